What follows belongs to an exercise in optimizing a design on an open flow for small area, a short achievable clock period and few clock cycles per item; a production flow would make more cautious choices. RTL that was checked went through simulation tests only; none was proved equivalent to the original. Order is by start time. A run may have started before the one above it ended, and the first run may already hold edits. Some runs may be left out. An edit can pass the tests and still lose a function that they never use. For runs 2, 3, 5 to 9, 12 to 14 and 19, only the layout was checked, not whether the RTL still works.

===== flow/design.v =====
module fft8 #(
    parameter integer WIDTH = 16   
)(
    input  logic                   clk,
    input  logic                   rst,
    input  logic                   in_valid,
    output logic                   in_ready,      
    input  logic [8*WIDTH-1:0]     in_re_flat,    
    input  logic [8*WIDTH-1:0]     in_im_flat,    
    output logic                   out_valid,
    output logic [8*WIDTH-1:0]     out_re_flat,   
    output logic [8*WIDTH-1:0]     out_im_flat    
);
    logic signed [WIDTH-1:0] in_re [0:7], in_im [0:7];
    logic signed [WIDTH-1:0] out_re [0:7], out_im [0:7];
    always_comb begin
        for (int i = 0; i < 8; i++) begin
            in_re[i] = in_re_flat[WIDTH*i +: WIDTH];
            in_im[i] = in_im_flat[WIDTH*i +: WIDTH];
            out_re_flat[WIDTH*i +: WIDTH] = out_re[i];
            out_im_flat[WIDTH*i +: WIDTH] = out_im[i];
        end
    end
    localparam signed [WIDTH-1:0] W1_re = 16'sd23170;  
    localparam signed [WIDTH-1:0] W1_im = -16'sd23170;
    localparam signed [WIDTH-1:0] W2_re = 16'sd0;
    localparam signed [WIDTH-1:0] W2_im = -16'sd32768;  
    localparam signed [WIDTH-1:0] W3_re = -16'sd23170;
    localparam signed [WIDTH-1:0] W3_im = -16'sd23170;
    logic signed [WIDTH-1:0] stage0_re [0:7], stage0_im [0:7];  
    logic signed [WIDTH-1:0] stage1_re [0:7], stage1_im [0:7];  
    logic signed [WIDTH-1:0] stage2_re [0:7], stage2_im [0:7];  
    logic signed [31:0] mul_re, mul_im;
    logic signed [WIDTH-1:0] t2_re, t2_im;
    typedef enum logic [1:0] {IDLE, STAGE1, STAGE2, STAGE3} state_t;
    (* fsm_encoding = "none" *) state_t state;
    assign in_ready = (state == IDLE);
    always_ff @(posedge clk or posedge rst) begin
        if (rst) begin
            state <= IDLE;
            out_valid <= 1'b0;
        end else begin
            case (state)
                IDLE: begin
                    out_valid <= 1'b0;
                    if (in_valid) state <= STAGE1;
                end
                STAGE1: state <= STAGE2;
                STAGE2: state <= STAGE3;
                STAGE3: begin
                    out_valid <= 1'b1;
                    state <= IDLE;
                end
            endcase
        end
    end
    always_ff @(posedge clk) begin
        begin
            case (state)
                IDLE: begin
                    if (in_valid) begin
                        for (int i = 0; i < 8; i++) begin
                            stage0_re[i] <= in_re[i];
                            stage0_im[i] <= in_im[i];
                        end
                    end
                end
                STAGE1: begin
                    stage1_re[0] <= stage0_re[0] + stage0_re[4];
                    stage1_im[0] <= stage0_im[0] + stage0_im[4];
                    stage1_re[4] <= stage0_re[0] - stage0_re[4];
                    stage1_im[4] <= stage0_im[0] - stage0_im[4];
                    stage1_re[1] <= stage0_re[1] + stage0_re[5];
                    stage1_im[1] <= stage0_im[1] + stage0_im[5];
                    stage1_re[5] <= stage0_re[1] - stage0_re[5];
                    stage1_im[5] <= stage0_im[1] - stage0_im[5];
                    stage1_re[2] <= stage0_re[2] + stage0_re[6];
                    stage1_im[2] <= stage0_im[2] + stage0_im[6];
                    stage1_re[6] <= stage0_re[2] - stage0_re[6];
                    stage1_im[6] <= stage0_im[2] - stage0_im[6];
                    stage1_re[3] <= stage0_re[3] + stage0_re[7];
                    stage1_im[3] <= stage0_im[3] + stage0_im[7];
                    stage1_re[7] <= stage0_re[3] - stage0_re[7];
                    stage1_im[7] <= stage0_im[3] - stage0_im[7];
                end
                STAGE2: begin
                    stage2_re[0] <= stage1_re[0] + stage1_re[2];
                    stage2_im[0] <= stage1_im[0] + stage1_im[2];
                    stage2_re[2] <= stage1_re[0] - stage1_re[2];
                    stage2_im[2] <= stage1_im[0] - stage1_im[2];
                    stage2_re[1] <= stage1_re[4] + stage1_im[6];
                    stage2_im[1] <= stage1_im[4] - stage1_re[6];
                    stage2_re[3] <= stage1_re[4] - stage1_im[6];
                    stage2_im[3] <= stage1_im[4] + stage1_re[6];
                    stage2_re[4] <= stage1_re[1] + stage1_re[3];
                    stage2_im[4] <= stage1_im[1] + stage1_im[3];
                    stage2_re[6] <= stage1_re[1] - stage1_re[3];
                    stage2_im[6] <= stage1_im[1] - stage1_im[3];
                    stage2_re[5] <= stage1_re[5] + stage1_im[7];
                    stage2_im[5] <= stage1_im[5] - stage1_re[7];
                    stage2_re[7] <= stage1_re[5] - stage1_im[7];
                    stage2_im[7] <= stage1_im[5] + stage1_re[7];
                end
                STAGE3: begin
                    out_re[0] <= stage2_re[0] + stage2_re[4];
                    out_im[0] <= stage2_im[0] + stage2_im[4];
                    out_re[4] <= stage2_re[0] - stage2_re[4];
                    out_im[4] <= stage2_im[0] - stage2_im[4];
                    mul_re = stage2_re[5]*W1_re - stage2_im[5]*W1_im;
                    mul_im = stage2_re[5]*W1_im + stage2_im[5]*W1_re;
                    mul_re = mul_re >>> (WIDTH-1);
                    mul_im = mul_im >>> (WIDTH-1);
                    out_re[1] <= stage2_re[1] + mul_re[WIDTH-1:0];
                    out_im[1] <= stage2_im[1] + mul_im[WIDTH-1:0];
                    out_re[5] <= stage2_re[1] - mul_re[WIDTH-1:0];
                    out_im[5] <= stage2_im[1] - mul_im[WIDTH-1:0];
                    mul_re = stage2_re[6]*W2_re - stage2_im[6]*W2_im;
                    mul_im = stage2_re[6]*W2_im + stage2_im[6]*W2_re;
                    mul_re = mul_re >>> (WIDTH-1);
                    mul_im = mul_im >>> (WIDTH-1);
                    out_re[2] <= stage2_re[2] + mul_re[WIDTH-1:0];
                    out_im[2] <= stage2_im[2] + mul_im[WIDTH-1:0];
                    out_re[6] <= stage2_re[2] - mul_re[WIDTH-1:0];
                    out_im[6] <= stage2_im[2] - mul_im[WIDTH-1:0];
                    mul_re = stage2_re[7]*W3_re - stage2_im[7]*W3_im;
                    mul_im = stage2_re[7]*W3_im + stage2_im[7]*W3_re;
                    mul_re = mul_re >>> (WIDTH-1);
                    mul_im = mul_im >>> (WIDTH-1);
                    out_re[3] <= stage2_re[3] + mul_re[WIDTH-1:0];
                    out_im[3] <= stage2_im[3] + mul_im[WIDTH-1:0];
                    out_re[7] <= stage2_re[3] - mul_re[WIDTH-1:0];
                    out_im[7] <= stage2_im[3] - mul_im[WIDTH-1:0];
                end
            endcase
        end
    end
endmodule

===== flow/run.sh =====
#!/bin/bash
# synth_recipe.tcl (not shown) runs the flow's synth.tcl, then flattens the netlist and writes it again
# the make line also repeats each setting of config.mk as NAME=value (left out here)
make -C /OpenROAD-flow-scripts/flow DESIGN_CONFIG=/design/flow/config.mk WORK_HOME=/design/flow/orfs CLKGATE_MAP_FILE= SYNTH_SCRIPT=/design/flow/synth_recipe.tcl finish

===== flow/config.mk =====
export PLATFORM = sky130hd
export DESIGN_NAME = fft8
export DESIGN_NICKNAME = fft8
export VERILOG_FILES = /design/flow/design.v
export SDC_FILE = /design/flow/constraint.sdc
export NUM_CORES = 4
export LEC_CHECK = 0
export CAP_MARGIN = 20
export CORE_MARGIN = 2
export CORE_UTILIZATION = 40
export PLACE_DENSITY = 0.6
export SLEW_MARGIN = 20

===== flow/constraint.sdc =====
create_clock -name core_clock -period 11.0 [get_ports {clk}]
set_input_delay 2.2000 -clock core_clock [delete_from_list [all_inputs] [get_ports {clk}]]
set_output_delay 2.2000 -clock core_clock [all_outputs]
set_load 0.01 [all_outputs]

==> summary.txt, run 1 <==
status: timing/DRC/antenna clean
Critical Path RT: 11.53 ns
fmax: 0.0981 GHz
Post-Syn Area: 94,400 µm²
Worst Tran Pin Value: 1.09 ns
vias after detailed routing: 66.0k
Critical Path Max Stage Delay: 0.71 ns
Die Footprint: 240,000 µm²
RSZ-0062 raised after global routing: no
drt initial violations: 4,144
die height: 490 µm
Syn Area/Cell: 10.3 µm²
CTS root buffer: clkbuf_16
PostCTS Resize Cnt: 0
critical path peak fanout: 7
Core Area: 235,000 µm²
Max-slew headroom: 27.6%
Area growth syn-to-layout: 13.8%
worst skew pair latency: 0.82 ns
Crit. End Element: register
pin count of the biggest net entering global routing: 143
Final Net Count: 12.1k
sequential cell area: 30,100 µm²
YS warnings: 11
fraction of layout cells with a size suffix above 1: 2.98%
Worst setup SP type: register
vias in the first global route: 66.4k
total wire length: 276,000 µm
Worst Path Arrival: 10.72 ns
via/cell ratio: 5.09
Yosys cell types: 75
async set or reset register ratio after synthesis: 0.299%
detailed placement HPWL: 233,000 µm
clock tree sinks: 1,003
Setup Skew: 0.0787 ns
antenna violations before repair: 25
Num CTS Buffers: 116
EDFF count, synth: 1,000
drt drc: 0
port bufs: 516
WL/cell: 21.3 µm
setup violation total in the final timing report: 0
ys flop type: edfxtp_1
most common cell after layout, fill and taps aside: inv_1
row count: 178
Die W: 490 µm
final hold violations: 0
Seq cells post-synth: 1,003
DRT Pass-1 Iters: 8
first-pass GRT wire length: 406,000 µm
syn_nets: 11.5k
crit path time final: 10.19 ns
I/O Pins: 517
post-synthesis sequential area ratio: 31.9%
post-CTS setup buffers: 0
hold crit path type: reg -> reg
maxcap violations: 0
Final Max Tran Viols: 0
multi-input logic area: 57,000 µm²
H-Tree Depth: 3
total gr overflow: 0
commonest non-fill, non-tap cells in the layout: inv_1 (1,851), ha_1 (1,551), edfxtp_1 (1,000)
WS Path Type: reg -> reg
CP dominant cell by count: inv_1
post-cts hold buffer count: 0
cells after synthesis: 9,139
post-route setup TNS: 0 ns
fillers: 21.9k
effective utilization at floorplan: 40.2%
Worst-path clk slew: 0.07 ns
period utilisation layout: 92.7%
gr usage total: 22.7%
ANT nets after route: 0
Slowest-stage cell, CP: a2111oi_0
CTS tree: built
CTS Buffer Depth: 3
GP Congestion: 0.938
worst max-delay path, delay by kind of cell, from the launching register on:
kind                     cells  cell delay (ns)
AND/OR/NAND/NOR              4             0.75
XOR/XNOR                     3             0.74
buffers and inverters        8             0.69
adder cells (fa/ha/maj)      9             3.84
flip-flops                   1             0.43
AO/OA/AOI/OAI               13             3.50
sequential cells by signal, indices dropped and copies added (netlist names):
register	flops
out_im	124
out_re	124
out_valid	1
stage0_im	128
stage0_re	128
stage1_im	124
stage1_re	124
stage2_im	124
stage2_re	124
state	2
cells in the mapped netlist (all sizes together) (25+ instances only):
master | number | area, µm²
nand2 | 196 | 736
xor2 | 188 | 1650
nor2 | 471 | 1770
nand2b | 87 | 544
o41ai | 43 | 392
fa | 584 | 11700
nand3 | 86 | 430
and3 | 124 | 776
a31oi | 50 | 313
mux2i | 28 | 280
ha | 1554 | 19400
a21o | 102 | 766
a21boi | 31 | 233
clkbuf | 82 | 308
nor3 | 155 | 776
o2111ai | 25 | 219
and2 | 49 | 307
o21ai | 399 | 2000
inv | 1851 | 6950
a2111oi | 31 | 280
o21a | 32 | 240
o31ai | 28 | 210
nor2b | 143 | 895
nor4 | 62 | 388
or3 | 49 | 322
or2 | 27 | 169
xnor2 | 660 | 5780
edfxtp | 1000 | 30000
o21bai | 163 | 1220
a21oi | 559 | 2800
cells by family after synthesis:
| kind of cell | after synthesis | synth area share [%] |
|---|---|---|
| buf+inv | 1946 | 7.77 |
| simple gates | 1526 | 8.17 |
| compound gates | 1641 | 10.8 |
| flops | 1003 | 31.9 |
| xor+xnor | 853 | 7.99 |
| mux | 32 | 0.345 |
| fa+ha+maj | 2138 | 33.0 |
per-layer routing:
metal	GRT usage, %	wire length [µm]
met5	0	13
met4	7.73	9850
met3	2.45	12600
met2	38.5	132000
met1	30.0	122000
cell type report:
class,count,area share (%)
Clock buffer,129,2.75
Multi-Input combinational cell,6190,53.0
Antenna cell,9,0.0210
Inverter,1851,6.47
Timing Repair Buffer,551,5.08
Clock inverter,90,0.965
Sequential cell,1003,28.0
Tap cell,3150,3.67
path summary, 6_finish.rpt:
check                                 from       endpoint  slack, ns  depth (start not counted)
setup reg to reg           stage2_re[7][5]  out_re[7][15]       0.81                         37
max in group asynchronous              rst       state[0]       9.31                          2
hold reg to reg                  out_valid      out_valid       0.52                          1
setup / recovery           stage2_re[7][5]  out_re[7][15]       0.81                         37
hold / removal                   out_valid      out_valid       0.52                          1
min in group asynchronous              rst      out_valid       1.55                          2
stage by stage:
step           hold slack, ns  setup WS (ns)  instances  cell area, µm²  util, %
3_5_place_dp            0.502          0.804      12700          103000     44.0
5_1_grt                 0.553          0.263      13000          107000     45.7
6_report                0.522          0.807      13000          107000     45.7
4_1_cts                 0.529          0.814      13000          107000     45.7
2_1_floorplan           0.550           1.18       9139           94400        -
3_3_place_gp            0.501          0.787      12700          103000     44.0
Testbench counts, summed over its fixed seeds: cycles 8,200, items 2,048.
Power of run 1 is not shown: default switching activity piles up to over one toggle a cycle in this logic, so the estimate is an artifact.
==> run 2: changes to the inputs <==
==> flow/design.v (replaced) <==
module fft8 #(
    parameter integer WIDTH = 16,
    parameter bit R0 = 1'b1,    
    parameter bit R1 = 1'b1,    
    parameter bit R2 = 1'b1,    
    parameter bit R3 = 1'b1     
)(
    input  logic                   clk,
    input  logic                   rst,
    input  logic                   in_valid,
    output logic                   in_ready,
    input  logic [8*WIDTH-1:0]     in_re_flat,
    input  logic [8*WIDTH-1:0]     in_im_flat,
    output logic                   out_valid,
    output logic [8*WIDTH-1:0]     out_re_flat,
    output logic [8*WIDTH-1:0]     out_im_flat
);
    localparam integer NREG = R0 + R1 + R2 + R3;
    logic [NREG-1:0] vld;
    always_ff @(posedge clk or posedge rst) begin
        if (rst) begin
            vld      <= '0;
            in_ready <= 1'b0;
        end else begin
            vld      <= {vld, in_valid & in_ready};
            in_ready <= 1'b1;
        end
    end
    assign out_valid = vld[NREG-1];
    logic signed [WIDTH-1:0] x_re [0:7], x_im [0:7];
    logic signed [WIDTH-1:0] a_re [0:7], a_im [0:7];
    logic signed [WIDTH-1:0] b_re [0:7], b_im [0:7];
    logic signed [WIDTH-1:0] y_re [0:7], y_im [0:7];
    logic signed [WIDTH-1:0] s0_re [0:7], s0_im [0:7];
    logic signed [WIDTH-1:0] s1_re [0:7], s1_im [0:7];
    logic signed [WIDTH-1:0] s2_re [0:7], s2_im [0:7];
    logic signed [WIDTH-1:0] s3_re [0:7], s3_im [0:7];
    always_comb
        for (int i = 0; i < 8; i++) begin
            x_re[i] = in_re_flat[WIDTH*i +: WIDTH];
            x_im[i] = in_im_flat[WIDTH*i +: WIDTH];
        end
    generate
        if (R0) begin : g_r0
            always_ff @(posedge clk)
                for (int i = 0; i < 8; i++) begin
                    s0_re[i] <= x_re[i];
                    s0_im[i] <= x_im[i];
                end
        end else begin : g_n0
            always_comb
                for (int i = 0; i < 8; i++) begin
                    s0_re[i] = x_re[i];
                    s0_im[i] = x_im[i];
                end
        end
    endgenerate
    always_comb
        for (int k = 0; k < 4; k++) begin
            a_re[k]   = s0_re[k] + s0_re[k+4];
            a_im[k]   = s0_im[k] + s0_im[k+4];
            a_re[k+4] = s0_re[k] - s0_re[k+4];
            a_im[k+4] = s0_im[k] - s0_im[k+4];
        end
    generate
        if (R1) begin : g_r1
            always_ff @(posedge clk)
                for (int i = 0; i < 8; i++) begin
                    s1_re[i] <= a_re[i];
                    s1_im[i] <= a_im[i];
                end
        end else begin : g_n1
            always_comb
                for (int i = 0; i < 8; i++) begin
                    s1_re[i] = a_re[i];
                    s1_im[i] = a_im[i];
                end
        end
    endgenerate
    always_comb begin
        b_re[0] = s1_re[0] + s1_re[2];  b_im[0] = s1_im[0] + s1_im[2];
        b_re[2] = s1_re[0] - s1_re[2];  b_im[2] = s1_im[0] - s1_im[2];
        b_re[4] = s1_re[1] + s1_re[3];  b_im[4] = s1_im[1] + s1_im[3];
        b_re[6] = s1_re[1] - s1_re[3];  b_im[6] = s1_im[1] - s1_im[3];
        b_re[1] = s1_re[4] + s1_im[6];  b_im[1] = s1_im[4] - s1_re[6];
        b_re[3] = s1_re[4] - s1_im[6];  b_im[3] = s1_im[4] + s1_re[6];
        b_re[5] = s1_re[5] + s1_im[7];  b_im[5] = s1_im[5] - s1_re[7];
        b_re[7] = s1_re[5] - s1_im[7];  b_im[7] = s1_im[5] + s1_re[7];
    end
    generate
        if (R2) begin : g_r2
            always_ff @(posedge clk)
                for (int i = 0; i < 8; i++) begin
                    s2_re[i] <= b_re[i];
                    s2_im[i] <= b_im[i];
                end
        end else begin : g_n2
            always_comb
                for (int i = 0; i < 8; i++) begin
                    s2_re[i] = b_re[i];
                    s2_im[i] = b_im[i];
                end
        end
    endgenerate
    logic signed [16:0] p1s, p1d, p3s, p3d;
    logic signed [31:0] m1r, m1i, m3r, m3i;
    always_comb begin
        p1s = s2_re[5] + s2_im[5];           
        p1d = s2_im[5] - s2_re[5];           
        p3d = s2_im[7] - s2_re[7];           
        p3s = s2_re[7] + s2_im[7];           
        m1r = (32'sd23170 * p1s) >>> 15;
        m1i = (32'sd23170 * p1d) >>> 15;
        m3r = (32'sd23170 * p3d) >>> 15;
        m3i = (-32'sd23170 * p3s) >>> 15;
        y_re[0] = s2_re[0] + s2_re[4];  y_im[0] = s2_im[0] + s2_im[4];
        y_re[4] = s2_re[0] - s2_re[4];  y_im[4] = s2_im[0] - s2_im[4];
        y_re[2] = s2_re[2] + s2_im[6];  y_im[2] = s2_im[2] - s2_re[6];
        y_re[6] = s2_re[2] - s2_im[6];  y_im[6] = s2_im[2] + s2_re[6];
        y_re[1] = s2_re[1] + m1r[15:0]; y_im[1] = s2_im[1] + m1i[15:0];
        y_re[5] = s2_re[1] - m1r[15:0]; y_im[5] = s2_im[1] - m1i[15:0];
        y_re[3] = s2_re[3] + m3r[15:0]; y_im[3] = s2_im[3] + m3i[15:0];
        y_re[7] = s2_re[3] - m3r[15:0]; y_im[7] = s2_im[3] - m3i[15:0];
    end
    generate
        if (R3) begin : g_r3
            always_ff @(posedge clk)
                for (int i = 0; i < 8; i++) begin
                    s3_re[i] <= y_re[i];
                    s3_im[i] <= y_im[i];
                end
        end else begin : g_n3
            always_comb
                for (int i = 0; i < 8; i++) begin
                    s3_re[i] = y_re[i];
                    s3_im[i] = y_im[i];
                end
        end
    endgenerate
    always_comb
        for (int i = 0; i < 8; i++) begin
            out_re_flat[WIDTH*i +: WIDTH] = s3_re[i];
            out_im_flat[WIDTH*i +: WIDTH] = s3_im[i];
        end
endmodule
==> run 2 against run 1 <==
  * Sequential share of layout area fell by 3.4 points
  * Via count is 22% lower
  * Routed wire length down 28%
  * Die area is 26% lower
  * Critical path depth down 1
  * Register-to-register slack improved by 0.35 ns
  * Highest routed layer is now met4
  * Still clean on timing, DRC and antenna
  * Critical path type unchanged
  * Area after synthesis shrank 26%
  * Worst setup slack better by 0.35 ns
==> summary.txt, run 2 <==
status: timing/DRC/antenna clean
H-Tree Depth: 3 (unchanged)
Seq cells post-synth: 1,005 (+0.20%)
Non-Filler Instances: 10.5k (-19%)
synth top area cells: dfxtp_1 (29%), ha_1 (23%), fa_1 (9.4%)
CTS tree: built
Die W: 423 µm (-14%)
via/cell ratio: 4.88 (-4.2%)
GP Congestion: 0.958 (+2.2%)
Worst Tran Pin Value: 1.16 ns (+0.0762 ns)
final hold violations: 0 (unchanged)
ys flop type: dfxtp_1
Setup Skew: 0.0346 ns (-0.0441 ns)
YS warnings: 17 (+6)
area leader, netlist: dfxtp_1
Worst-path clk slew: 0.06 ns (about the same)
Post-Syn Area: 70,100 µm² (-26%)
antenna violations before repair: 22 (-12%)
Setup WS pre-CTS: 1.21 ns (+0.405 ns)
M3 GR Usage: 2.24% (-0.21 points)
cell count after placement: 10.3k (-19%)
Die Footprint: 179,000 µm² (-26%)
Final Net Count: 9,944 (-18%)
Critical Path Max Stage Delay: 0.61 ns (-0.10 ns)
Worst Path Buf+Inv: 2 (-6)
syn_nets: 9,394 (-19%)
DRT Pass-1 Iters: 6 (-2)
Area growth syn-to-layout: 16.7%
drt initial violations: 2,444 (-41%)
clock tree sinks: 1,005 (+0.20%)
Worst Path Arrival: 10.46 ns (-0.26 ns)
row count: 153 (-14%)
vias after detailed routing: 51.3k (-22%)
cells after synthesis: 7,537 (-18%)
detailed placement HPWL: 169,000 µm (-27%)
die height: 423 µm (-14%)
design area: 81,800 µm² (-24%)
fin worst setup slack: 1.16 ns (+0.352 ns)
setup violation total in the final timing report: 0 (unchanged)
EDFF count, synth: 0 (-100%)
total gr overflow: 0 (unchanged)
Critical Path Start: s2_re[7][1]
hold wc startpoint: vld[0]
first-pass GRT wire length: 301,000 µm (-26%)
GRT met1 Usage: 27.0% (-3.0 points)
RSZ-0062 raised after global routing: no
CTS Buffer Depth: 3 (unchanged)
GR peak layer: met2
post-synthesis sequential area ratio: 28.7% (-3.2 points)
GRT met2 Usage: 38.7% (+0.25 points)
top-count cell post-synth: inv_1
fmax: 0.102 GHz (+3.6%)
fraction of layout cells with a size suffix above 1: 3.19% (+0.21 points)
port bufs: 516 (unchanged)
Core Area: 174,000 µm² (-26%)
worst skew pair latency: 0.77 ns (-0.05 ns)
drt drc: 0 (unchanged)
CP top delay family: compound AO/OA/AOI/OAI gates
r2r startpoint: s2_re[7][1]
Max-slew headroom: 21.5% (-6.1 points)
I/O Pins: 517 (unchanged)
ANT nets after route: 0 (unchanged)
Post-synth top cells: inv_1 (1,422), ha_1 (1,270), dfxtp_1 (1,000), xnor2_1 (590), nor2_1 (452)
maxcap violations: 0 (unchanged)
Area after DPL: 77,900 µm² (-25%)
Critical Path RT: 11.61 ns (+0.08 ns)
critical path peak fanout: 6 (-1)
Num CTS Buffers: 111 (-4.3%)
Slowest-stage cell, CP: xnor2_1
top cell type's share of synthesized area: 28.6% (-3.3 points)
vias in the first global route: 52.6k (-21%)
post-route setup TNS: 0 ns (unchanged)
WL/cell: 18.8 µm (-12%)
async set or reset register ratio after synthesis: 0.498% (+0.20 points)
crit path time final: 9.84 ns (-0.352 ns)
PostCTS Resize Cnt: 0 (unchanged)
Yosys cell types: 89 (+19%)
gr usage total: 21.9% (-0.77 points)
post-cts hold buffer count: 0 (unchanged)
total wire length: 198,000 µm (-28%)
biggest regs: s0_im x128, s0_re x128
effective utilization at floorplan: 40.3% (+0.11 points)
post-CTS setup buffers: 0 (unchanged)
Crit. End Element: register
period utilisation layout: 89.5% (-3.2 points)
pin count of the biggest net entering global routing: 29 (-80%)
hold crit path type: reg -> reg
CTS root buffer: clkbuf_16
most common cell after layout, fill and taps aside: inv_1
Worst setup SP type: register
Final Max Tran Viols: 0 (unchanged)
commonest non-fill, non-tap cells in the layout: inv_1 (1,422), ha_1 (1,270), dfxtp_1 (1,000)
WS Path Type: reg -> reg
Syn Area/Cell: 9.30 µm² (-9.9%)
-- run 2: cell types whose count changed in the layout (fill, tap and decap cells not counted), moves of 20 or more --
| cell | change |
|---|---|
| nor3_1 | -28 |
| o21bai_1 | -20 |
| edfxtp_1 | -1000 |
| a21o_1 | -34 |
| ha_1 | -281 |
| o21ai_0 | -66 |
| inv_1 | -429 |
| clkbuf_8 | +21 |
| dfxtp_1 | +1000 |
| nand2_1 | -87 |
| xor2_1 | -68 |
| a21oi_1 | -111 |
| xnor2_1 | -70 |
| fa_1 | -256 |
-- run 2: final cells by class --
class | instances | area (µm²)
repair buffers | 533 | 5290
flip-flops and latches | 1005 | 20100
inverters | 1425 | 5350
well taps | 2325 | 2910
fillers | 16400 | 92200
multi-input cells | 5011 | 44200
clock buffers | 152 | 3160
clock inverters | 56 | 722
diodes | 12 | 30.0
-- run 2: worst paths after layout --
check | to | slack [ns] | depth (start not counted)
setup / recovery | s3_re[7][15] | 1.16 | 36
hold / removal | vld[1] | 0.35 | 0
min in group asynchronous | vld[2] | 1.64 | 2
max in group asynchronous | in_ready | 9.20 | 2
setup reg to reg | s3_re[7][15] | 1.16 | 36
hold reg to reg | vld[1] | 0.35 | 0
-- run 2: through the flow --
stage,hold slack [ns],util (%)
finish,0.349,47.0
global route,0.366,47.0
CTS,0.355,47.0
detailed placement,0.340,44.8
global placement,0.336,44.8
floorplan,0.331,-
-- run 2: cell families after synthesis --
kind of cell / synth area share (%)
AO/OA/AOI/OAI: 12.0
other: 0.0107
multiplexers: 0.332
XOR/XNOR: 8.95
adder cells (fa/ha/maj): 32.0
buffers and inverters: 8.20
flip-flops: 28.7
AND/OR/NAND/NOR: 9.75
-- run 2: per-layer routing --
metal  up-vias  share of wire [%]  wire (µm)
met5         -                  0          0
met4         0                4.4       8620
met3       259                3.3       6520
met2       962                 49      96100
met1     24300                 44      86700
li1      25700                  -          -
Power of run 2 is left out for the same reason.
==> run 3: changes to the inputs <==
==> flow/design.v (replaced) <==
module fft8_twiddle #(
    parameter bit CEIL = 1'b0     
)(
    input  logic signed [16:0] s,
    output logic [15:0]        hi_a,
    output logic [15:0]        hi_b,
    output logic               c15
);
    localparam logic [30:0] K = 31'(-(64'sd23170 <<< 16) + (CEIL ? 64'sd32767 : 64'sd0));
    logic [30:0] u;
    logic [30:0] t0, t1, t2, t3, t4, t5;
    logic [30:0] a1, b1, a2, b2, a3, b3, a4, b4, a5, b5;
    logic [15:0] lo;
    always_comb begin
        u  = {14'd0, ~s[16], s[15:0]};
        t0 = u << 1;  t1 = u << 7;  t2 = u << 9;
        t3 = u << 11; t4 = u << 12; t5 = u << 14;
        a1 = t0 ^ t1 ^ t2;  b1 = ((t0 & t1) | (t0 & t2) | (t1 & t2)) << 1;
        a2 = t3 ^ t4 ^ t5;  b2 = ((t3 & t4) | (t3 & t5) | (t4 & t5)) << 1;
        a3 = a1 ^ b1 ^ a2;  b3 = ((a1 & b1) | (a1 & a2) | (b1 & a2)) << 1;
        a4 = b2 ^ K ^ a3;   b4 = ((b2 & K) | (b2 & a3) | (K & a3)) << 1;
        a5 = a4 ^ b4 ^ b3;  b5 = ((a4 & b4) | (a4 & b3) | (b4 & b3)) << 1;
        lo   = {1'b0, a5[14:0]} + {1'b0, b5[14:0]};
        c15  = lo[15];
        hi_a = a5[30:15];
        hi_b = b5[30:15];
    end
endmodule
module fft8_bfly_t (
    input  logic [15:0] b,
    input  logic [15:0] ha,
    input  logic [15:0] hb,
    input  logic        c,
    output logic [15:0] y,
    output logic [15:0] z
);
    logic [15:0] p1, q1, p2, q2;
    always_comb begin
        p1 = b ^ ha ^ hb;
        q1 = {((b & ha) | (b & hb) | (ha & hb)), 1'b0};
        y  = p1 + q1 + {15'd0, c};
        p2 = b ^ ~ha ^ ~hb;
        q2 = {((b & ~ha) | (b & ~hb) | (~ha & ~hb)), 1'b1};
        z  = p2 + q2 + {15'd0, ~c};
    end
endmodule
module fft8 #(
    parameter integer WIDTH = 16,
    parameter bit RT = 1'b0       
)(
    input  logic                   clk,
    input  logic                   rst,
    input  logic                   in_valid,
    output logic                   in_ready,
    input  logic [8*WIDTH-1:0]     in_re_flat,
    input  logic [8*WIDTH-1:0]     in_im_flat,
    output logic                   out_valid,
    output logic [8*WIDTH-1:0]     out_re_flat,
    output logic [8*WIDTH-1:0]     out_im_flat
);
    localparam integer NREG = 3 + RT;
    logic [NREG-1:0] vld;
    always_ff @(posedge clk or posedge rst) begin
        if (rst) begin
            vld      <= '0;
            in_ready <= 1'b0;
        end else begin
            vld      <= {vld[NREG-2:0], in_valid & in_ready};
            in_ready <= 1'b1;
        end
    end
    assign out_valid = vld[NREG-1];
    logic signed [15:0] x_re [0:7], x_im [0:7];
    always_comb
        for (int i = 0; i < 8; i++) begin
            x_re[i] = in_re_flat[16*i +: 16];
            x_im[i] = in_im_flat[16*i +: 16];
        end
    logic signed [15:0] a_re [0:7], a_im [0:7];
    always_ff @(posedge clk)
        for (int k = 0; k < 4; k++) begin
            a_re[k]   <= x_re[k] + x_re[k+4];
            a_im[k]   <= x_im[k] + x_im[k+4];
            a_re[k+4] <= x_re[k] - x_re[k+4];
            a_im[k+4] <= x_im[k] - x_im[k+4];
        end
    logic signed [15:0] b_re [0:7], b_im [0:7];
    logic signed [15:0] b5_re, b5_im, b7_re, b7_im;
    logic signed [16:0] s1, d1, s3, d3;
    always_comb begin
        b5_re = a_re[5] + a_im[7];  b5_im = a_im[5] - a_re[7];
        b7_re = a_re[5] - a_im[7];  b7_im = a_im[5] + a_re[7];
    end
    always_ff @(posedge clk) begin
        b_re[0] <= a_re[0] + a_re[2];  b_im[0] <= a_im[0] + a_im[2];
        b_re[2] <= a_re[0] - a_re[2];  b_im[2] <= a_im[0] - a_im[2];
        b_re[4] <= a_re[1] + a_re[3];  b_im[4] <= a_im[1] + a_im[3];
        b_re[6] <= a_re[1] - a_re[3];  b_im[6] <= a_im[1] - a_im[3];
        b_re[1] <= a_re[4] + a_im[6];  b_im[1] <= a_im[4] - a_re[6];
        b_re[3] <= a_re[4] - a_im[6];  b_im[3] <= a_im[4] + a_re[6];
        s1 <= b5_re + b5_im;
        d1 <= b5_im - b5_re;
        s3 <= b7_re + b7_im;
        d3 <= b7_im - b7_re;
    end
    logic [15:0] t_a [0:3], t_b [0:3];
    logic        t_c [0:3];
    fft8_twiddle u_t0 (.s(s1), .hi_a(t_a[0]), .hi_b(t_b[0]), .c15(t_c[0]));
    fft8_twiddle u_t1 (.s(d1), .hi_a(t_a[1]), .hi_b(t_b[1]), .c15(t_c[1]));
    fft8_twiddle u_t2 (.s(d3), .hi_a(t_a[2]), .hi_b(t_b[2]), .c15(t_c[2]));
    fft8_twiddle #(.CEIL(1'b1)) u_t3 (.s(s3), .hi_a(t_a[3]), .hi_b(t_b[3]), .c15(t_c[3]));
    logic [15:0] r_a [0:3], r_b [0:3];
    logic        r_c [0:3];
    logic signed [15:0] c_re [0:7], c_im [0:7];    
    generate
        if (RT) begin : g_rt
            always_ff @(posedge clk) begin
                for (int k = 0; k < 4; k++) begin
                    r_a[k] <= t_a[k];
                    r_b[k] <= t_b[k];
                    r_c[k] <= t_c[k];
                end
                for (int k = 0; k < 5; k++) begin
                    c_re[k] <= b_re[k];
                    c_im[k] <= b_im[k];
                end
                c_re[6] <= b_re[6];  c_im[6] <= b_im[6];
            end
        end else begin : g_nt
            always_comb begin
                for (int k = 0; k < 4; k++) begin
                    r_a[k] = t_a[k];
                    r_b[k] = t_b[k];
                    r_c[k] = t_c[k];
                end
                for (int k = 0; k < 5; k++) begin
                    c_re[k] = b_re[k];
                    c_im[k] = b_im[k];
                end
                c_re[6] = b_re[6];  c_im[6] = b_im[6];
            end
        end
    endgenerate
    assign c_re[5] = '0;  assign c_im[5] = '0;
    assign c_re[7] = '0;  assign c_im[7] = '0;
    logic [15:0] o_re [0:7], o_im [0:7];
    fft8_bfly_t u_x1r (.b(c_re[1]), .ha(r_a[0]), .hb(r_b[0]), .c(r_c[0]), .y(o_re[1]), .z(o_re[5]));
    fft8_bfly_t u_x1i (.b(c_im[1]), .ha(r_a[1]), .hb(r_b[1]), .c(r_c[1]), .y(o_im[1]), .z(o_im[5]));
    fft8_bfly_t u_x3r (.b(c_re[3]), .ha(r_a[2]), .hb(r_b[2]), .c(r_c[2]), .y(o_re[3]), .z(o_re[7]));
    fft8_bfly_t u_x3i (.b(c_im[3]), .ha(r_a[3]), .hb(r_b[3]), .c(r_c[3]), .y(o_im[7]), .z(o_im[3]));
    always_comb begin
        o_re[0] = c_re[0] + c_re[4];  o_im[0] = c_im[0] + c_im[4];
        o_re[4] = c_re[0] - c_re[4];  o_im[4] = c_im[0] - c_im[4];
        o_re[2] = c_re[2] + c_im[6];  o_im[2] = c_im[2] - c_re[6];
        o_re[6] = c_re[2] - c_im[6];  o_im[6] = c_im[2] + c_re[6];
    end
    logic [15:0] y_re [0:7], y_im [0:7];
    always_ff @(posedge clk)
        for (int i = 0; i < 8; i++) begin
            y_re[i] <= o_re[i];
            y_im[i] <= o_im[i];
        end
    always_comb
        for (int i = 0; i < 8; i++) begin
            out_re_flat[16*i +: 16] = y_re[i];
            out_im_flat[16*i +: 16] = y_im[i];
        end
endmodule
==> run 3 against run 2 <==
  * Area after synthesis is 15% lower
  * Routed wire length is 8.3% lower
  * Clock skew is 0.036 ns higher
  * Non-clock buffer count is 16 lower
  * Fmax is 64% higher
  * Sequential cell count is 249 lower
  * Register-to-register slack better by 3.8 ns
  * Sequential share of layout area is 3.0 points lower
  * Final cell count is 13% lower
  * Via count is 12% lower
==> summary.txt, run 3 <==
post-synthesis sequential area ratio: 25.4% (-3.4 points)
RSZ-0062 raised after global routing: no
Syn Area/Cell: 9.04 µm² (-2.8%)
Crit. End Element: register
drt initial violations: 2,753 (+13%)
post-CTS setup buffers: 0 (unchanged)
fmax: 0.167 GHz (+64%)
Final Max Tran Viols: 0 (unchanged)
async set or reset register ratio after synthesis: 0.529% (+0.032 points)
EDFF count, synth: 0 (unchanged)
Critical Path RT: 11.64 ns (+0.03 ns)
crit path time final: 5.99 ns (-3.85 ns)
Yosys cell types: 80 (-10%)
H-Tree Depth: 3 (unchanged)
Worst-path clk slew: 0.06 ns (about the same)
clock tree sinks: 756 (-25%)
fin worst setup slack: 5.01 ns (+3.85 ns)
most common cell after layout, fill and taps aside: inv_1
CTS root buffer: clkbuf_16
biggest regs: y_im x126, y_re x126
total wire length: 182,000 µm (-8.3%)
port bufs: 516 (unchanged)
detailed placement HPWL: 155,000 µm (-8.7%)
largest family of logic cells by synthesized area: adder cells
antenna violations before repair: 25 (+14%)
Setup Skew: 0.0704 ns (+0.0358 ns)
DRT Pass-1 Iters: 8 (+2)
hold crit path type: reg -> reg
Core Area: 148,000 µm² (-15%)
mux contribution to synthesized area: 0.0712% (-0.26 points)
ys flop type: dfxtp_1
Area after DPL: 66,800 µm² (-14%)
cells after synthesis: 6,609 (-12%)
Die W: 390 µm (-7.6%)
Die Footprint: 152,000 µm² (-15%)
worst skew pair latency: 0.74 ns (-0.03 ns)
effective utilization at floorplan: 40.4% (+0.076 points)
Post-synth top cells: inv_1 (1,220), ha_1 (959), dfxtp_1 (752), xnor2_1 (548), a21oi_1 (535)
design area: 70,100 µm² (-14%)
critical path peak fanout: 6 (unchanged)
synth top area cells: dfxtp_1 (25%), ha_1 (20%), fa_1 (13%)
setup violation total in the final timing report: 0 (unchanged)
status: timing/DRC/antenna clean
commonest non-fill, non-tap cells in the layout: inv_1 (1,220), ha_1 (959), dfxtp_1 (752)
via/cell ratio: 4.98 (+2.1%)
period utilisation layout: 54.5% (-35 points)
top cell type's share of synthesized area: 25.2% (-3.4 points)
WL/cell: 19.9 µm (+5.8%)
post-cts hold buffer count: 0 (unchanged)
Post-Syn Area: 59,700 µm² (-15%)
fillers: 14.0k (-14%)
PostCTS Resize Cnt: 0 (unchanged)
Setup WS pre-CTS: 5.02 ns (+3.82 ns)
CTS tree: built
Final Net Count: 8,697 (-13%)
CTS Buffer Depth: 3 (unchanged)
pin count of the biggest net entering global routing: 16 (-45%)
post-synthesis xor/xnor area fraction: 10.4% (+1.4 points)
GP Congestion: 0.967 (+1.0%)
Adder-Cell Fraction of Synth Area: 32.7% (+0.65 points)
post-synthesis simple-gate area fraction: 8.54% (-1.2 points)
row count: 141 (-7.8%)
Worst Path Arrival: 6.64 ns (-3.82 ns)
final hold violations: 0 (unchanged)
die height: 390 µm (-7.6%)
area leader, netlist: dfxtp_1
Area growth syn-to-layout: 17.4%
fraction of layout cells with a size suffix above 1: 3.07% (-0.12 points)
maxcap violations: 0 (unchanged)
ANT nets after route: 0 (unchanged)
vias after detailed routing: 45.4k (-12%)
first-pass GRT wire length: 270,000 µm (-10%)
total gr overflow: 0 (unchanged)
syn_nets: 8,203 (-13%)
Num CTS Buffers: 93 (-16%)
Worst Tran Pin Value: 1.18 ns (+0.0176 ns)
YS warnings: 53 (+36)
vias in the first global route: 45.3k (-14%)
drt drc: 0 (unchanged)
top-count cell post-synth: inv_1
Compound-Gate Fraction of Synth Area: 14.5% (+2.5 points)
WS Path Type: reg -> reg
I/O Pins: 517 (unchanged)
gr usage total: 23.4% (+1.5 points)
Seq cells post-synth: 756 (-25%)
Worst setup SP type: register
post-route setup TNS: 0 ns (unchanged)
Max-slew headroom: 20.5% (-1.0 points)
Core Util, Final: 47.4% (+0.37 points)
==> run 3: cell count changes after synthesis, moves of 63 or more <==
cell,before,now
a21oi_1,448,535
and3_1,119,33
dfxtp_1,1000,752
ha_1,1270,959
inv_1,1422,1220
nand3_1,80,17
o21ai_0,334,255
==> run 3: worst max-delay path: stages, from the launching register on <==
cell and delay, ns:
dfxtp_1 0.56, inv_1 0.15, fa_1 0.55, inv_1 0.06, fa_1 0.49, inv_1 0.04, ha_1 0.28, fa_1 0.50
inv_1 0.05, ha_1 0.29, o2111ai_1 0.12, o21ai_0 0.19, a21o_1 0.17, ha_1 0.17, inv_1 0.06, fa_1 0.42
a21o_1 0.21, a21oi_2 0.17, nor2b_1 0.09, o41a_1 0.35, o41a_1 0.39, a211oi_2 0.22, o21bai_1 0.08, a21oi_1 0.17
xnor2_1 0.14
==> run 3: per-layer routing <==
metal | global-route usage (%) | share of wire, % | vias up | wire length, µm
li1 | - | - | 22400 | -
met1 | 32.7 | 47 | 21500 | 85500
met2 | 37.6 | 45 | 1247 | 81000
met3 | 3.39 | 5.6 | 208 | 10300
met4 | 6.40 | 2.6 | 8 | 4720
met5 | 0 | 0.026 | - | 48
==> run 3: cell families (layout without fill, tap and decap cells) <==
logic type	after synthesis	after routing
buffers and inverters	1338	1905
other	1	11
adder cells (fa/ha/maj)	1335	1335
XOR/XNOR	706	706
multiplexers	4	4
AO/OA/AOI/OAI	1380	1380
AND/OR/NAND/NOR	1089	1089
flip-flops	756	756
==> run 3: metrics by stage <==
| stage | hold WS, ns | std cells |
|---|---|---|
| global route | 0.364 | 9107 |
| floorplan | 0.331 | 6609 |
| global placement | 0.333 | 8938 |
| CTS | 0.358 | 9106 |
| finish | 0.354 | 9116 |
| detailed placement | 0.336 | 8938 |
==> run 3: final cells by class <==
| class | instances | area (µm²) | area share, % |
|---|---|---|---|
| antenna | 10 | 25.0 | 0.0357 |
| clock buffer | 118 | 2570 | 3.67 |
| clock inverter | 50 | 722 | 1.03 |
| inverter | 1220 | 4580 | 6.53 |
| multi-input combinational | 4515 | 39500 | 56.3 |
| sequential | 756 | 15200 | 21.6 |
| tap | 1930 | 2410 | 3.44 |
| timing repair buffer | 517 | 5170 | 7.37 |
==> run 3: final timing paths <==
kind	from	end	slack [ns]	cells after the start
max	s3[4]	y_im[3][14]	5.01	24
min	vld[1]	vld[2]	0.35	0
max reg2reg	s3[4]	y_im[3][14]	5.01	24
min reg2reg	vld[1]	vld[2]	0.35	0
max in group asynchronous	rst	vld[2]	9.17	2
min in group asynchronous	rst	in_ready	1.68	2
Power of run 3 is left out for the same reason.
==> run 4: changes to the inputs <==
--- a/flow/design.v
+++ b/flow/design.v
@@ -47,5 +47,5 @@
 module fft8 #(
     parameter integer WIDTH = 16,
-    parameter bit RT = 1'b0       
+    parameter bit RT = 1'b1       
 )(
     input  logic                   clk,
==> run 4 against run 3 <==
  * Final area rose by 14%
  * Via count rose by 8.9%
  * Fmax rose by 25%
  * Final cell count rose by 9.8%
  * Worst setup slack improved by 1.2 ns
  * First-iteration DRC count fell by 6.8%
  * Count of clock-buffer cells in the layout rose by 37
  * Largest cell class unchanged
==> summary.txt, run 4 <==
Hold Slack: 0.304 ns (-0.0498 ns)
Num CTS Buffers: 120 (+29%)
Die W: 417 µm (+6.7%)
fin worst setup slack: 6.20 ns (+1.19 ns)
top-count cell post-synth: inv_1
maxcap violations: 0 (unchanged)
cells after synthesis: 7,207 (+9.0%)
Max-slew headroom: 33.5% (+13 points)
worst hold endpoint: c_im[2][9]
vias after detailed routing: 49.4k (+8.9%)
I/O Pins: 517 (unchanged)
Post-Syn Area: 68,100 µm² (+14%)
final hold violations: 0 (unchanged)
post-route setup TNS: 0 ns (unchanged)
R2R Path End: s1[15]
H-Tree Depth: 3 (unchanged)
r2r startpoint: a_im[5][0]
Worst Tran Pin Value: 0.988 ns (-0.192 ns)
Area after DPL: 75,300 µm² (+13%)
Seq cells post-synth: 1,075 (+42%)
antenna violations before repair: 23 (-8.0%)
CTS tree: built
Core Area: 169,000 µm² (+14%)
Crit. End Element: register
first-pass GRT wire length: 299,000 µm (+11%)
die height: 417 µm (+6.7%)
commonest non-fill, non-tap cells in the layout: inv_1 (1,168), dfxtp_1 (1,070), ha_1 (956)
RSZ-0062 raised after global routing: no
top cell type's share of synthesized area: 31.5% (+6.3 points)
worst skew pair latency: 0.81 ns (+0.07 ns)
ys flop type: dfxtp_1
Worst setup SP type: register
most common cell after layout, fill and taps aside: inv_1
Critical Path RT: 11.59 ns (-0.05 ns)
drt initial violations: 2,567 (-6.8%)
total gr overflow: 0 (unchanged)
Final Net Count: 9,266 (+6.5%)
row count: 151 (+7.1%)
EDFF count, synth: 0 (unchanged)
DRT Pass-1 Iters: 6 (-2)
WS Path Type: reg -> reg
Post-synth top cells: inv_1 (1,168), dfxtp_1 (1,070), ha_1 (956), nor2_1 (567), xnor2_1 (540)
period utilisation layout: 43.7% (-11 points)
YS warnings: 53 (unchanged)
Setup WS pre-CTS: 5.85 ns (+0.829 ns)
pin count of the biggest net entering global routing: 22 (+6)
Syn Area/Cell: 9.45 µm² (+4.5%)
post-cts hold buffer count: 0 (unchanged)
design area: 79,800 µm² (+14%)
area leader, netlist: dfxtp_1
post-synthesis sequential area ratio: 31.7% (+6.3 points)
hold crit path type: reg -> reg
Worst-path clk slew: 0.06 ns (about the same)
effective utilization at floorplan: 40.2% (-0.14 points)
WHS Path Cells: 0 (unchanged)
PostCTS Resize Cnt: 0 (unchanged)
Area growth syn-to-layout: 17.2%
post-CTS setup buffers: 0 (unchanged)
Final Max Tran Viols: 0 (unchanged)
detailed placement HPWL: 170,000 µm (+9.6%)
Setup Skew: 0.0617 ns (-0.00871 ns)
total wire length: 199,000 µm (+9.8%)
CTS Buffer Depth: 3 (unchanged)
Worst Path Arrival: 5.39 ns (-1.25 ns)
crit path time final: 4.80 ns (-1.19 ns)
clock tree sinks: 1,075 (+42%)
vias in the first global route: 49.7k (+9.7%)
WL/cell: 19.9 µm (about the same)
async set or reset register ratio after synthesis: 0.465% (-0.064 points)
biggest regs: y_im x126, y_re x126
CTS root buffer: clkbuf_16
gr usage total: 22.6% (-0.81 points)
critical path peak fanout: 7 (+1)
hold wc startpoint: b_im[2][9]
r2r setup slk: 6.20 ns (+1.19 ns)
GP Congestion: 0.956 (-1.2%)
port bufs: 516 (unchanged)
via/cell ratio: 4.94 (-0.83%)
status: timing/DRC/antenna clean
ANT nets after route: 0 (unchanged)
fmax: 0.208 GHz (+25%)
syn_nets: 8,799 (+7.3%)
setup violation total in the final timing report: 0 (unchanged)
Yosys cell types: 95 (+19%)
fraction of layout cells with a size suffix above 1: 3.62% (+0.56 points)
Die Footprint: 173,000 µm² (+14%)
synth top area cells: dfxtp_1 (31%), ha_1 (18%), fa_1 (11%)
drt drc: 0 (unchanged)
Reg2Reg Depth: 19 (-21%)
## run 4: cell count changes in the layout (fill, tap and decap cells not counted), sizes merged, moves of 18 or more
| cell | change |
|---|---|
| a21oi | -35 |
| o21ai | -41 |
| xor2 | +28 |
| nor4 | +25 |
| nand2b | +18 |
| o21bai | +27 |
| nor2 | +54 |
| inv | -48 |
| nand3 | +52 |
| a21o | +34 |
| nor3 | +45 |
| clkbuf | +37 |
| dfxtp | +318 |
## run 4: layer usage
metal	GRT usage, %	part of all wire, %
met3	3.05	3.5
met4	8.65	4.1
met2	39.9	49
met5	0	0.063
met1	27.8	43
## run 4: worst max path at each step
stage | start | cells after the start | end
after floorplan | in_re_flat[16] | 11 | a_re[5][14]
after global placement | in_im_flat[0] | 12 | a_im[0][14]
after detailed placement | in_im_flat[0] | 12 | a_im[0][14]
after CTS | a_im[5][0] | 19 | s1[15]
after global routing | a_im[5][0] | 18 | s1[16]
final | a_im[5][0] | 19 | s1[15]
## run 4: layout make-up
class / count / area [µm²]
diodes: 10 / 25.0
clock buffers: 155 / 3330
well taps: 2218 / 2780
flip-flops and latches: 1075 / 21500
inverters: 1174 / 4410
fillers: 16100 / 89500
multi-input cells: 4787 / 41400
clock inverters: 74 / 1120
repair buffers: 516 / 5160
## run 4: critical path: stages (launching register included)
cell	delay, ns
dfxtp_1	0.48
inv_1	0.13
ha_1	0.23
fa_1	0.41
nor2b_1	0.17
o21a_1	0.15
o21ai_1	0.08
a21oi_1	0.21
and4_1	0.22
nor3_1	0.07
xnor2_1	0.37
ha_1	0.41
and3_1	0.20
a221o_1	0.37
a21oi_1	0.16
o31ai_1	0.12
a21oi_1	0.23
o21bai_1	0.08
a21oi_1	0.21
xnor2_1	0.33
## run 4: through the flow
stage                     utilization (%)  instances
after floorplan                         -       7207
after global placement               44.5       9770
after detailed placement             44.5       9770
after CTS                            47.1       9999
after global routing                 47.1      10000
final                                47.1      10000
## run 4: cell families after synthesis
logic type      synth area share [%]
compound gates                  13.5
buf+inv                         7.51
fa+ha+maj                       28.7
simple gates                    9.27
flops                           31.7
xor+xnor                        9.34
mux                           0.0294
other cells                  0.00551
Testbench counts for the RTL of run 4, summed over its fixed seeds: cycles 2,080, items 2,048.
Power of run 4 is left out for the same reason.
==> run 5: changes to the inputs <==
--- a/flow/design.v
+++ b/flow/design.v
@@ -46,6 +46,5 @@
 endmodule
 module fft8 #(
-    parameter integer WIDTH = 16,
-    parameter bit RT = 1'b1       
+    parameter integer WIDTH = 16
 )(
     input  logic                   clk,
@@ -59,5 +58,5 @@
     output logic [8*WIDTH-1:0]     out_im_flat
 );
-    localparam integer NREG = 3 + RT;
+    localparam integer NREG = 5;
     logic [NREG-1:0] vld;
     always_ff @(posedge clk or posedge rst) begin
@@ -86,10 +85,4 @@
         end
     logic signed [15:0] b_re [0:7], b_im [0:7];
-    logic signed [15:0] b5_re, b5_im, b7_re, b7_im;
-    logic signed [16:0] s1, d1, s3, d3;
-    always_comb begin
-        b5_re = a_re[5] + a_im[7];  b5_im = a_im[5] - a_re[7];
-        b7_re = a_re[5] - a_im[7];  b7_im = a_im[5] + a_re[7];
-    end
     always_ff @(posedge clk) begin
         b_re[0] <= a_re[0] + a_re[2];  b_im[0] <= a_im[0] + a_im[2];
@@ -99,8 +92,21 @@
         b_re[1] <= a_re[4] + a_im[6];  b_im[1] <= a_im[4] - a_re[6];
         b_re[3] <= a_re[4] - a_im[6];  b_im[3] <= a_im[4] + a_re[6];
-        s1 <= b5_re + b5_im;
-        d1 <= b5_im - b5_re;
-        s3 <= b7_re + b7_im;
-        d3 <= b7_im - b7_re;
+        b_re[5] <= a_re[5] + a_im[7];  b_im[5] <= a_im[5] - a_re[7];
+        b_re[7] <= a_re[5] - a_im[7];  b_im[7] <= a_im[5] + a_re[7];
+    end
+    logic signed [16:0] s1, d1, s3, d3;
+    logic signed [15:0] e_re [0:7], e_im [0:7];     
+    logic signed [15:0] q_re [0:1], q_im [0:1];     
+    always_ff @(posedge clk) begin
+        s1 <= b_re[5] + b_im[5];
+        d1 <= b_im[5] - b_re[5];
+        s3 <= b_re[7] + b_im[7];
+        d3 <= b_im[7] - b_re[7];
+        e_re[0] <= b_re[0] + b_re[4];  e_im[0] <= b_im[0] + b_im[4];
+        e_re[4] <= b_re[0] - b_re[4];  e_im[4] <= b_im[0] - b_im[4];
+        e_re[2] <= b_re[2] + b_im[6];  e_im[2] <= b_im[2] - b_re[6];
+        e_re[6] <= b_re[2] - b_im[6];  e_im[6] <= b_im[2] + b_re[6];
+        q_re[0] <= b_re[1];  q_im[0] <= b_im[1];
+        q_re[1] <= b_re[3];  q_im[1] <= b_im[3];
     end
     logic [15:0] t_a [0:3], t_b [0:3];
@@ -112,47 +118,31 @@
     logic [15:0] r_a [0:3], r_b [0:3];
     logic        r_c [0:3];
-    logic signed [15:0] c_re [0:7], c_im [0:7];    
-    generate
-        if (RT) begin : g_rt
-            always_ff @(posedge clk) begin
-                for (int k = 0; k < 4; k++) begin
-                    r_a[k] <= t_a[k];
-                    r_b[k] <= t_b[k];
-                    r_c[k] <= t_c[k];
-                end
-                for (int k = 0; k < 5; k++) begin
-                    c_re[k] <= b_re[k];
-                    c_im[k] <= b_im[k];
-                end
-                c_re[6] <= b_re[6];  c_im[6] <= b_im[6];
-            end
-        end else begin : g_nt
-            always_comb begin
-                for (int k = 0; k < 4; k++) begin
-                    r_a[k] = t_a[k];
-                    r_b[k] = t_b[k];
-                    r_c[k] = t_c[k];
-                end
-                for (int k = 0; k < 5; k++) begin
-                    c_re[k] = b_re[k];
-                    c_im[k] = b_im[k];
-                end
-                c_re[6] = b_re[6];  c_im[6] = b_im[6];
-            end
+    logic signed [15:0] f_re [0:7], f_im [0:7];     
+    logic signed [15:0] g_re [0:1], g_im [0:1];     
+    always_ff @(posedge clk) begin
+        for (int k = 0; k < 4; k++) begin
+            r_a[k] <= t_a[k];
+            r_b[k] <= t_b[k];
+            r_c[k] <= t_c[k];
         end
-    endgenerate
-    assign c_re[5] = '0;  assign c_im[5] = '0;
-    assign c_re[7] = '0;  assign c_im[7] = '0;
+        for (int k = 0; k < 8; k += 2) begin
+            f_re[k] <= e_re[k];
+            f_im[k] <= e_im[k];
+        end
+        for (int k = 0; k < 2; k++) begin
+            g_re[k] <= q_re[k];
+            g_im[k] <= q_im[k];
+        end
+    end
     logic [15:0] o_re [0:7], o_im [0:7];
-    fft8_bfly_t u_x1r (.b(c_re[1]), .ha(r_a[0]), .hb(r_b[0]), .c(r_c[0]), .y(o_re[1]), .z(o_re[5]));
-    fft8_bfly_t u_x1i (.b(c_im[1]), .ha(r_a[1]), .hb(r_b[1]), .c(r_c[1]), .y(o_im[1]), .z(o_im[5]));
-    fft8_bfly_t u_x3r (.b(c_re[3]), .ha(r_a[2]), .hb(r_b[2]), .c(r_c[2]), .y(o_re[3]), .z(o_re[7]));
-    fft8_bfly_t u_x3i (.b(c_im[3]), .ha(r_a[3]), .hb(r_b[3]), .c(r_c[3]), .y(o_im[7]), .z(o_im[3]));
-    always_comb begin
-        o_re[0] = c_re[0] + c_re[4];  o_im[0] = c_im[0] + c_im[4];
-        o_re[4] = c_re[0] - c_re[4];  o_im[4] = c_im[0] - c_im[4];
-        o_re[2] = c_re[2] + c_im[6];  o_im[2] = c_im[2] - c_re[6];
-        o_re[6] = c_re[2] - c_im[6];  o_im[6] = c_im[2] + c_re[6];
-    end
+    fft8_bfly_t u_x1r (.b(g_re[0]), .ha(r_a[0]), .hb(r_b[0]), .c(r_c[0]), .y(o_re[1]), .z(o_re[5]));
+    fft8_bfly_t u_x1i (.b(g_im[0]), .ha(r_a[1]), .hb(r_b[1]), .c(r_c[1]), .y(o_im[1]), .z(o_im[5]));
+    fft8_bfly_t u_x3r (.b(g_re[1]), .ha(r_a[2]), .hb(r_b[2]), .c(r_c[2]), .y(o_re[3]), .z(o_re[7]));
+    fft8_bfly_t u_x3i (.b(g_im[1]), .ha(r_a[3]), .hb(r_b[3]), .c(r_c[3]), .y(o_im[7]), .z(o_im[3]));
+    always_comb
+        for (int k = 0; k < 8; k += 2) begin
+            o_re[k] = f_re[k];
+            o_im[k] = f_im[k];
+        end
     logic [15:0] y_re [0:7], y_im [0:7];
     always_ff @(posedge clk)
==> run 5 against run 4 <==
  * Final cell count increased by 7.4%
  * Clock skew decreased by 0.036 ns
  * Worst setup slack improved by 0.22 ns
  * Die area increased by 8.1%
  * Worst hold slack improved by 0.015 ns
  * Area after synthesis increased by 8.2%
  * Non-clock buffer count increased by 3
==> summary.txt, run 5 <==
vias in the first global route: 52.8k (+6.3%)
r2r setup slk: 7.21 ns (+1.01 ns)
CTS Buffer Depth: 3 (unchanged)
RSZ-0062 raised after global routing: no
CP endpoint: a_re[2][14]
detailed placement HPWL: 175,000 µm (+3.0%)
Yosys cell types: 89 (-6.3%)
Critical Path Start: in_re_flat[32]
CTS root buffer: clkbuf_16
I/O Pins: 517 (unchanged)
Worst Tran Pin Value: 1.01 ns (+0.0262 ns)
Worst Path Arrival: 5.26 ns (-0.13 ns)
die height: 433 µm (+4.0%)
most common cell after layout, fill and taps aside: dfxtp_1
Area growth syn-to-layout: 17.9%
syn_nets: 9,220 (+4.8%)
Syn Area/Cell: 9.65 µm² (+2.2%)
fmax: 0.218 GHz (+4.8%)
ys flop type: dfxtp_1
total wire length: 209,000 µm (+4.8%)
row count: 157 (+4.0%)
WS Path Type: in -> reg
maxcap violations: 0 (unchanged)
EDFF count, synth: 0 (unchanged)
post-synthesis simple-gate area fraction: 9.07% (-0.20 points)
Setup WS pre-CTS: 5.59 ns (-0.265 ns)
first-pass GRT wire length: 313,000 µm (+4.5%)
biggest regs: y_im x126, y_re x126
Crit. End Element: register
Worst setup SP type: input pin
fraction of layout cells with a size suffix above 1: 3.79% (+0.17 points)
async set or reset register ratio after synthesis: 0.454% (-0.012 points)
antenna violations before repair: 25 (+8.7%)
drt drc: 0 (unchanged)
effective utilization at floorplan: 40.2% (about the same)
design area: 86,800 µm² (+8.8%)
Die Footprint: 188,000 µm² (+8.1%)
Seq cells post-synth: 1,323 (+23%)
post-cts hold buffer count: 0 (unchanged)
post-CTS setup buffers: 0 (unchanged)
gr usage total: 22.0% (-0.64 points)
Compound-Gate Fraction of Synth Area: 13.2% (-0.34 points)
sequential cell area: 26,500 µm² (+23%)
critical path peak fanout: 3 (-4)
largest family of logic cells by synthesized area: adder cells
mux contribution to synthesized area: 0.122% (+0.093 points)
clock tree sinks: 1,323 (+23%)
worst skew pair latency: 0.81 ns (about the same)
Final Net Count: 9,740 (+5.1%)
Num CTS Buffers: 152 (+27%)
Worst-path clk slew: 0.06 ns (about the same)
fillers: 17.3k (+7.5%)
Setup Skew: 0.0254 ns (-0.0363 ns)
Area after DPL: 81,300 µm² (+8.0%)
Adder-Cell Fraction of Synth Area: 26.4% (-2.2 points)
fin worst setup slack: 6.42 ns (+0.222 ns)
crit path time final: 4.58 ns (-0.222 ns)
Post-synth top cells: dfxtp_1 (1,317), inv_1 (1,231), ha_1 (957), nor2_1 (568), a21oi_1 (548)
Die W: 433 µm (+4.0%)
WL/cell: 19.4 µm (-2.5%)
post-synthesis xor/xnor area fraction: 8.01% (-1.3 points)
Core Area: 183,000 µm² (+8.2%)
drt initial violations: 2,675 (+4.2%)
port bufs: 516 (unchanged)
cells after synthesis: 7,630 (+5.9%)
H-Tree Depth: 4 (+1)
top-count cell post-synth: dfxtp_1
ANT nets after route: 0 (unchanged)
hold wc startpoint: e_re[4][10]
vias after detailed routing: 52.7k (+6.8%)
Critical Path RT: 11.68 ns (+0.09 ns)
period utilisation layout: 41.7% (-2.0 points)
post-synthesis sequential area ratio: 36.0% (+4.4 points)
via/cell ratio: 4.91 (-0.61%)
Post-Syn Area: 73,600 µm² (+8.2%)
GP Congestion: 0.923 (-3.4%)
area leader, netlist: dfxtp_1
post-route setup TNS: 0 ns (unchanged)
DRT Pass-1 Iters: 6 (unchanged)
YS warnings: 57 (+7.5%)
final hold violations: 0 (unchanged)
status: timing/DRC/antenna clean
Final Max Tran Viols: 0 (unchanged)
synth top area cells: dfxtp_1 (36%), ha_1 (16%), fa_1 (10%)
R2R Path End: y_re[7][14]
pin count of the biggest net entering global routing: 22 (unchanged)
setup violation total in the final timing report: 0 (unchanged)
commonest non-fill, non-tap cells in the layout: dfxtp_1 (1,317), inv_1 (1,231), ha_1 (957)
total gr overflow: 0 (unchanged)
CTS tree: built
Reg2Reg Depth: 13 (-6)
PostCTS Resize Cnt: 0 (unchanged)
hold crit path type: reg -> reg
Max-slew headroom: 31.9% (-1.5 points)
multi-input logic area: 41,800 µm² (+1.0%)
top cell type's share of synthesized area: 35.8% (+4.3 points)
r2r startpoint: g_re[1][0]
==> run 5: per-stage QoR <==
stage / util (%) / hold slack (ns) / cells
after floorplan: - / 0.310 / 7630
after global placement: 44.4 / 0.310 / 10500
after detailed placement: 44.4 / 0.312 / 10500
after CTS: 47.4 / 0.319 / 10700
after global routing: 47.4 / 0.317 / 10800
final: 47.4 / 0.319 / 10800
==> run 5: cells by family (layout without fill, tap and decap cells) <==
logic type	after synthesis	count (layout)
adder cells (fa/ha/maj)	1331	1331
buffers and inverters	1396	2043
multiplexers	9	9
AO/OA/AOI/OAI	1528	1528
other	1	13
flip-flops	1323	1323
XOR/XNOR	673	673
AND/OR/NAND/NOR	1369	1369
==> run 5: worst min path at each step <==
stage / slack (ns) / depth (start not counted) / end
floorplan: 0.31 / 0 / f_im[0][10]
global placement: 0.31 / 0 / g_re[0][12]
detailed placement: 0.31 / 0 / f_im[2][11]
CTS: 0.32 / 0 / f_re[4][1]
global route: 0.32 / 0 / f_re[4][10]
finish: 0.32 / 0 / f_re[4][10]
==> run 5: worst max-delay path: stages <==
cell and delay, ns:
clkdlybuf4s50_1 0.49, ha_1 0.45, inv_1 0.11, fa_1 0.43
o21bai_1 0.16, a21oi_1 0.14, o21ba_2 0.23, o41ai_1 0.40
a311oi_1 0.22, o21bai_1 0.18, a21oi_1 0.10, xor2_1 0.16
==> run 5: layer usage <==
| layer | GRT usage [%] | up-vias | part of all wire, % |
|---|---|---|---|
| met4 | 9.13 | 8 | 4.0 |
| met5 | 0 | - | 0.024 |
| met1 | 26.9 | 25200 | 43 |
| met3 | 2.98 | 323 | 3.9 |
| li1 | - | 26000 | - |
| met2 | 38.6 | 1175 | 49 |
==> run 5: final cells by class <==
type,instances,share of cell area (%)
Timing Repair Buffer,519,5.98
Clock buffer,194,4.90
Clock inverter,87,1.38
Inverter,1243,5.38
Sequential cell,1323,30.6
Multi-Input combinational cell,4911,48.2
Tap cell,2464,3.55
Antenna cell,12,0.0346
Power of run 5 is left out for the same reason.
==> run 6: changes to the inputs <==
--- a/flow/design.v
+++ b/flow/design.v
@@ -45,4 +45,37 @@
     end
 endmodule
+module fft8_bf #(
+    parameter integer N = 16
+)(
+    input  logic [N-1:0] a,
+    input  logic [N-1:0] b,
+    output logic [N-1:0] s,
+    output logic [N-1:0] d
+);
+    localparam integer L = $clog2(N);
+    logic [N-1:0] p, g, h;
+    logic [N-1:0] gs [0:L], ps [0:L], gd [0:L], pd [0:L];
+    always_comb begin
+        p = a ^ b;
+        g = a & b;             
+        h = a & ~b;            
+        gs[0] = g;  ps[0] = p;
+        gd[0] = h;  pd[0] = ~p;
+        gd[0][0] = h[0] | ~p[0];
+        for (int l = 0; l < L; l++) begin
+            gs[l+1] = gs[l];  ps[l+1] = ps[l];
+            gd[l+1] = gd[l];  pd[l+1] = pd[l];
+            for (int j = 0; j < N; j++)
+                if ((j >> l) & 1) begin
+                    gs[l+1][j] = gs[l][j] | (ps[l][j] & gs[l][((j >> l) << l) - 1]);
+                    ps[l+1][j] = ps[l][j] & ps[l][((j >> l) << l) - 1];
+                    gd[l+1][j] = gd[l][j] | (pd[l][j] & gd[l][((j >> l) << l) - 1]);
+                    pd[l+1][j] = pd[l][j] & pd[l][((j >> l) << l) - 1];
+                end
+        end
+        s = p ^ {gs[L][N-2:0], 1'b0};
+        d = ~p ^ {gd[L][N-2:0], 1'b1};
+    end
+endmodule
 module fft8 #(
     parameter integer WIDTH = 16
@@ -76,35 +109,50 @@
             x_im[i] = in_im_flat[16*i +: 16];
         end
+    logic [15:0] a_re_c [0:7], a_im_c [0:7];
+    for (genvar k = 0; k < 4; k++) begin : g_s1
+        fft8_bf u_re (.a(x_re[k]), .b(x_re[k+4]), .s(a_re_c[k]), .d(a_re_c[k+4]));
+        fft8_bf u_im (.a(x_im[k]), .b(x_im[k+4]), .s(a_im_c[k]), .d(a_im_c[k+4]));
+    end
     logic signed [15:0] a_re [0:7], a_im [0:7];
     always_ff @(posedge clk)
-        for (int k = 0; k < 4; k++) begin
-            a_re[k]   <= x_re[k] + x_re[k+4];
-            a_im[k]   <= x_im[k] + x_im[k+4];
-            a_re[k+4] <= x_re[k] - x_re[k+4];
-            a_im[k+4] <= x_im[k] - x_im[k+4];
-        end
+        for (int k = 0; k < 8; k++) begin
+            a_re[k] <= a_re_c[k];
+            a_im[k] <= a_im_c[k];
+        end
+    logic [15:0] b_re_c [0:7], b_im_c [0:7];
+    fft8_bf u_b0r (.a(a_re[0]), .b(a_re[2]), .s(b_re_c[0]), .d(b_re_c[2]));
+    fft8_bf u_b0i (.a(a_im[0]), .b(a_im[2]), .s(b_im_c[0]), .d(b_im_c[2]));
+    fft8_bf u_b4r (.a(a_re[1]), .b(a_re[3]), .s(b_re_c[4]), .d(b_re_c[6]));
+    fft8_bf u_b4i (.a(a_im[1]), .b(a_im[3]), .s(b_im_c[4]), .d(b_im_c[6]));
+    fft8_bf u_b1r (.a(a_re[4]), .b(a_im[6]), .s(b_re_c[1]), .d(b_re_c[3]));
+    fft8_bf u_b1i (.a(a_im[4]), .b(a_re[6]), .s(b_im_c[3]), .d(b_im_c[1]));
+    fft8_bf u_b5r (.a(a_re[5]), .b(a_im[7]), .s(b_re_c[5]), .d(b_re_c[7]));
+    fft8_bf u_b5i (.a(a_im[5]), .b(a_re[7]), .s(b_im_c[7]), .d(b_im_c[5]));
     logic signed [15:0] b_re [0:7], b_im [0:7];
-    always_ff @(posedge clk) begin
-        b_re[0] <= a_re[0] + a_re[2];  b_im[0] <= a_im[0] + a_im[2];
-        b_re[2] <= a_re[0] - a_re[2];  b_im[2] <= a_im[0] - a_im[2];
-        b_re[4] <= a_re[1] + a_re[3];  b_im[4] <= a_im[1] + a_im[3];
-        b_re[6] <= a_re[1] - a_re[3];  b_im[6] <= a_im[1] - a_im[3];
-        b_re[1] <= a_re[4] + a_im[6];  b_im[1] <= a_im[4] - a_re[6];
-        b_re[3] <= a_re[4] - a_im[6];  b_im[3] <= a_im[4] + a_re[6];
-        b_re[5] <= a_re[5] + a_im[7];  b_im[5] <= a_im[5] - a_re[7];
-        b_re[7] <= a_re[5] - a_im[7];  b_im[7] <= a_im[5] + a_re[7];
-    end
+    always_ff @(posedge clk)
+        for (int k = 0; k < 8; k++) begin
+            b_re[k] <= b_re_c[k];
+            b_im[k] <= b_im_c[k];
+        end
     logic signed [16:0] s1, d1, s3, d3;
     logic signed [15:0] e_re [0:7], e_im [0:7];     
     logic signed [15:0] q_re [0:1], q_im [0:1];     
+    logic [16:0] s1_c, d1_c, s3_c, d3_c;
+    logic [15:0] e_re_c [0:7], e_im_c [0:7];
+    fft8_bf #(.N(17)) u_s1 (.a({b_im[5][15], b_im[5]}), .b({b_re[5][15], b_re[5]}), .s(s1_c), .d(d1_c));
+    fft8_bf #(.N(17)) u_s3 (.a({b_im[7][15], b_im[7]}), .b({b_re[7][15], b_re[7]}), .s(s3_c), .d(d3_c));
+    fft8_bf u_e0r (.a(b_re[0]), .b(b_re[4]), .s(e_re_c[0]), .d(e_re_c[4]));
+    fft8_bf u_e0i (.a(b_im[0]), .b(b_im[4]), .s(e_im_c[0]), .d(e_im_c[4]));
+    fft8_bf u_e2r (.a(b_re[2]), .b(b_im[6]), .s(e_re_c[2]), .d(e_re_c[6]));
+    fft8_bf u_e2i (.a(b_im[2]), .b(b_re[6]), .s(e_im_c[6]), .d(e_im_c[2]));
     always_ff @(posedge clk) begin
-        s1 <= b_re[5] + b_im[5];
-        d1 <= b_im[5] - b_re[5];
-        s3 <= b_re[7] + b_im[7];
-        d3 <= b_im[7] - b_re[7];
-        e_re[0] <= b_re[0] + b_re[4];  e_im[0] <= b_im[0] + b_im[4];
-        e_re[4] <= b_re[0] - b_re[4];  e_im[4] <= b_im[0] - b_im[4];
-        e_re[2] <= b_re[2] + b_im[6];  e_im[2] <= b_im[2] - b_re[6];
-        e_re[6] <= b_re[2] - b_im[6];  e_im[6] <= b_im[2] + b_re[6];
+        s1 <= s1_c;
+        d1 <= d1_c;
+        s3 <= s3_c;
+        d3 <= d3_c;
+        for (int k = 0; k < 8; k += 2) begin
+            e_re[k] <= e_re_c[k];
+            e_im[k] <= e_im_c[k];
+        end
         q_re[0] <= b_re[1];  q_im[0] <= b_im[1];
         q_re[1] <= b_re[3];  q_im[1] <= b_im[3];
==> flow/flow/run.sh (new file) <==
#!/bin/bash
# The standard layout, with the port buffers made of sky130_fd_sc_hd__buf_2
# instead of the flow's default pick.  make's output goes to standard.log;
# each ORFS step keeps its own log under orfs/logs/.
set -euo pipefail
bash standard.sh "BUFFER_PORTS_ARGS=-buffer_cell sky130_fd_sc_hd__buf_2" finish > standard.log 2>&1
==> flow/standard.sh (new file) <==
#!/bin/bash
# synth_recipe.tcl (not shown) runs the flow's synth.tcl, then flattens the netlist and writes it again
# the make line also repeats each setting of config.mk as NAME=value (left out here)
make -C /OpenROAD-flow-scripts/flow DESIGN_CONFIG=/design/flow/config.mk WORK_HOME=/design/flow/orfs CLKGATE_MAP_FILE= SYNTH_SCRIPT=/design/flow/synth_recipe.tcl "${@:-finish}"
removed: flow/run.sh
==> run 6 against run 5 <==
  * Final area shrank 8.4%
  * Sequential share of layout area grew 2.8 points
  * Clock skew decreased by 0.0037 ns
  * Synthesized cell count is 16% lower
  * Critical endpoint is now a_re[1][15]
  * Largest cell class unchanged
==> summary.txt, run 6 <==
status: timing/DRC/antenna clean
fmax: 0.243 GHz (+11%)
Worst Path Buf+Inv: 2 (unchanged)
GR peak layer: met2
clock tree sinks: 1,323 (unchanged)
top cell type's share of synthesized area: 38.3% (+2.5 points)
drt initial violations: 2,015 (-25%)
total gr overflow: 0 (unchanged)
fillers: 15.9k (-7.9%)
biggest regs: y_im x126, y_re x126
effective utilization at floorplan: 40.2% (about the same)
die height: 419 µm (-3.3%)
CTS Buffer Depth: 3 (unchanged)
port bufs: 516 (unchanged)
Post-synth top cells: dfxtp_1 (1,317), inv_1 (1,128), ha_1 (913), fa_1 (506), a21oi_1 (357)
M3 GR Usage: 3.11% (+0.13 points)
vias after detailed routing: 44.1k (-16%)
post-CTS setup buffers: 0 (unchanged)
Critical Path RT: 11.68 ns (about the same)
Cell Chain, Critical Path: buf_2 > ha_1 > inv_1 > fa_1 > o21ba_2 > o21bai_1 > a21oi_2 > o31ai_2 > or3_4 > mux2i_1 > nor2_1
gr usage total: 21.1% (-0.90 points)
fin worst setup slack: 6.88 ns (+0.461 ns)
detailed placement HPWL: 156,000 µm (-11%)
setup violation total in the final timing report: 0 (unchanged)
Die Footprint: 175,000 µm² (-6.4%)
hold crit path type: reg -> reg
via/cell ratio: 4.67 (-4.8%)
Core Area: 171,000 µm² (-6.4%)
Worst-path clk slew: 0.06 ns (about the same)
Post-Syn Area: 68,900 µm² (-6.5%)
Setup WS pre-CTS: 5.97 ns (+0.381 ns)
pin count of the biggest net entering global routing: 22 (unchanged)
antenna violations before repair: 55 (+120%)
Critical Path Max Stage Delay: 0.58 ns (+0.09 ns)
async set or reset register ratio after synthesis: 0.454% (unchanged)
Die W: 419 µm (-3.3%)
Max-slew headroom: 45.1% (+13 points)
ys flop type: dfxtp_1
total wire length: 185,000 µm (-11%)
Final Net Count: 8,669 (-11%)
first-pass GRT wire length: 274,000 µm (-12%)
post-cts hold buffer count: 0 (unchanged)
GRT met1 Usage: 24.5% (-2.4 points)
Worst Path Arrival: 4.81 ns (-0.45 ns)
Seq cells post-synth: 1,323 (unchanged)
H-Tree Depth: 4 (unchanged)
PostCTS Resize Cnt: 0 (unchanged)
syn_nets: 8,076 (-12%)
RSZ-0062 raised after global routing: no
fraction of layout cells with a size suffix above 1: 12.2% (+8.4 points)
Yosys cell types: 66 (-26%)
commonest non-fill, non-tap cells in the layout: dfxtp_1 (1,317), inv_1 (1,128), ha_1 (913)
sequential cell area: 26,500 µm² (unchanged)
area leader, netlist: dfxtp_1
YS warnings: 73 (+28%)
Final Max Tran Viols: 0 (unchanged)
Setup Skew: 0.0217 ns (-0.00372 ns)
post-synthesis sequential area ratio: 38.5% (+2.5 points)
DRT Pass-1 Iters: 5 (-1)
drt drc: 0 (unchanged)
WL/cell: 19.6 µm (+0.78%)
Slowest-stage cell, CP: o21bai_1
CTS root buffer: clkbuf_16
post-route setup TNS: 0 ns (unchanged)
synth top area cells: dfxtp_1 (38%), ha_1 (17%), fa_1 (15%)
top-count cell post-synth: dfxtp_1
row count: 152 (-3.2%)
ANT nets after route: 0 (unchanged)
CP top delay family: compound AO/OA/AOI/OAI gates
most common cell after layout, fill and taps aside: dfxtp_1
critical path peak fanout: 3 (unchanged)
Worst setup SP type: input pin
Num CTS Buffers: 153 (+0.66%)
maxcap violations: 0 (unchanged)
final hold violations: 0 (unchanged)
GP Congestion: 0.916 (-0.84%)
Area growth syn-to-layout: 15.4%
multi-input logic area: 37,700 µm² (-9.8%)
Worst Tran Pin Value: 0.814 ns (-0.200 ns)
worst skew pair latency: 0.79 ns (-0.02 ns)
WS Path Type: in -> reg
I/O Pins: 517 (unchanged)
cells after synthesis: 6,398 (-16%)
CTS tree: built
period utilisation layout: 37.5% (-4.2 points)
vias in the first global route: 45.4k (-14%)
Syn Area/Cell: 10.8 µm² (+12%)
EDFF count, synth: 0 (unchanged)
GRT met2 Usage: 37.4% (-1.2 points)
crit path time final: 4.12 ns (-0.461 ns)
Crit. End Element: register
run 6: cell families (layout without fill, tap and decap cells):
logic type               after synthesis  in the layout  share of synthesized area, %
adder cells (fa/ha/maj)             1419           1419                          31.3
flip-flops                          1323           1323                          38.5
buffers and inverters               1208           1924                          6.70
AO/OA/AOI/OAI                       1093           1093                          10.5
AND/OR/NAND/NOR                      742            742                          5.13
XOR/XNOR                             595            595                          7.57
multiplexers                          17             17                         0.247
other                                  1             32                       0.00545
run 6: worst reg2reg max path: stages, from the launching register on:
cell and delay (ns):
dfxtp_1 0.45, fa_1 0.48, inv_1 0.08, ha_1 0.18
inv_1 0.07, fa_1 0.48, a211oi_1 0.27, o21bai_1 0.14
a21oi_1 0.23, o21bai_1 0.12, a211oi_1 0.60, o21ai_0 0.24
xor2_1 0.18
run 6: cell type report:
class / instances / share of cell area (%)
multi-input combinational: 3867 / 47.5
tap: 2310 / 3.64
sequential: 1323 / 33.4
clock inverter: 83 / 1.46
antenna: 31 / 0.0976
timing repair buffer: 518 / 3.27
clock buffer: 195 / 5.39
inverter: 1128 / 5.33
run 6: metrics by stage:
step	instances	util [%]	cell area, µm²	hold WS [ns]
2_1_floorplan	6398	-	68900	0.310
6_report	9455	46.4	79500	0.319
4_1_cts	9424	46.3	79400	0.321
3_5_place_dp	9146	43.2	74000	0.312
5_1_grt	9449	46.4	79500	0.323
3_3_place_gp	9146	43.2	74000	0.310
run 6: path summary, 6_finish.rpt:
check	start	endpoint	slack (ns)	cells past startpoint
worst max register to register	g_re[1][0]	y_re[5][14]	7.36	12
worst min register to register	q_im[0][3]	g_im[0][3]	0.32	0
worst max-delay path	in_re_flat[80]	a_re[1][15]	6.88	11
min in group asynchronous	rst	vld[4]	1.32	2
worst min-delay path	q_im[0][3]	g_im[0][3]	0.32	0
max in group asynchronous	rst	in_ready	9.47	2
run 6: metal layers:
metal	up-vias	wire (µm)
met3	354	6260
met4	20	9930
li1	21700	-
met1	21200	75700
met2	863	93000
met5	-	124
Power of run 6 is left out for the same reason.
==> run 7: changes to the inputs <==
==> flow/flow/run.sh (replaced) <==
#!/bin/bash
# The standard layout, with the port buffers made of sky130_fd_sc_hd__buf_2
# instead of the flow's default pick, and timing repair asked to leave 7 ns
# of setup slack.  make's output goes to standard.log; each ORFS step keeps
# its own log under orfs/logs/.
set -euo pipefail
bash standard.sh "BUFFER_PORTS_ARGS=-buffer_cell sky130_fd_sc_hd__buf_2" SETUP_SLACK_MARGIN=7 finish > standard.log 2>&1
==> run 7 against run 6 <==
  * Utilization decreased by 0.065 points
  * Area after synthesis unchanged
  * Worst hold slack got worse by 0.011 ns
  * Highest routed layer unchanged
  * Clock skew increased by 0.011 ns
  * Final area decreased by 0.14%
  * Largest cell class unchanged
  * Fmax increased by 7.4%
==> summary.txt, run 7 <==
post-synthesis sequential area ratio: 38.5% (unchanged)
ANT nets after route: 0 (unchanged)
setup violation total in the final timing report: 0 (unchanged)
effective utilization at floorplan: 40.2% (unchanged)
PostCTS Resize Cnt: 0 (unchanged)
final hold violations: 0 (unchanged)
Post-synth top cells: dfxtp_1 (1,317), inv_1 (1,128), ha_1 (913), fa_1 (506), a21oi_1 (357)
r2r startpoint: g_re[1][0]
row count: 152 (unchanged)
cells after synthesis: 6,398 (unchanged)
status: timing/DRC/antenna clean
total wire length: 184,000 µm (-0.56%)
async set or reset register ratio after synthesis: 0.454% (unchanged)
Syn Area/Cell: 10.8 µm² (unchanged)
Area growth syn-to-layout: 15.3%
Die Footprint: 175,000 µm² (unchanged)
clock tree sinks: 1,323 (unchanged)
fraction of layout cells with a size suffix above 1: 12.5% (+0.26 points)
GR peak layer: met2
r2r setup slk: 7.41 ns (+0.05 ns)
WHS Path Cells: 0 (unchanged)
commonest non-fill, non-tap cells in the layout: dfxtp_1 (1,317), inv_1 (1,128), ha_1 (913)
Max-slew headroom: 37.1% (-8.0 points)
fmax: 0.261 GHz (+7.4%)
I/O Pins: 517 (unchanged)
EDFF count, synth: 0 (unchanged)
Die W: 419 µm (unchanged)
Worst Tran Pin Value: 0.932 ns (+0.118 ns)
CTS Buffer Depth: 3 (unchanged)
Final Max Tran Viols: 0 (unchanged)
post-cts hold buffer count: 0 (unchanged)
ys flop type: dfxtp_1
top cell type's share of synthesized area: 38.3% (unchanged)
crit path time final: 3.84 ns (-0.285 ns)
Final Net Count: 8,665 (-0.046%)
via/cell ratio: 4.65 (-0.40%)
top-count cell post-synth: dfxtp_1
H-Tree Depth: 4 (unchanged)
Worst setup SP type: input pin
Setup Skew: 0.0323 ns (+0.0106 ns)
GRT met1 Usage: 24.3% (-0.22 points)
area leader, netlist: dfxtp_1
Yosys cell types: 66 (unchanged)
most common cell after layout, fill and taps aside: dfxtp_1
post-route setup TNS: 0 ns (unchanged)
die height: 419 µm (unchanged)
Worst Path Arrival: 4.50 ns (-0.31 ns)
total gr overflow: 0 (unchanged)
Reg2Reg Depth: 12 (unchanged)
vias after detailed routing: 43.9k (-0.50%)
Worst-path clk slew: 0.06 ns (about the same)
WS Path Type: in -> reg
critical path peak fanout: 6 (+3)
YS warnings: 73 (unchanged)
GRT met2 Usage: 37.3% (-0.11 points)
M3 GR Usage: 3.28% (+0.17 points)
Seq cells post-synth: 1,323 (unchanged)
R2R Path End: y_re[5][14]
drt drc: 0 (unchanged)
gr usage total: 21.0% (-0.084 points)
worst skew pair latency: 0.80 ns (about the same)
Post-Syn Area: 68,900 µm² (unchanged)
port bufs: 516 (unchanged)
first-pass GRT wire length: 274,000 µm (-0.22%)
antenna violations before repair: 45 (-18%)
biggest regs: y_im x126, y_re x126
syn_nets: 8,076 (unchanged)
CTS tree: built
GP Congestion: 0.932 (+1.8%)
DRT Pass-1 Iters: 7 (+2)
Num CTS Buffers: 149 (-2.6%)
Critical Path RT: 11.66 ns (-0.02 ns)
worst hold endpoint: y_re[4][7]
RSZ-0062 raised after global routing: no
post-CTS setup buffers: 0 (unchanged)
maxcap violations: 0 (unchanged)
vias in the first global route: 45.4k (+0.068%)
Crit. End Element: register
CTS root buffer: clkbuf_16
detailed placement HPWL: 156,000 µm (-0.32%)
Core Area: 171,000 µm² (unchanged)
drt initial violations: 2,111 (+4.8%)
pin count of the biggest net entering global routing: 22 (unchanged)
period utilisation layout: 34.9% (-2.6 points)
synth top area cells: dfxtp_1 (38%), ha_1 (17%), fa_1 (15%)
hold wc startpoint: f_re[4][7]
hold crit path type: reg -> reg
WL/cell: 19.5 µm (-0.45%)
[run 7: logic make-up (layout without fill, tap and decap cells)]
| kind of cell | after synthesis | in the layout | share of synthesized area (%) |
|---|---|---|---|
| AO/OA/AOI/OAI | 1093 | 1093 | 10.5 |
| buffers and inverters | 1208 | 1918 | 6.70 |
| AND/OR/NAND/NOR | 742 | 742 | 5.13 |
| adder cells (fa/ha/maj) | 1419 | 1419 | 31.3 |
| other | 1 | 28 | 0.00545 |
| XOR/XNOR | 595 | 595 | 7.57 |
| multiplexers | 17 | 17 | 0.247 |
| flip-flops | 1323 | 1323 | 38.5 |
[run 7: cell type report]
type	instances	area [µm²]
well taps	2310	2890
diodes	27	67.6
inverters	1128	4230
flip-flops and latches	1323	26500
fillers	16000	92000
repair buffers	518	2600
clock inverters	78	953
clock buffers	194	4250
multi-input cells	3867	37900
[run 7: metrics by stage]
step	instance area, µm²	setup slack [ns]	hold WS (ns)	utilization [%]	std cells
global route	79400	7.11	0.327	46.3	9436
global placement	74100	6.29	0.310	43.2	9146
finish	79400	7.16	0.309	46.3	9445
CTS	79300	7.16	0.316	46.3	9418
detailed placement	74100	6.29	0.312	43.2	9146
floorplan	69000	6.95	0.310	-	6398
[run 7: worst max path at each step]
stage / startpoint / end / slack, ns
after floorplan: in_im_flat[0] / a_im[0][15] / 6.95
final: in_im_flat[85] / a_im[1][15] / 7.16
after CTS: in_im_flat[85] / a_im[1][9] / 7.16
after global placement: in_im_flat[85] / a_im[1][9] / 6.29
after global routing: in_im_flat[85] / a_im[1][15] / 7.11
after detailed placement: in_im_flat[85] / a_im[1][9] / 6.29
[run 7: worst max-delay path, stage by stage]
cell      delay [ns]
buf_2           0.09
inv_1           0.04
ha_1            0.40
inv_1           0.09
a2111o_1        0.41
a21oi_1         0.59
o211ai_1        0.18
a31oi_1         0.25
o21bai_1        0.12
xnor2_1         0.13
[run 7: metal layers]
layer,vias up,share of wire [%],routed length [µm]
met5,-,0.060,111
met1,21100,41,74800
met2,807,50,92700
met3,304,3.6,6610
met4,18,5.3,9780
li1,21700,-,-
Power of run 7 is left out for the same reason.
==> run 8: changes to the inputs <==
==> flow/flow/run.sh (replaced) <==
#!/bin/bash
# The standard layout, with the port buffers made of sky130_fd_sc_hd__buf_2
# instead of the flow's default pick, and timing repair asked to leave 7.6 ns
# of setup slack.  make's output goes to standard.log; each ORFS step keeps
# its own log under orfs/logs/.
set -euo pipefail
bash standard.sh "BUFFER_PORTS_ARGS=-buffer_cell sky130_fd_sc_hd__buf_2" SETUP_SLACK_MARGIN=7.6 finish > standard.log 2>&1
==> run 8 against run 7 <==
  * First-iteration DRC count down 7.9%
  * Still clean on timing, DRC and antenna
  * Worst setup slack improved by 0.33 ns
  * Critical path depth is 9 lower
  * Sequential cell count is the same
  * Routed wire length increased by 2.3%
  * Final cell count increased by 0.58%
  * Final area rose by 4.1%
  * Largest cell class unchanged
  * Area after synthesis unchanged
  * Clock skew shrank 0.0021 ns
  * Worst hold slack improved by 0.0027 ns
==> summary.txt, run 8 <==
Final Net Count: 8,723 (+0.67%)
final hold violations: 0 (unchanged)
Core Area: 171,000 µm² (unchanged)
ANT nets after route: 0 (unchanged)
Setup Skew: 0.0302 ns (-0.00210 ns)
post-route setup TNS: 0 ns (unchanged)
area leader, netlist: dfxtp_1
synth top area cells: dfxtp_1 (38%), ha_1 (17%), fa_1 (15%)
mux contribution to synthesized area: 0.247% (unchanged)
DRT Pass-1 Iters: 5 (-2)
fillers: 15.6k (-2.2%)
port bufs: 516 (unchanged)
total gr overflow: 0 (unchanged)
Worst Tran Pin Value: 1.08 ns (+0.151 ns)
post-synthesis sequential area ratio: 38.5% (unchanged)
GR peak layer: met2
I/O Pins: 517 (unchanged)
pin count of the biggest net entering global routing: 22 (unchanged)
detailed placement HPWL: 157,000 µm (+1.2%)
Worst Path Buf+Inv: 1 (-2)
Post-synth top cells: dfxtp_1 (1,317), inv_1 (1,128), ha_1 (913), fa_1 (506), a21oi_1 (357)
Non-Filler Instances: 9,500 (+0.58%)
YS warnings: 73 (unchanged)
critical path peak fanout: 2 (-4)
Critical Path RT: 8.80 ns (-2.86 ns)
syn_nets: 8,076 (unchanged)
Yosys cell types: 66 (unchanged)
Area growth syn-to-layout: 20.0%
Post-Syn Area: 68,900 µm² (unchanged)
die height: 419 µm (unchanged)
Syn Area/Cell: 10.8 µm² (unchanged)
first-pass GRT wire length: 279,000 µm (+1.9%)
vias after detailed routing: 44.4k (+1.1%)
Crit. End Element: primary output
Slowest-stage cell, CP: dfxtp_4
post-synthesis xor/xnor area fraction: 7.57% (unchanged)
period utilisation layout: 31.9% (-3.0 points)
crit path time final: 3.51 ns (-0.327 ns)
Critical Path Max Stage Delay: 0.38 ns (-0.21 ns)
drt drc: 0 (unchanged)
Seq cells post-synth: 1,323 (unchanged)
fmax: 0.285 GHz (+9.3%)
ys flop type: dfxtp_1
worst skew pair latency: 0.80 ns (about the same)
Num CTS Buffers: 144 (-3.4%)
Die W: 419 µm (unchanged)
effective utilization at floorplan: 40.2% (unchanged)
total wire length: 188,000 µm (+2.3%)
commonest non-fill, non-tap cells in the layout: dfxtp_1 (1,151), inv_1 (1,093), ha_1 (862)
RSZ-0062 raised after global routing: yes
sequential cell area: 26,800 µm² (+1.0%)
row count: 152 (unchanged)
WS Path Type: reg -> out
biggest regs: y_im x126, y_re x126
cell count after placement: 9,145 (-0.011%)
clock tree sinks: 1,323 (unchanged)
H-Tree Depth: 4 (unchanged)
post-cts hold buffer count: 0 (unchanged)
fraction of layout cells with a size suffix above 1: 18.1% (+5.6 points)
Compound-Gate Fraction of Synth Area: 10.5% (unchanged)
post-synthesis simple-gate area fraction: 5.13% (unchanged)
GP Congestion: 0.937 (+0.54%)
vias in the first global route: 45.8k (+0.81%)
most common cell after layout, fill and taps aside: dfxtp_1
Worst Path Arrival: 1.31 ns (-3.19 ns)
GRT met1 Usage: 25.0% (+0.73 points)
antenna violations before repair: 38 (-16%)
CTS root buffer: clkbuf_16
M3 GR Usage: 2.80% (-0.48 points)
EDFF count, synth: 0 (unchanged)
GRT met2 Usage: 38.5% (+1.2 points)
top cell type's share of synthesized area: 38.3% (unchanged)
Adder-Cell Fraction of Synth Area: 31.3% (unchanged)
Die Footprint: 175,000 µm² (unchanged)
setup violation total in the final timing report: 0 (unchanged)
drt initial violations: 1,944 (-7.9%)
gr usage total: 21.4% (+0.44 points)
Cell Chain, Critical Path: buf_2
status: timing/DRC/antenna clean
Final Max Tran Viols: 0 (unchanged)
Worst-path clk slew: 0.06 ns (about the same)
CP top delay family: flip-flops
largest family of logic cells by synthesized area: adder cells
top-count cell post-synth: dfxtp_1
WL/cell: 19.8 µm (+1.7%)
multi-input logic area: 39,100 µm² (+3.2%)
CTS tree: built
maxcap violations: 0 (unchanged)
hold crit path type: reg -> reg
CTS Buffer Depth: 3 (unchanged)
cells after synthesis: 6,398 (unchanged)
via/cell ratio: 4.67 (+0.49%)
async set or reset register ratio after synthesis: 0.454% (unchanged)
Worst setup SP type: register
Max-slew headroom: 27.6% (-9.5 points)
-- run 8: cell types whose count changed in the layout (fill, tap and decap cells not counted), moves of 51 or more --
cell	before	now
buf_2	516	328
buf_6	0	181
dfxtp_1	1317	1151
dfxtp_2	0	143
buf_4	2	64
ha_1	913	862
-- run 8: final timing paths --
kind,start,endpoint,slack (ns),depth (start not counted)
max,y_im[6][0],out_im_flat[96],7.49,1
min,q_im[0][10],g_im[0][10],0.31,0
max reg2reg,g_im[1][0],y_im[3][14],7.74,11
min reg2reg,q_im[0][10],g_im[0][10],0.31,0
max in group asynchronous,rst,vld[1],9.48,2
min in group asynchronous,rst,vld[3],1.33,2
-- run 8: per-layer routing --
layer	routed length (µm)	part of all wire, %
met1	77000	41
met2	95100	51
met3	5630	3.0
met4	10400	5.5
met5	11	0.0058
-- run 8: timing repair --
action	4_1_cts	5_1_grt
setup buffers	24	40
cloned	0	0
resized for setup	289	182
pin swaps	33	96
setup endpoints to repair	299	315
endpoints found under the hold margin	0	0
-- run 8: cell type report --
class / count / area share, %
Antenna cell: 33 / 0.0999
Clock inverter: 71 / 1.30
Inverter: 1128 / 5.31
Multi-Input combinational cell: 3867 / 47.3
Tap cell: 2310 / 3.50
Sequential cell: 1323 / 32.4
Clock buffer: 187 / 4.93
Timing Repair Buffer: 581 / 5.21
-- run 8: per-stage QoR --
stage | worst slack, ns | hold WS [ns] | instance area (µm²) | utilization (%)
finish | 7.49 | 0.311 | 82700 | 48.2
global route | 7.44 | 0.316 | 82600 | 48.2
CTS | 7.43 | 0.310 | 81600 | 47.6
detailed placement | 6.47 | 0.312 | 75100 | 43.9
global placement | 6.48 | 0.310 | 75100 | 43.9
floorplan | 7.05 | 0.310 | 70100 | -
-- run 8: cells by family after synthesis --
family	Yosys count
fa+ha+maj	1419
flops	1323
buf+inv	1208
compound gates	1093
simple gates	742
xor+xnor	595
mux	17
other cells	1
-- run 8: worst reg2reg max path: cells and delay by family (launching register included) --
family                     cells  cell delay (ns)
AOI/OAI and AO/OA              4             1.11
xor gates and xnor gates       1             0.15
adders and majority gates      3             1.19
buffers and inverters          1             0.05
DFF                            1             0.37
and+or+nand+nor                2             0.25
Power of run 8 is left out for the same reason.
==> run 9: changes to the inputs <==
==> flow/flow/run.sh (replaced) <==
#!/bin/bash
# The standard layout, with the port buffers made of sky130_fd_sc_hd__buf_2
# instead of the flow's default pick, and timing repair asked to leave 8.2 ns
# of setup slack.  make's output goes to standard.log; each ORFS step keeps
# its own log under orfs/logs/.
set -euo pipefail
bash standard.sh "BUFFER_PORTS_ARGS=-buffer_cell sky130_fd_sc_hd__buf_2" SETUP_SLACK_MARGIN=8.2 finish > standard.log 2>&1
==> run 9 against run 8 <==
  * Still clean on timing, DRC and antenna
  * Global-route usage increased by 0.40 points
  * Count of clock-buffer cells in the layout is 3 lower
  * First-iteration DRC count increased by 1.7%
  * Critical endpoint is now in_ready
==> summary.txt, run 9 <==
Worst setup SP type: register
period utilisation layout: 32.0% (+0.14 points)
clock tree sinks: 1,323 (unchanged)
Core Area: 171,000 µm² (unchanged)
ys flop type: dfxtp_1
drt initial violations: 1,977 (+1.7%)
GP Congestion: 0.936 (about the same)
Final Net Count: 8,870 (+1.7%)
vias in the first global route: 47.4k (+3.5%)
fraction of layout cells with a size suffix above 1: 25.3% (+7.3 points)
most common cell after layout, fill and taps aside: dfxtp_1
area leader, netlist: dfxtp_1
Slowest-stage cell, CP: dfrtp_1
setup violation total in the final timing report: 0 (unchanged)
CTS Buffer Depth: 3 (unchanged)
detailed placement HPWL: 157,000 µm (-0.50%)
Num CTS Buffers: 148 (+2.8%)
status: timing/DRC/antenna clean
pin count of the biggest net entering global routing: 17 (-23%)
CTS root buffer: clkbuf_16
cells after synthesis: 6,398 (unchanged)
EDFF count, synth: 0 (unchanged)
biggest regs: y_im x126, y_re x126
Critical Path RT: 8.80 ns (about the same)
effective utilization at floorplan: 40.2% (unchanged)
Worst Path Buf+Inv: 1 (unchanged)
syn_nets: 8,076 (unchanged)
Post-Syn Area: 68,900 µm² (unchanged)
Max-slew headroom: 28.1% (+0.50 points)
Yosys cell types: 66 (unchanged)
worst skew pair latency: 0.82 ns (+0.02 ns)
H-Tree Depth: 4 (unchanged)
port bufs: 516 (unchanged)
post-route setup TNS: 0 ns (unchanged)
cell count after placement: 9,147 (+0.022%)
Non-Filler Instances: 9,655 (+1.6%)
Worst-path clk slew: 0.06 ns (about the same)
WS Path Type: reg -> out
die height: 419 µm (unchanged)
design area: 86,800 µm² (+5.0%)
fmax: 0.284 GHz (-0.45%)
Setup Skew: 0.0433 ns (+0.0131 ns)
DRT Pass-1 Iters: 7 (+2)
Post-synth top cells: dfxtp_1 (1,317), inv_1 (1,128), ha_1 (913), fa_1 (506), a21oi_1 (357)
Die Footprint: 175,000 µm² (unchanged)
first-pass GRT wire length: 285,000 µm (+2.3%)
ANT nets after route: 0 (unchanged)
I/O Pins: 517 (unchanged)
Cell Chain, Critical Path: buf_6
Seq cells post-synth: 1,323 (unchanged)
Syn Area/Cell: 10.8 µm² (unchanged)
WL/cell: 19.9 µm (+0.66%)
top-count cell post-synth: dfxtp_1
Crit. End Element: primary output
synth top area cells: dfxtp_1 (38%), ha_1 (17%), fa_1 (15%)
final hold violations: 0 (unchanged)
total gr overflow: 0 (unchanged)
drt drc: 0 (unchanged)
YS warnings: 73 (unchanged)
Worst Path Arrival: 1.33 ns (+0.02 ns)
antenna violations before repair: 46 (+21%)
CP top delay family: flip-flops
crit path time final: 3.53 ns (+0.0159 ns)
async set or reset register ratio after synthesis: 0.454% (unchanged)
vias after detailed routing: 45.5k (+2.4%)
Critical Path Max Stage Delay: 0.39 ns (about the same)
via/cell ratio: 4.71 (+0.78%)
commonest non-fill, non-tap cells in the layout: dfxtp_1 (1,112), inv_1 (1,046), ha_1 (821)
post-synthesis sequential area ratio: 38.5% (unchanged)
Area growth syn-to-layout: 26.0%
Area after DPL: 75,200 µm² (about the same)
maxcap violations: 0 (unchanged)
row count: 152 (unchanged)
hold crit path type: reg -> reg
Final Max Tran Viols: 0 (unchanged)
total wire length: 193,000 µm (+2.3%)
gr usage total: 21.8% (+0.40 points)
Worst Tran Pin Value: 1.08 ns (-0.00741 ns)
critical path peak fanout: 2 (unchanged)
top cell type's share of synthesized area: 38.3% (unchanged)
CTS tree: built
Die W: 419 µm (unchanged)
RSZ-0062 raised after global routing: yes
run 9: cell count changes in the layout (fill, tap and decap cells not counted), sizes merged:
cell,previous run,this run
buf,580,723
bufinv,21,20
clkbuf,188,185
clkinv,29,31
clkinvlp,13,25
diode,33,30
inv,1136,1141
run 9: path summary, 6_finish.rpt:
path                            start    endpoint  slack [ns]  cells after the start
max                          in_ready    in_ready        7.47                      1
min                        f_re[0][8]  y_re[0][8]        0.32                      0
max reg2reg                     d3[0]      r_c[0]        8.14                     11
min reg2reg                f_re[0][8]  y_re[0][8]        0.32                      0
max in group asynchronous         rst      vld[4]        9.52                      2
min in group asynchronous         rst    in_ready        1.30                      2
run 9: timing repair:
action	in CTS	in global routing
setup buffers	125	80
pin swaps	273	220
setup endpoints to repair	566	564
gates resized for setup	656	439
hold endpoints to repair	0	0
hold buffers	0	0
run 9: metal layers:
metal  GRT usage, %  part of all wire, %  vias to the layer above
li1               -                    -                    22100
met1           25.1                   40                    22100
met2           38.9                   51                      863
met3           3.13                  3.1                      372
met4           11.7                  6.2                       12
met5              0                0.040                        -
run 9: cells by family (layout without fill, tap and decap cells):
kind of cell             count (synthesis)  after routing  synth area share (%)
adder cells (fa/ha/maj)               1419           1419                  31.3
flip-flops                            1323           1323                  38.5
buffers and inverters                 1208           2125                  6.70
AO/OA/AOI/OAI                         1093           1093                  10.5
AND/OR/NAND/NOR                        742            742                  5.13
XOR/XNOR                               595            595                  7.57
multiplexers                            17             17                 0.247
other                                    1             31               0.00545
run 9: cell type report:
type	instances	area (µm²)
Tap cell	2310	2890
Antenna cell	30	75.1
Multi-Input combinational cell	3867	41400
Fill cell	15100	84600
Clock buffer	184	4030
Sequential cell	1323	26800
Clock inverter	89	1300
Inverter	1128	4400
Timing Repair Buffer	724	5810
run 9: per-stage QoR:
stage                     hold WS [ns]  setup WS [ns]  utilization [%]
after floorplan                  0.310           7.05                -
after global placement           0.311           6.55             43.9
after detailed placement         0.312           6.51             43.9
after CTS                        0.316           7.41             49.1
after global routing             0.324           7.41             50.6
final                            0.318           7.47             50.7
Power of run 9 is left out for the same reason.
==> run 10: changes to the inputs <==
--- a/flow/design.v
+++ b/flow/design.v
@@ -53,5 +53,5 @@
     output logic [N-1:0] d
 );
-    localparam integer L = $clog2(N);
+    localparam integer L = (N > 16) ? 5 : 4;    
     logic [N-1:0] p, g, h;
     logic [N-1:0] gs [0:L], ps [0:L], gd [0:L], pd [0:L];
==> flow/flow/run.sh (replaced) <==
#!/bin/bash
# The standard layout, with the port buffers made of sky130_fd_sc_hd__buf_2
# instead of the flow's default pick, and timing repair asked to leave 7.6 ns
# of setup slack.  make's output goes to standard.log; each ORFS step keeps
# its own log under orfs/logs/.
set -euo pipefail
bash standard.sh "BUFFER_PORTS_ARGS=-buffer_cell sky130_fd_sc_hd__buf_2" SETUP_SLACK_MARGIN=7.6 finish > standard.log 2>&1
==> run 10 against run 9 <==
  * Routed wire length shrank 2.2%
  * Critical path depth is the same
  * Synthesized cell count is the same
  * Global-route usage shrank 0.40 points
  * Register-to-register slack lost 0.40 ns
  * Final area shrank 4.8%
  * Sequential cell count is the same
  * Fmax grew 0.45%
  * Worst setup slack gained 0.016 ns
  * Utilization shrank 2.4 points
  * Non-clock buffer count shrank 143
==> summary.txt, run 10 <==
status: timing/DRC/antenna clean
area leader, netlist: dfxtp_1
YS warnings: 73 (unchanged)
Final Max Tran Viols: 0 (unchanged)
cells after synthesis: 6,398 (unchanged)
vias after detailed routing: 44.4k (-2.4%)
Die W: 419 µm (unchanged)
Worst Path Arrival: 1.31 ns (-0.02 ns)
R2R Path End: y_im[3][14]
Setup Skew: 0.0302 ns (-0.0131 ns)
row count: 152 (unchanged)
Worst Path Buf+Inv: 1 (unchanged)
Num CTS Buffers: 144 (-2.7%)
vias in the first global route: 45.8k (-3.4%)
fin worst setup slack: 7.49 ns (+0.0159 ns)
Worst-path clk slew: 0.06 ns (about the same)
Critical Path RT: 8.80 ns (about the same)
Final Net Count: 8,723 (-1.7%)
Crit path depth: 1 (unchanged)
total gr overflow: 0 (unchanged)
Slowest-stage cell, CP: dfxtp_4
effective utilization at floorplan: 40.2% (unchanged)
port bufs: 516 (unchanged)
Worst Tran Pin Value: 1.08 ns (+0.00741 ns)
CP endpoint: out_im_flat[96]
Critical Path Start: y_im[6][0]
CTS root buffer: clkbuf_16
DRT Pass-1 Iters: 5 (-2)
ys flop type: dfxtp_1
WS Path Type: reg -> out
final hold violations: 0 (unchanged)
Yosys cell types: 66 (unchanged)
fillers: 15.6k (+3.3%)
Area growth syn-to-layout: 20.0%
sequential cell area: 26,800 µm² (-0.24%)
Post-synth top cells: dfxtp_1 (1,317), inv_1 (1,128), ha_1 (913), fa_1 (506), a21oi_1 (357)
commonest non-fill, non-tap cells in the layout: dfxtp_1 (1,151), inv_1 (1,093), ha_1 (862)
GP Congestion: 0.937 (about the same)
via/cell ratio: 4.67 (-0.78%)
hold crit path type: reg -> reg
Core Area: 171,000 µm² (unchanged)
setup violation total in the final timing report: 0 (unchanged)
CP top delay family: flip-flops
EDFF count, synth: 0 (unchanged)
Die Footprint: 175,000 µm² (unchanged)
Max-slew headroom: 27.6% (-0.50 points)
crit path time final: 3.51 ns (-0.0159 ns)
post-route setup TNS: 0 ns (unchanged)
drt initial violations: 1,944 (-1.7%)
Critical Path Max Stage Delay: 0.38 ns (about the same)
top cell type's share of synthesized area: 38.3% (unchanged)
async set or reset register ratio after synthesis: 0.454% (unchanged)
r2r setup slk: 7.74 ns (-0.40 ns)
top-count cell post-synth: dfxtp_1
detailed placement HPWL: 157,000 µm (+0.50%)
Syn Area/Cell: 10.8 µm² (unchanged)
Hold Slack: 0.311 ns (-0.00661 ns)
CTS tree: built
Crit. End Element: primary output
Cell Chain, Critical Path: buf_2
maxcap violations: 0 (unchanged)
I/O Pins: 517 (unchanged)
post-synthesis sequential area ratio: 38.5% (unchanged)
Post-Syn Area: 68,900 µm² (unchanged)
multi-input logic area: 39,100 µm² (-5.8%)
worst skew pair latency: 0.80 ns (-0.02 ns)
WL/cell: 19.8 µm (-0.65%)
pin count of the biggest net entering global routing: 22 (+5)
H-Tree Depth: 4 (unchanged)
post-cts hold buffer count: 0 (unchanged)
r2r startpoint: g_im[1][0]
drt drc: 0 (unchanged)
Reg2Reg Depth: 11 (unchanged)
ANT nets after route: 0 (unchanged)
most common cell after layout, fill and taps aside: dfxtp_1
biggest regs: y_im x126, y_re x126
antenna violations before repair: 38 (-17%)
gr usage total: 21.4% (-0.40 points)
period utilisation layout: 31.9% (-0.14 points)
Setup WS pre-CTS: 6.47 ns (-0.0407 ns)
RSZ-0062 raised after global routing: yes
clock tree sinks: 1,323 (unchanged)
Worst setup SP type: register
first-pass GRT wire length: 279,000 µm (-2.3%)
CTS Buffer Depth: 3 (unchanged)
syn_nets: 8,076 (unchanged)
synth top area cells: dfxtp_1 (38%), ha_1 (17%), fa_1 (15%)
fmax: 0.285 GHz (+0.45%)
critical path peak fanout: 2 (unchanged)
total wire length: 188,000 µm (-2.2%)
Seq cells post-synth: 1,323 (unchanged)
die height: 419 µm (unchanged)
fraction of layout cells with a size suffix above 1: 18.1% (-7.3 points)
==> run 10: cell counts after synthesis <==
Identical to the previous run, type by type.
==> run 10: cell families (layout without fill, tap and decap cells) <==
kind of cell	Yosys count	after routing	synth area share (%)
compound gates	1093	1093	10.5
simple gates	742	742	5.13
mux	17	17	0.247
other cells	1	34	0.00545
flops	1323	1323	38.5
xor+xnor	595	595	7.57
buf+inv	1208	1967	6.70
fa+ha+maj	1419	1419	31.3
==> run 10: metal layers <==
metal	vias up	wire [µm]	track usage [%]
met3	353	5630	2.80
met2	810	95100	38.5
met5	-	11	0
met4	2	10400	10.4
met1	21400	77000	25.0
li1	21800	-	-
==> run 10: worst min-delay path by stage <==
stage | from | to | depth (start not counted)
after floorplan | e_im[0][10] | f_im[0][10] | 0
after global placement | b_im[3][7] | q_im[1][7] | 0
after detailed placement | e_re[2][7] | f_re[2][7] | 0
after CTS | q_im[0][8] | g_im[0][8] | 0
after global routing | q_im[0][6] | g_im[0][6] | 0
final | q_im[0][10] | g_im[0][10] | 0
==> run 10: repair_timing <==
item | in CTS | in global routing
endpoints found under the setup margin | 299 | 315
pin swaps | 33 | 96
hold endpoints to repair | 0 | 0
buffers inserted | 24 | 40
gates resized for setup | 289 | 182
==> run 10: final cells by class <==
class,instances,share of cell area [%]
antenna,33,0.0999
clock buffer,187,4.93
clock inverter,71,1.30
inverter,1128,5.31
multi-input combinational,3867,47.3
sequential,1323,32.4
tap,2310,3.50
timing repair buffer,581,5.21
==> run 10: per-stage QoR <==
step           cell area [µm²]  util (%)  std cells
3_5_place_dp             75100      43.9       9145
4_1_cts                  81600      47.6       9427
6_report                 82700      48.2       9500
5_1_grt                  82600      48.2       9493
3_3_place_gp             75100      43.9       9145
2_1_floorplan            70100         -       6398
Testbench counts for the RTL of run 10, summed over its fixed seeds: cycles 2,088, items 2,048.
Power of run 10 is left out for the same reason.
==> run 11: changes to the inputs <==
--- a/flow/config.mk
+++ b/flow/config.mk
@@ -8,5 +8,5 @@
 export CAP_MARGIN = 20
 export CORE_MARGIN = 2
-export CORE_UTILIZATION = 40
-export PLACE_DENSITY = 0.6
+export CORE_UTILIZATION = 60
+export PLACE_DENSITY = 0.72
 export SLEW_MARGIN = 20
==> run 11 against run 10 <==
  * Final cell count is 8.7% lower
  * Clock skew shrank 0.0065 ns
  * Non-clock buffer count is 1 lower
  * Via count up 1.3%
  * Register-to-register slack barely moved
  * Area after synthesis stayed put
  * Critical path depth stayed put
  * Worst hold slack improved by 0.0048 ns
  * Critical path type unchanged
==> summary.txt, run 11 <==
status: timing/DRC/antenna clean
syn_nets: 8,076 (unchanged)
pin count of the biggest net entering global routing: 22 (unchanged)
antenna violations before repair: 30 (-21%)
Worst-path clk slew: 0.06 ns (about the same)
GP Congestion: 0.947 (+1.1%)
detailed placement HPWL: 141,000 µm (-10%)
Syn Area/Cell: 10.8 µm² (unchanged)
CP top delay family: flip-flops
Worst setup SP type: register
most common cell after layout, fill and taps aside: dfxtp_1
biggest regs: y_im x126, y_re x126
area leader, netlist: dfxtp_1
WL/cell: 19.8 µm (-0.15%)
Setup Skew: 0.0237 ns (-0.00648 ns)
RSZ-0062 raised after global routing: yes
effective utilization at floorplan: 60.4% (+20 points)
hold crit path type: reg -> reg
post-synthesis sequential area ratio: 38.5% (unchanged)
crit path time final: 3.48 ns (-0.0339 ns)
Worst Tran Pin Value: 0.889 ns (-0.194 ns)
Seq cells post-synth: 1,323 (unchanged)
CTS Buffer Depth: 3 (unchanged)
Core Area: 114,000 µm² (-33%)
synth top area cells: dfxtp_1 (38%), ha_1 (17%), fa_1 (15%)
Die Footprint: 118,000 µm² (-33%)
sequential cell area: 26,700 µm² (-0.20%)
worst skew pair latency: 0.76 ns (-0.04 ns)
Post-Syn Area: 68,900 µm² (unchanged)
H-Tree Depth: 4 (unchanged)
top cell type's share of synthesized area: 38.3% (unchanged)
Max-slew headroom: 40.0% (+12 points)
post-cts hold buffer count: 0 (unchanged)
vias in the first global route: 45.9k (+0.30%)
fraction of layout cells with a size suffix above 1: 17.5% (-0.55 points)
WS Path Type: reg -> out
CTS root buffer: clkbuf_16
ys flop type: dfxtp_1
total wire length: 172,000 µm (-8.8%)
gr usage total: 29.2% (+7.8 points)
Area growth syn-to-layout: 17.8%
Hold Slack: 0.316 ns (+0.00485 ns)
via/cell ratio: 5.19 (+11%)
vias after detailed routing: 45.0k (+1.3%)
total gr overflow: 0 (unchanged)
critical path peak fanout: 2 (unchanged)
row count: 124 (-18%)
Worst Path Arrival: 1.28 ns (-0.03 ns)
die height: 343 µm (-18%)
Die W: 343 µm (-18%)
EDFF count, synth: 0 (unchanged)
port bufs: 516 (unchanged)
setup violation total in the final timing report: 0 (unchanged)
maxcap violations: 0 (unchanged)
fillers: 8,411 (-46%)
Slowest-stage cell, CP: dfxtp_4
fmax: 0.288 GHz (+0.98%)
Cell Chain, Critical Path: buf_6
Worst Path Buf+Inv: 1 (unchanged)
drt drc: 0 (unchanged)
Core Util, Final: 71.1% (+23 points)
drt initial violations: 2,389 (+23%)
Final Net Count: 8,718 (-0.057%)
first-pass GRT wire length: 259,000 µm (-7.0%)
top-count cell post-synth: dfxtp_1
Num CTS Buffers: 140 (-2.8%)
CTS tree: built
YS warnings: 73 (unchanged)
Yosys cell types: 66 (unchanged)
async set or reset register ratio after synthesis: 0.454% (unchanged)
I/O Pins: 517 (unchanged)
commonest non-fill, non-tap cells in the layout: dfxtp_1 (1,175), inv_1 (1,092), ha_1 (866)
Post-synth top cells: dfxtp_1 (1,317), inv_1 (1,128), ha_1 (913), fa_1 (506), a21oi_1 (357)
ANT nets after route: 0 (unchanged)
final hold violations: 0 (unchanged)
Critical Path RT: 8.80 ns (about the same)
post-route setup TNS: 0 ns (unchanged)
multi-input logic area: 39,000 µm² (-0.14%)
period utilisation layout: 31.6% (-0.31 points)
clock tree sinks: 1,323 (unchanged)
Crit. End Element: primary output
DRT Pass-1 Iters: 7 (+2)
Critical Path Max Stage Delay: 0.40 ns (+0.02 ns)
cells after synthesis: 6,398 (unchanged)
Final Max Tran Viols: 0 (unchanged)
run 11: repair_timing:
item                                    CTS  global route
pin swaps                                45            91
endpoints found under the setup margin  309           309
endpoints found under the hold margin     0             0
setup buffers                            22            41
gates resized for setup                 251           160
run 11: cell families (layout without fill, tap and decap cells):
| kind of cell | Yosys count | after routing | share of synthesized area (%) |
|---|---|---|---|
| DFF | 1323 | 1323 | 38.5 |
| other | 1 | 9 | 0.00545 |
| AOI/OAI and AO/OA | 1093 | 1093 | 10.5 |
| and+or+nand+nor | 742 | 742 | 5.13 |
| adders and majority gates | 1419 | 1419 | 31.3 |
| buffers and inverters | 1208 | 1963 | 6.70 |
| muxes | 17 | 17 | 0.247 |
| xor gates and xnor gates | 595 | 595 | 7.57 |
run 11: final cells by class:
| class | count | share of cell area [%] |
|---|---|---|
| Multi-Input combinational cell | 3867 | 48.1 |
| Sequential cell | 1323 | 32.9 |
| Inverter | 1128 | 5.41 |
| Timing Repair Buffer | 580 | 5.13 |
| Clock buffer | 182 | 4.86 |
| Tap cell | 1512 | 2.33 |
| Clock inverter | 73 | 1.23 |
| Antenna cell | 8 | 0.0247 |
run 11: final timing paths:
path                       startpoint               to  slack, ns  cells after the start
max                        y_im[4][0]  out_im_flat[64]       7.52                      1
min                        b_re[3][9]       q_re[1][9]       0.32                      0
max reg2reg                     s3[3]           r_c[3]       7.75                     10
min reg2reg                b_re[3][9]       q_re[1][9]       0.32                      0
max in group asynchronous         rst           vld[1]       9.46                      2
min in group asynchronous         rst           vld[2]       1.34                      2
run 11: stage by stage:
stage,setup slack [ns],instances,area (µm²)
floorplan,7.05,6398,70100
detailed placement,6.55,8347,74100
global placement,6.60,8347,74100
CTS,7.47,8624,80200
global route,7.46,8671,81100
finish,7.52,8673,81100
run 11: per-layer routing:
| metal | vias up | GRT usage [%] | routed length (µm) |
|---|---|---|---|
| met1 | 21800 | 37.3 | 73700 |
| met2 | 1063 | 49.6 | 82600 |
| met3 | 305 | 4.59 | 8140 |
| met5 | - | 0 | 146 |
| met4 | 22 | 12.0 | 6960 |
| li1 | 21800 | - | - |
Power of run 11 is left out for the same reason.
==> run 12: changes to the inputs <==
--- a/flow/design.v
+++ b/flow/design.v
@@ -1,28 +1,26 @@
-module fft8_twiddle #(
-    parameter bit CEIL = 1'b0     
-)(
+module fft8_twiddle (
     input  logic signed [16:0] s,
     output logic [15:0]        hi_a,
     output logic [15:0]        hi_b,
-    output logic               c15
-);
-    localparam logic [30:0] K = 31'(-(64'sd23170 <<< 16) + (CEIL ? 64'sd32767 : 64'sd0));
-    logic [30:0] u;
+    output logic               c15,
+    output logic               nz
+);
+    logic [30:0] x;
     logic [30:0] t0, t1, t2, t3, t4, t5;
-    logic [30:0] a1, b1, a2, b2, a3, b3, a4, b4, a5, b5;
+    logic [30:0] a1, b1, a2, b2, a3, b3, a4, b4;
     logic [15:0] lo;
     always_comb begin
-        u  = {14'd0, ~s[16], s[15:0]};
-        t0 = u << 1;  t1 = u << 7;  t2 = u << 9;
-        t3 = u << 11; t4 = u << 12; t5 = u << 14;
+        x  = 31'(s);
+        t0 = x << 1;  t1 = x << 7;  t2 = x << 9;
+        t3 = x << 11; t4 = x << 12; t5 = x << 14;
         a1 = t0 ^ t1 ^ t2;  b1 = ((t0 & t1) | (t0 & t2) | (t1 & t2)) << 1;
         a2 = t3 ^ t4 ^ t5;  b2 = ((t3 & t4) | (t3 & t5) | (t4 & t5)) << 1;
         a3 = a1 ^ b1 ^ a2;  b3 = ((a1 & b1) | (a1 & a2) | (b1 & a2)) << 1;
-        a4 = b2 ^ K ^ a3;   b4 = ((b2 & K) | (b2 & a3) | (K & a3)) << 1;
-        a5 = a4 ^ b4 ^ b3;  b5 = ((a4 & b4) | (a4 & b3) | (b4 & b3)) << 1;
-        lo   = {1'b0, a5[14:0]} + {1'b0, b5[14:0]};
+        a4 = a3 ^ b3 ^ b2;  b4 = ((a3 & b3) | (a3 & b2) | (b3 & b2)) << 1;
+        lo   = {1'b0, a4[14:0]} + {1'b0, b4[14:0]};
         c15  = lo[15];
-        hi_a = a5[30:15];
-        hi_b = b5[30:15];
+        nz   = |lo[14:0];
+        hi_a = a4[30:15];
+        hi_b = b4[30:15];
     end
 endmodule
@@ -32,15 +30,15 @@
     input  logic [15:0] hb,
     input  logic        c,
+    input  logic        n,
     output logic [15:0] y,
     output logic [15:0] z
 );
-    logic [15:0] p1, q1, p2, q2;
+    logic [15:0] p, q1, q2;
     always_comb begin
-        p1 = b ^ ha ^ hb;
-        q1 = {((b & ha) | (b & hb) | (ha & hb)), 1'b0};
-        y  = p1 + q1 + {15'd0, c};
-        p2 = b ^ ~ha ^ ~hb;
-        q2 = {((b & ~ha) | (b & ~hb) | (~ha & ~hb)), 1'b1};
-        z  = p2 + q2 + {15'd0, ~c};
+        p  = b ^ ha ^ hb;
+        q1 = {((b & ha) | (b & hb) | (ha & hb)), n};
+        q2 = {((b & ~ha) | (b & ~hb) | (~ha & ~hb)), ~n};
+        y  = p + q1 + {15'd0, c};
+        z  = p + q2 + {15'd0, ~c};
     end
 endmodule
@@ -59,5 +57,5 @@
         p = a ^ b;
         g = a & b;             
-        h = a & ~b;            
+        h = a & p;             
         gs[0] = g;  ps[0] = p;
         gd[0] = h;  pd[0] = ~p;
@@ -160,10 +158,15 @@
     logic [15:0] t_a [0:3], t_b [0:3];
     logic        t_c [0:3];
-    fft8_twiddle u_t0 (.s(s1), .hi_a(t_a[0]), .hi_b(t_b[0]), .c15(t_c[0]));
-    fft8_twiddle u_t1 (.s(d1), .hi_a(t_a[1]), .hi_b(t_b[1]), .c15(t_c[1]));
-    fft8_twiddle u_t2 (.s(d3), .hi_a(t_a[2]), .hi_b(t_b[2]), .c15(t_c[2]));
-    fft8_twiddle #(.CEIL(1'b1)) u_t3 (.s(s3), .hi_a(t_a[3]), .hi_b(t_b[3]), .c15(t_c[3]));
+    logic        t_n [0:3];
+    logic        nz3;
+    fft8_twiddle u_t0 (.s(s1), .hi_a(t_a[0]), .hi_b(t_b[0]), .c15(t_c[0]), .nz());
+    fft8_twiddle u_t1 (.s(d1), .hi_a(t_a[1]), .hi_b(t_b[1]), .c15(t_c[1]), .nz());
+    fft8_twiddle u_t2 (.s(d3), .hi_a(t_a[2]), .hi_b(t_b[2]), .c15(t_c[2]), .nz());
+    fft8_twiddle u_t3 (.s(s3), .hi_a(t_a[3]), .hi_b(t_b[3]), .c15(t_c[3]), .nz(nz3));
+    assign t_n[0] = 1'b0;  assign t_n[1] = 1'b0;  assign t_n[2] = 1'b0;
+    assign t_n[3] = nz3;    
     logic [15:0] r_a [0:3], r_b [0:3];
     logic        r_c [0:3];
+    logic        r_n;
     logic signed [15:0] f_re [0:7], f_im [0:7];     
     logic signed [15:0] g_re [0:1], g_im [0:1];     
@@ -174,4 +177,5 @@
             r_c[k] <= t_c[k];
         end
+        r_n <= t_n[3];
         for (int k = 0; k < 8; k += 2) begin
             f_re[k] <= e_re[k];
@@ -184,8 +188,8 @@
     end
     logic [15:0] o_re [0:7], o_im [0:7];
-    fft8_bfly_t u_x1r (.b(g_re[0]), .ha(r_a[0]), .hb(r_b[0]), .c(r_c[0]), .y(o_re[1]), .z(o_re[5]));
-    fft8_bfly_t u_x1i (.b(g_im[0]), .ha(r_a[1]), .hb(r_b[1]), .c(r_c[1]), .y(o_im[1]), .z(o_im[5]));
-    fft8_bfly_t u_x3r (.b(g_re[1]), .ha(r_a[2]), .hb(r_b[2]), .c(r_c[2]), .y(o_re[3]), .z(o_re[7]));
-    fft8_bfly_t u_x3i (.b(g_im[1]), .ha(r_a[3]), .hb(r_b[3]), .c(r_c[3]), .y(o_im[7]), .z(o_im[3]));
+    fft8_bfly_t u_x1r (.b(g_re[0]), .ha(r_a[0]), .hb(r_b[0]), .c(r_c[0]), .n(1'b0), .y(o_re[1]), .z(o_re[5]));
+    fft8_bfly_t u_x1i (.b(g_im[0]), .ha(r_a[1]), .hb(r_b[1]), .c(r_c[1]), .n(1'b0), .y(o_im[1]), .z(o_im[5]));
+    fft8_bfly_t u_x3r (.b(g_re[1]), .ha(r_a[2]), .hb(r_b[2]), .c(r_c[2]), .n(1'b0), .y(o_re[3]), .z(o_re[7]));
+    fft8_bfly_t u_x3i (.b(g_im[1]), .ha(r_a[3]), .hb(r_b[3]), .c(r_c[3]), .n(r_n), .y(o_im[7]), .z(o_im[3]));
     always_comb
         for (int k = 0; k < 8; k += 2) begin
--- a/flow/config.mk
+++ b/flow/config.mk
@@ -8,5 +8,5 @@
 export CAP_MARGIN = 20
 export CORE_MARGIN = 2
-export CORE_UTILIZATION = 60
-export PLACE_DENSITY = 0.72
+export CORE_UTILIZATION = 40
+export PLACE_DENSITY = 0.6
 export SLEW_MARGIN = 20
==> run 12 against run 11 <==
  * Via count fell by 1.5%
  * Synthesized cell count fell by 1.4%
  * Utilization fell by 23 points
  * First-iteration DRC count fell by 11%
  * Final area rose by 0.17%
  * Non-clock buffer count fell by 3
  * Global-route usage fell by 8.1 points
  * Routed wire length rose by 7.1%
  * Critical endpoint is now a_im[3][14]
==> summary.txt, run 12 <==
status: timing/DRC/antenna clean
YS warnings: 74 (+1.4%)
syn_nets: 7,686 (-4.8%)
RSZ-0062 raised after global routing: yes
vias after detailed routing: 44.3k (-1.5%)
commonest non-fill, non-tap cells in the layout: dfxtp_1 (1,158), inv_1 (887), ha_1 (612)
Final Max Tran Viols: 0 (unchanged)
top-count cell post-synth: dfxtp_1
total wire length: 184,000 µm (+7.1%)
Max-slew headroom: 34.9% (-5.1 points)
WHS Path Cells: 0 (unchanged)
cells after synthesis: 6,309 (-1.4%)
die height: 414 µm (+21%)
via/cell ratio: 4.76 (-8.2%)
Syn Area/Cell: 10.7 µm² (-0.83%)
CTS Buffer Depth: 3 (unchanged)
Die W: 414 µm (+21%)
max FFs per register: 125
async set or reset register ratio after synthesis: 0.454% (+0.00069 points)
r2r setup slk: 7.74 ns (about the same)
effective utilization at floorplan: 40.3% (-20 points)
r2r startpoint: g_im[1][0]
post-synthesis sequential area ratio: 39.3% (+0.81 points)
final hold violations: 0 (unchanged)
Area after DPL: 73,600 µm² (-0.73%)
Post-Syn Area: 67,300 µm² (-2.2%)
post-cts hold buffer count: 0 (unchanged)
Core Area: 167,000 µm² (+47%)
fraction of layout cells with a size suffix above 1: 19.3% (+1.8 points)
area leader, netlist: dfxtp_1
WS Path Type: in -> reg
CTS root buffer: clkbuf_16
Worst Path Arrival: 4.45 ns (+3.17 ns)
I/O Pins: 517 (unchanged)
post-route setup TNS: 0 ns (unchanged)
Worst Tran Pin Value: 0.969 ns (+0.0801 ns)
DRT Pass-1 Iters: 5 (-2)
hold crit path type: reg -> reg
Largest Register: y_im
synth top area cells: dfxtp_1 (39%), fa_1 (13%), ha_1 (13%)
design area: 81,300 µm² (+0.17%)
Yosys cell types: 82 (+24%)
most common cell after layout, fill and taps aside: dfxtp_1
Slowest-stage cell, CP: fa_2
critical path peak fanout: 4 (+2)
R2R Path End: y_im[7][14]
Critical Path Max Stage Delay: 0.34 ns (-0.06 ns)
total gr overflow: 0 (unchanged)
drt drc: 0 (unchanged)
Critical Path RT: 11.74 ns (+2.94 ns)
crit path time final: 3.71 ns (+0.235 ns)
Worst setup SP type: input pin
EDFF count, synth: 0 (unchanged)
hold wc startpoint: f_im[6][10]
Setup Skew: 0.0302 ns (+0.00645 ns)
WL/cell: 19.7 µm (-0.21%)
worst skew pair latency: 0.81 ns (+0.05 ns)
maxcap violations: 0 (unchanged)
ys flop type: dfxtp_1
drt initial violations: 2,115 (-11%)
Crit. End Element: register
port bufs: 516 (unchanged)
antenna violations before repair: 55 (+83%)
Seq cells post-synth: 1,321 (-0.15%)
clock tree sinks: 1,321 (-0.15%)
H-Tree Depth: 4 (unchanged)
period utilisation layout: 33.7% (+2.1 points)
row count: 150 (+21%)
first-pass GRT wire length: 272,000 µm (+5.1%)
Worst-path clk slew: 0.07 ns (about the same)
Die Footprint: 172,000 µm² (+46%)
fin worst setup slack: 7.29 ns (-0.235 ns)
Cell Chain, Critical Path: buf_8 > ha_4 > inv_2 > fa_2 > or2_4 > a211oi_4 > buf_6 > o211ai_1 > a221oi_2 > buf_4 > o41ai_4 > o21bai_1 > xnor2_1
vias in the first global route: 45.3k (-1.3%)
Post-synth top cells: dfxtp_1 (1,315), inv_1 (899), ha_1 (679), fa_1 (439), xnor2_1 (393)
worst hold endpoint: y_im[6][10]
CTS tree: built
Setup WS pre-CTS: 6.05 ns (-0.498 ns)
gr usage total: 21.1% (-8.1 points)
GP Congestion: 0.915 (-3.4%)
Num CTS Buffers: 148 (+5.7%)
pin count of the biggest net entering global routing: 22 (unchanged)
Area growth syn-to-layout: 20.7%
Reg2Reg Depth: 10 (unchanged)
fmax: 0.270 GHz (-6.3%)
detailed placement HPWL: 152,000 µm (+7.3%)
Final Net Count: 8,324 (-4.5%)
top cell type's share of synthesized area: 39.1% (+0.80 points)
ANT nets after route: 0 (unchanged)
setup violation total in the final timing report: 0 (unchanged)
-- run 12: cell type report --
| cell class | count | area [µm²] |
|---|---|---|
| well taps | 2204 | 2760 |
| repair buffers | 577 | 4220 |
| inverters | 900 | 3380 |
| fillers | 15200 | 85900 |
| clock buffers | 182 | 3980 |
| multi-input cells | 3999 | 38800 |
| flip-flops and latches | 1321 | 26700 |
| diodes | 32 | 80.1 |
| clock inverters | 93 | 1340 |
-- run 12: timing repair --
item,4_1_cts,5_1_grt
pin swaps,72,58
cloned,0,0
endpoints found under the hold margin,0,0
buffers inserted,32,28
setup endpoints to repair,320,328
resized for setup,306,164
-- run 12: worst max path at each step --
stage               startpoint          end  slack (ns)
4_1_cts        in_re_flat[112]  a_re[3][14]        7.41
5_1_grt         in_im_flat[80]  a_im[1][14]        7.25
2_1_floorplan   in_im_flat[16]  a_im[1][14]        6.83
3_3_place_gp    in_im_flat[16]  a_im[1][14]        6.09
3_5_place_dp    in_im_flat[16]  a_im[1][14]        6.05
6_report       in_im_flat[112]  a_im[3][14]        7.29
-- run 12: metal layers --
| layer | vias to the layer above | wire length, µm | GRT usage (%) |
|---|---|---|---|
| met2 | 891 | 90200 | 36.8 |
| li1 | 21900 | - | - |
| met4 | 16 | 10300 | 11.3 |
| met3 | 322 | 6550 | 3.12 |
| met1 | 21200 | 76600 | 25.0 |
| met5 | - | 93 | 0 |
-- run 12: logic make-up after synthesis --
kind of cell,synth area share (%)
other,0.00557
adder cells (fa/ha/maj),25.7
multiplexers,2.02
flip-flops,39.3
AND/OR/NAND/NOR,8.10
XOR/XNOR,8.88
buffers and inverters,5.61
AO/OA/AOI/OAI,10.4
-- run 12: per-stage QoR --
stage / util (%) / hold WS [ns] / instances
floorplan: - / 0.310 / 6309
global placement: 44.0 / 0.310 / 8941
detailed placement: 44.0 / 0.312 / 8941
CTS: 48.0 / 0.310 / 9248
global route: 48.6 / 0.315 / 9299
finish: 48.6 / 0.309 / 9308
-- run 12: worst max-delay path: cells and delay by family --
| kind | cells | cell delay (ns) |
|---|---|---|
| buffers and inverters | 4 | 0.45 |
| adders and majority gates | 2 | 0.46 |
| and+or+nand+nor | 1 | 0.26 |
| xor gates and xnor gates | 1 | 0.14 |
| AOI/OAI and AO/OA | 5 | 0.94 |
Power of run 12 is left out for the same reason.
==> run 13: changes to the inputs <==
--- a/flow/config.mk
+++ b/flow/config.mk
@@ -9,4 +9,6 @@
 export CORE_MARGIN = 2
 export CORE_UTILIZATION = 40
+export CTS_CLUSTER_DIAMETER = 100
+export CTS_CLUSTER_SIZE = 30
 export PLACE_DENSITY = 0.6
 export SLEW_MARGIN = 20
==> run 13 against run 12 <==
  * Still clean
  * Worst setup slack worse by 0.053 ns
  * Die area did not move
  * Final area decreased by 4.0%
  * Register-to-register slack barely moved
  * Fmax fell by 1.4%
  * Via count fell by 1.9%
  * Largest cell class unchanged
  * Highest routed layer unchanged
==> summary.txt, run 13 <==
r2r setup slk: 7.75 ns (about the same)
I/O Pins: 517 (unchanged)
post-synthesis sequential area ratio: 39.3% (unchanged)
hold crit path type: reg -> reg
critical path peak fanout: 4 (unchanged)
fmax: 0.266 GHz (-1.4%)
drt initial violations: 2,190 (+3.5%)
multi-input logic area: 38,900 µm² (+0.14%)
WL/cell: 19.8 µm (+0.37%)
Die Footprint: 172,000 µm² (unchanged)
Crit. End Element: register
Die W: 414 µm (unchanged)
WS Path Type: in -> reg
CTS tree: built
clock tree sinks: 1,321 (unchanged)
CTS Buffer Depth: 3 (unchanged)
Reg2Reg Depth: 10 (unchanged)
setup violation total in the final timing report: 0 (unchanged)
Largest Register: y_im
Worst setup SP type: input pin
row count: 150 (unchanged)
Critical Path Max Stage Delay: 0.36 ns (+0.02 ns)
period utilisation layout: 34.2% (+0.48 points)
vias in the first global route: 44.2k (-2.6%)
YS warnings: 74 (unchanged)
most common cell after layout, fill and taps aside: dfxtp_1
CP endpoint: a_im[3][14]
final hold violations: 0 (unchanged)
antenna violations before repair: 56 (+1.8%)
Syn Area/Cell: 10.7 µm² (unchanged)
Max-slew headroom: 38.5% (+3.6 points)
Cell Chain, Critical Path: buf_8 > ha_4 > inv_2 > fa_2 > or2_4 > a211oi_4 > buf_6 > o211ai_1 > a221oi_2 > buf_4 > o41ai_4 > o21bai_1 > xnor2_1
gr usage total: 20.6% (-0.46 points)
max FFs per register: 125 (unchanged)
EDFF count, synth: 0 (unchanged)
Core Area: 167,000 µm² (unchanged)
Slowest-stage cell, CP: fa_2
H-Tree Depth: 2 (-2)
Critical Path RT: 11.67 ns (-0.07 ns)
GP Congestion: 0.915 (unchanged)
Crit path depth: 13 (unchanged)
WHS Path Cells: 0 (unchanged)
CTS root buffer: clkbuf_16
top cell type's share of synthesized area: 39.1% (unchanged)
CP top delay family: compound AO/OA/AOI/OAI gates
area leader, netlist: dfxtp_1
pin count of the biggest net entering global routing: 32 (+45%)
ANT nets after route: 0 (unchanged)
syn_nets: 7,686 (unchanged)
Worst Tran Pin Value: 0.919 ns (-0.0501 ns)
port bufs: 516 (unchanged)
ys flop type: dfxtp_1
Worst Path Arrival: 4.43 ns (-0.02 ns)
status: timing/DRC/antenna clean
Setup Skew: 0.0495 ns (+0.0194 ns)
RSZ-0062 raised after global routing: yes
top-count cell post-synth: dfxtp_1
first-pass GRT wire length: 268,000 µm (-1.6%)
Seq cells post-synth: 1,321 (unchanged)
Worst Path Buf+Inv: 4 (unchanged)
drt drc: 0 (unchanged)
DRT Pass-1 Iters: 7 (+2)
detailed placement HPWL: 152,000 µm (unchanged)
Area growth syn-to-layout: 15.8%
sequential cell area: 26,700 µm² (about the same)
post-route setup TNS: 0 ns (unchanged)
cells after synthesis: 6,309 (unchanged)
r2r startpoint: a_re[6][0]
maxcap violations: 0 (unchanged)
worst skew pair latency: 0.74 ns (-0.07 ns)
via/cell ratio: 4.76 (about the same)
effective utilization at floorplan: 40.3% (unchanged)
synth top area cells: dfxtp_1 (39%), fa_1 (13%), ha_1 (13%)
fillers: 15.5k (+1.9%)
post-cts hold buffer count: 0 (unchanged)
Final Max Tran Viols: 0 (unchanged)
vias after detailed routing: 43.5k (-1.9%)
crit path time final: 3.76 ns (+0.0530 ns)
Post-synth top cells: dfxtp_1 (1,315), inv_1 (899), ha_1 (679), fa_1 (439), xnor2_1 (393)
Yosys cell types: 82 (unchanged)
Final Net Count: 8,244 (-0.96%)
total gr overflow: 0 (unchanged)
R2R Path End: b_re[0][12]
Worst-path clk slew: 0.12 ns (+0.05 ns)
Critical Path Start: in_im_flat[112]
Num CTS Buffers: 59 (-60%)
commonest non-fill, non-tap cells in the layout: dfxtp_1 (1,158), inv_1 (889), ha_1 (612)
async set or reset register ratio after synthesis: 0.454% (unchanged)
total wire length: 181,000 µm (-1.6%)
die height: 414 µm (unchanged)
Post-Syn Area: 67,300 µm² (unchanged)
fraction of layout cells with a size suffix above 1: 17.6% (-1.7 points)
[run 13: worst min-delay path by stage]
stage	from	end
6_report	f_im[4][4]	y_im[4][4]
5_1_grt	q_re[0][15]	g_re[0][15]
4_1_cts	f_im[4][4]	y_im[4][4]
3_5_place_dp	e_im[2][15]	f_im[2][15]
3_3_place_gp	b_im[1][5]	q_im[0][5]
2_1_floorplan	e_im[0][10]	f_im[0][10]
[run 13: cell type report]
class,instances,share of cell area [%]
tap,2204,3.54
antenna,29,0.0931
clock buffer,67,1.99
clock inverter,24,0.483
timing repair buffer,586,5.49
sequential,1321,34.2
inverter,900,4.33
multi-input combinational,3999,49.9
[run 13: routing by layer]
metal  part of all wire (%)  vias up  GRT usage (%)
li1                       -    21600              -
met1                     42    20800           25.0
met2                     50      739           36.5
met3                    3.2      282           2.35
met4                    4.9       16           9.64
met5                  0.053        -              0
[run 13: cells by family after synthesis]
family / synth area share (%)
other cells: 0.00557
simple gates: 8.10
mux: 2.02
compound gates: 10.4
flops: 39.3
xor+xnor: 8.88
buf+inv: 5.61
fa+ha+maj: 25.7
[run 13: through the flow]
| stage | instance area (µm²) | util (%) | hold WS [ns] | setup WS (ns) | instances |
|---|---|---|---|---|---|
| 2_1_floorplan | 68800 | - | 0.310 | 6.83 | 6309 |
| 3_3_place_gp | 73600 | 44.0 | 0.310 | 6.09 | 8941 |
| 3_5_place_dp | 73600 | 44.0 | 0.312 | 6.05 | 8941 |
| 4_1_cts | 77000 | 46.1 | 0.312 | 7.33 | 9070 |
| 5_1_grt | 78000 | 46.6 | 0.322 | 7.19 | 9123 |
| 6_report | 78000 | 46.6 | 0.313 | 7.24 | 9130 |
[run 13: timing repair]
item | in CTS | in global routing
gates resized for setup | 319 | 163
pin swaps | 84 | 66
setup endpoints to repair | 323 | 326
hold endpoints to repair | 0 | 0
setup buffers | 38 | 31
Power of run 13 is left out for the same reason.
==> run 14: changes to the inputs <==
==> flow/flow/run.sh (replaced) <==
#!/bin/bash
# The standard layout, with the port buffers made of sky130_fd_sc_hd__buf_2
# instead of the flow's default pick, and timing repair asked to leave 7.8 ns
# of setup slack.  make's output goes to standard.log; each ORFS step keeps
# its own log under orfs/logs/.
set -euo pipefail
bash standard.sh "BUFFER_PORTS_ARGS=-buffer_cell sky130_fd_sc_hd__buf_2" SETUP_SLACK_MARGIN=7.8 finish > standard.log 2>&1
--- a/flow/config.mk
+++ b/flow/config.mk
@@ -9,6 +9,6 @@
 export CORE_MARGIN = 2
 export CORE_UTILIZATION = 40
-export CTS_CLUSTER_DIAMETER = 100
-export CTS_CLUSTER_SIZE = 30
+export CTS_CLUSTER_DIAMETER = 90
+export CTS_CLUSTER_SIZE = 25
 export PLACE_DENSITY = 0.6
 export SLEW_MARGIN = 20
==> run 14 against run 13 <==
  * Die area is the same
  * Worst setup slack got worse by 0.027 ns
  * Final area rose by 3.2%
  * Register-to-register slack gained 0.16 ns
  * Largest cell class unchanged
  * Utilization rose by 1.5 points
  * Fmax fell by 0.71%
  * First-iteration DRC count fell by 2.6%
  * Final cell count increased by 1.3%
==> summary.txt, run 14 <==
vias in the first global route: 45.1k (+2.2%)
r2r setup slk: 7.91 ns (+0.16 ns)
via/cell ratio: 4.77 (+0.25%)
RSZ-0062 raised after global routing: yes
Seq cells post-synth: 1,321 (unchanged)
drt drc: 0 (unchanged)
worst hold endpoint: f_im[2][7]
Max-slew headroom: 38.7% (+0.15 points)
Post-synth top cells: dfxtp_1 (1,315), inv_1 (899), ha_1 (679), fa_1 (439), xnor2_1 (393)
Worst setup SP type: input pin
hold wc startpoint: e_im[2][7]
period utilisation layout: 34.5% (+0.25 points)
pin count of the biggest net entering global routing: 27 (-16%)
Die Footprint: 172,000 µm² (unchanged)
Reg2Reg Depth: 9 (-1)
total wire length: 185,000 µm (+2.4%)
fmax: 0.264 GHz (-0.71%)
maxcap violations: 0 (unchanged)
Largest Register: y_im
fin worst setup slack: 7.21 ns (-0.0270 ns)
status: timing/DRC/antenna clean
most common cell after layout, fill and taps aside: dfxtp_1
area leader, netlist: dfxtp_1
critical path peak fanout: 4 (unchanged)
clock tree sinks: 1,321 (unchanged)
top cell type's share of synthesized area: 39.1% (unchanged)
commonest non-fill, non-tap cells in the layout: dfxtp_1 (1,150), inv_1 (872), ha_1 (593)
fraction of layout cells with a size suffix above 1: 21.0% (+3.4 points)
ys flop type: dfxtp_1
Non-Filler Instances: 9,249 (+1.3%)
EDFF count, synth: 0 (unchanged)
CP dominant cell by count: buf_4
Setup Skew: 0.0291 ns (-0.0204 ns)
cell count after placement: 8,941 (unchanged)
Core Area: 167,000 µm² (unchanged)
R2R Path End: y_re[5][15]
hold crit path type: reg -> reg
vias after detailed routing: 44.1k (+1.6%)
I/O Pins: 517 (unchanged)
Worst Tran Pin Value: 0.917 ns (-0.00232 ns)
setup violation total in the final timing report: 0 (unchanged)
Die W: 414 µm (unchanged)
Worst Path Buf+Inv: 5 (+1)
CP top delay family: compound AO/OA/AOI/OAI gates
final hold violations: 0 (unchanged)
post-cts hold buffer count: 0 (unchanged)
Worst-path clk slew: 0.10 ns (-0.02 ns)
drt initial violations: 2,134 (-2.6%)
top-count cell post-synth: dfxtp_1
die height: 414 µm (unchanged)
crit path time final: 3.79 ns (+0.0270 ns)
CTS root buffer: clkbuf_16
Area growth syn-to-layout: 19.6%
H-Tree Depth: 3 (+1)
r2r startpoint: g_re[0][2]
ANT nets after route: 0 (unchanged)
worst skew pair latency: 0.71 ns (-0.03 ns)
Num CTS Buffers: 76 (+29%)
synth top area cells: dfxtp_1 (39%), fa_1 (13%), ha_1 (13%)
WS Path Type: in -> reg
Cell Chain, Critical Path: buf_8 > ha_4 > inv_2 > fa_2 > or2_4 > a211oi_4 > buf_6 > o211ai_1 > a221oi_2 > buf_4 > o41ai_4 > buf_4 > xnor2_1
detailed placement HPWL: 153,000 µm (+0.71%)
Final Max Tran Viols: 0 (unchanged)
effective utilization at floorplan: 40.3% (unchanged)
Setup WS pre-CTS: 6.12 ns (+0.0687 ns)
Critical Path RT: 11.59 ns (-0.08 ns)
Post-Syn Area: 67,300 µm² (unchanged)
CTS tree: built
antenna violations before repair: 55 (-1.8%)
GP Congestion: 0.909 (-0.66%)
CTS Buffer Depth: 3 (unchanged)
post-route setup TNS: 0 ns (unchanged)
gr usage total: 21.1% (+0.44 points)
total gr overflow: 0 (unchanged)
YS warnings: 74 (unchanged)
Syn Area/Cell: 10.7 µm² (unchanged)
row count: 150 (unchanged)
Hold Slack: 0.316 ns (+0.00273 ns)
Crit. End Element: register
Yosys cell types: 82 (unchanged)
Critical Path Max Stage Delay: 0.33 ns (-0.03 ns)
DRT Pass-1 Iters: 5 (-2)
cells after synthesis: 6,309 (unchanged)
Slowest-stage cell, CP: fa_2
post-synthesis sequential area ratio: 39.3% (unchanged)
Final Net Count: 8,340 (+1.2%)
WL/cell: 20.0 µm (+1.1%)
first-pass GRT wire length: 274,000 µm (+2.1%)
port bufs: 516 (unchanged)
max FFs per register: 125 (unchanged)
WHS Path Cells: 0 (unchanged)
syn_nets: 7,686 (unchanged)
Worst Path Arrival: 4.38 ns (-0.05 ns)
async set or reset register ratio after synthesis: 0.454% (unchanged)
[run 14: cell counts after synthesis]
Identical to the previous run, type by type.
[run 14: area by class of cell]
class / count / area (µm²)
fill: 15200 / 86700
sequential: 1321 / 26700
inverter: 900 / 3390
tap: 2204 / 2760
multi-input combinational: 3999 / 39900
clock inverter: 41 / 527
timing repair buffer: 665 / 5170
clock buffer: 84 / 1980
antenna: 35 / 87.6
[run 14: cell families after synthesis]
family | after synthesis | share of synthesized area (%)
adders and majority gates | 1118 | 25.7
DFF | 1321 | 39.3
and+or+nand+nor | 1081 | 8.10
xor gates and xnor gates | 683 | 8.88
muxes | 128 | 2.02
AOI/OAI and AO/OA | 988 | 10.4
buffers and inverters | 989 | 5.61
other | 1 | 0.00557
[run 14: layer usage]
layer / GRT usage (%) / up-vias / wire length, µm
li1: - / 21900 / -
met1: 25.8 / 21200 / 78800
met2: 37.0 / 798 / 91500
met3: 2.22 / 279 / 5310
met4: 10.1 / 12 / 9550
met5: 0 / - / 91
[run 14: stage by stage]
step / util [%] / area [µm²]
4_1_cts: 46.9 / 78500
5_1_grt: 48.1 / 80500
6_report: 48.1 / 80500
3_5_place_dp: 44.0 / 73700
3_3_place_gp: 44.0 / 73700
2_1_floorplan: - / 68800
[run 14: repair_timing]
item	CTS	global route
resized for setup	418	355
buffers inserted	71	77
pin swaps	149	159
endpoints found under the setup margin	398	404
[run 14: worst reg2reg max path: stages (launching register included)]
cell,delay (ns)
dfxtp_1,0.42
fa_1,0.48
ha_1,0.37
o211ai_1,0.19
a21oi_1,0.09
o41ai_1,0.53
o21ai_0,0.24
a21oi_1,0.34
o31ai_1,0.16
xnor2_1,0.15
[run 14: worst max-delay path by stage]
stage,start,endpoint,slack (ns),depth (start not counted)
CTS,in_im_flat[112],a_im[3][14],7.31,13
detailed placement,in_im_flat[16],a_im[1][14],6.12,11
global route,in_im_flat[16],a_im[1][14],7.11,13
global placement,in_im_flat[16],a_im[1][14],6.14,11
floorplan,in_im_flat[16],a_im[1][14],6.83,10
finish,in_im_flat[16],a_im[1][13],7.21,13
Power of run 14 is left out for the same reason.
==> run 15: changes to the inputs <==
--- a/flow/design.v
+++ b/flow/design.v
@@ -89,5 +89,5 @@
     output logic [8*WIDTH-1:0]     out_im_flat
 );
-    localparam integer NREG = 5;
+    localparam integer NREG = 6;
     logic [NREG-1:0] vld;
     always_ff @(posedge clk or posedge rst) begin
@@ -102,8 +102,8 @@
     assign out_valid = vld[NREG-1];
     logic signed [15:0] x_re [0:7], x_im [0:7];
-    always_comb
+    always_ff @(posedge clk)
         for (int i = 0; i < 8; i++) begin
-            x_re[i] = in_re_flat[16*i +: 16];
-            x_im[i] = in_im_flat[16*i +: 16];
+            x_re[i] <= in_re_flat[16*i +: 16];
+            x_im[i] <= in_im_flat[16*i +: 16];
         end
     logic [15:0] a_re_c [0:7], a_im_c [0:7];
==> flow/flow/run.sh (replaced) <==
#!/bin/bash
# The standard layout, with the port buffers made of sky130_fd_sc_hd__buf_2
# instead of the flow's default pick, and timing repair asked to leave 7.7 ns
# of setup slack.  make's output goes to standard.log; each ORFS step keeps
# its own log under orfs/logs/.
set -euo pipefail
bash standard.sh "BUFFER_PORTS_ARGS=-buffer_cell sky130_fd_sc_hd__buf_2" SETUP_SLACK_MARGIN=7.7 finish > standard.log 2>&1
==> run 15 against run 14 <==
  * Critical path depth is 12 lower
  * Non-clock buffer count down 148
  * Synthesized cell count is 2.9% higher
  * Utilization down 2.7 points
  * First-iteration DRC count fell by 12%
  * Worst hold slack improved by 0.0041 ns
  * Critical endpoint is now out_im_flat[120]
==> summary.txt, run 15 <==
YS warnings: 74 (unchanged)
fmax: 0.289 GHz (+9.4%)
GP Congestion: 0.908 (-0.11%)
Worst Path Arrival: 1.26 ns (-3.12 ns)
top-count cell post-synth: dfxtp_1
syn_nets: 7,866 (+2.3%)
most common cell after layout, fill and taps aside: dfxtp_1
maxcap violations: 0 (unchanged)
worst skew pair latency: 0.78 ns (+0.07 ns)
CP top delay family: flip-flops
fraction of layout cells with a size suffix above 1: 12.5% (-8.6 points)
detailed placement HPWL: 149,000 µm (-2.8%)
synth top area cells: dfxtp_1 (44%), fa_1 (12%), ha_1 (12%)
Hold Slack: 0.320 ns (+0.00406 ns)
CP endpoint: out_im_flat[120]
first-pass GRT wire length: 265,000 µm (-3.3%)
effective utilization at floorplan: 40.2% (-0.12 points)
WS Path Type: reg -> out
async set or reset register ratio after synthesis: 0.444% (-0.011 points)
Reg2Reg Depth: 10 (+1)
CTS Buffer Depth: 3 (unchanged)
port bufs: 516 (unchanged)
I/O Pins: 517 (unchanged)
Die Footprint: 182,000 µm² (+6.0%)
status: timing/DRC/antenna clean
crit path time final: 3.46 ns (-0.326 ns)
hold wc startpoint: q_re[1][1]
total wire length: 178,000 µm (-3.9%)
cells after synthesis: 6,489 (+2.9%)
ANT nets after route: 0 (unchanged)
Num CTS Buffers: 89 (+17%)
Die W: 427 µm (+2.9%)
R2R Path End: y_im[7][14]
pin count of the biggest net entering global routing: 26 (-3.7%)
Crit. End Element: primary output
post-cts hold buffer count: 0 (unchanged)
Worst Path Buf+Inv: 1 (-4)
gr usage total: 19.4% (-1.6 points)
Seq cells post-synth: 1,578 (+19%)
Setup Skew: 0.0794 ns (+0.0503 ns)
vias after detailed routing: 43.8k (-0.80%)
Critical Path Max Stage Delay: 0.37 ns (+0.04 ns)
Core Util, Final: 45.5% (-2.7 points)
antenna violations before repair: 21 (-62%)
Critical Path RT: 8.80 ns (-2.79 ns)
Max-slew headroom: 44.0% (+5.3 points)
WL/cell: 18.9 µm (-5.5%)
Cell Chain, Critical Path: buf_6
Final Max Tran Viols: 0 (unchanged)
post-synthesis sequential area ratio: 44.3% (+5.0 points)
Area growth syn-to-layout: 13.3%
CTS tree: built
vias in the first global route: 45.1k (-0.089%)
period utilisation layout: 31.5% (-3.0 points)
Core Area: 178,000 µm² (+6.3%)
Yosys cell types: 77 (-6.1%)
Post-Syn Area: 71,400 µm² (+6.0%)
RSZ-0062 raised after global routing: yes
Syn Area/Cell: 11.0 µm² (+3.1%)
clock tree sinks: 1,578 (+19%)
Worst-path clk slew: 0.10 ns (about the same)
drt drc: 0 (unchanged)
Slowest-stage cell, CP: dfxtp_4
CTS root buffer: clkbuf_16
H-Tree Depth: 3 (unchanged)
DRT Pass-1 Iters: 5 (unchanged)
design area: 80,900 µm² (+0.48%)
EDFF count, synth: 0 (unchanged)
setup violation total in the final timing report: 0 (unchanged)
Post-synth top cells: dfxtp_1 (1,571), inv_1 (837), ha_1 (679), fa_1 (439), nor2_1 (364)
Crit path depth: 1 (-12)
Worst setup SP type: register
commonest non-fill, non-tap cells in the layout: dfxtp_1 (1,403), inv_1 (837), ha_1 (679)
post-route setup TNS: 0 ns (unchanged)
Area after DPL: 76,500 µm² (+3.9%)
final hold violations: 0 (unchanged)
via/cell ratio: 4.66 (-2.4%)
ys flop type: dfxtp_1
Final Net Count: 8,368 (+0.34%)
r2r setup slk: 7.70 ns (-0.21 ns)
Critical Path Start: y_im[7][8]
area leader, netlist: dfxtp_1
Worst Tran Pin Value: 0.837 ns (-0.0796 ns)
die height: 427 µm (+2.9%)
drt initial violations: 1,869 (-12%)
fillers: 16.5k (+8.5%)
WHS Path Cells: 0 (unchanged)
row count: 155 (+3.3%)
r2r startpoint: r_a[3][0]
total gr overflow: 0 (unchanged)
hold crit path type: reg -> reg
top cell type's share of synthesized area: 44.0% (+4.9 points)
critical path peak fanout: 1 (-3)
biggest regs: x_im x128, x_re x128, y_im x125
## run 15: per-stage QoR
stage                     cells  setup WS [ns]
after global routing       9393           7.48
final                      9402           7.54
after CTS                  9392           7.46
after detailed placement   9255           7.24
after floorplan            6489           7.74
after global placement     9255           7.22
## run 15: repair_timing
item / CTS / global route
buffers inserted: 0 / 0
setup endpoints to repair: 265 / 270
gates resized for setup: 251 / 123
hold endpoints to repair: 0 / 0
## run 15: cells by family after synthesis
kind of cell,Yosys count,synth area share (%)
flops,1578,44.3
simple gates,1115,7.83
xor+xnor,653,8.01
buf+inv,943,5.01
fa+ha+maj,1118,24.2
compound gates,933,8.55
other cells,1,0.00525
mux,148,2.11
## run 15: worst min path at each step
stage,to,slack (ns)
after CTS,g_im[1][1],0.32
after global routing,g_re[1][1],0.32
final,g_re[1][1],0.32
after global placement,g_re[1][13],0.31
after floorplan,f_im[0][10],0.31
after detailed placement,f_im[4][3],0.31
## run 15: area by class of cell
cell class | count | area, µm² | share of cell area [%]
multi-input combinational | 3968 | 36300 | 44.9
antenna | 10 | 25.0 | 0.0309
inverter | 837 | 3140 | 3.88
clock inverter | 43 | 677 | 0.837
sequential | 1578 | 31900 | 39.4
tap | 2355 | 2950 | 3.64
clock buffer | 94 | 2300 | 2.84
timing repair buffer | 517 | 3650 | 4.52
## run 15: routing by layer
metal / global-route usage, % / wire length (µm) / vias to the layer above
met3: 2.20 / 5860 / 188
met1: 24.4 / 78300 / 20900
met2: 34.3 / 87200 / 679
li1: - / - / 22000
met4: 7.24 / 6550 / 2
met5: 0 / 13 / -
Testbench counts for the RTL of run 15, summed over its fixed seeds: cycles 2,096, items 2,048.
Power of run 15 is left out for the same reason.
==> run 16: changes to the inputs <==
--- a/flow/design.v
+++ b/flow/design.v
@@ -89,5 +89,5 @@
     output logic [8*WIDTH-1:0]     out_im_flat
 );
-    localparam integer NREG = 6;
+    localparam integer NREG = 5;
     logic [NREG-1:0] vld;
     always_ff @(posedge clk or posedge rst) begin
@@ -102,19 +102,28 @@
     assign out_valid = vld[NREG-1];
     logic signed [15:0] x_re [0:7], x_im [0:7];
+    always_comb
+        for (int i = 0; i < 8; i++) begin
+            x_re[i] = in_re_flat[16*i +: 16];
+            x_im[i] = in_im_flat[16*i +: 16];
+        end
+    logic [7:0] u_hi [0:1][0:3], v_hi [0:1][0:3];
+    logic [7:0] s_lo [0:1][0:3], d_lo [0:1][0:3];
+    logic       s_c [0:1][0:3], d_c [0:1][0:3];
     always_ff @(posedge clk)
-        for (int i = 0; i < 8; i++) begin
-            x_re[i] <= in_re_flat[16*i +: 16];
-            x_im[i] <= in_im_flat[16*i +: 16];
-        end
-    logic [15:0] a_re_c [0:7], a_im_c [0:7];
-    for (genvar k = 0; k < 4; k++) begin : g_s1
-        fft8_bf u_re (.a(x_re[k]), .b(x_re[k+4]), .s(a_re_c[k]), .d(a_re_c[k+4]));
-        fft8_bf u_im (.a(x_im[k]), .b(x_im[k+4]), .s(a_im_c[k]), .d(a_im_c[k+4]));
-    end
+        for (int k = 0; k < 4; k++) begin
+            {s_c[0][k], s_lo[0][k]} <= {1'b0, x_re[k][7:0]} + {1'b0, x_re[k+4][7:0]};
+            {d_c[0][k], d_lo[0][k]} <= {1'b0, x_re[k][7:0]} + {1'b0, ~x_re[k+4][7:0]} + 9'd1;
+            {s_c[1][k], s_lo[1][k]} <= {1'b0, x_im[k][7:0]} + {1'b0, x_im[k+4][7:0]};
+            {d_c[1][k], d_lo[1][k]} <= {1'b0, x_im[k][7:0]} + {1'b0, ~x_im[k+4][7:0]} + 9'd1;
+            u_hi[0][k] <= x_re[k][15:8];  v_hi[0][k] <= x_re[k+4][15:8];
+            u_hi[1][k] <= x_im[k][15:8];  v_hi[1][k] <= x_im[k+4][15:8];
+        end
     logic signed [15:0] a_re [0:7], a_im [0:7];
-    always_ff @(posedge clk)
-        for (int k = 0; k < 8; k++) begin
-            a_re[k] <= a_re_c[k];
-            a_im[k] <= a_im_c[k];
+    always_comb
+        for (int k = 0; k < 4; k++) begin
+            a_re[k]   = {8'(u_hi[0][k] + v_hi[0][k] + 8'(s_c[0][k])), s_lo[0][k]};
+            a_re[k+4] = {8'(u_hi[0][k] + ~v_hi[0][k] + 8'(d_c[0][k])), d_lo[0][k]};
+            a_im[k]   = {8'(u_hi[1][k] + v_hi[1][k] + 8'(s_c[1][k])), s_lo[1][k]};
+            a_im[k+4] = {8'(u_hi[1][k] + ~v_hi[1][k] + 8'(d_c[1][k])), d_lo[1][k]};
         end
     logic [15:0] b_re_c [0:7], b_im_c [0:7];
==> run 16 against run 15 <==
  * Sequential cell count down 241
  * Critical endpoint is now out_re_flat[71]
  * Routed wire length hardly changed
  * Clock skew down 0.047 ns
==> summary.txt, run 16 <==
status: timing/DRC/antenna clean
ys flop type: dfxtp_1
gr usage total: 20.6% (+1.1 points)
crit path time final: 3.41 ns (-0.0509 ns)
area leader, netlist: dfxtp_1
syn_nets: 7,788 (-0.99%)
max FFs per register: 125
CTS Buffer Depth: 3 (unchanged)
GP Congestion: 0.896 (-1.4%)
Worst Path Buf+Inv: 1 (unchanged)
top-count cell post-synth: dfxtp_1
async set or reset register ratio after synthesis: 0.449% (+0.0052 points)
RSZ-0062 raised after global routing: yes
Critical Path Max Stage Delay: 0.38 ns (about the same)
effective utilization at floorplan: 40.3% (+0.12 points)
total wire length: 178,000 µm (about the same)
via/cell ratio: 4.73 (+1.6%)
row count: 150 (-3.2%)
Critical Path RT: 8.80 ns (about the same)
commonest non-fill, non-tap cells in the layout: dfxtp_1 (1,147), inv_1 (945), ha_1 (674)
Post-synth top cells: dfxtp_1 (1,331), inv_1 (985), ha_1 (727), fa_1 (455), xnor2_1 (401)
port bufs: 516 (unchanged)
most common cell after layout, fill and taps aside: dfxtp_1
first-pass GRT wire length: 267,000 µm (+0.79%)
CP top delay family: flip-flops
fillers: 15.6k (-5.5%)
Yosys cell types: 96 (+25%)
antenna violations before repair: 22 (+4.8%)
Die W: 414 µm (-2.9%)
fin worst setup slack: 7.59 ns (+0.0509 ns)
Seq cells post-synth: 1,337 (-15%)
WL/cell: 19.5 µm (+3.3%)
Final Max Tran Viols: 0 (unchanged)
post-route setup TNS: 0 ns (unchanged)
CTS tree: built
Die Footprint: 171,000 µm² (-5.7%)
Worst Tran Pin Value: 0.920 ns (+0.0824 ns)
Worst setup SP type: register
CTS root buffer: clkbuf_16
Worst Path Arrival: 1.21 ns (-0.05 ns)
clock tree sinks: 1,337 (-15%)
setup violation total in the final timing report: 0 (unchanged)
pin count of the biggest net entering global routing: 26 (unchanged)
hold crit path type: reg -> reg
fraction of layout cells with a size suffix above 1: 16.8% (+4.4 points)
drt drc: 0 (unchanged)
Final Net Count: 8,292 (-0.91%)
worst skew pair latency: 0.72 ns (-0.06 ns)
I/O Pins: 517 (unchanged)
Slowest-stage cell, CP: dfxtp_4
detailed placement HPWL: 151,000 µm (+1.5%)
Crit. End Element: primary output
sequential cell area: 27,100 µm² (-15%)
period utilisation layout: 31.0% (-0.46 points)
multi-input logic area: 37,600 µm² (+3.6%)
YS warnings: 84 (+14%)
drt initial violations: 1,834 (-1.9%)
Max-slew headroom: 38.1% (-6.0 points)
total gr overflow: 0 (unchanged)
Area growth syn-to-layout: 15.3%
die height: 414 µm (-2.9%)
WS Path Type: reg -> out
post-cts hold buffer count: 0 (unchanged)
final hold violations: 0 (unchanged)
top cell type's share of synthesized area: 39.6% (-4.4 points)
synth top area cells: dfxtp_1 (40%), fa_1 (14%), ha_1 (14%)
Largest Register: y_im
Num CTS Buffers: 76 (-15%)
Post-Syn Area: 67,300 µm² (-5.8%)
Core Area: 167,000 µm² (-6.1%)
critical path peak fanout: 1 (unchanged)
Setup WS pre-CTS: 6.71 ns (-0.523 ns)
EDFF count, synth: 0 (unchanged)
Setup Skew: 0.0328 ns (-0.0466 ns)
vias in the first global route: 44.5k (-1.2%)
ANT nets after route: 0 (unchanged)
DRT Pass-1 Iters: 6 (+1)
Worst-path clk slew: 0.10 ns (about the same)
vias after detailed routing: 43.1k (-1.6%)
post-synthesis sequential area ratio: 39.8% (-4.5 points)
fmax: 0.293 GHz (+1.5%)
maxcap violations: 0 (unchanged)
cells after synthesis: 6,347 (-2.2%)
H-Tree Depth: 3 (unchanged)
Syn Area/Cell: 10.6 µm² (-3.7%)
Cell Chain, Critical Path: buf_6
-- run 16: changes by cell type after synthesis, sizes merged, moves of 89 or more --
| cell | delta |
|---|---|
| xnor2 | +92 |
| xor2 | -92 |
| inv | +148 |
| nand2b | -89 |
| dfxtp | -240 |
-- run 16: worst reg2reg max path, cell delays in order (launching register included) --
cell	delay [ns]
dfxtp_4	0.43
fa_1	0.48
fa_2	0.40
fa_1	0.49
a211o_1	0.34
a21oi_1	0.19
o21ai_1	0.16
a41oi_2	0.27
o31ai_1	0.11
a21oi_1	0.18
xnor2_1	0.13
-- run 16: layout make-up --
cell class	instances	area share [%]
inverters	985	4.95
clock buffers	81	2.53
multi-input cells	3918	48.5
repair buffers	533	4.82
well taps	2204	3.56
diodes	5	0.0161
clock inverters	37	0.768
flip-flops and latches	1337	34.9
-- run 16: logic make-up after synthesis --
family	Yosys count	synth area share, %
AO/OA/AOI/OAI	1064	10.3
adder cells (fa/ha/maj)	1182	27.1
buffers and inverters	1092	6.18
AND/OR/NAND/NOR	952	7.08
multiplexers	66	1.02
XOR/XNOR	653	8.50
other	1	0.00557
flip-flops	1337	39.8
-- run 16: final timing paths --
path | start | end | slack (ns) | cells after the start
setup / recovery | y_re[4][7] | out_re_flat[71] | 7.59 | 1
hold / removal | e_re[0][8] | f_re[0][8] | 0.31 | 0
setup reg to reg | g_im[1][0] | y_im[7][14] | 7.75 | 10
hold reg to reg | e_re[0][8] | f_re[0][8] | 0.31 | 0
max in group asynchronous | rst | in_ready | 9.41 | 2
min in group asynchronous | rst | vld[0] | 1.39 | 2
-- run 16: metrics by stage --
stage / cells / instance area [µm²] / hold slack [ns] / utilization (%)
floorplan: 6347 / 68000 / 0.310 / -
global placement: 8964 / 72900 / 0.310 / 43.6
detailed placement: 8964 / 72900 / 0.312 / 43.6
CTS: 9087 / 76500 / 0.310 / 45.8
global route: 9096 / 77500 / 0.308 / 46.4
finish: 9100 / 77500 / 0.311 / 46.4
-- run 16: layer usage --
layer | track usage (%) | wire length (µm) | vias up
met2 | 36.8 | 89000 | 739
met4 | 6.97 | 6600 | 16
li1 | - | - | 21400
met3 | 2.63 | 5540 | 221
met1 | 25.4 | 76600 | 20700
met5 | 0 | 107 | -
-- run 16: what timing repair did --
action | in CTS | in global routing
hold endpoints to repair | 0 | 0
pin swaps | 14 | 47
setup endpoints to repair | 310 | 324
setup buffers | 5 | 8
gates resized for setup | 289 | 243
Testbench counts for the RTL of run 16, summed over its fixed seeds: cycles 2,088, items 2,048.
Power of run 16 is left out for the same reason.
==> run 17: changes to the inputs <==
==> flow/flow/run.sh (replaced) <==
#!/bin/bash
# The standard layout, with the port buffers made of sky130_fd_sc_hd__buf_2
# instead of the flow's default pick, and timing repair asked to leave 7.8 ns
# of setup slack.  make's output goes to standard.log; each ORFS step keeps
# its own log under orfs/logs/.
set -euo pipefail
bash standard.sh "BUFFER_PORTS_ARGS=-buffer_cell sky130_fd_sc_hd__buf_2" SETUP_SLACK_MARGIN=7.8 finish > standard.log 2>&1
--- a/flow/config.mk
+++ b/flow/config.mk
@@ -8,7 +8,7 @@
 export CAP_MARGIN = 20
 export CORE_MARGIN = 2
-export CORE_UTILIZATION = 40
+export CORE_UTILIZATION = 55
 export CTS_CLUSTER_DIAMETER = 90
 export CTS_CLUSTER_SIZE = 25
-export PLACE_DENSITY = 0.6
+export PLACE_DENSITY = 0.7
 export SLEW_MARGIN = 20
==> run 17 against run 16 <==
  * Critical path depth did not move
  * Count of clock-buffer cells in the layout fell by 10
  * Synthesized cell count did not move
  * Global-route usage rose by 5.6 points
  * Sequential share of layout area rose by 0.38 points
  * Register-to-register slack improved by 0.05 ns
  * Critical endpoint is now out_re_flat[105]
  * Largest cell class unchanged
==> summary.txt, run 17 <==
vias after detailed routing: 43.5k (+1.0%)
fmax: 0.292 GHz (-0.47%)
Core Area: 122,000 µm² (-27%)
synth top area cells: dfxtp_1 (40%), fa_1 (14%), ha_1 (14%)
EDFF count, synth: 0 (unchanged)
Post-synth top cells: dfxtp_1 (1,331), inv_1 (985), ha_1 (727), fa_1 (455), xnor2_1 (401)
detailed placement HPWL: 138,000 µm (-8.3%)
Largest Register: y_im
Die Footprint: 125,000 µm² (-27%)
syn_nets: 7,788 (unchanged)
post-synthesis sequential area ratio: 39.8% (unchanged)
r2r setup slk: 7.80 ns (+0.05 ns)
Setup Skew: 0.0428 ns (+0.00994 ns)
Worst Path Arrival: 1.23 ns (+0.02 ns)
via/cell ratio: 5.11 (+7.9%)
Seq cells post-synth: 1,337 (unchanged)
drt drc: 0 (unchanged)
fin worst setup slack: 7.57 ns (-0.0161 ns)
Final Net Count: 8,303 (+0.13%)
async set or reset register ratio after synthesis: 0.449% (unchanged)
r2r startpoint: g_im[1][0]
largest family of logic cells by synthesized area: adder cells
Worst Tran Pin Value: 0.938 ns (+0.0188 ns)
worst skew pair latency: 0.73 ns (about the same)
WL/cell: 19.5 µm (-0.48%)
Num CTS Buffers: 69 (-9.2%)
ys flop type: dfxtp_1
WHS Path Cells: 0 (unchanged)
Reg2Reg Depth: 10 (unchanged)
CTS tree: built
post-synthesis xor/xnor area fraction: 8.50% (unchanged)
commonest non-fill, non-tap cells in the layout: dfxtp_1 (1,177), inv_1 (943), ha_1 (671)
Post-Syn Area: 67,300 µm² (unchanged)
Core Util, Final: 63.0% (+17 points)
Critical Path Max Stage Delay: 0.37 ns (about the same)
R2R Path End: y_im[7][14]
max FFs per register: 125 (unchanged)
Worst-path clk slew: 0.10 ns (about the same)
CP top delay family: flip-flops
GP Congestion: 0.904 (+0.92%)
Crit. End Element: primary output
pin count of the biggest net entering global routing: 26 (unchanged)
I/O Pins: 517 (unchanged)
Worst Path Buf+Inv: 1 (unchanged)
CTS Buffer Depth: 3 (unchanged)
top cell type's share of synthesized area: 39.6% (unchanged)
setup violation total in the final timing report: 0 (unchanged)
top-count cell post-synth: dfxtp_1
Slowest-stage cell, CP: dfxtp_4
Setup WS pre-CTS: 6.88 ns (+0.166 ns)
clock tree sinks: 1,337 (unchanged)
first-pass GRT wire length: 250,000 µm (-6.2%)
mux contribution to synthesized area: 1.02% (unchanged)
row count: 128 (-15%)
status: timing/DRC/antenna clean
GR peak layer: met2
Cell Chain, Critical Path: buf_6
fillers: 9,796 (-37%)
YS warnings: 84 (unchanged)
maxcap violations: 0 (unchanged)
Critical Path Start: y_re[6][9]
die height: 354 µm (-15%)
vias in the first global route: 44.1k (-0.87%)
area leader, netlist: dfxtp_1
effective utilization at floorplan: 55.3% (+15 points)
Die W: 354 µm (-15%)
RSZ-0062 raised after global routing: yes
Adder-Cell Fraction of Synth Area: 27.1% (unchanged)
period utilisation layout: 31.2% (+0.15 points)
M3 GR Usage: 3.22% (+0.59 points)
post-route setup TNS: 0 ns (unchanged)
DRT Pass-1 Iters: 5 (-1)
Worst setup SP type: register
post-synthesis simple-gate area fraction: 7.08% (unchanged)
GRT met1 Usage: 33.8% (+8.4 points)
ANT nets after route: 0 (unchanged)
worst hold endpoint: y_im[4][4]
CTS root buffer: clkbuf_16
cells after synthesis: 6,347 (unchanged)
Compound-Gate Fraction of Synth Area: 10.3% (unchanged)
drt initial violations: 2,223 (+21%)
port bufs: 516 (unchanged)
WS Path Type: reg -> out
post-cts hold buffer count: 0 (unchanged)
critical path peak fanout: 1 (unchanged)
cell count after placement: 8,383 (-6.5%)
antenna violations before repair: 28 (+27%)
most common cell after layout, fill and taps aside: dfxtp_1
Syn Area/Cell: 10.6 µm² (unchanged)
Final Max Tran Viols: 0 (unchanged)
total gr overflow: 0 (unchanged)
hold crit path type: reg -> reg
crit path time final: 3.43 ns (+0.0161 ns)
fraction of layout cells with a size suffix above 1: 17.1% (+0.30 points)
Area growth syn-to-layout: 13.8%
Max-slew headroom: 36.8% (-1.3 points)
Non-Filler Instances: 8,520 (-6.4%)
gr usage total: 26.2% (+5.6 points)
total wire length: 166,000 µm (-6.8%)
hold wc startpoint: f_im[4][4]
Critical Path RT: 8.80 ns (about the same)
Yosys cell types: 96 (unchanged)
H-Tree Depth: 3 (unchanged)
GRT met2 Usage: 45.4% (+8.5 points)
final hold violations: 0 (unchanged)
[run 17: cell count changes in the layout (fill, tap and decap cells not counted), moves of 17 or more]
cell / delta
a21oi_1: -17
a21oi_2: +18
buf_2: +32
buf_4: +19
buf_6: -34
dfxtp_1: +30
dfxtp_2: -26
[run 17: layer usage]
metal | part of all wire, % | routed length (µm) | vias up
met5 | 0.080 | 133 | -
met4 | 3.7 | 6080 | 22
met3 | 3.8 | 6250 | 245
met2 | 49 | 80500 | 873
met1 | 44 | 72700 | 21000
li1 | - | - | 21400
[run 17: logic make-up (layout without fill, tap and decap cells)]
group                      Yosys count  after routing
DFF                               1337           1337
adders and majority gates         1182           1182
buffers and inverters             1092           1631
AOI/OAI and AO/OA                 1064           1064
and+or+nand+nor                    952            952
xor gates and xnor gates           653            653
muxes                               66             66
other                                1             10
[run 17: what timing repair did]
| action | in CTS | in global routing |
|---|---|---|
| setup buffers | 12 | 21 |
| endpoints found under the hold margin | 0 | 0 |
| endpoints found under the setup margin | 317 | 338 |
| gates resized for setup | 228 | 294 |
| pin swaps | 21 | 67 |
[run 17: how the worst max path moves through the flow]
stage	end	cells past startpoint	slack (ns)
after detailed placement	d_c[4]	11	6.88
after CTS	out_re_flat[105]	1	7.52
after global placement	d_c[4]	11	6.93
final	out_re_flat[105]	1	7.57
after floorplan	d_c[5]	10	7.49
after global routing	in_ready	1	7.51
[run 17: metrics by stage]
stage          instance area [µm²]  hold slack, ns
2_1_floorplan                68000           0.310
3_3_place_gp                 72200           0.310
3_5_place_dp                 72200           0.312
4_1_cts                      75200           0.319
5_1_grt                      76600           0.324
6_report                     76600           0.319
[run 17: area by class of cell]
| cell class | count | area [µm²] | share of cell area (%) |
|---|---|---|---|
| sequential | 1337 | 27000 | 35.3 |
| tap | 1625 | 2030 | 2.66 |
| clock inverter | 24 | 349 | 0.456 |
| multi-input combinational | 3918 | 37900 | 49.5 |
| inverter | 985 | 3860 | 5.04 |
| timing repair buffer | 551 | 3690 | 4.81 |
| clock buffer | 71 | 1730 | 2.26 |
| antenna | 9 | 22.5 | 0.0294 |
Power of run 17 is left out for the same reason.
==> run 18: changes to the inputs <==
--- a/flow/config.mk
+++ b/flow/config.mk
@@ -8,7 +8,7 @@
 export CAP_MARGIN = 20
 export CORE_MARGIN = 2
-export CORE_UTILIZATION = 55
+export CORE_UTILIZATION = 60
 export CTS_CLUSTER_DIAMETER = 90
 export CTS_CLUSTER_SIZE = 25
-export PLACE_DENSITY = 0.7
+export PLACE_DENSITY = 0.75
 export SLEW_MARGIN = 20
==> run 18 against run 17 <==
  * Non-clock buffer count is 18 higher
  * Final cell count decreased by 1.5%
  * Clock skew shrank 0.0055 ns
  * Count of clock-buffer cells in the layout grew 2
  * Worst setup slack better by 0.051 ns
  * Via count up 0.81%
  * Die area down 8.2%
  * Register-to-register slack is essentially flat
  * Global-route usage rose by 2.3 points
  * Synthesized cell count unchanged
  * Fmax grew 1.5%
  * Critical endpoint is now out_re_flat[71]
  * Largest cell class unchanged
  * Highest routed layer unchanged
==> summary.txt, run 18 <==
status: timing/DRC/antenna clean
Num CTS Buffers: 67 (-2.9%)
final hold violations: 0 (unchanged)
WHS Path Cells: 0 (unchanged)
Worst setup SP type: register
fillers: 8,352 (-15%)
row count: 122 (-4.7%)
most common cell after layout, fill and taps aside: dfxtp_1
Core Util, Final: 69.0% (+6.0 points)
r2r setup slk: 7.80 ns (about the same)
syn_nets: 7,788 (unchanged)
DRT Pass-1 Iters: 5 (unchanged)
pin count of the biggest net entering global routing: 26 (unchanged)
EDFF count, synth: 0 (unchanged)
period utilisation layout: 30.7% (-0.46 points)
worst skew pair latency: 0.69 ns (-0.04 ns)
area leader, netlist: dfxtp_1
Die Footprint: 115,000 µm² (-8.2%)
die height: 339 µm (-4.2%)
first-pass GRT wire length: 252,000 µm (+0.71%)
ys flop type: dfxtp_1
Max-slew headroom: 26.2% (-11 points)
commonest non-fill, non-tap cells in the layout: dfxtp_1 (1,154), inv_1 (935), ha_1 (671)
Worst Tran Pin Value: 1.09 ns (+0.157 ns)
Post-synth top cells: dfxtp_1 (1,331), inv_1 (985), ha_1 (727), fa_1 (455), xnor2_1 (401)
max FFs per register: 125 (unchanged)
detailed placement HPWL: 136,000 µm (-1.3%)
GP Congestion: 0.971 (+7.5%)
Final Max Tran Viols: 0 (unchanged)
WS Path Type: reg -> out
total wire length: 166,000 µm (-0.10%)
setup violation total in the final timing report: 0 (unchanged)
Worst Path Arrival: 1.18 ns (-0.05 ns)
Cell Chain, Critical Path: buf_6
CTS tree: built
effective utilization at floorplan: 60.6% (+5.3 points)
maxcap violations: 0 (unchanged)
top cell type's share of synthesized area: 39.6% (unchanged)
r2r startpoint: u_hi[5][0]
Yosys cell types: 96 (unchanged)
CTS Buffer Depth: 3 (unchanged)
Worst-path clk slew: 0.09 ns (about the same)
Post-Syn Area: 67,300 µm² (unchanged)
drt initial violations: 2,316 (+4.2%)
I/O Pins: 517 (unchanged)
Critical Path Start: y_re[4][7]
post-route setup TNS: 0 ns (unchanged)
H-Tree Depth: 3 (unchanged)
CTS root buffer: clkbuf_16
Critical Path Max Stage Delay: 0.40 ns (+0.03 ns)
crit path time final: 3.38 ns (-0.0510 ns)
YS warnings: 84 (unchanged)
gr usage total: 28.5% (+2.3 points)
Largest Register: y_im
CP top delay family: flip-flops
antenna violations before repair: 25 (-11%)
Setup Skew: 0.0373 ns (-0.00545 ns)
async set or reset register ratio after synthesis: 0.449% (unchanged)
total gr overflow: 0 (unchanged)
cells after synthesis: 6,347 (unchanged)
clock tree sinks: 1,337 (unchanged)
vias in the first global route: 45.1k (+2.3%)
ANT nets after route: 0 (unchanged)
Slowest-stage cell, CP: dfxtp_4
vias after detailed routing: 43.9k (+0.81%)
RSZ-0062 raised after global routing: yes
Crit. End Element: primary output
Area growth syn-to-layout: 13.8% (about the same)
critical path peak fanout: 1 (unchanged)
post-cts hold buffer count: 0 (unchanged)
R2R Path End: b_im[5][15]
Core Area: 111,000 µm² (-8.7%)
top-count cell post-synth: dfxtp_1
fraction of layout cells with a size suffix above 1: 17.6% (+0.43 points)
post-synthesis sequential area ratio: 39.8% (unchanged)
hold wc startpoint: f_re[2][15]
WL/cell: 19.7 µm (+1.4%)
Critical Path RT: 8.80 ns (about the same)
Reg2Reg Depth: 12 (+2)
port bufs: 516 (unchanged)
Crit path depth: 1 (unchanged)
synth top area cells: dfxtp_1 (40%), fa_1 (14%), ha_1 (14%)
worst hold endpoint: y_re[2][15]
Final Net Count: 8,319 (+0.19%)
hold crit path type: reg -> reg
via/cell ratio: 5.23 (+2.3%)
Worst Path Buf+Inv: 1 (unchanged)
drt drc: 0 (unchanged)
fmax: 0.296 GHz (+1.5%)
Die W: 339 µm (-4.2%)
Syn Area/Cell: 10.6 µm² (unchanged)
Seq cells post-synth: 1,337 (unchanged)
==> run 18: cell types whose count changed in the layout (fill, tap and decap cells not counted), sizes merged <==
cell,before,now
clkinvlp,1,3
clkbuf,71,75
buf,551,567
diode,9,7
inv,1000,996
clkinv,8,3
==> run 18: per-stage QoR <==
step / instance area [µm²] / worst slack (ns) / cells / hold slack [ns]
6_report: 76500 / 7.62 / 8394 / 0.329
5_1_grt: 76500 / 7.58 / 8390 / 0.331
4_1_cts: 75200 / 7.57 / 8365 / 0.330
3_5_place_dp: 72000 / 6.92 / 8246 / 0.312
3_3_place_gp: 72000 / 6.98 / 8246 / 0.310
2_1_floorplan: 68000 / 7.49 / 6347 / 0.310
==> run 18: how the worst max path moves through the flow <==
stage / endpoint
floorplan: d_c[5]
global placement: d_c[4]
detailed placement: d_c[0]
CTS: out_re_flat[105]
global route: in_ready
finish: out_re_flat[71]
==> run 18: logic make-up (layout without fill, tap and decap cells) <==
kind of cell,Yosys count,after routing,synth area share (%)
simple gates,952,952,7.08
fa+ha+maj,1182,1182,27.1
buf+inv,1092,1644,6.18
compound gates,1064,1064,10.3
flops,1337,1337,39.8
xor+xnor,653,653,8.50
mux,66,66,1.02
other cells,1,8,0.00557
==> run 18: repair_timing <==
action                                  CTS  global route
endpoints found under the setup margin  315           341
pin swaps                                36            85
setup buffers                            29            22
hold endpoints to repair                  0             0
resized for setup                       262           321
==> run 18: layout make-up <==
class	instances	area (µm²)	area share (%)
Clock inverter	17	190	0.249
Clock buffer	73	1730	2.26
Multi-Input combinational cell	3918	37800	49.4
Inverter	985	3860	5.04
Timing Repair Buffer	569	4030	5.26
Tap cell	1488	1860	2.43
Antenna cell	7	17.5	0.0229
Sequential cell	1337	27100	35.4
==> run 18: layer usage <==
metal / vias up / part of all wire, % / GRT usage, %
li1: 21400 / - / -
met1: 21200 / 42 / 35.8
met2: 1000 / 49 / 49.5
met3: 278 / 4.0 / 3.61
met4: 16 / 4.7 / 12.0
met5: - / 0.059 / 0
Power of run 18 is left out for the same reason.
==> run 19: changes to the inputs <==
--- a/flow/design.v
+++ b/flow/design.v
@@ -107,23 +107,25 @@
             x_im[i] = in_im_flat[16*i +: 16];
         end
-    logic [7:0] u_hi [0:1][0:3], v_hi [0:1][0:3];
-    logic [7:0] s_lo [0:1][0:3], d_lo [0:1][0:3];
-    logic       s_c [0:1][0:3], d_c [0:1][0:3];
+    localparam integer LO = 6;
+    localparam integer HI = 16 - LO;
+    logic [HI-1:0] u_hi [0:1][0:3], v_hi [0:1][0:3];
+    logic [LO-1:0] s_lo [0:1][0:3], d_lo [0:1][0:3];
+    logic          s_c [0:1][0:3], d_c [0:1][0:3];
     always_ff @(posedge clk)
         for (int k = 0; k < 4; k++) begin
-            {s_c[0][k], s_lo[0][k]} <= {1'b0, x_re[k][7:0]} + {1'b0, x_re[k+4][7:0]};
-            {d_c[0][k], d_lo[0][k]} <= {1'b0, x_re[k][7:0]} + {1'b0, ~x_re[k+4][7:0]} + 9'd1;
-            {s_c[1][k], s_lo[1][k]} <= {1'b0, x_im[k][7:0]} + {1'b0, x_im[k+4][7:0]};
-            {d_c[1][k], d_lo[1][k]} <= {1'b0, x_im[k][7:0]} + {1'b0, ~x_im[k+4][7:0]} + 9'd1;
-            u_hi[0][k] <= x_re[k][15:8];  v_hi[0][k] <= x_re[k+4][15:8];
-            u_hi[1][k] <= x_im[k][15:8];  v_hi[1][k] <= x_im[k+4][15:8];
+            {s_c[0][k], s_lo[0][k]} <= {1'b0, x_re[k][LO-1:0]} + {1'b0, x_re[k+4][LO-1:0]};
+            {d_c[0][k], d_lo[0][k]} <= {1'b0, x_re[k][LO-1:0]} + {1'b0, ~x_re[k+4][LO-1:0]} + (LO+1)'(1);
+            {s_c[1][k], s_lo[1][k]} <= {1'b0, x_im[k][LO-1:0]} + {1'b0, x_im[k+4][LO-1:0]};
+            {d_c[1][k], d_lo[1][k]} <= {1'b0, x_im[k][LO-1:0]} + {1'b0, ~x_im[k+4][LO-1:0]} + (LO+1)'(1);
+            u_hi[0][k] <= x_re[k][15:LO];  v_hi[0][k] <= x_re[k+4][15:LO];
+            u_hi[1][k] <= x_im[k][15:LO];  v_hi[1][k] <= x_im[k+4][15:LO];
         end
     logic signed [15:0] a_re [0:7], a_im [0:7];
     always_comb
         for (int k = 0; k < 4; k++) begin
-            a_re[k]   = {8'(u_hi[0][k] + v_hi[0][k] + 8'(s_c[0][k])), s_lo[0][k]};
-            a_re[k+4] = {8'(u_hi[0][k] + ~v_hi[0][k] + 8'(d_c[0][k])), d_lo[0][k]};
-            a_im[k]   = {8'(u_hi[1][k] + v_hi[1][k] + 8'(s_c[1][k])), s_lo[1][k]};
-            a_im[k+4] = {8'(u_hi[1][k] + ~v_hi[1][k] + 8'(d_c[1][k])), d_lo[1][k]};
+            a_re[k]   = {HI'(u_hi[0][k] + v_hi[0][k] + HI'(s_c[0][k])), s_lo[0][k]};
+            a_re[k+4] = {HI'(u_hi[0][k] + ~v_hi[0][k] + HI'(d_c[0][k])), d_lo[0][k]};
+            a_im[k]   = {HI'(u_hi[1][k] + v_hi[1][k] + HI'(s_c[1][k])), s_lo[1][k]};
+            a_im[k+4] = {HI'(u_hi[1][k] + ~v_hi[1][k] + HI'(d_c[1][k])), d_lo[1][k]};
         end
     logic [15:0] b_re_c [0:7], b_im_c [0:7];
==> flow/flow/run.sh (replaced) <==
#!/bin/bash
# The standard layout, with the port buffers made of sky130_fd_sc_hd__buf_2
# instead of the flow's default pick, and timing repair asked to leave 7.75 ns
# of setup slack.  make's output goes to standard.log; each ORFS step keeps
# its own log under orfs/logs/.
set -euo pipefail
bash standard.sh "BUFFER_PORTS_ARGS=-buffer_cell sky130_fd_sc_hd__buf_2" SETUP_SLACK_MARGIN=7.75 finish > standard.log 2>&1
==> run 19 against run 18 <==
  * Still clean on timing, DRC and antenna
  * Non-clock buffer count rose by 90
  * Final area rose by 1.6%
  * Worst setup slack got worse by 0.060 ns
  * Worst hold slack got worse by 0.0088 ns
  * Count of clock-buffer cells in the layout fell by 7
  * Area after synthesis fell by 0.75%
  * Final cell count rose by 0.57%
  * Critical path depth did not move
  * First-iteration DRC count rose by 15%
  * Via count rose by 1.9%
  * Sequential share of layout area fell by 0.56 points
==> summary.txt, run 19 <==
CTS tree: built
Yosys cell types: 94 (-2.1%)
EDFF count, synth: 0 (unchanged)
drt drc: 0 (unchanged)
status: timing/DRC/antenna clean
Compound-Gate Fraction of Synth Area: 9.67% (-0.66 points)
CTS Buffer Depth: 3 (unchanged)
clock tree sinks: 1,337 (unchanged)
post-route setup TNS: 0 ns (unchanged)
Worst Tran Pin Value: 0.877 ns (-0.218 ns)
via/cell ratio: 5.30 (+1.3%)
total gr overflow: 0 (unchanged)
Die W: 338 µm (-0.37%)
Num CTS Buffers: 61 (-9.0%)
top-count cell post-synth: dfxtp_1
vias after detailed routing: 44.7k (+1.9%)
synth top area cells: dfxtp_1 (40%), fa_1 (14%), ha_1 (14%)
ANT nets after route: 0 (unchanged)
pin count of the biggest net entering global routing: 27 (+3.8%)
Worst Path Buf+Inv: 1 (unchanged)
GP Congestion: 0.953 (-1.9%)
Largest Register: y_im
async set or reset register ratio after synthesis: 0.449% (unchanged)
WL/cell: 20.1 µm (+1.7%)
top cell type's share of synthesized area: 39.9% (+0.30 points)
Adder-Cell Fraction of Synth Area: 27.3% (+0.20 points)
crit path time final: 3.44 ns (+0.0599 ns)
CTS root buffer: clkbuf_16
setup violation total in the final timing report: 0 (unchanged)
syn_nets: 7,754 (-0.44%)
Worst Path Arrival: 1.24 ns (+0.06 ns)
fmax: 0.291 GHz (-1.7%)
WS Path Type: reg -> out
critical path peak fanout: 2 (+1)
Setup Skew: 0.0312 ns (-0.00615 ns)
Slowest-stage cell, CP: dfrtp_1
Die Footprint: 114,000 µm² (-0.74%)
die height: 338 µm (-0.37%)
antenna violations before repair: 18 (-28%)
cells after synthesis: 6,313 (-0.54%)
Critical Path Max Stage Delay: 0.39 ns (about the same)
Core Area: 111,000 µm² (-0.41%)
port bufs: 516 (unchanged)
Post-Syn Area: 66,800 µm² (-0.75%)
CP top delay family: flip-flops
post-synthesis simple-gate area fraction: 7.73% (+0.66 points)
total wire length: 169,000 µm (+2.3%)
Area growth syn-to-layout: 16.4%
largest family of logic cells by synthesized area: adder cells
hold crit path type: reg -> reg
Seq cells post-synth: 1,337 (unchanged)
commonest non-fill, non-tap cells in the layout: dfxtp_1 (1,138), inv_1 (926), ha_1 (658)
drt initial violations: 2,655 (+15%)
effective utilization at floorplan: 60.4% (-0.20 points)
first-pass GRT wire length: 251,000 µm (-0.39%)
vias in the first global route: 44.9k (-0.49%)
Critical Path RT: 8.80 ns (about the same)
Final Net Count: 8,373 (+0.65%)
post-synthesis xor/xnor area fraction: 8.46% (-0.037 points)
Final Max Tran Viols: 0 (unchanged)
fraction of layout cells with a size suffix above 1: 20.4% (+2.8 points)
area leader, netlist: dfxtp_1
max FFs per register: 125 (unchanged)
row count: 122 (unchanged)
gr usage total: 29.0% (+0.53 points)
worst skew pair latency: 0.73 ns (+0.04 ns)
H-Tree Depth: 2 (-1)
post-cts hold buffer count: 0 (unchanged)
ys flop type: dfxtp_1
mux contribution to synthesized area: 0.602% (-0.42 points)
I/O Pins: 517 (unchanged)
Worst setup SP type: register
Worst-path clk slew: 0.09 ns (about the same)
DRT Pass-1 Iters: 6 (+1)
maxcap violations: 0 (unchanged)
period utilisation layout: 31.3% (+0.54 points)
Syn Area/Cell: 10.6 µm² (-0.21%)
most common cell after layout, fill and taps aside: dfxtp_1
final hold violations: 0 (unchanged)
YS warnings: 84 (unchanged)
RSZ-0062 raised after global routing: yes
post-synthesis sequential area ratio: 40.1% (+0.30 points)
Crit. End Element: primary output
detailed placement HPWL: 137,000 µm (+0.68%)
Post-synth top cells: dfxtp_1 (1,331), inv_1 (965), ha_1 (727), fa_1 (455), nor2_1 (385)
Cell Chain, Critical Path: buf_2
Max-slew headroom: 41.5% (+15 points)
## run 19: changes by cell type after synthesis, sizes merged, moves of 14 or more
cell,delta
nor3,+73
inv,-20
a21oi,-70
xnor2,-19
nand2,+37
nor2b,-14
o21a,+15
o21ai,-34
mux2i,-14
nor2,+61
## run 19: cell type report
cell class                 count  area (µm²)
fill                        8130       32800
inverter                     965        3700
antenna                        6        15.0
sequential                  1337       27100
tap                         1488        1860
timing repair buffer         659        4790
multi-input combinational   3908       38600
clock buffer                  66        1570
clock inverter                13         185
## run 19: repair_timing
| action | 4_1_cts | 5_1_grt |
|---|---|---|
| setup buffers | 70 | 71 |
| hold endpoints to repair | 0 | 0 |
| resized for setup | 458 | 406 |
| pin swaps | 85 | 152 |
| setup endpoints to repair | 350 | 359 |
## run 19: worst paths after layout
path,end,slack (ns),cells past startpoint,start
worst min register to register,y_re[2][2],0.32,0,f_re[2][2]
max in group asynchronous,vld[1],9.42,2,rst
worst max register to register,b_im[2][15],7.67,17,s_c[6]
min in group asynchronous,vld[0],1.38,2,rst
worst min-delay path,y_re[2][2],0.32,0,f_re[2][2]
worst max-delay path,in_ready,7.56,1,in_ready
## run 19: through the flow
step	setup slack (ns)	instances	utilization, %	hold slack (ns)	cell area (µm²)
final	7.56	8442	70.4	0.320	77800
after global routing	7.49	8436	70.3	0.331	77700
after CTS	7.51	8365	68.2	0.324	75400
after detailed placement	7.03	8216	64.4	0.312	71200
after global placement	7.06	8216	64.4	0.310	71200
after floorplan	7.72	6313	-	0.310	67200
## run 19: cell families (layout without fill, tap and decap cells)
| group | Yosys count | in the layout |
|---|---|---|
| xor gates and xnor gates | 642 | 642 |
| AOI/OAI and AO/OA | 967 | 967 |
| adders and majority gates | 1182 | 1182 |
| buffers and inverters | 1068 | 1703 |
| other | 1 | 7 |
| DFF | 1337 | 1337 |
| and+or+nand+nor | 1077 | 1077 |
| muxes | 39 | 39 |
## run 19: routing by layer
metal  GRT usage, %  part of all wire [%]  vias up
met4           11.3                   4.6        4
met3           3.53                   5.5      288
li1               -                     -    21400
met1           36.9                    41    21700
met5              0                 0.012        -
met2           50.4                    49     1306
Power of run 19 is left out for the same reason.
==> run 20: changes to the inputs <==
==> flow/design.v: back to that of run 16 <==
==> flow/flow/run.sh (replaced) <==
#!/bin/bash
# The standard layout, with the port buffers made of sky130_fd_sc_hd__buf_2
# instead of the flow's default pick, and timing repair asked to leave 7.65 ns
# of setup slack.  make's output goes to standard.log; each ORFS step keeps
# its own log under orfs/logs/.
set -euo pipefail
bash standard.sh "BUFFER_PORTS_ARGS=-buffer_cell sky130_fd_sc_hd__buf_2" SETUP_SLACK_MARGIN=7.65 finish > standard.log 2>&1
==> run 20 against run 19 <==
  * Worst setup slack gained 0.054 ns
  * Die area grew 0.74%
  * Final area is 2.9% lower
  * Area after synthesis increased by 0.75%
  * Still clean
  * Critical path type unchanged
==> summary.txt, run 20 <==
ANT nets after route: 0 (unchanged)
total wire length: 162,000 µm (-4.1%)
port bufs: 516 (unchanged)
drt initial violations: 2,373 (-11%)
Cell Chain, Critical Path: buf_2
Die Footprint: 115,000 µm² (+0.74%)
fillers: 8,423 (+3.6%)
most common cell after layout, fill and taps aside: dfxtp_1
EDFF count, synth: 0 (unchanged)
hold crit path type: reg -> reg
Setup Skew: 0.0344 ns (+0.00324 ns)
Core Area: 111,000 µm² (+0.41%)
Critical Path RT: 8.80 ns (about the same)
setup violation total in the final timing report: 0 (unchanged)
die height: 339 µm (+0.37%)
top cell type's share of synthesized area: 39.6% (-0.30 points)
WS Path Type: reg -> out
Crit. End Element: primary output
Post-Syn Area: 67,300 µm² (+0.75%)
gr usage total: 28.2% (-0.85 points)
Worst-path clk slew: 0.09 ns (about the same)
Area growth syn-to-layout: 12.2%
crit path time final: 3.38 ns (-0.0539 ns)
Largest Register: y_im
period utilisation layout: 30.8% (-0.49 points)
syn_nets: 7,788 (+0.44%)
GP Congestion: 0.975 (+2.3%)
I/O Pins: 517 (unchanged)
CTS root buffer: clkbuf_16
CTS tree: built
Worst Tran Pin Value: 1.03 ns (+0.153 ns)
Hold Slack: 0.317 ns (-0.00289 ns)
WL/cell: 19.4 µm (-3.1%)
CTS Buffer Depth: 3 (unchanged)
drt drc: 0 (unchanged)
critical path peak fanout: 2 (unchanged)
post-synthesis sequential area ratio: 39.8% (-0.30 points)
Die W: 339 µm (+0.37%)
via/cell ratio: 5.20 (-1.8%)
H-Tree Depth: 3 (+1)
Worst setup SP type: register
Max-slew headroom: 30.6% (-11 points)
antenna violations before repair: 26 (+8)
Final Max Tran Viols: 0 (unchanged)
effective utilization at floorplan: 60.6% (+0.20 points)
top-count cell post-synth: dfxtp_1
ys flop type: dfxtp_1
Num CTS Buffers: 68 (+11%)
final hold violations: 0 (unchanged)
synth top area cells: dfxtp_1 (40%), fa_1 (14%), ha_1 (14%)
Final Net Count: 8,275 (-1.2%)
pin count of the biggest net entering global routing: 27 (unchanged)
post-route setup TNS: 0 ns (unchanged)
RSZ-0062 raised after global routing: yes
vias after detailed routing: 43.5k (-2.7%)
Slowest-stage cell, CP: dfrtp_1
commonest non-fill, non-tap cells in the layout: dfxtp_1 (1,188), inv_1 (952), ha_1 (681)
Worst Path Arrival: 1.18 ns (-0.06 ns)
status: timing/DRC/antenna clean
fraction of layout cells with a size suffix above 1: 14.9% (-5.5 points)
row count: 122 (unchanged)
vias in the first global route: 44.6k (-0.63%)
first-pass GRT wire length: 249,000 µm (-0.65%)
Seq cells post-synth: 1,337 (unchanged)
Post-synth top cells: dfxtp_1 (1,331), inv_1 (985), ha_1 (727), fa_1 (455), xnor2_1 (401)
max FFs per register: 125 (unchanged)
maxcap violations: 0 (unchanged)
Yosys cell types: 96 (+2.1%)
Critical Path Max Stage Delay: 0.39 ns (about the same)
total gr overflow: 0 (unchanged)
clock tree sinks: 1,337 (unchanged)
YS warnings: 84 (unchanged)
detailed placement HPWL: 136,000 µm (-1.3%)
area leader, netlist: dfxtp_1
worst skew pair latency: 0.68 ns (-0.05 ns)
Syn Area/Cell: 10.6 µm² (+0.21%)
Worst Path Buf+Inv: 1 (unchanged)
async set or reset register ratio after synthesis: 0.449% (unchanged)
cells after synthesis: 6,347 (+0.54%)
CP top delay family: flip-flops
fmax: 0.295 GHz (+1.6%)
DRT Pass-1 Iters: 6 (unchanged)
-- run 20: cell types whose count changed in the layout (fill, tap and decap cells not counted), moves of 49 or more --
cell / before / now
buf_4: 122 / 7
a21oi_1: 227 / 326
nor3_1: 133 / 69
xnor2_1: 338 / 396
buf_6: 187 / 135
dfxtp_1: 1138 / 1188
dfxtp_2: 186 / 136
nor2_1: 372 / 323
-- run 20: cells by family (layout without fill, tap and decap cells) --
family	after synthesis	in the layout	synth area share, %
AOI/OAI and AO/OA	1064	1064	10.3
xor gates and xnor gates	653	653	8.50
adders and majority gates	1182	1182	27.1
buffers and inverters	1092	1606	6.18
DFF	1337	1337	39.8
muxes	66	66	1.02
other	1	11	0.00557
and+or+nand+nor	952	952	7.08
-- run 20: path summary, 6_finish.rpt --
kind	endpoint	from	slack, ns	depth (start not counted)
max	in_ready	in_ready	7.62	1
min reg2reg	q_re[0][2]	b_re[1][2]	0.32	0
min in group asynchronous	in_ready	rst	1.43	2
max reg2reg	b_im[7][15]	u_hi[5][0]	7.66	11
min	q_re[0][2]	b_re[1][2]	0.32	0
max in group asynchronous	vld[0]	rst	9.37	2
-- run 20: per-layer routing --
metal / global-route usage [%] / wire (µm) / part of all wire (%)
met1: 35.9 / 69600 / 43
met2: 49.0 / 79200 / 49
met3: 3.28 / 6430 / 4.0
met4: 10.9 / 7060 / 4.3
met5: 0 / 138 / 0.085
-- run 20: cell type report --
type	instances	area, µm²	share of cell area [%]
well taps	1488	1860	2.47
flip-flops and latches	1337	27000	35.7
repair buffers	524	3490	4.62
clock inverters	21	269	0.356
multi-input cells	3918	37200	49.3
inverters	985	3840	5.08
clock buffers	76	1790	2.38
diodes	10	25.0	0.0331
-- run 20: repair_timing --
item,in CTS,in global routing
hold buffers,0,0
pin swaps,1,16
buffers inserted,0,6
cloned,0,0
setup endpoints to repair,158,227
resized for setup,179,194
-- run 20: per-stage QoR --
step | instances | setup WS (ns) | area (µm²) | util [%]
floorplan | 6347 | 7.49 | 68000 | -
global placement | 8246 | 6.96 | 72000 | 64.8
detailed placement | 8246 | 6.95 | 72000 | 64.8
CTS | 8343 | 7.53 | 74700 | 67.3
global route | 8356 | 7.52 | 75500 | 68.0
finish | 8359 | 7.62 | 75500 | 68.0
Testbench counts for the RTL of run 20, summed over its fixed seeds: cycles 2,088, items 2,048.
Power of run 20 is left out for the same reason.
==> run 21: changes to the inputs <==
==> flow/run.sh (new file) <==
#!/bin/bash
# synth_recipe.tcl (not shown) runs the flow's synth.tcl, then flattens the netlist and writes it again
# the make line also repeats each setting of config.mk as NAME=value (left out here)
make -C /OpenROAD-flow-scripts/flow DESIGN_CONFIG=/design/flow/config.mk WORK_HOME=/design/flow/orfs CLKGATE_MAP_FILE= SYNTH_SCRIPT=/design/flow/synth_recipe.tcl finish
--- a/flow/config.mk
+++ b/flow/config.mk
@@ -12,3 +12,4 @@
 export CTS_CLUSTER_SIZE = 25
 export PLACE_DENSITY = 0.75
+export SETUP_SLACK_MARGIN = 5
 export SLEW_MARGIN = 20
removed: flow/flow/run.sh
removed: flow/standard.sh
==> run 21 against run 20 <==
  * Utilization up 0.23 points
  * Register-to-register slack got worse by 0.35 ns
  * Via count is 0.51% higher
  * Worst hold slack improved by 0.0070 ns
  * Fmax shrank 12%
  * Count of clock-buffer cells in the layout down 4
  * Final cell count down 0.25%
  * Largest cell class unchanged
==> summary.txt, run 21 <==
status: timing/DRC/antenna clean
post-synthesis sequential area ratio: 39.8% (unchanged)
PostCTS Resize Cnt: 0 (-100%)
via/cell ratio: 5.24 (+0.77%)
Largest Register: y_im
async set or reset register ratio after synthesis: 0.449% (unchanged)
post-route setup TNS: 0 ns (unchanged)
drt initial violations: 2,448 (+3.2%)
Core Area: 111,000 µm² (unchanged)
Post-Syn Area: 67,300 µm² (unchanged)
Worst Tran Pin Value: 0.985 ns (-0.0452 ns)
Final Max Tran Viols: 0 (unchanged)
worst skew pair latency: 0.69 ns (about the same)
clock tree sinks: 1,337 (unchanged)
Final Net Count: 8,266 (-0.11%)
Post-synth top cells: dfxtp_1 (1,331), inv_1 (985), ha_1 (727), fa_1 (455), xnor2_1 (401)
DRT Pass-1 Iters: 5 (-1)
Num CTS Buffers: 66 (-2.9%)
commonest non-fill, non-tap cells in the layout: dfxtp_1 (1,330), inv_1 (985), ha_1 (727)
CTS Buffer Depth: 3 (unchanged)
Max-slew headroom: 34.2% (+3.6 points)
fmax: 0.259 GHz (-12%)
GRT met1 Usage: 36.2% (+0.30 points)
fraction of layout cells with a size suffix above 1: 2.59% (-12 points)
Setup Skew: 0.0330 ns (-0.00142 ns)
RSZ-0062 raised after global routing: no
Critical Path RT: 8.80 ns (about the same)
total wire length: 164,000 µm (+0.75%)
GRT met2 Usage: 49.0% (about the same)
Syn Area/Cell: 10.6 µm² (unchanged)
Die Footprint: 115,000 µm² (unchanged)
effective utilization at floorplan: 60.6% (unchanged)
WL/cell: 19.6 µm (+1.0%)
H-Tree Depth: 3 (unchanged)
pin count of the biggest net entering global routing: 26 (-3.7%)
Slowest-stage cell, CP: clkdlybuf4s50_1
Worst Path Buf+Inv: 1 (unchanged)
Yosys cell types: 96 (unchanged)
YS warnings: 84 (unchanged)
synth top area cells: dfxtp_1 (40%), fa_1 (14%), ha_1 (14%)
total gr overflow: 0 (unchanged)
M3 GR Usage: 3.40% (+0.12 points)
area leader, netlist: dfxtp_1
ANT nets after route: 0 (unchanged)
post-CTS setup buffers: 0 (unchanged)
most common cell after layout, fill and taps aside: dfxtp_1
CTS tree: built
vias in the first global route: 44.3k (-0.72%)
gr usage total: 28.4% (+0.26 points)
GR peak layer: met2
hold crit path type: reg -> reg
period utilisation layout: 35.2% (+4.4 points)
Critical Path Max Stage Delay: 0.57 ns (+0.18 ns)
top cell type's share of synthesized area: 39.6% (unchanged)
GP Congestion: 0.956 (-2.0%)
maxcap violations: 0 (unchanged)
Area growth syn-to-layout: 12.6%
critical path peak fanout: 1 (-1)
drt drc: 0 (unchanged)
max FFs per register: 125 (unchanged)
port bufs: 516 (unchanged)
Crit. End Element: primary output
cells after synthesis: 6,347 (unchanged)
Worst-path clk slew: 0.10 ns (about the same)
antenna violations before repair: 26 (unchanged)
Cell Chain, Critical Path: clkdlybuf4s50_1
final hold violations: 0 (unchanged)
die height: 339 µm (unchanged)
vias after detailed routing: 43.7k (+0.51%)
detailed placement HPWL: 138,000 µm (+1.5%)
top-count cell post-synth: dfxtp_1
fillers: 8,581 (+1.9%)
setup violation total in the final timing report: 0 (unchanged)
Die W: 339 µm (unchanged)
WS Path Type: reg -> out
post-cts hold buffer count: 0 (unchanged)
syn_nets: 7,788 (unchanged)
ys flop type: dfxtp_1
CTS root buffer: clkbuf_16
Worst Path Arrival: 1.67 ns (+0.49 ns)
crit path time final: 3.87 ns (+0.483 ns)
row count: 122 (unchanged)
Seq cells post-synth: 1,337 (unchanged)
EDFF count, synth: 0 (unchanged)
first-pass GRT wire length: 251,000 µm (+0.72%)
Worst setup SP type: register
I/O Pins: 517 (unchanged)
CP top delay family: buffers and inverters
run 21: metal layers:
metal | routed length, µm | share of wire (%) | up-vias
li1 | - | - | 21300
met1 | 70300 | 43 | 21000
met2 | 78800 | 48 | 1098
met3 | 7060 | 4.3 | 264
met4 | 7330 | 4.5 | 24
met5 | 161 | 0.098 | -
run 21: kinds of logic after synthesis:
logic type,share of synthesized area (%)
xor gates and xnor gates,8.50
adders and majority gates,27.1
buffers and inverters,6.18
other,0.00557
muxes,1.02
AOI/OAI and AO/OA,10.3
DFF,39.8
and+or+nand+nor,7.08
run 21: worst paths after layout:
path                                   endpoint  slack [ns]  depth (start not counted)  startpoint
worst min register to register       y_re[0][2]        0.32                          0  f_re[0][2]
min in group asynchronous                vld[0]        1.75                          2         rst
worst max-delay path            out_re_flat[38]        7.13                          1  y_re[2][6]
worst min-delay path                 y_re[0][2]        0.32                          0  f_re[0][2]
worst max register to register      b_im[1][15]        7.31                         12      d_c[2]
max in group asynchronous                vld[4]        9.08                          2         rst
run 21: per-stage QoR:
step                      setup slack, ns  instance area (µm²)  hold WS [ns]  utilization (%)  instances
after floorplan                      7.30                67300         0.310                -       6347
after CTS                            7.07                75700         0.322             68.3       8333
after global placement               6.61                73800         0.310             66.5       8245
after detailed placement             6.55                73800         0.312             66.5       8245
after global routing                 6.99                75800         0.328             68.3       8337
final                                7.13                75800         0.324             68.3       8338
run 21: cell type report:
type / count / area (µm²) / share of cell area [%]
Tap cell: 1488 / 1860 / 2.46
Sequential cell: 1337 / 26800 / 35.4
Inverter: 985 / 3700 / 4.88
Multi-Input combinational cell: 3918 / 36300 / 47.9
Timing Repair Buffer: 517 / 5170 / 6.83
Clock buffer: 72 / 1690 / 2.24
Clock inverter: 16 / 205 / 0.271
Antenna cell: 5 / 12.5 / 0.0165
Power of run 21 is left out for the same reason.

## what the ideal ports hide
The results above use ideal ports. As a check the final layouts listed here were re-extracted and re-timed, cells and wires unchanged. Step 1 sets driving cells, clkbuf_16 on the clock port and buf_2 on the other inputs (assumed; they add their load-dependent delay and slew). Step 2 moves the port delays by t, midway between the first and last clock arrival at a register: inputs arrive t later, outputs are due t later. That takes back most of the time a late clock gives input paths. a / b / c = no drivers / after step 1 / after step 2; a / b = the first two.
| run | shift t [ns] | setup slack, ns | slew at the worst register clock pin (ns) |
|---|---|---|---|
| run 1 | 0.875 | 0.807 / 0.807 / 0.807 | 0.07 / 0.07 |
| run 2 | 0.825 | 1.160 / 1.160 / 1.160 | 0.07 / 0.07 |
| run 3 | 0.775 | 5.007 / 5.007 / 5.007 | 0.07 / 0.07 |
| run 4 | 0.852 | 6.195 / 6.195 / 5.783 | 0.07 / 0.07 |
| run 5 | 0.888 | 6.417 / 6.473 / 5.585 | 0.07 / 0.07 |
| run 6 | 0.863 | 6.878 / 6.942 / 6.078 | 0.07 / 0.07 |
| run 7 | 0.868 | 7.163 / 7.227 / 6.359 | 0.06 / 0.06 |
| run 8 | 0.865 | 7.490 / 7.407 / 6.684 | 0.07 / 0.07 |
| run 9 | 0.883 | 7.475 / 7.387 / 6.711 | 0.07 / 0.07 |
| run 10 | 0.865 | 7.490 / 7.407 / 6.684 | 0.07 / 0.07 |
| run 11 | 0.837 | 7.524 / 7.440 / 6.723 | 0.07 / 0.07 |
| run 12 | 0.883 | 7.290 / 7.314 / 6.430 | 0.07 / 0.07 |
| run 13 | 0.793 | 7.237 / 7.256 / 6.462 | 0.12 / 0.12 |
| run 14 | 0.777 | 7.210 / 7.222 / 6.445 | 0.10 / 0.10 |
| run 15 | 0.835 | 7.536 / 7.449 / 7.697 | 0.10 / 0.10 |
| run 16 | 0.786 | 7.587 / 7.506 / 6.984 | 0.10 / 0.10 |
| run 17 | 0.785 | 7.571 / 7.492 / 7.076 | 0.11 / 0.11 |
| run 18 | 0.743 | 7.622 / 7.544 / 7.068 | 0.10 / 0.10 |
| run 19 | 0.792 | 7.562 / 7.485 / 7.204 | 0.11 / 0.11 |
| run 20 | 0.740 | 7.616 / 7.537 / 7.008 | 0.10 / 0.10 |
| run 21 | 0.750 | 7.133 / 7.053 / 6.403 | 0.11 / 0.11 |
After both steps every run listed still meets setup and hold. The setup slack of run 12, which loses most, moves by +0.024 ns with the drivers and by -0.860 ns with both steps.
